Context: an optimization exercise on an open-source flow, tuned for small area, a short achievable clock period and few clock cycles. The choices shown serve that exercise and are no tape-out recipe. Function was checked by simulation only, so behaviour that the tests miss may differ from the original. Order is by start time. A run may have started before the one above it ended, and the first run may already hold edits. The series may have gaps, and a smaller design here may also do less where the tests do not look.

## flow/design.v

```verilog
`timescale 1ns / 1ps
module van_der_pol_simple(
    input wire clk,
    input wire rst,
    input wire start,
    input wire [31:0] x_init,
    input wire [31:0] u_init,
    input wire [31:0] dt,
    input wire [31:0] mu,
    input wire [31:0] t_max,
    output reg [31:0] x_out,
    output reg [31:0] u_out,
    output reg [31:0] t_out,
    output reg done,
    output reg valid
);
    localparam FRAC_BITS = 16;
    localparam ONE = 32'h00010000;
    localparam IDLE = 2'd0;
    localparam COMPUTE = 2'd1;
    localparam DONE_STATE = 2'd2;
    reg [1:0] state;
    reg [31:0] x, u, t;
    wire signed [63:0] x_sq_full;
    wire signed [31:0] x_squared;
    wire signed [31:0] one_minus_x_sq;
    wire signed [63:0] damping_full;
    wire signed [31:0] damping_term;
    wire signed [63:0] du_dt_full;
    wire signed [31:0] du_dt;
    wire signed [63:0] dx_dt_scaled;
    wire signed [63:0] du_dt_scaled;
    assign x_sq_full = $signed(x) * $signed(x);
    assign x_squared = x_sq_full[47:16];   
    assign one_minus_x_sq = ONE - x_squared;
    assign damping_full = $signed(mu) * $signed(one_minus_x_sq);
    assign damping_term = damping_full[47:16];
    assign du_dt_full = $signed(damping_term) * $signed(u);
    assign du_dt = du_dt_full[47:16] - x;
    assign dx_dt_scaled = $signed(u) * $signed(dt);
    assign du_dt_scaled = $signed(du_dt) * $signed(dt);
    always @(posedge clk or posedge rst) begin
        if (rst) begin
            state <= IDLE;
            x <= 0;
            u <= 0;
            t <= 0;
            x_out <= 0;
            u_out <= 0;
            t_out <= 0;
            done <= 0;
            valid <= 0;
        end
        else begin
            case (state)
                IDLE: begin
                    valid <= 0;
                    done <= 0;
                    if (start) begin
                        x <= x_init;
                        u <= u_init;
                        t <= 0;
                        state <= COMPUTE;
                    end
                end
                COMPUTE: begin
                    if (t < t_max) begin
                        x <= x + dx_dt_scaled[47:16];
                        u <= u + du_dt_scaled[47:16];
                        t <= t + dt;
                        x_out <= x;
                        u_out <= u;
                        t_out <= t;
                        valid <= 1;
                    end
                    else begin
                        state <= DONE_STATE;
                        done <= 1;
                        valid <= 1;
                        x_out <= x;
                        u_out <= u;
                        t_out <= t;
                    end
                end
                DONE_STATE: begin
                    valid <= 1;
                    done <= 1;
                end
                default: state <= IDLE;
            endcase
        end
    end
endmodule
```

## flow/run.sh

```bash
#!/bin/bash
# synth_recipe.tcl (not shown) runs the flow's synth.tcl, then flattens the netlist and writes it again
# the make line also repeats each setting of config.mk as NAME=value (left out here)
make -C /OpenROAD-flow-scripts/flow DESIGN_CONFIG=/design/flow/config.mk WORK_HOME=/design/flow/orfs CLKGATE_MAP_FILE= SYNTH_SCRIPT=/design/flow/synth_recipe.tcl finish
```

## flow/config.mk

```make
export PLATFORM = sky130hd
export DESIGN_NAME = van_der_pol_simple
export DESIGN_NICKNAME = van_der_pol_simple
export VERILOG_FILES = /design/flow/design.v
export SDC_FILE = /design/flow/constraint.sdc
export NUM_CORES = 4
export LEC_CHECK = 0
export CAP_MARGIN = 20
export CORE_MARGIN = 2
export CORE_UTILIZATION = 40
export SLEW_MARGIN = 20
```

## flow/constraint.sdc

```tcl
create_clock -name core_clock -period 40.0 [get_ports {clk}]
set_input_delay 8.0000 -clock core_clock [delete_from_list [all_inputs] [get_ports {clk}]]
set_output_delay 8.0000 -clock core_clock [all_outputs]
set_load 0.01 [all_outputs]
```

==> results of run 1 <==
==> kinds of logic (layout without fill, tap and decap cells) <==
logic type               after synthesis  count (layout)  synth area share (%)
flip-flops                           196             196                 3.209
other                                  0              14                     0
multiplexers                         137             137                0.9806
adder cells (fa/ha/maj)             5109            5109                 62.12
AND/OR/NAND/NOR                     4804            4804                 15.13
XOR/XNOR                             429             430                 2.618
AO/OA/AOI/OAI                        757             757                 3.312
buffers and inverters               5138            4909                 12.62
==> through the flow <==
stage / instances / setup slack (ns) / cell area, sq um / utilization, %
3_5_place_dp: 21327 / 0.6548 / 161600 / 42.36
5_1_grt: 21380 / 0.001780 / 162700 / 42.66
2_1_floorplan: 16570 / 6.039 / 152900 / -
4_1_cts: 21360 / 0.5496 / 162300 / 42.56
3_3_place_gp: 21327 / 0.7896 / 161600 / 42.36
6_report: 21394 / 1.963 / 162700 / 42.67
==> final timing paths <==
path	start	end
worst max-delay path	x[20]	u[31]
worst min-delay path	u_out[6]	u_out[6]
worst max register to register	x[20]	u[31]
worst min register to register	u_out[6]	u_out[6]
max in group asynchronous	rst	u[3]
min in group asynchronous	rst	t[27]
==> per-layer routing <==
layer	vias up	track usage (%)	routed length (microns)	part of all wire, %
li1	46821	-	-	-
met1	57843	34.19	196200	41
met2	4135	41.86	225300	47
met3	769	4.456	38950	8.1
met4	16	9.914	23110	4.8
met5	-	0	107	0.022
==> cells in the final DEF (no fill, tap or decap), drive strengths merged, types with 31 or more instances in the layout <==
master / netlist / layout
a21o: 95 / 95
a21oi: 201 / 201
and2: 1421 / 1421
and3: 62 / 62
buf: 20 / 374
clkdlybuf4s50: 0 / 228
dfrtp: 196 / 196
fa: 4135 / 4135
ha: 974 / 974
inv: 4267 / 4262
mux2: 102 / 102
mux2i: 35 / 35
nand2: 2308 / 2308
nand2b: 104 / 104
nand3: 52 / 52
nor2: 429 / 429
nor2b: 234 / 234
nor3: 86 / 86
o21a: 56 / 56
o21ai: 156 / 156
o21bai: 43 / 43
o31ai: 31 / 31
xnor2: 322 / 322
xor2: 91 / 92
==> worst register-to-register path, delay by kind of cell, from the launching register on <==
family                   cells  cell delay [ns]
AO/OA/AOI/OAI               45             9.86
AND/OR/NAND/NOR             24             5.72
XOR/XNOR                     7             1.67
flip-flops                   1             0.83
buffers and inverters       20             1.68
adder cells (fa/ha/maj)     38            18.13
==> flip-flops by register name, summed over array words and instances, names as in the netlist <==
register,cells
done,1
state,2
t,32
t_out,32
u,32
u_out,32
valid,1
x,32
x_out,32
==> area by class of cell <==
| class | instances | share of cell area, % |
|---|---|---|
| timing repair buffer | 602 | 3.114 |
| multi-input combinational | 11237 | 79.61 |
| clock inverter | 3 | 0.03998 |
| inverter | 4274 | 9.880 |
| antenna | 14 | 0.02153 |
| tap | 5038 | 3.873 |
| clock buffer | 30 | 0.4205 |
| sequential | 196 | 3.038 |
==> timing repair <==
item	CTS	global route
setup buffers	0	18
hold buffers	0	0
endpoints found under the setup margin	0	13
gates resized for setup	0	33
==> run notes, run 1 <==
status=finished clean; ys flop type=dfrtp_1; row count=227; worst slew pin tran=1.163 ns; Area Growth Syn to Fin=6.464%; Reg clk slew, reported paths=approximately 0.080 ns; GP Congestion=just under 1; Post-Syn Nets=21842; CP required=40.44 ns; top cells by count, synth=inv_1 (4258), fa_1 (4135), nand2_1 (2308); largest net degree at the start of global routing=between 70 and 80; Slew Limit Headroom=between 20 and 25%; final hold slack=0.5103 ns; Filler cells=~37000; cell family with most CP delay=adder cells; Routed Antenna Nets=0; Clock Sinks=between 150 and 200; Die Footprint=387100 sq um; CORE AREA=~380000 sq um; I/O Buffers=between 200 and 300; Yosys top cell by area=fa_1; drt total wl=483700 microns; Critical Path Fanout Max=16; Critical Path Most Common Cell=fa_1; RSZ-0062 raised after global routing=false; vias=109584; CTS root buf=clkbuf_16; top cells by area, synth=fa_1 (54%), inv_1 (10%), ha_1 (8.0%), and2_1 (5.8%), nand2_1 (5.7%); fin crit period=roughly 38 ns; CP max-delay cell=dfrtp_1; Final Max Slew Viols=0; Final #Nets=between 20000 and 25000; Via-to-Cell Ratio=5.122; Hold Crit Class=flop to flop; WP buf/inv=20; crit path DAT=between 30 and 40 ns; register area=just under 5000 sq um; Die H=about 620 microns; Post-DP HPWL=roughly 390000 microns; via count of the first global-routing pass=between 100k and 150k; Worst-Skew Late Latency=a little over 0.6 ns; IO Count=between 200 and 300; CP Launch Type=flop; area of the multi-input gates=129600 sq um; Worst Hold Depth=1; chip width=622.2 microns; Initial Utilization=approximately two fifths; share of cells above drive strength 1=4.357%; #FFs+latches synth=~200; first-pass GRT wire length=approximately 750000 microns; async set-reset flop share out of synthesis=between 90% and 100%; H-tree depth=4; library cells used by synthesis=a little under 100; Pre-antenna DRT Iters=5; Mapped Cells=16570; number of synthesized flops with an enable pin=0; count leader, synth=inv_1; Tot GR Track Use=25.69%; slowest stage delay, CP=between 0.8 and 0.9 ns; Clock Path Buffers=3; Ys Warns=1; DRC Markers=0; clock skew=between 0.05 and 0.06 ns; Worst setup EP type=flop; critical path depth=~130; sequential fraction of the synthesis area=between 3 and 4%; Mean Syn Cell Area=just over 9 sq um; Max Clk Rate=about 26 MHz; CTS tree=yes; initial antenna violation count=29; TNS Setup=0 ns; FF-to-FF path depth=134; part of the cycle the worst path needs=roughly 95%; Setup CP Type=flop to flop; DR iter-0 viols=between 7000 and 8000; FF-to-FF setup slack=slightly below 2 ns; number of max-cap violations=0; Congestion Overflow GR=0; post-synth top area share=54.15%; final setup violation count=0; Fin. Hold Viols=0; Synth Cell Area=152900 sq um; TritonCTS buffer count=25; WL/cell=between 20 and 25 microns
Testbench counts, summed over its fixed seeds: cycles 21,157.
Power of run 1 is not shown: default switching activity piles up to over one toggle a cycle in this logic, so the estimate is an artifact.
==> run 2: changes to the inputs <==
==> flow/design.v (replaced) <==
module van_der_pol_simple(
    input wire clk,
    input wire rst,
    input wire start,
    input wire [31:0] x_init,
    input wire [31:0] u_init,
    input wire [31:0] dt,
    input wire [31:0] mu,
    input wire [31:0] t_max,
    output wire [31:0] x_out,
    output wire [31:0] u_out,
    output wire [31:0] t_out,
    output reg done,
    output reg valid
);
    reg [31:0] x, u, t, p;
    reg [31:0] mu_r, dt_r, tm_r;
    reg [4:0] ph;
    reg run;
    assign x_out = x;
    assign u_out = u;
    assign t_out = t;
    wire [31:0] ma = ph[0] ? x : ph[1] ? mu_r : ph[4] ? p : u;
    wire [31:0] mb = ph[0] ? x : (ph[1] | ph[2]) ? p : dt_r;
    wire [31:0] add_hi = ph[0] ? 32'h00010000 : ph[2] ? ~x : ph[3] ? x : ph[4] ? u : 32'd0;
    wire [15:0] add_lo = {16{ph[0] | ph[2]}};
    wire [31:0] r;
    vdp_mul mul (
        .a(ma), .b(mb), .neg(ph[0]), .add({add_hi, add_lo}), .cin(ph[2]), .r(r)
    );
    wire [31:0] t_next = t + dt_r;
    wire last = t_next >= tm_r;
    wire idle = ~run & ~done;
    always @(posedge clk) begin
        if (idle) begin
            x <= x_init;
            u <= u_init;
            t <= 32'd0;
            mu_r <= mu;
            dt_r <= dt;
            tm_r <= t_max;
        end else if (run) begin
            if (ph[0] | ph[1] | ph[2]) p <= r;
            if (ph[3]) x <= r;
            if (ph[4]) begin
                u <= r;
                t <= t_next;
            end
        end
    end
    wire tz = tm_r == 32'd0;
    always @(posedge clk or posedge rst) begin
        if (rst) begin
            ph <= 5'b00001;
            run <= 1'b0;
            done <= 1'b0;
            valid <= 1'b0;
        end else if (idle) begin
            ph <= 5'b00001;
            run <= start;
        end else if (run) begin
            ph <= {ph[3:0], ph[4]};
            valid <= ph[0] & ~tz;
            if ((ph[0] & tz) | (ph[4] & last)) begin
                run <= 1'b0;
                done <= 1'b1;
            end
        end
    end
endmodule
module vdp_mul (
    input  wire [31:0] a,
    input  wire [31:0] b,
    input  wire        neg,
    input  wire [47:0] add,
    input  wire        cin,
    output wire [31:0] r
);
    wire [32:0] bx = {b, 1'b0};
    wire [32:0] ae = {a[31], a};
    wire [33:0] a2 = {a[31], a, 1'b0};
    wire one0 = bx[1] ^ bx[0];
    wire two0 = (bx[2] & ~bx[1] & ~bx[0]) | (~bx[2] & bx[1] & bx[0]);
    wire s0 = bx[2] ^ neg;
    wire [32:0] pp0 = (({33{one0}} & ae) | ({33{two0}} & a2[32:0])) ^ {33{s0}};
    wire one1 = bx[3] ^ bx[2];
    wire two1 = (bx[4] & ~bx[3] & ~bx[2]) | (~bx[4] & bx[3] & bx[2]);
    wire s1 = bx[4] ^ neg;
    wire [32:0] pp1 = (({33{one1}} & ae) | ({33{two1}} & a2[32:0])) ^ {33{s1}};
    wire one2 = bx[5] ^ bx[4];
    wire two2 = (bx[6] & ~bx[5] & ~bx[4]) | (~bx[6] & bx[5] & bx[4]);
    wire s2 = bx[6] ^ neg;
    wire [32:0] pp2 = (({33{one2}} & ae) | ({33{two2}} & a2[32:0])) ^ {33{s2}};
    wire one3 = bx[7] ^ bx[6];
    wire two3 = (bx[8] & ~bx[7] & ~bx[6]) | (~bx[8] & bx[7] & bx[6]);
    wire s3 = bx[8] ^ neg;
    wire [32:0] pp3 = (({33{one3}} & ae) | ({33{two3}} & a2[32:0])) ^ {33{s3}};
    wire one4 = bx[9] ^ bx[8];
    wire two4 = (bx[10] & ~bx[9] & ~bx[8]) | (~bx[10] & bx[9] & bx[8]);
    wire s4 = bx[10] ^ neg;
    wire [32:0] pp4 = (({33{one4}} & ae) | ({33{two4}} & a2[32:0])) ^ {33{s4}};
    wire one5 = bx[11] ^ bx[10];
    wire two5 = (bx[12] & ~bx[11] & ~bx[10]) | (~bx[12] & bx[11] & bx[10]);
    wire s5 = bx[12] ^ neg;
    wire [32:0] pp5 = (({33{one5}} & ae) | ({33{two5}} & a2[32:0])) ^ {33{s5}};
    wire one6 = bx[13] ^ bx[12];
    wire two6 = (bx[14] & ~bx[13] & ~bx[12]) | (~bx[14] & bx[13] & bx[12]);
    wire s6 = bx[14] ^ neg;
    wire [32:0] pp6 = (({33{one6}} & ae) | ({33{two6}} & a2[32:0])) ^ {33{s6}};
    wire one7 = bx[15] ^ bx[14];
    wire two7 = (bx[16] & ~bx[15] & ~bx[14]) | (~bx[16] & bx[15] & bx[14]);
    wire s7 = bx[16] ^ neg;
    wire [32:0] pp7 = (({33{one7}} & ae) | ({33{two7}} & a2[32:0])) ^ {33{s7}};
    wire one8 = bx[17] ^ bx[16];
    wire two8 = (bx[18] & ~bx[17] & ~bx[16]) | (~bx[18] & bx[17] & bx[16]);
    wire s8 = bx[18] ^ neg;
    wire [32:0] pp8 = (({33{one8}} & ae) | ({33{two8}} & a2[32:0])) ^ {33{s8}};
    wire one9 = bx[19] ^ bx[18];
    wire two9 = (bx[20] & ~bx[19] & ~bx[18]) | (~bx[20] & bx[19] & bx[18]);
    wire s9 = bx[20] ^ neg;
    wire [32:0] pp9 = (({33{one9}} & ae) | ({33{two9}} & a2[32:0])) ^ {33{s9}};
    wire one10 = bx[21] ^ bx[20];
    wire two10 = (bx[22] & ~bx[21] & ~bx[20]) | (~bx[22] & bx[21] & bx[20]);
    wire s10 = bx[22] ^ neg;
    wire [32:0] pp10 = (({33{one10}} & ae) | ({33{two10}} & a2[32:0])) ^ {33{s10}};
    wire one11 = bx[23] ^ bx[22];
    wire two11 = (bx[24] & ~bx[23] & ~bx[22]) | (~bx[24] & bx[23] & bx[22]);
    wire s11 = bx[24] ^ neg;
    wire [32:0] pp11 = (({33{one11}} & ae) | ({33{two11}} & a2[32:0])) ^ {33{s11}};
    wire one12 = bx[25] ^ bx[24];
    wire two12 = (bx[26] & ~bx[25] & ~bx[24]) | (~bx[26] & bx[25] & bx[24]);
    wire s12 = bx[26] ^ neg;
    wire [32:0] pp12 = (({33{one12}} & ae) | ({33{two12}} & a2[32:0])) ^ {33{s12}};
    wire one13 = bx[27] ^ bx[26];
    wire two13 = (bx[28] & ~bx[27] & ~bx[26]) | (~bx[28] & bx[27] & bx[26]);
    wire s13 = bx[28] ^ neg;
    wire [32:0] pp13 = (({33{one13}} & ae) | ({33{two13}} & a2[32:0])) ^ {33{s13}};
    wire one14 = bx[29] ^ bx[28];
    wire two14 = (bx[30] & ~bx[29] & ~bx[28]) | (~bx[30] & bx[29] & bx[28]);
    wire s14 = bx[30] ^ neg;
    wire [32:0] pp14 = (({33{one14}} & ae) | ({33{two14}} & a2[32:0])) ^ {33{s14}};
    wire one15 = bx[31] ^ bx[30];
    wire two15 = (bx[32] & ~bx[31] & ~bx[30]) | (~bx[32] & bx[31] & bx[30]);
    wire s15 = bx[32] ^ neg;
    wire [32:0] pp15 = (({33{one15}} & ae) | ({33{two15}} & a2[32:0])) ^ {33{s15}};
    wire fs0;
    wire fc0;
    wire fs1;
    wire fc1;
    wire fs2;
    wire fc2;
    wire fs3;
    wire fc3;
    wire fs4;
    wire fc4;
    wire fs5;
    wire fc5;
    wire fs6;
    wire fc6;
    wire fs7;
    wire fc7;
    wire fs8;
    wire fc8;
    wire fs9;
    wire fc9;
    wire fs10;
    wire fc10;
    wire fs11;
    wire fc11;
    wire fs12;
    wire fc12;
    wire fs13;
    wire fc13;
    wire fs14;
    wire fc14;
    wire fs15;
    wire fc15;
    wire fs16;
    wire fc16;
    wire fs17;
    wire fc17;
    wire fs18;
    wire fc18;
    wire fs19;
    wire fc19;
    wire fs20;
    wire fc20;
    wire fs21;
    wire fc21;
    wire fs22;
    wire fc22;
    wire fs23;
    wire fc23;
    wire fs24;
    wire fc24;
    wire fs25;
    wire fc25;
    wire fs26;
    wire fc26;
    wire fs27;
    wire fc27;
    wire fs28;
    wire fc28;
    wire fs29;
    wire fc29;
    wire fs30;
    wire fc30;
    wire fs31;
    wire fc31;
    wire fs32;
    wire fc32;
    wire fs33;
    wire fc33;
    wire fs34;
    wire fc34;
    wire fs35;
    wire fc35;
    wire fs36;
    wire fc36;
    wire fs37;
    wire fc37;
    wire fs38;
    wire fc38;
    wire fs39;
    wire fc39;
    wire fs40;
    wire fc40;
    wire fs41;
    wire fc41;
    wire fs42;
    wire fc42;
    wire fs43;
    wire fc43;
    wire fs44;
    wire fc44;
    wire fs45;
    wire fc45;
    wire fs46;
    wire fc46;
    wire fs47;
    wire fc47;
    wire fs48;
    wire fc48;
    wire fs49;
    wire fc49;
    wire fs50;
    wire fc50;
    wire fs51;
    wire fc51;
    wire fs52;
    wire fc52;
    wire fs53;
    wire fc53;
    wire fs54;
    wire fc54;
    wire fs55;
    wire fc55;
    wire fs56;
    wire fc56;
    wire fs57;
    wire fc57;
    wire fs58;
    wire fc58;
    wire fs59;
    wire fc59;
    wire fs60;
    wire fc60;
    wire fs61;
    wire fc61;
    wire fs62;
    wire fc62;
    wire fs63;
    wire fc63;
    wire fs64;
    wire fc64;
    wire fs65;
    wire fc65;
    wire fs66;
    wire fc66;
    wire fs67;
    wire fc67;
    wire fs68;
    wire fc68;
    wire fs69;
    wire fc69;
    wire fs70;
    wire fc70;
    wire fs71;
    wire fc71;
    wire fs72;
    wire fc72;
    wire fs73;
    wire fc73;
    wire fs74;
    wire fc74;
    wire fs75;
    wire fc75;
    wire fs76;
    wire fc76;
    wire fs77;
    wire fc77;
    wire fs78;
    wire fc78;
    wire fs79;
    wire fc79;
    wire fs80;
    wire fc80;
    wire fs81;
    wire fc81;
    wire fs82;
    wire fc82;
    wire fs83;
    wire fc83;
    wire fs84;
    wire fc84;
    wire fs85;
    wire fc85;
    wire fs86;
    wire fc86;
    wire fs87;
    wire fc87;
    wire fs88;
    wire fc88;
    wire fs89;
    wire fc89;
    wire fs90;
    wire fc90;
    wire fs91;
    wire fc91;
    wire fs92;
    wire fc92;
    wire fs93;
    wire fc93;
    wire fs94;
    wire fc94;
    wire fs95;
    wire fc95;
    wire fs96;
    wire fc96;
    wire fs97;
    wire fc97;
    wire fs98;
    wire fc98;
    wire fs99;
    wire fc99;
    wire fs100;
    wire fc100;
    wire fs101;
    wire fc101;
    wire fs102;
    wire fc102;
    wire fs103;
    wire fc103;
    wire fs104;
    wire fc104;
    wire fs105;
    wire fc105;
    wire fs106;
    wire fc106;
    wire fs107;
    wire fc107;
    wire fs108;
    wire fc108;
    wire fs109;
    wire fc109;
    wire fs110;
    wire fc110;
    wire fs111;
    wire fc111;
    wire fs112;
    wire fc112;
    wire fs113;
    wire fc113;
    wire fs114;
    wire fc114;
    wire fs115;
    wire fc115;
    wire fs116;
    wire fc116;
    wire fs117;
    wire fc117;
    wire fs118;
    wire fc118;
    wire fs119;
    wire fc119;
    wire fs120;
    wire fc120;
    wire fs121;
    wire fc121;
    wire fs122;
    wire fc122;
    wire fs123;
    wire fc123;
    wire fs124;
    wire fc124;
    wire fs125;
    wire fc125;
    wire fs126;
    wire fc126;
    wire fs127;
    wire fc127;
    wire fs128;
    wire fc128;
    wire fs129;
    wire fc129;
    wire fs130;
    wire fc130;
    wire fs131;
    wire fc131;
    wire fs132;
    wire fc132;
    wire fs133;
    wire fc133;
    wire fs134;
    wire fc134;
    wire fs135;
    wire fc135;
    wire fs136;
    wire fc136;
    wire fs137;
    wire fc137;
    wire fs138;
    wire fc138;
    wire fs139;
    wire fc139;
    wire fs140;
    wire fc140;
    wire fs141;
    wire fc141;
    wire fs142;
    wire fc142;
    wire fs143;
    wire fc143;
    wire fs144;
    wire fc144;
    wire fs145;
    wire fc145;
    wire fs146;
    wire fc146;
    wire fs147;
    wire fc147;
    wire fs148;
    wire fc148;
    wire fs149;
    wire fc149;
    wire fs150;
    wire fc150;
    wire fs151;
    wire fc151;
    wire fs152;
    wire fc152;
    wire fs153;
    wire fc153;
    wire fs154;
    wire fc154;
    wire fs155;
    wire fc155;
    wire fs156;
    wire fc156;
    wire fs157;
    wire fc157;
    wire fs158;
    wire fc158;
    wire fs159;
    wire fc159;
    wire fs160;
    wire fc160;
    wire fs161;
    wire fc161;
    wire fs162;
    wire fc162;
    wire fs163;
    wire fc163;
    wire fs164;
    wire fc164;
    wire fs165;
    wire fc165;
    wire fs166;
    wire fc166;
    wire fs167;
    wire fc167;
    wire fs168;
    wire fc168;
    wire fs169;
    wire fc169;
    wire fs170;
    wire fc170;
    wire fs171;
    wire fc171;
    wire fs172;
    wire fc172;
    wire fs173;
    wire fc173;
    wire fs174;
    wire fc174;
    wire fs175;
    wire fc175;
    wire fs176;
    wire fc176;
    wire fs177;
    wire fc177;
    wire fs178;
    wire fc178;
    wire fs179;
    wire fc179;
    wire fs180;
    wire fc180;
    wire fs181;
    wire fc181;
    wire fs182;
    wire fc182;
    wire fs183;
    wire fc183;
    wire fs184;
    wire fc184;
    wire fs185;
    wire fc185;
    wire fs186;
    wire fc186;
    wire fs187;
    wire fc187;
    wire fs188;
    wire fc188;
    wire fs189;
    wire fc189;
    wire fs190;
    wire fc190;
    wire fs191;
    wire fc191;
    wire fs192;
    wire fc192;
    wire fs193;
    wire fc193;
    wire fs194;
    wire fc194;
    wire fs195;
    wire fc195;
    wire fs196;
    wire fc196;
    wire fs197;
    wire fc197;
    wire fs198;
    wire fc198;
    wire fs199;
    wire fc199;
    wire fs200;
    wire fc200;
    wire fs201;
    wire fc201;
    wire fs202;
    wire fc202;
    wire fs203;
    wire fc203;
    wire fs204;
    wire fc204;
    wire fs205;
    wire fc205;
    wire fs206;
    wire fc206;
    wire fs207;
    wire fc207;
    wire fs208;
    wire fc208;
    wire fs209;
    wire fc209;
    wire fs210;
    wire fc210;
    wire fs211;
    wire fc211;
    wire fs212;
    wire fc212;
    wire fs213;
    wire fc213;
    wire fs214;
    wire fc214;
    wire fs215;
    wire fc215;
    wire fs216;
    wire fc216;
    wire fs217;
    wire fc217;
    wire fs218;
    wire fc218;
    wire fs219;
    wire fc219;
    wire fs220;
    wire fc220;
    wire fs221;
    wire fc221;
    wire fs222;
    wire fc222;
    wire fs223;
    wire fc223;
    wire fs224;
    wire fc224;
    wire fs225;
    wire fc225;
    wire fs226;
    wire fc226;
    wire fs227;
    wire fc227;
    wire fs228;
    wire fc228;
    wire fs229;
    wire fc229;
    wire fs230;
    wire fc230;
    wire fs231;
    wire fc231;
    wire fs232;
    wire fc232;
    wire fs233;
    wire fc233;
    wire fs234;
    wire fc234;
    wire fs235;
    wire fc235;
    wire fs236;
    wire fc236;
    wire fs237;
    wire fc237;
    wire fs238;
    wire fc238;
    wire fs239;
    wire fc239;
    wire fs240;
    wire fc240;
    wire fs241;
    wire fc241;
    wire fs242;
    wire fc242;
    wire fs243;
    wire fc243;
    wire fs244;
    wire fc244;
    wire fs245;
    wire fc245;
    wire fs246;
    wire fc246;
    wire fs247;
    wire fc247;
    wire fs248;
    wire fc248;
    wire fs249;
    wire fc249;
    wire fs250;
    wire fc250;
    wire fs251;
    wire fc251;
    wire fs252;
    wire fc252;
    wire fs253;
    wire fc253;
    wire fs254;
    wire fc254;
    wire fs255;
    wire fc255;
    wire fs256;
    wire fc256;
    wire fs257;
    wire fc257;
    wire fs258;
    wire fc258;
    wire fs259;
    wire fc259;
    wire fs260;
    wire fc260;
    wire fs261;
    wire fc261;
    wire fs262;
    wire fc262;
    wire fs263;
    wire fc263;
    wire fs264;
    wire fc264;
    wire fs265;
    wire fc265;
    wire fs266;
    wire fc266;
    wire fs267;
    wire fc267;
    wire fs268;
    wire fc268;
    wire fs269;
    wire fc269;
    wire fs270;
    wire fc270;
    wire fs271;
    wire fc271;
    wire fs272;
    wire fc272;
    wire fs273;
    wire fc273;
    wire fs274;
    wire fc274;
    wire fs275;
    wire fc275;
    wire fs276;
    wire fc276;
    wire fs277;
    wire fc277;
    wire fs278;
    wire fc278;
    wire fs279;
    wire fc279;
    wire fs280;
    wire fc280;
    wire fs281;
    wire fc281;
    wire fs282;
    wire fc282;
    wire fs283;
    wire fc283;
    wire fs284;
    wire fc284;
    wire fs285;
    wire fc285;
    wire fs286;
    wire fc286;
    wire fs287;
    wire fc287;
    wire fs288;
    wire fc288;
    wire fs289;
    wire fc289;
    wire fs290;
    wire fc290;
    wire fs291;
    wire fc291;
    wire fs292;
    wire fc292;
    wire fs293;
    wire fc293;
    wire fs294;
    wire fc294;
    wire fs295;
    wire fc295;
    wire fs296;
    wire fc296;
    wire fs297;
    wire fc297;
    wire fs298;
    wire fc298;
    wire fs299;
    wire fc299;
    wire fs300;
    wire fc300;
    wire fs301;
    wire fc301;
    wire fs302;
    wire fc302;
    wire fs303;
    wire fc303;
    wire fs304;
    wire fc304;
    wire fs305;
    wire fc305;
    wire fs306;
    wire fc306;
    wire fs307;
    wire fc307;
    wire fs308;
    wire fc308;
    wire fs309;
    wire fc309;
    wire fs310;
    wire fc310;
    wire fs311;
    wire fc311;
    wire fs312;
    wire fc312;
    wire fs313;
    wire fc313;
    wire fs314;
    wire fc314;
    wire fs315;
    wire fc315;
    wire fs316;
    wire fc316;
    wire fs317;
    wire fc317;
    wire fs318;
    wire fc318;
    wire fs319;
    wire fc319;
    wire fs320;
    wire fc320;
    wire fs321;
    wire fc321;
    wire fs322;
    wire fc322;
    wire fs323;
    wire fc323;
    wire fs324;
    wire fc324;
    wire fs325;
    wire fc325;
    wire fs326;
    wire fc326;
    wire fs327;
    wire fc327;
    wire fs328;
    wire fc328;
    wire fs329;
    wire fc329;
    wire fs330;
    wire fc330;
    wire fs331;
    wire fc331;
    wire fs332;
    wire fc332;
    wire fs333;
    wire fc333;
    wire fs334;
    wire fc334;
    wire fs335;
    wire fc335;
    wire fs336;
    wire fc336;
    wire fs337;
    wire fc337;
    wire fs338;
    wire fc338;
    wire fs339;
    wire fc339;
    wire fs340;
    wire fc340;
    wire fs341;
    wire fc341;
    wire fs342;
    wire fc342;
    wire fs343;
    wire fc343;
    wire fs344;
    wire fc344;
    wire fs345;
    wire fc345;
    wire fs346;
    wire fc346;
    wire fs347;
    wire fc347;
    wire fs348;
    wire fc348;
    wire fs349;
    wire fc349;
    wire fs350;
    wire fc350;
    wire fs351;
    wire fc351;
    wire fs352;
    wire fc352;
    wire fs353;
    wire fc353;
    wire fs354;
    wire fc354;
    wire fs355;
    wire fc355;
    wire fs356;
    wire fc356;
    wire fs357;
    wire fc357;
    wire fs358;
    wire fc358;
    wire fs359;
    wire fc359;
    wire fs360;
    wire fc360;
    wire fs361;
    wire fc361;
    wire fs362;
    wire fc362;
    wire fs363;
    wire fc363;
    wire fs364;
    wire fc364;
    wire fs365;
    wire fc365;
    wire fs366;
    wire fc366;
    wire fs367;
    wire fc367;
    wire fs368;
    wire fc368;
    wire fs369;
    wire fc369;
    wire fs370;
    wire fc370;
    wire fs371;
    wire fc371;
    wire fs372;
    wire fc372;
    wire fs373;
    wire fc373;
    wire fs374;
    wire fc374;
    wire fs375;
    wire fc375;
    wire fs376;
    wire fc376;
    wire fs377;
    wire fc377;
    wire fs378;
    wire fc378;
    wire fs379;
    wire fc379;
    wire fs380;
    wire fc380;
    wire fs381;
    wire fc381;
    wire fs382;
    wire fc382;
    wire fs383;
    wire fc383;
    wire fs384;
    wire fc384;
    wire fs385;
    wire fc385;
    wire fs386;
    wire fc386;
    wire fs387;
    wire fc387;
    wire fs388;
    wire fc388;
    wire fs389;
    wire fc389;
    wire fs390;
    wire fc390;
    wire fs391;
    wire fc391;
    wire fs392;
    wire fc392;
    wire fs393;
    wire fc393;
    wire fs394;
    wire fc394;
    wire fs395;
    wire fc395;
    wire fs396;
    wire fc396;
    wire fs397;
    wire fc397;
    wire fs398;
    wire fc398;
    wire fs399;
    wire fc399;
    wire fs400;
    wire fc400;
    wire fs401;
    wire fc401;
    wire fs402;
    wire fc402;
    wire fs403;
    wire fc403;
    wire fs404;
    wire fc404;
    wire fs405;
    wire fc405;
    wire fs406;
    wire fc406;
    wire fs407;
    wire fc407;
    wire fs408;
    wire fc408;
    wire fs409;
    wire fc409;
    wire fs410;
    wire fc410;
    wire fs411;
    wire fc411;
    wire fs412;
    wire fc412;
    wire fs413;
    wire fc413;
    wire fs414;
    wire fc414;
    wire fs415;
    wire fc415;
    wire fs416;
    wire fc416;
    wire fs417;
    wire fc417;
    wire fs418;
    wire fc418;
    wire fs419;
    wire fc419;
    wire fs420;
    wire fc420;
    wire fs421;
    wire fc421;
    wire fs422;
    wire fc422;
    wire fs423;
    wire fc423;
    wire fs424;
    wire fc424;
    wire fs425;
    wire fc425;
    wire fs426;
    wire fc426;
    wire fs427;
    wire fc427;
    wire fs428;
    wire fc428;
    wire fs429;
    wire fc429;
    wire fs430;
    wire fc430;
    wire fs431;
    wire fc431;
    wire fs432;
    wire fc432;
    wire fs433;
    wire fc433;
    wire fs434;
    wire fc434;
    wire fs435;
    wire fc435;
    wire fs436;
    wire fc436;
    wire fs437;
    wire fc437;
    wire fs438;
    wire fc438;
    wire fs439;
    wire fc439;
    wire fs440;
    wire fc440;
    wire fs441;
    wire fc441;
    wire fs442;
    wire fc442;
    wire fs443;
    wire fc443;
    wire fs444;
    wire fc444;
    wire fs445;
    wire fc445;
    wire fs446;
    wire fc446;
    wire fs447;
    wire fc447;
    wire fs448;
    wire fc448;
    wire fs449;
    wire fc449;
    wire fs450;
    wire fc450;
    wire fs451;
    wire fc451;
    wire fs452;
    wire fc452;
    wire fs453;
    wire fc453;
    wire fs454;
    wire fc454;
    wire fs455;
    wire fc455;
    wire fs456;
    wire fc456;
    wire fs457;
    wire fc457;
    wire fs458;
    wire fc458;
    wire fs459;
    wire fc459;
    wire fs460;
    wire fc460;
    wire fs461;
    wire fc461;
    wire fs462;
    wire fc462;
    wire fs463;
    wire fc463;
    wire fs464;
    wire fc464;
    wire fs465;
    wire fc465;
    wire fs466;
    wire fc466;
    wire fs467;
    wire fc467;
    wire fs468;
    wire fc468;
    wire fs469;
    wire fc469;
    wire fs470;
    wire fc470;
    wire fs471;
    wire fc471;
    assign fs0 = add[22] ^ s11;
    assign fc0 = add[22] & s11;
    assign fs1 = add[23] ^ pp0[23];
    assign fc1 = add[23] & pp0[23];
    assign fs2 = add[24] ^ s12 ^ pp0[24];
    assign fc2 = (add[24] & s12) | (add[24] & pp0[24]) | (s12 & pp0[24]);
    assign fs3 = pp1[22] ^ pp2[20];
    assign fc3 = pp1[22] & pp2[20];
    assign fs4 = add[25] ^ pp0[25] ^ pp1[23];
    assign fc4 = (add[25] & pp0[25]) | (add[25] & pp1[23]) | (pp0[25] & pp1[23]);
    assign fs5 = pp2[21] ^ pp3[19];
    assign fc5 = pp2[21] & pp3[19];
    assign fs6 = add[26] ^ s13 ^ pp0[26];
    assign fc6 = (add[26] & s13) | (add[26] & pp0[26]) | (s13 & pp0[26]);
    assign fs7 = pp1[24] ^ pp2[22] ^ pp3[20];
    assign fc7 = (pp1[24] & pp2[22]) | (pp1[24] & pp3[20]) | (pp2[22] & pp3[20]);
    assign fs8 = pp4[18] ^ pp5[16];
    assign fc8 = pp4[18] & pp5[16];
    assign fs9 = add[27] ^ pp0[27] ^ pp1[25];
    assign fc9 = (add[27] & pp0[27]) | (add[27] & pp1[25]) | (pp0[27] & pp1[25]);
    assign fs10 = pp2[23] ^ pp3[21] ^ pp4[19];
    assign fc10 = (pp2[23] & pp3[21]) | (pp2[23] & pp4[19]) | (pp3[21] & pp4[19]);
    assign fs11 = pp5[17] ^ pp6[15];
    assign fc11 = pp5[17] & pp6[15];
    assign fs12 = add[28] ^ s14 ^ pp0[28];
    assign fc12 = (add[28] & s14) | (add[28] & pp0[28]) | (s14 & pp0[28]);
    assign fs13 = pp1[26] ^ pp2[24] ^ pp3[22];
    assign fc13 = (pp1[26] & pp2[24]) | (pp1[26] & pp3[22]) | (pp2[24] & pp3[22]);
    assign fs14 = pp4[20] ^ pp5[18] ^ pp6[16];
    assign fc14 = (pp4[20] & pp5[18]) | (pp4[20] & pp6[16]) | (pp5[18] & pp6[16]);
    assign fs15 = pp7[14] ^ pp8[12];
    assign fc15 = pp7[14] & pp8[12];
    assign fs16 = add[29] ^ pp0[29] ^ pp1[27];
    assign fc16 = (add[29] & pp0[29]) | (add[29] & pp1[27]) | (pp0[29] & pp1[27]);
    assign fs17 = pp2[25] ^ pp3[23] ^ pp4[21];
    assign fc17 = (pp2[25] & pp3[23]) | (pp2[25] & pp4[21]) | (pp3[23] & pp4[21]);
    assign fs18 = pp5[19] ^ pp6[17] ^ pp7[15];
    assign fc18 = (pp5[19] & pp6[17]) | (pp5[19] & pp7[15]) | (pp6[17] & pp7[15]);
    assign fs19 = pp8[13] ^ pp9[11];
    assign fc19 = pp8[13] & pp9[11];
    assign fs20 = add[30] ^ s15 ^ pp0[30];
    assign fc20 = (add[30] & s15) | (add[30] & pp0[30]) | (s15 & pp0[30]);
    assign fs21 = pp1[28] ^ pp2[26] ^ pp3[24];
    assign fc21 = (pp1[28] & pp2[26]) | (pp1[28] & pp3[24]) | (pp2[26] & pp3[24]);
    assign fs22 = pp4[22] ^ pp5[20] ^ pp6[18];
    assign fc22 = (pp4[22] & pp5[20]) | (pp4[22] & pp6[18]) | (pp5[20] & pp6[18]);
    assign fs23 = pp7[16] ^ pp8[14] ^ pp9[12];
    assign fc23 = (pp7[16] & pp8[14]) | (pp7[16] & pp9[12]) | (pp8[14] & pp9[12]);
    assign fs24 = pp10[10] ^ pp11[8];
    assign fc24 = pp10[10] & pp11[8];
    assign fs25 = add[31] ^ pp0[31] ^ pp1[29];
    assign fc25 = (add[31] & pp0[31]) | (add[31] & pp1[29]) | (pp0[31] & pp1[29]);
    assign fs26 = pp2[27] ^ pp3[25] ^ pp4[23];
    assign fc26 = (pp2[27] & pp3[25]) | (pp2[27] & pp4[23]) | (pp3[25] & pp4[23]);
    assign fs27 = pp5[21] ^ pp6[19] ^ pp7[17];
    assign fc27 = (pp5[21] & pp6[19]) | (pp5[21] & pp7[17]) | (pp6[19] & pp7[17]);
    assign fs28 = pp8[15] ^ pp9[13] ^ pp10[11];
    assign fc28 = (pp8[15] & pp9[13]) | (pp8[15] & pp10[11]) | (pp9[13] & pp10[11]);
    assign fs29 = pp11[9] ^ pp12[7];
    assign fc29 = pp11[9] & pp12[7];
    assign fs30 = ~(add[32] ^ ~pp0[32]);
    assign fc30 = add[32] | ~pp0[32];
    assign fs31 = pp1[30] ^ pp2[28] ^ pp3[26];
    assign fc31 = (pp1[30] & pp2[28]) | (pp1[30] & pp3[26]) | (pp2[28] & pp3[26]);
    assign fs32 = pp4[24] ^ pp5[22] ^ pp6[20];
    assign fc32 = (pp4[24] & pp5[22]) | (pp4[24] & pp6[20]) | (pp5[22] & pp6[20]);
    assign fs33 = pp7[18] ^ pp8[16] ^ pp9[14];
    assign fc33 = (pp7[18] & pp8[16]) | (pp7[18] & pp9[14]) | (pp8[16] & pp9[14]);
    assign fs34 = pp10[12] ^ pp11[10] ^ pp12[8];
    assign fc34 = (pp10[12] & pp11[10]) | (pp10[12] & pp12[8]) | (pp11[10] & pp12[8]);
    assign fs35 = ~(add[33] ^ pp1[31]);
    assign fc35 = add[33] | pp1[31];
    assign fs36 = pp2[29] ^ pp3[27] ^ pp4[25];
    assign fc36 = (pp2[29] & pp3[27]) | (pp2[29] & pp4[25]) | (pp3[27] & pp4[25]);
    assign fs37 = pp5[23] ^ pp6[21] ^ pp7[19];
    assign fc37 = (pp5[23] & pp6[21]) | (pp5[23] & pp7[19]) | (pp6[21] & pp7[19]);
    assign fs38 = pp8[17] ^ pp9[15] ^ pp10[13];
    assign fc38 = (pp8[17] & pp9[15]) | (pp8[17] & pp10[13]) | (pp9[15] & pp10[13]);
    assign fs39 = pp11[11] ^ pp12[9];
    assign fc39 = pp11[11] & pp12[9];
    assign fs40 = add[34] ^ ~pp1[32] ^ pp2[30];
    assign fc40 = (add[34] & ~pp1[32]) | (add[34] & pp2[30]) | (~pp1[32] & pp2[30]);
    assign fs41 = pp3[28] ^ pp4[26] ^ pp5[24];
    assign fc41 = (pp3[28] & pp4[26]) | (pp3[28] & pp5[24]) | (pp4[26] & pp5[24]);
    assign fs42 = pp6[22] ^ pp7[20] ^ pp8[18];
    assign fc42 = (pp6[22] & pp7[20]) | (pp6[22] & pp8[18]) | (pp7[20] & pp8[18]);
    assign fs43 = pp9[16] ^ pp10[14] ^ pp11[12];
    assign fc43 = (pp9[16] & pp10[14]) | (pp9[16] & pp11[12]) | (pp10[14] & pp11[12]);
    assign fs44 = ~(add[35] ^ pp2[31]);
    assign fc44 = add[35] | pp2[31];
    assign fs45 = pp3[29] ^ pp4[27] ^ pp5[25];
    assign fc45 = (pp3[29] & pp4[27]) | (pp3[29] & pp5[25]) | (pp4[27] & pp5[25]);
    assign fs46 = pp6[23] ^ pp7[21] ^ pp8[19];
    assign fc46 = (pp6[23] & pp7[21]) | (pp6[23] & pp8[19]) | (pp7[21] & pp8[19]);
    assign fs47 = pp9[17] ^ pp10[15];
    assign fc47 = pp9[17] & pp10[15];
    assign fs48 = add[36] ^ ~pp2[32] ^ pp3[30];
    assign fc48 = (add[36] & ~pp2[32]) | (add[36] & pp3[30]) | (~pp2[32] & pp3[30]);
    assign fs49 = pp4[28] ^ pp5[26] ^ pp6[24];
    assign fc49 = (pp4[28] & pp5[26]) | (pp4[28] & pp6[24]) | (pp5[26] & pp6[24]);
    assign fs50 = pp7[22] ^ pp8[20] ^ pp9[18];
    assign fc50 = (pp7[22] & pp8[20]) | (pp7[22] & pp9[18]) | (pp8[20] & pp9[18]);
    assign fs51 = ~(add[37] ^ pp3[31]);
    assign fc51 = add[37] | pp3[31];
    assign fs52 = pp4[29] ^ pp5[27] ^ pp6[25];
    assign fc52 = (pp4[29] & pp5[27]) | (pp4[29] & pp6[25]) | (pp5[27] & pp6[25]);
    assign fs53 = pp7[23] ^ pp8[21];
    assign fc53 = pp7[23] & pp8[21];
    assign fs54 = add[38] ^ ~pp3[32] ^ pp4[30];
    assign fc54 = (add[38] & ~pp3[32]) | (add[38] & pp4[30]) | (~pp3[32] & pp4[30]);
    assign fs55 = pp5[28] ^ pp6[26] ^ pp7[24];
    assign fc55 = (pp5[28] & pp6[26]) | (pp5[28] & pp7[24]) | (pp6[26] & pp7[24]);
    assign fs56 = ~(add[39] ^ pp4[31]);
    assign fc56 = add[39] | pp4[31];
    assign fs57 = pp5[29] ^ pp6[27];
    assign fc57 = pp5[29] & pp6[27];
    assign fs58 = add[40] ^ ~pp4[32] ^ pp5[30];
    assign fc58 = (add[40] & ~pp4[32]) | (add[40] & pp5[30]) | (~pp4[32] & pp5[30]);
    assign fs59 = add[14] ^ s7;
    assign fc59 = add[14] & s7;
    assign fs60 = add[15] ^ pp0[15];
    assign fc60 = add[15] & pp0[15];
    assign fs61 = add[16] ^ s8 ^ pp0[16];
    assign fc61 = (add[16] & s8) | (add[16] & pp0[16]) | (s8 & pp0[16]);
    assign fs62 = pp1[14] ^ pp2[12];
    assign fc62 = pp1[14] & pp2[12];
    assign fs63 = add[17] ^ pp0[17] ^ pp1[15];
    assign fc63 = (add[17] & pp0[17]) | (add[17] & pp1[15]) | (pp0[17] & pp1[15]);
    assign fs64 = pp2[13] ^ pp3[11];
    assign fc64 = pp2[13] & pp3[11];
    assign fs65 = add[18] ^ s9 ^ pp0[18];
    assign fc65 = (add[18] & s9) | (add[18] & pp0[18]) | (s9 & pp0[18]);
    assign fs66 = pp1[16] ^ pp2[14] ^ pp3[12];
    assign fc66 = (pp1[16] & pp2[14]) | (pp1[16] & pp3[12]) | (pp2[14] & pp3[12]);
    assign fs67 = pp4[10] ^ pp5[8];
    assign fc67 = pp4[10] & pp5[8];
    assign fs68 = add[19] ^ pp0[19] ^ pp1[17];
    assign fc68 = (add[19] & pp0[19]) | (add[19] & pp1[17]) | (pp0[19] & pp1[17]);
    assign fs69 = pp2[15] ^ pp3[13] ^ pp4[11];
    assign fc69 = (pp2[15] & pp3[13]) | (pp2[15] & pp4[11]) | (pp3[13] & pp4[11]);
    assign fs70 = pp5[9] ^ pp6[7];
    assign fc70 = pp5[9] & pp6[7];
    assign fs71 = add[20] ^ s10 ^ pp0[20];
    assign fc71 = (add[20] & s10) | (add[20] & pp0[20]) | (s10 & pp0[20]);
    assign fs72 = pp1[18] ^ pp2[16] ^ pp3[14];
    assign fc72 = (pp1[18] & pp2[16]) | (pp1[18] & pp3[14]) | (pp2[16] & pp3[14]);
    assign fs73 = pp4[12] ^ pp5[10] ^ pp6[8];
    assign fc73 = (pp4[12] & pp5[10]) | (pp4[12] & pp6[8]) | (pp5[10] & pp6[8]);
    assign fs74 = pp7[6] ^ pp8[4];
    assign fc74 = pp7[6] & pp8[4];
    assign fs75 = add[21] ^ pp0[21] ^ pp1[19];
    assign fc75 = (add[21] & pp0[21]) | (add[21] & pp1[19]) | (pp0[21] & pp1[19]);
    assign fs76 = pp2[17] ^ pp3[15] ^ pp4[13];
    assign fc76 = (pp2[17] & pp3[15]) | (pp2[17] & pp4[13]) | (pp3[15] & pp4[13]);
    assign fs77 = pp5[11] ^ pp6[9] ^ pp7[7];
    assign fc77 = (pp5[11] & pp6[9]) | (pp5[11] & pp7[7]) | (pp6[9] & pp7[7]);
    assign fs78 = pp8[5] ^ pp9[3];
    assign fc78 = pp8[5] & pp9[3];
    assign fs79 = fs0 ^ pp0[22] ^ pp1[20];
    assign fc79 = (fs0 & pp0[22]) | (fs0 & pp1[20]) | (pp0[22] & pp1[20]);
    assign fs80 = pp2[18] ^ pp3[16] ^ pp4[14];
    assign fc80 = (pp2[18] & pp3[16]) | (pp2[18] & pp4[14]) | (pp3[16] & pp4[14]);
    assign fs81 = pp5[12] ^ pp6[10] ^ pp7[8];
    assign fc81 = (pp5[12] & pp6[10]) | (pp5[12] & pp7[8]) | (pp6[10] & pp7[8]);
    assign fs82 = pp8[6] ^ pp9[4] ^ pp10[2];
    assign fc82 = (pp8[6] & pp9[4]) | (pp8[6] & pp10[2]) | (pp9[4] & pp10[2]);
    assign fs83 = fc0 ^ pp1[21] ^ pp2[19];
    assign fc83 = (fc0 & pp1[21]) | (fc0 & pp2[19]) | (pp1[21] & pp2[19]);
    assign fs84 = pp3[17] ^ pp4[15] ^ pp5[13];
    assign fc84 = (pp3[17] & pp4[15]) | (pp3[17] & pp5[13]) | (pp4[15] & pp5[13]);
    assign fs85 = pp6[11] ^ pp7[9] ^ pp8[7];
    assign fc85 = (pp6[11] & pp7[9]) | (pp6[11] & pp8[7]) | (pp7[9] & pp8[7]);
    assign fs86 = pp9[5] ^ pp10[3] ^ pp11[1];
    assign fc86 = (pp9[5] & pp10[3]) | (pp9[5] & pp11[1]) | (pp10[3] & pp11[1]);
    assign fs87 = pp3[18] ^ pp4[16] ^ pp5[14];
    assign fc87 = (pp3[18] & pp4[16]) | (pp3[18] & pp5[14]) | (pp4[16] & pp5[14]);
    assign fs88 = pp6[12] ^ pp7[10] ^ pp8[8];
    assign fc88 = (pp6[12] & pp7[10]) | (pp6[12] & pp8[8]) | (pp7[10] & pp8[8]);
    assign fs89 = pp9[6] ^ pp10[4] ^ pp11[2];
    assign fc89 = (pp9[6] & pp10[4]) | (pp9[6] & pp11[2]) | (pp10[4] & pp11[2]);
    assign fs90 = pp12[0] ^ fc1 ^ fs3;
    assign fc90 = (pp12[0] & fc1) | (pp12[0] & fs3) | (fc1 & fs3);
    assign fs91 = pp4[17] ^ pp5[15] ^ pp6[13];
    assign fc91 = (pp4[17] & pp5[15]) | (pp4[17] & pp6[13]) | (pp5[15] & pp6[13]);
    assign fs92 = pp7[11] ^ pp8[9] ^ pp9[7];
    assign fc92 = (pp7[11] & pp8[9]) | (pp7[11] & pp9[7]) | (pp8[9] & pp9[7]);
    assign fs93 = pp10[5] ^ pp11[3] ^ pp12[1];
    assign fc93 = (pp10[5] & pp11[3]) | (pp10[5] & pp12[1]) | (pp11[3] & pp12[1]);
    assign fs94 = fc3 ^ fs5 ^ fc2;
    assign fc94 = (fc3 & fs5) | (fc3 & fc2) | (fs5 & fc2);
    assign fs95 = pp6[14] ^ pp7[12] ^ pp8[10];
    assign fc95 = (pp6[14] & pp7[12]) | (pp6[14] & pp8[10]) | (pp7[12] & pp8[10]);
    assign fs96 = pp9[8] ^ pp10[6] ^ pp11[4];
    assign fc96 = (pp9[8] & pp10[6]) | (pp9[8] & pp11[4]) | (pp10[6] & pp11[4]);
    assign fs97 = pp12[2] ^ pp13[0] ^ fc5;
    assign fc97 = (pp12[2] & pp13[0]) | (pp12[2] & fc5) | (pp13[0] & fc5);
    assign fs98 = fs8 ^ fc4 ^ fs6;
    assign fc98 = (fs8 & fc4) | (fs8 & fs6) | (fc4 & fs6);
    assign fs99 = pp7[13] ^ pp8[11] ^ pp9[9];
    assign fc99 = (pp7[13] & pp8[11]) | (pp7[13] & pp9[9]) | (pp8[11] & pp9[9]);
    assign fs100 = pp10[7] ^ pp11[5] ^ pp12[3];
    assign fc100 = (pp10[7] & pp11[5]) | (pp10[7] & pp12[3]) | (pp11[5] & pp12[3]);
    assign fs101 = pp13[1] ^ fc8 ^ fs11;
    assign fc101 = (pp13[1] & fc8) | (pp13[1] & fs11) | (fc8 & fs11);
    assign fs102 = fc6 ^ fc7 ^ fs9;
    assign fc102 = (fc6 & fc7) | (fc6 & fs9) | (fc7 & fs9);
    assign fs103 = pp9[10] ^ pp10[8] ^ pp11[6];
    assign fc103 = (pp9[10] & pp10[8]) | (pp9[10] & pp11[6]) | (pp10[8] & pp11[6]);
    assign fs104 = pp12[4] ^ pp13[2] ^ pp14[0];
    assign fc104 = (pp12[4] & pp13[2]) | (pp12[4] & pp14[0]) | (pp13[2] & pp14[0]);
    assign fs105 = fc11 ^ fs15 ^ fc9;
    assign fc105 = (fc11 & fs15) | (fc11 & fc9) | (fs15 & fc9);
    assign fs106 = fc10 ^ fs12 ^ fs13;
    assign fc106 = (fc10 & fs12) | (fc10 & fs13) | (fs12 & fs13);
    assign fs107 = pp10[9] ^ pp11[7] ^ pp12[5];
    assign fc107 = (pp10[9] & pp11[7]) | (pp10[9] & pp12[5]) | (pp11[7] & pp12[5]);
    assign fs108 = pp13[3] ^ pp14[1] ^ fc15;
    assign fc108 = (pp13[3] & pp14[1]) | (pp13[3] & fc15) | (pp14[1] & fc15);
    assign fs109 = fs19 ^ fc12 ^ fc13;
    assign fc109 = (fs19 & fc12) | (fs19 & fc13) | (fc12 & fc13);
    assign fs110 = fc14 ^ fs16 ^ fs17;
    assign fc110 = (fc14 & fs16) | (fc14 & fs17) | (fs16 & fs17);
    assign fs111 = pp12[6] ^ pp13[4] ^ pp14[2];
    assign fc111 = (pp12[6] & pp13[4]) | (pp12[6] & pp14[2]) | (pp13[4] & pp14[2]);
    assign fs112 = pp15[0] ^ fc19 ^ fs24;
    assign fc112 = (pp15[0] & fc19) | (pp15[0] & fs24) | (fc19 & fs24);
    assign fs113 = fc16 ^ fc17 ^ fc18;
    assign fc113 = (fc16 & fc17) | (fc16 & fc18) | (fc17 & fc18);
    assign fs114 = fs20 ^ fs21 ^ fs22;
    assign fc114 = (fs20 & fs21) | (fs20 & fs22) | (fs21 & fs22);
    assign fs115 = pp13[5] ^ pp14[3] ^ pp15[1];
    assign fc115 = (pp13[5] & pp14[3]) | (pp13[5] & pp15[1]) | (pp14[3] & pp15[1]);
    assign fs116 = fc24 ^ fs29 ^ fc20;
    assign fc116 = (fc24 & fs29) | (fc24 & fc20) | (fs29 & fc20);
    assign fs117 = fc21 ^ fc22 ^ fc23;
    assign fc117 = (fc21 & fc22) | (fc21 & fc23) | (fc22 & fc23);
    assign fs118 = fs25 ^ fs26 ^ fs27;
    assign fc118 = (fs25 & fs26) | (fs25 & fs27) | (fs26 & fs27);
    assign fs119 = pp13[6] ^ pp14[4] ^ pp15[2];
    assign fc119 = (pp13[6] & pp14[4]) | (pp13[6] & pp15[2]) | (pp14[4] & pp15[2]);
    assign fs120 = fc29 ^ fc25 ^ fc26;
    assign fc120 = (fc29 & fc25) | (fc29 & fc26) | (fc25 & fc26);
    assign fs121 = fc27 ^ fc28 ^ fs30;
    assign fc121 = (fc27 & fc28) | (fc27 & fs30) | (fc28 & fs30);
    assign fs122 = fs31 ^ fs32 ^ fs33;
    assign fc122 = (fs31 & fs32) | (fs31 & fs33) | (fs32 & fs33);
    assign fs123 = pp13[7] ^ pp14[5] ^ pp15[3];
    assign fc123 = (pp13[7] & pp14[5]) | (pp13[7] & pp15[3]) | (pp14[5] & pp15[3]);
    assign fs124 = fs39 ^ fc30 ^ fc31;
    assign fc124 = (fs39 & fc30) | (fs39 & fc31) | (fc30 & fc31);
    assign fs125 = fc32 ^ fc33 ^ fc34;
    assign fc125 = (fc32 & fc33) | (fc32 & fc34) | (fc33 & fc34);
    assign fs126 = fs35 ^ fs36 ^ fs37;
    assign fc126 = (fs35 & fs36) | (fs35 & fs37) | (fs36 & fs37);
    assign fs127 = pp12[10] ^ pp13[8] ^ pp14[6];
    assign fc127 = (pp12[10] & pp13[8]) | (pp12[10] & pp14[6]) | (pp13[8] & pp14[6]);
    assign fs128 = pp15[4] ^ fc39 ^ fc35;
    assign fc128 = (pp15[4] & fc39) | (pp15[4] & fc35) | (fc39 & fc35);
    assign fs129 = fc36 ^ fc37 ^ fc38;
    assign fc129 = (fc36 & fc37) | (fc36 & fc38) | (fc37 & fc38);
    assign fs130 = fs40 ^ fs41 ^ fs42;
    assign fc130 = (fs40 & fs41) | (fs40 & fs42) | (fs41 & fs42);
    assign fs131 = pp11[13] ^ pp12[11] ^ pp13[9];
    assign fc131 = (pp11[13] & pp12[11]) | (pp11[13] & pp13[9]) | (pp12[11] & pp13[9]);
    assign fs132 = pp14[7] ^ pp15[5] ^ fs47;
    assign fc132 = (pp14[7] & pp15[5]) | (pp14[7] & fs47) | (pp15[5] & fs47);
    assign fs133 = fc40 ^ fc41 ^ fc42;
    assign fc133 = (fc40 & fc41) | (fc40 & fc42) | (fc41 & fc42);
    assign fs134 = fc43 ^ fs44 ^ fs45;
    assign fc134 = (fc43 & fs44) | (fc43 & fs45) | (fs44 & fs45);
    assign fs135 = pp10[16] ^ pp11[14] ^ pp12[12];
    assign fc135 = (pp10[16] & pp11[14]) | (pp10[16] & pp12[12]) | (pp11[14] & pp12[12]);
    assign fs136 = pp13[10] ^ pp14[8] ^ pp15[6];
    assign fc136 = (pp13[10] & pp14[8]) | (pp13[10] & pp15[6]) | (pp14[8] & pp15[6]);
    assign fs137 = fc47 ^ fc44 ^ fc45;
    assign fc137 = (fc47 & fc44) | (fc47 & fc45) | (fc44 & fc45);
    assign fs138 = fc46 ^ fs48 ^ fs49;
    assign fc138 = (fc46 & fs48) | (fc46 & fs49) | (fs48 & fs49);
    assign fs139 = pp9[19] ^ pp10[17] ^ pp11[15];
    assign fc139 = (pp9[19] & pp10[17]) | (pp9[19] & pp11[15]) | (pp10[17] & pp11[15]);
    assign fs140 = pp12[13] ^ pp13[11] ^ pp14[9];
    assign fc140 = (pp12[13] & pp13[11]) | (pp12[13] & pp14[9]) | (pp13[11] & pp14[9]);
    assign fs141 = pp15[7] ^ fs53 ^ fc48;
    assign fc141 = (pp15[7] & fs53) | (pp15[7] & fc48) | (fs53 & fc48);
    assign fs142 = fc49 ^ fc50 ^ fs51;
    assign fc142 = (fc49 & fc50) | (fc49 & fs51) | (fc50 & fs51);
    assign fs143 = pp8[22] ^ pp9[20] ^ pp10[18];
    assign fc143 = (pp8[22] & pp9[20]) | (pp8[22] & pp10[18]) | (pp9[20] & pp10[18]);
    assign fs144 = pp11[16] ^ pp12[14] ^ pp13[12];
    assign fc144 = (pp11[16] & pp12[14]) | (pp11[16] & pp13[12]) | (pp12[14] & pp13[12]);
    assign fs145 = pp14[10] ^ pp15[8] ^ fc53;
    assign fc145 = (pp14[10] & pp15[8]) | (pp14[10] & fc53) | (pp15[8] & fc53);
    assign fs146 = fc51 ^ fc52 ^ fs54;
    assign fc146 = (fc51 & fc52) | (fc51 & fs54) | (fc52 & fs54);
    assign fs147 = pp7[25] ^ pp8[23] ^ pp9[21];
    assign fc147 = (pp7[25] & pp8[23]) | (pp7[25] & pp9[21]) | (pp8[23] & pp9[21]);
    assign fs148 = pp10[19] ^ pp11[17] ^ pp12[15];
    assign fc148 = (pp10[19] & pp11[17]) | (pp10[19] & pp12[15]) | (pp11[17] & pp12[15]);
    assign fs149 = pp13[13] ^ pp14[11] ^ pp15[9];
    assign fc149 = (pp13[13] & pp14[11]) | (pp13[13] & pp15[9]) | (pp14[11] & pp15[9]);
    assign fs150 = fs57 ^ fc54 ^ fc55;
    assign fc150 = (fs57 & fc54) | (fs57 & fc55) | (fc54 & fc55);
    assign fs151 = pp6[28] ^ pp7[26] ^ pp8[24];
    assign fc151 = (pp6[28] & pp7[26]) | (pp6[28] & pp8[24]) | (pp7[26] & pp8[24]);
    assign fs152 = pp9[22] ^ pp10[20] ^ pp11[18];
    assign fc152 = (pp9[22] & pp10[20]) | (pp9[22] & pp11[18]) | (pp10[20] & pp11[18]);
    assign fs153 = pp12[16] ^ pp13[14] ^ pp14[12];
    assign fc153 = (pp12[16] & pp13[14]) | (pp12[16] & pp14[12]) | (pp13[14] & pp14[12]);
    assign fs154 = pp15[10] ^ fc57 ^ fc56;
    assign fc154 = (pp15[10] & fc57) | (pp15[10] & fc56) | (fc57 & fc56);
    assign fs155 = ~add[41] ^ pp5[31] ^ pp6[29];
    assign fc155 = (~add[41] & pp5[31]) | (~add[41] & pp6[29]) | (pp5[31] & pp6[29]);
    assign fs156 = pp7[27] ^ pp8[25] ^ pp9[23];
    assign fc156 = (pp7[27] & pp8[25]) | (pp7[27] & pp9[23]) | (pp8[25] & pp9[23]);
    assign fs157 = pp10[21] ^ pp11[19] ^ pp12[17];
    assign fc157 = (pp10[21] & pp11[19]) | (pp10[21] & pp12[17]) | (pp11[19] & pp12[17]);
    assign fs158 = pp13[15] ^ pp14[13] ^ pp15[11];
    assign fc158 = (pp13[15] & pp14[13]) | (pp13[15] & pp15[11]) | (pp14[13] & pp15[11]);
    assign fs159 = add[41] ^ add[42] ^ ~pp5[32];
    assign fc159 = (add[41] & add[42]) | (add[41] & ~pp5[32]) | (add[42] & ~pp5[32]);
    assign fs160 = pp6[30] ^ pp7[28] ^ pp8[26];
    assign fc160 = (pp6[30] & pp7[28]) | (pp6[30] & pp8[26]) | (pp7[28] & pp8[26]);
    assign fs161 = pp9[24] ^ pp10[22] ^ pp11[20];
    assign fc161 = (pp9[24] & pp10[22]) | (pp9[24] & pp11[20]) | (pp10[22] & pp11[20]);
    assign fs162 = pp12[18] ^ pp13[16] ^ pp14[14];
    assign fc162 = (pp12[18] & pp13[16]) | (pp12[18] & pp14[14]) | (pp13[16] & pp14[14]);
    assign fs163 = ~(add[43] ^ pp6[31]);
    assign fc163 = add[43] | pp6[31];
    assign fs164 = pp7[29] ^ pp8[27] ^ pp9[25];
    assign fc164 = (pp7[29] & pp8[27]) | (pp7[29] & pp9[25]) | (pp8[27] & pp9[25]);
    assign fs165 = pp10[23] ^ pp11[21] ^ pp12[19];
    assign fc165 = (pp10[23] & pp11[21]) | (pp10[23] & pp12[19]) | (pp11[21] & pp12[19]);
    assign fs166 = pp13[17] ^ pp14[15];
    assign fc166 = pp13[17] & pp14[15];
    assign fs167 = add[44] ^ ~pp6[32] ^ pp7[30];
    assign fc167 = (add[44] & ~pp6[32]) | (add[44] & pp7[30]) | (~pp6[32] & pp7[30]);
    assign fs168 = pp8[28] ^ pp9[26] ^ pp10[24];
    assign fc168 = (pp8[28] & pp9[26]) | (pp8[28] & pp10[24]) | (pp9[26] & pp10[24]);
    assign fs169 = pp11[22] ^ pp12[20] ^ pp13[18];
    assign fc169 = (pp11[22] & pp12[20]) | (pp11[22] & pp13[18]) | (pp12[20] & pp13[18]);
    assign fs170 = ~(add[45] ^ pp7[31]);
    assign fc170 = add[45] | pp7[31];
    assign fs171 = pp8[29] ^ pp9[27] ^ pp10[25];
    assign fc171 = (pp8[29] & pp9[27]) | (pp8[29] & pp10[25]) | (pp9[27] & pp10[25]);
    assign fs172 = pp11[23] ^ pp12[21];
    assign fc172 = pp11[23] & pp12[21];
    assign fs173 = add[46] ^ ~pp7[32] ^ pp8[30];
    assign fc173 = (add[46] & ~pp7[32]) | (add[46] & pp8[30]) | (~pp7[32] & pp8[30]);
    assign fs174 = pp9[28] ^ pp10[26] ^ pp11[24];
    assign fc174 = (pp9[28] & pp10[26]) | (pp9[28] & pp11[24]) | (pp10[26] & pp11[24]);
    assign fs175 = ~(add[47] ^ pp8[31]);
    assign fc175 = add[47] | pp8[31];
    assign fs176 = pp9[29] ^ pp10[27];
    assign fc176 = pp9[29] & pp10[27];
    assign fs177 = add[8] ^ s4;
    assign fc177 = add[8] & s4;
    assign fs178 = add[9] ^ pp0[9];
    assign fc178 = add[9] & pp0[9];
    assign fs179 = add[10] ^ s5 ^ pp0[10];
    assign fc179 = (add[10] & s5) | (add[10] & pp0[10]) | (s5 & pp0[10]);
    assign fs180 = pp1[8] ^ pp2[6];
    assign fc180 = pp1[8] & pp2[6];
    assign fs181 = add[11] ^ pp0[11] ^ pp1[9];
    assign fc181 = (add[11] & pp0[11]) | (add[11] & pp1[9]) | (pp0[11] & pp1[9]);
    assign fs182 = pp2[7] ^ pp3[5];
    assign fc182 = pp2[7] & pp3[5];
    assign fs183 = add[12] ^ s6 ^ pp0[12];
    assign fc183 = (add[12] & s6) | (add[12] & pp0[12]) | (s6 & pp0[12]);
    assign fs184 = pp1[10] ^ pp2[8] ^ pp3[6];
    assign fc184 = (pp1[10] & pp2[8]) | (pp1[10] & pp3[6]) | (pp2[8] & pp3[6]);
    assign fs185 = pp4[4] ^ pp5[2];
    assign fc185 = pp4[4] & pp5[2];
    assign fs186 = add[13] ^ pp0[13] ^ pp1[11];
    assign fc186 = (add[13] & pp0[13]) | (add[13] & pp1[11]) | (pp0[13] & pp1[11]);
    assign fs187 = pp2[9] ^ pp3[7] ^ pp4[5];
    assign fc187 = (pp2[9] & pp3[7]) | (pp2[9] & pp4[5]) | (pp3[7] & pp4[5]);
    assign fs188 = pp5[3] ^ pp6[1];
    assign fc188 = pp5[3] & pp6[1];
    assign fs189 = fs59 ^ pp0[14] ^ pp1[12];
    assign fc189 = (fs59 & pp0[14]) | (fs59 & pp1[12]) | (pp0[14] & pp1[12]);
    assign fs190 = pp2[10] ^ pp3[8] ^ pp4[6];
    assign fc190 = (pp2[10] & pp3[8]) | (pp2[10] & pp4[6]) | (pp3[8] & pp4[6]);
    assign fs191 = pp5[4] ^ pp6[2] ^ pp7[0];
    assign fc191 = (pp5[4] & pp6[2]) | (pp5[4] & pp7[0]) | (pp6[2] & pp7[0]);
    assign fs192 = fc59 ^ pp1[13] ^ pp2[11];
    assign fc192 = (fc59 & pp1[13]) | (fc59 & pp2[11]) | (pp1[13] & pp2[11]);
    assign fs193 = pp3[9] ^ pp4[7] ^ pp5[5];
    assign fc193 = (pp3[9] & pp4[7]) | (pp3[9] & pp5[5]) | (pp4[7] & pp5[5]);
    assign fs194 = pp6[3] ^ pp7[1] ^ fs60;
    assign fc194 = (pp6[3] & pp7[1]) | (pp6[3] & fs60) | (pp7[1] & fs60);
    assign fs195 = pp3[10] ^ pp4[8] ^ pp5[6];
    assign fc195 = (pp3[10] & pp4[8]) | (pp3[10] & pp5[6]) | (pp4[8] & pp5[6]);
    assign fs196 = pp6[4] ^ pp7[2] ^ pp8[0];
    assign fc196 = (pp6[4] & pp7[2]) | (pp6[4] & pp8[0]) | (pp7[2] & pp8[0]);
    assign fs197 = fc60 ^ fs62 ^ fs61;
    assign fc197 = (fc60 & fs62) | (fc60 & fs61) | (fs62 & fs61);
    assign fs198 = pp4[9] ^ pp5[7] ^ pp6[5];
    assign fc198 = (pp4[9] & pp5[7]) | (pp4[9] & pp6[5]) | (pp5[7] & pp6[5]);
    assign fs199 = pp7[3] ^ pp8[1] ^ fc62;
    assign fc199 = (pp7[3] & pp8[1]) | (pp7[3] & fc62) | (pp8[1] & fc62);
    assign fs200 = fs64 ^ fc61 ^ fs63;
    assign fc200 = (fs64 & fc61) | (fs64 & fs63) | (fc61 & fs63);
    assign fs201 = pp6[6] ^ pp7[4] ^ pp8[2];
    assign fc201 = (pp6[6] & pp7[4]) | (pp6[6] & pp8[2]) | (pp7[4] & pp8[2]);
    assign fs202 = pp9[0] ^ fc64 ^ fs67;
    assign fc202 = (pp9[0] & fc64) | (pp9[0] & fs67) | (fc64 & fs67);
    assign fs203 = fc63 ^ fs65 ^ fs66;
    assign fc203 = (fc63 & fs65) | (fc63 & fs66) | (fs65 & fs66);
    assign fs204 = pp7[5] ^ pp8[3] ^ pp9[1];
    assign fc204 = (pp7[5] & pp8[3]) | (pp7[5] & pp9[1]) | (pp8[3] & pp9[1]);
    assign fs205 = fc67 ^ fs70 ^ fc65;
    assign fc205 = (fc67 & fs70) | (fc67 & fc65) | (fs70 & fc65);
    assign fs206 = fc66 ^ fs68 ^ fs69;
    assign fc206 = (fc66 & fs68) | (fc66 & fs69) | (fs68 & fs69);
    assign fs207 = pp9[2] ^ pp10[0] ^ fc70;
    assign fc207 = (pp9[2] & pp10[0]) | (pp9[2] & fc70) | (pp10[0] & fc70);
    assign fs208 = fs74 ^ fc68 ^ fc69;
    assign fc208 = (fs74 & fc68) | (fs74 & fc69) | (fc68 & fc69);
    assign fs209 = fs71 ^ fs72 ^ fs73;
    assign fc209 = (fs71 & fs72) | (fs71 & fs73) | (fs72 & fs73);
    assign fs210 = pp10[1] ^ fc74 ^ fs78;
    assign fc210 = (pp10[1] & fc74) | (pp10[1] & fs78) | (fc74 & fs78);
    assign fs211 = fc71 ^ fc72 ^ fc73;
    assign fc211 = (fc71 & fc72) | (fc71 & fc73) | (fc72 & fc73);
    assign fs212 = fs75 ^ fs76 ^ fs77;
    assign fc212 = (fs75 & fs76) | (fs75 & fs77) | (fs76 & fs77);
    assign fs213 = pp11[0] ^ fc78 ^ fc75;
    assign fc213 = (pp11[0] & fc78) | (pp11[0] & fc75) | (fc78 & fc75);
    assign fs214 = fc76 ^ fc77 ^ fs79;
    assign fc214 = (fc76 & fc77) | (fc76 & fs79) | (fc77 & fs79);
    assign fs215 = fs80 ^ fs81 ^ fs82;
    assign fc215 = (fs80 & fs81) | (fs80 & fs82) | (fs81 & fs82);
    assign fs216 = fs1 ^ fc79 ^ fc80;
    assign fc216 = (fs1 & fc79) | (fs1 & fc80) | (fc79 & fc80);
    assign fs217 = fc81 ^ fc82 ^ fs83;
    assign fc217 = (fc81 & fc82) | (fc81 & fs83) | (fc82 & fs83);
    assign fs218 = fs84 ^ fs85 ^ fs86;
    assign fc218 = (fs84 & fs85) | (fs84 & fs86) | (fs85 & fs86);
    assign fs219 = fc83 ^ fc84 ^ fc85;
    assign fc219 = (fc83 & fc84) | (fc83 & fc85) | (fc84 & fc85);
    assign fs220 = fc86 ^ fs87 ^ fs88;
    assign fc220 = (fc86 & fs87) | (fc86 & fs88) | (fs87 & fs88);
    assign fs221 = fs89 ^ fs2 ^ fs90;
    assign fc221 = (fs89 & fs2) | (fs89 & fs90) | (fs2 & fs90);
    assign fs222 = fc87 ^ fc88 ^ fc89;
    assign fc222 = (fc87 & fc88) | (fc87 & fc89) | (fc88 & fc89);
    assign fs223 = fs91 ^ fs92 ^ fs93;
    assign fc223 = (fs91 & fs92) | (fs91 & fs93) | (fs92 & fs93);
    assign fs224 = fs4 ^ fc90 ^ fs94;
    assign fc224 = (fs4 & fc90) | (fs4 & fs94) | (fc90 & fs94);
    assign fs225 = fc91 ^ fc92 ^ fc93;
    assign fc225 = (fc91 & fc92) | (fc91 & fc93) | (fc92 & fc93);
    assign fs226 = fs95 ^ fs96 ^ fs7;
    assign fc226 = (fs95 & fs96) | (fs95 & fs7) | (fs96 & fs7);
    assign fs227 = fs97 ^ fc94 ^ fs98;
    assign fc227 = (fs97 & fc94) | (fs97 & fs98) | (fc94 & fs98);
    assign fs228 = fc95 ^ fc96 ^ fs99;
    assign fc228 = (fc95 & fc96) | (fc95 & fs99) | (fc96 & fs99);
    assign fs229 = fs100 ^ fs10 ^ fc97;
    assign fc229 = (fs100 & fs10) | (fs100 & fc97) | (fs10 & fc97);
    assign fs230 = fs101 ^ fc98 ^ fs102;
    assign fc230 = (fs101 & fc98) | (fs101 & fs102) | (fc98 & fs102);
    assign fs231 = fc99 ^ fc100 ^ fs103;
    assign fc231 = (fc99 & fc100) | (fc99 & fs103) | (fc100 & fs103);
    assign fs232 = fs104 ^ fs14 ^ fc101;
    assign fc232 = (fs104 & fs14) | (fs104 & fc101) | (fs14 & fc101);
    assign fs233 = fc102 ^ fs105 ^ fs106;
    assign fc233 = (fc102 & fs105) | (fc102 & fs106) | (fs105 & fs106);
    assign fs234 = fc103 ^ fc104 ^ fs107;
    assign fc234 = (fc103 & fc104) | (fc103 & fs107) | (fc104 & fs107);
    assign fs235 = fs18 ^ fs108 ^ fc105;
    assign fc235 = (fs18 & fs108) | (fs18 & fc105) | (fs108 & fc105);
    assign fs236 = fc106 ^ fs109 ^ fs110;
    assign fc236 = (fc106 & fs109) | (fc106 & fs110) | (fs109 & fs110);
    assign fs237 = fc107 ^ fs111 ^ fs23;
    assign fc237 = (fc107 & fs111) | (fc107 & fs23) | (fs111 & fs23);
    assign fs238 = fc108 ^ fc109 ^ fs112;
    assign fc238 = (fc108 & fc109) | (fc108 & fs112) | (fc109 & fs112);
    assign fs239 = fc110 ^ fs113 ^ fs114;
    assign fc239 = (fc110 & fs113) | (fc110 & fs114) | (fs113 & fs114);
    assign fs240 = fc111 ^ fs115 ^ fs28;
    assign fc240 = (fc111 & fs115) | (fc111 & fs28) | (fs115 & fs28);
    assign fs241 = fc112 ^ fc113 ^ fc114;
    assign fc241 = (fc112 & fc113) | (fc112 & fc114) | (fc113 & fc114);
    assign fs242 = fs116 ^ fs117 ^ fs118;
    assign fc242 = (fs116 & fs117) | (fs116 & fs118) | (fs117 & fs118);
    assign fs243 = fc115 ^ fs119 ^ fs34;
    assign fc243 = (fc115 & fs119) | (fc115 & fs34) | (fs119 & fs34);
    assign fs244 = fc116 ^ fc117 ^ fc118;
    assign fc244 = (fc116 & fc117) | (fc116 & fc118) | (fc117 & fc118);
    assign fs245 = fs120 ^ fs121 ^ fs122;
    assign fc245 = (fs120 & fs121) | (fs120 & fs122) | (fs121 & fs122);
    assign fs246 = fc119 ^ fs123 ^ fs38;
    assign fc246 = (fc119 & fs123) | (fc119 & fs38) | (fs123 & fs38);
    assign fs247 = fc120 ^ fc121 ^ fc122;
    assign fc247 = (fc120 & fc121) | (fc120 & fc122) | (fc121 & fc122);
    assign fs248 = fs124 ^ fs125 ^ fs126;
    assign fc248 = (fs124 & fs125) | (fs124 & fs126) | (fs125 & fs126);
    assign fs249 = fc123 ^ fs127 ^ fs43;
    assign fc249 = (fc123 & fs127) | (fc123 & fs43) | (fs127 & fs43);
    assign fs250 = fc124 ^ fc125 ^ fc126;
    assign fc250 = (fc124 & fc125) | (fc124 & fc126) | (fc125 & fc126);
    assign fs251 = fs128 ^ fs129 ^ fs130;
    assign fc251 = (fs128 & fs129) | (fs128 & fs130) | (fs129 & fs130);
    assign fs252 = fc127 ^ fs131 ^ fs46;
    assign fc252 = (fc127 & fs131) | (fc127 & fs46) | (fs131 & fs46);
    assign fs253 = fc128 ^ fc129 ^ fs132;
    assign fc253 = (fc128 & fc129) | (fc128 & fs132) | (fc129 & fs132);
    assign fs254 = fc130 ^ fs133 ^ fs134;
    assign fc254 = (fc130 & fs133) | (fc130 & fs134) | (fs133 & fs134);
    assign fs255 = fc131 ^ fs135 ^ fs136;
    assign fc255 = (fc131 & fs135) | (fc131 & fs136) | (fs135 & fs136);
    assign fs256 = fs50 ^ fc132 ^ fc133;
    assign fc256 = (fs50 & fc132) | (fs50 & fc133) | (fc132 & fc133);
    assign fs257 = fc134 ^ fs137 ^ fs138;
    assign fc257 = (fc134 & fs137) | (fc134 & fs138) | (fs137 & fs138);
    assign fs258 = fc135 ^ fc136 ^ fs139;
    assign fc258 = (fc135 & fc136) | (fc135 & fs139) | (fc136 & fs139);
    assign fs259 = fs140 ^ fs52 ^ fc137;
    assign fc259 = (fs140 & fs52) | (fs140 & fc137) | (fs52 & fc137);
    assign fs260 = fc138 ^ fs141 ^ fs142;
    assign fc260 = (fc138 & fs141) | (fc138 & fs142) | (fs141 & fs142);
    assign fs261 = fc139 ^ fc140 ^ fs143;
    assign fc261 = (fc139 & fc140) | (fc139 & fs143) | (fc140 & fs143);
    assign fs262 = fs144 ^ fs55 ^ fs145;
    assign fc262 = (fs144 & fs55) | (fs144 & fs145) | (fs55 & fs145);
    assign fs263 = fc141 ^ fc142 ^ fs146;
    assign fc263 = (fc141 & fc142) | (fc141 & fs146) | (fc142 & fs146);
    assign fs264 = fc143 ^ fc144 ^ fs147;
    assign fc264 = (fc143 & fc144) | (fc143 & fs147) | (fc144 & fs147);
    assign fs265 = fs148 ^ fs149 ^ fs56;
    assign fc265 = (fs148 & fs149) | (fs148 & fs56) | (fs149 & fs56);
    assign fs266 = fc145 ^ fc146 ^ fs150;
    assign fc266 = (fc145 & fc146) | (fc145 & fs150) | (fc146 & fs150);
    assign fs267 = fc147 ^ fc148 ^ fc149;
    assign fc267 = (fc147 & fc148) | (fc147 & fc149) | (fc148 & fc149);
    assign fs268 = fs151 ^ fs152 ^ fs153;
    assign fc268 = (fs151 & fs152) | (fs151 & fs153) | (fs152 & fs153);
    assign fs269 = fs58 ^ fc150 ^ fs154;
    assign fc269 = (fs58 & fc150) | (fs58 & fs154) | (fc150 & fs154);
    assign fs270 = fc151 ^ fc152 ^ fc153;
    assign fc270 = (fc151 & fc152) | (fc151 & fc153) | (fc152 & fc153);
    assign fs271 = fc58 ^ fs155 ^ fs156;
    assign fc271 = (fc58 & fs155) | (fc58 & fs156) | (fs155 & fs156);
    assign fs272 = fs157 ^ fs158 ^ fc154;
    assign fc272 = (fs157 & fs158) | (fs157 & fc154) | (fs158 & fc154);
    assign fs273 = pp15[12] ^ fc155 ^ fc156;
    assign fc273 = (pp15[12] & fc155) | (pp15[12] & fc156) | (fc155 & fc156);
    assign fs274 = fc157 ^ fc158 ^ fs159;
    assign fc274 = (fc157 & fc158) | (fc157 & fs159) | (fc158 & fs159);
    assign fs275 = fs160 ^ fs161 ^ fs162;
    assign fc275 = (fs160 & fs161) | (fs160 & fs162) | (fs161 & fs162);
    assign fs276 = pp15[13] ^ fs166 ^ fc159;
    assign fc276 = (pp15[13] & fs166) | (pp15[13] & fc159) | (fs166 & fc159);
    assign fs277 = fc160 ^ fc161 ^ fc162;
    assign fc277 = (fc160 & fc161) | (fc160 & fc162) | (fc161 & fc162);
    assign fs278 = fs163 ^ fs164 ^ fs165;
    assign fc278 = (fs163 & fs164) | (fs163 & fs165) | (fs164 & fs165);
    assign fs279 = pp14[16] ^ pp15[14] ^ fc166;
    assign fc279 = (pp14[16] & pp15[14]) | (pp14[16] & fc166) | (pp15[14] & fc166);
    assign fs280 = fc163 ^ fc164 ^ fc165;
    assign fc280 = (fc163 & fc164) | (fc163 & fc165) | (fc164 & fc165);
    assign fs281 = fs167 ^ fs168 ^ fs169;
    assign fc281 = (fs167 & fs168) | (fs167 & fs169) | (fs168 & fs169);
    assign fs282 = pp13[19] ^ pp14[17] ^ pp15[15];
    assign fc282 = (pp13[19] & pp14[17]) | (pp13[19] & pp15[15]) | (pp14[17] & pp15[15]);
    assign fs283 = fs172 ^ fc167 ^ fc168;
    assign fc283 = (fs172 & fc167) | (fs172 & fc168) | (fc167 & fc168);
    assign fs284 = fc169 ^ fs170 ^ fs171;
    assign fc284 = (fc169 & fs170) | (fc169 & fs171) | (fs170 & fs171);
    assign fs285 = pp12[22] ^ pp13[20] ^ pp14[18];
    assign fc285 = (pp12[22] & pp13[20]) | (pp12[22] & pp14[18]) | (pp13[20] & pp14[18]);
    assign fs286 = pp15[16] ^ fc172 ^ fc170;
    assign fc286 = (pp15[16] & fc172) | (pp15[16] & fc170) | (fc172 & fc170);
    assign fs287 = fc171 ^ fs173 ^ fs174;
    assign fc287 = (fc171 & fs173) | (fc171 & fs174) | (fs173 & fs174);
    assign fs288 = pp11[25] ^ pp12[23] ^ pp13[21];
    assign fc288 = (pp11[25] & pp12[23]) | (pp11[25] & pp13[21]) | (pp12[23] & pp13[21]);
    assign fs289 = pp14[19] ^ pp15[17] ^ fs176;
    assign fc289 = (pp14[19] & pp15[17]) | (pp14[19] & fs176) | (pp15[17] & fs176);
    assign fs290 = fc173 ^ fc174 ^ fs175;
    assign fc290 = (fc173 & fc174) | (fc173 & fs175) | (fc174 & fs175);
    assign fs291 = add[4] ^ s2;
    assign fc291 = add[4] & s2;
    assign fs292 = add[5] ^ pp0[5];
    assign fc292 = add[5] & pp0[5];
    assign fs293 = add[6] ^ s3 ^ pp0[6];
    assign fc293 = (add[6] & s3) | (add[6] & pp0[6]) | (s3 & pp0[6]);
    assign fs294 = pp1[4] ^ pp2[2];
    assign fc294 = pp1[4] & pp2[2];
    assign fs295 = add[7] ^ pp0[7] ^ pp1[5];
    assign fc295 = (add[7] & pp0[7]) | (add[7] & pp1[5]) | (pp0[7] & pp1[5]);
    assign fs296 = pp2[3] ^ pp3[1];
    assign fc296 = pp2[3] & pp3[1];
    assign fs297 = fs177 ^ pp0[8] ^ pp1[6];
    assign fc297 = (fs177 & pp0[8]) | (fs177 & pp1[6]) | (pp0[8] & pp1[6]);
    assign fs298 = pp2[4] ^ pp3[2] ^ pp4[0];
    assign fc298 = (pp2[4] & pp3[2]) | (pp2[4] & pp4[0]) | (pp3[2] & pp4[0]);
    assign fs299 = fc177 ^ pp1[7] ^ pp2[5];
    assign fc299 = (fc177 & pp1[7]) | (fc177 & pp2[5]) | (pp1[7] & pp2[5]);
    assign fs300 = pp3[3] ^ pp4[1] ^ fs178;
    assign fc300 = (pp3[3] & pp4[1]) | (pp3[3] & fs178) | (pp4[1] & fs178);
    assign fs301 = pp3[4] ^ pp4[2] ^ pp5[0];
    assign fc301 = (pp3[4] & pp4[2]) | (pp3[4] & pp5[0]) | (pp4[2] & pp5[0]);
    assign fs302 = fc178 ^ fs180 ^ fs179;
    assign fc302 = (fc178 & fs180) | (fc178 & fs179) | (fs180 & fs179);
    assign fs303 = pp4[3] ^ pp5[1] ^ fc180;
    assign fc303 = (pp4[3] & pp5[1]) | (pp4[3] & fc180) | (pp5[1] & fc180);
    assign fs304 = fs182 ^ fc179 ^ fs181;
    assign fc304 = (fs182 & fc179) | (fs182 & fs181) | (fc179 & fs181);
    assign fs305 = pp6[0] ^ fc182 ^ fs185;
    assign fc305 = (pp6[0] & fc182) | (pp6[0] & fs185) | (fc182 & fs185);
    assign fs306 = fc181 ^ fs183 ^ fs184;
    assign fc306 = (fc181 & fs183) | (fc181 & fs184) | (fs183 & fs184);
    assign fs307 = fc185 ^ fs188 ^ fc183;
    assign fc307 = (fc185 & fs188) | (fc185 & fc183) | (fs188 & fc183);
    assign fs308 = fc184 ^ fs186 ^ fs187;
    assign fc308 = (fc184 & fs186) | (fc184 & fs187) | (fs186 & fs187);
    assign fs309 = fc188 ^ fc186 ^ fc187;
    assign fc309 = (fc188 & fc186) | (fc188 & fc187) | (fc186 & fc187);
    assign fs310 = fs189 ^ fs190 ^ fs191;
    assign fc310 = (fs189 & fs190) | (fs189 & fs191) | (fs190 & fs191);
    assign fs311 = fc189 ^ fc190 ^ fc191;
    assign fc311 = (fc189 & fc190) | (fc189 & fc191) | (fc190 & fc191);
    assign fs312 = fs192 ^ fs193 ^ fs194;
    assign fc312 = (fs192 & fs193) | (fs192 & fs194) | (fs193 & fs194);
    assign fs313 = fc192 ^ fc193 ^ fs195;
    assign fc313 = (fc192 & fc193) | (fc192 & fs195) | (fc193 & fs195);
    assign fs314 = fs196 ^ fc194 ^ fs197;
    assign fc314 = (fs196 & fc194) | (fs196 & fs197) | (fc194 & fs197);
    assign fs315 = fc195 ^ fc196 ^ fs198;
    assign fc315 = (fc195 & fc196) | (fc195 & fs198) | (fc196 & fs198);
    assign fs316 = fs199 ^ fc197 ^ fs200;
    assign fc316 = (fs199 & fc197) | (fs199 & fs200) | (fc197 & fs200);
    assign fs317 = fc198 ^ fs201 ^ fc199;
    assign fc317 = (fc198 & fs201) | (fc198 & fc199) | (fs201 & fc199);
    assign fs318 = fs202 ^ fc200 ^ fs203;
    assign fc318 = (fs202 & fc200) | (fs202 & fs203) | (fc200 & fs203);
    assign fs319 = fc201 ^ fs204 ^ fc202;
    assign fc319 = (fc201 & fs204) | (fc201 & fc202) | (fs204 & fc202);
    assign fs320 = fc203 ^ fs205 ^ fs206;
    assign fc320 = (fc203 & fs205) | (fc203 & fs206) | (fs205 & fs206);
    assign fs321 = fc204 ^ fs207 ^ fc205;
    assign fc321 = (fc204 & fs207) | (fc204 & fc205) | (fs207 & fc205);
    assign fs322 = fc206 ^ fs208 ^ fs209;
    assign fc322 = (fc206 & fs208) | (fc206 & fs209) | (fs208 & fs209);
    assign fs323 = fc207 ^ fc208 ^ fs210;
    assign fc323 = (fc207 & fc208) | (fc207 & fs210) | (fc208 & fs210);
    assign fs324 = fc209 ^ fs211 ^ fs212;
    assign fc324 = (fc209 & fs211) | (fc209 & fs212) | (fs211 & fs212);
    assign fs325 = fc210 ^ fc211 ^ fc212;
    assign fc325 = (fc210 & fc211) | (fc210 & fc212) | (fc211 & fc212);
    assign fs326 = fs213 ^ fs214 ^ fs215;
    assign fc326 = (fs213 & fs214) | (fs213 & fs215) | (fs214 & fs215);
    assign fs327 = fc213 ^ fc214 ^ fc215;
    assign fc327 = (fc213 & fc214) | (fc213 & fc215) | (fc214 & fc215);
    assign fs328 = fs216 ^ fs217 ^ fs218;
    assign fc328 = (fs216 & fs217) | (fs216 & fs218) | (fs217 & fs218);
    assign fs329 = fc216 ^ fc217 ^ fc218;
    assign fc329 = (fc216 & fc217) | (fc216 & fc218) | (fc217 & fc218);
    assign fs330 = fs219 ^ fs220 ^ fs221;
    assign fc330 = (fs219 & fs220) | (fs219 & fs221) | (fs220 & fs221);
    assign fs331 = fc219 ^ fc220 ^ fs222;
    assign fc331 = (fc219 & fc220) | (fc219 & fs222) | (fc220 & fs222);
    assign fs332 = fs223 ^ fc221 ^ fs224;
    assign fc332 = (fs223 & fc221) | (fs223 & fs224) | (fc221 & fs224);
    assign fs333 = fc222 ^ fc223 ^ fs225;
    assign fc333 = (fc222 & fc223) | (fc222 & fs225) | (fc223 & fs225);
    assign fs334 = fs226 ^ fc224 ^ fs227;
    assign fc334 = (fs226 & fc224) | (fs226 & fs227) | (fc224 & fs227);
    assign fs335 = fc225 ^ fc226 ^ fs228;
    assign fc335 = (fc225 & fc226) | (fc225 & fs228) | (fc226 & fs228);
    assign fs336 = fs229 ^ fc227 ^ fs230;
    assign fc336 = (fs229 & fc227) | (fs229 & fs230) | (fc227 & fs230);
    assign fs337 = fc228 ^ fs231 ^ fc229;
    assign fc337 = (fc228 & fs231) | (fc228 & fc229) | (fs231 & fc229);
    assign fs338 = fs232 ^ fc230 ^ fs233;
    assign fc338 = (fs232 & fc230) | (fs232 & fs233) | (fc230 & fs233);
    assign fs339 = fc231 ^ fs234 ^ fc232;
    assign fc339 = (fc231 & fs234) | (fc231 & fc232) | (fs234 & fc232);
    assign fs340 = fs235 ^ fc233 ^ fs236;
    assign fc340 = (fs235 & fc233) | (fs235 & fs236) | (fc233 & fs236);
    assign fs341 = fc234 ^ fs237 ^ fc235;
    assign fc341 = (fc234 & fs237) | (fc234 & fc235) | (fs237 & fc235);
    assign fs342 = fs238 ^ fc236 ^ fs239;
    assign fc342 = (fs238 & fc236) | (fs238 & fs239) | (fc236 & fs239);
    assign fs343 = fc237 ^ fs240 ^ fc238;
    assign fc343 = (fc237 & fs240) | (fc237 & fc238) | (fs240 & fc238);
    assign fs344 = fc239 ^ fs241 ^ fs242;
    assign fc344 = (fc239 & fs241) | (fc239 & fs242) | (fs241 & fs242);
    assign fs345 = fc240 ^ fs243 ^ fc241;
    assign fc345 = (fc240 & fs243) | (fc240 & fc241) | (fs243 & fc241);
    assign fs346 = fc242 ^ fs244 ^ fs245;
    assign fc346 = (fc242 & fs244) | (fc242 & fs245) | (fs244 & fs245);
    assign fs347 = fc243 ^ fs246 ^ fc244;
    assign fc347 = (fc243 & fs246) | (fc243 & fc244) | (fs246 & fc244);
    assign fs348 = fc245 ^ fs247 ^ fs248;
    assign fc348 = (fc245 & fs247) | (fc245 & fs248) | (fs247 & fs248);
    assign fs349 = fc246 ^ fs249 ^ fc247;
    assign fc349 = (fc246 & fs249) | (fc246 & fc247) | (fs249 & fc247);
    assign fs350 = fc248 ^ fs250 ^ fs251;
    assign fc350 = (fc248 & fs250) | (fc248 & fs251) | (fs250 & fs251);
    assign fs351 = fc249 ^ fs252 ^ fc250;
    assign fc351 = (fc249 & fs252) | (fc249 & fc250) | (fs252 & fc250);
    assign fs352 = fs253 ^ fc251 ^ fs254;
    assign fc352 = (fs253 & fc251) | (fs253 & fs254) | (fc251 & fs254);
    assign fs353 = fc252 ^ fs255 ^ fc253;
    assign fc353 = (fc252 & fs255) | (fc252 & fc253) | (fs255 & fc253);
    assign fs354 = fs256 ^ fc254 ^ fs257;
    assign fc354 = (fs256 & fc254) | (fs256 & fs257) | (fc254 & fs257);
    assign fs355 = fc255 ^ fs258 ^ fc256;
    assign fc355 = (fc255 & fs258) | (fc255 & fc256) | (fs258 & fc256);
    assign fs356 = fs259 ^ fc257 ^ fs260;
    assign fc356 = (fs259 & fc257) | (fs259 & fs260) | (fc257 & fs260);
    assign fs357 = fc258 ^ fs261 ^ fc259;
    assign fc357 = (fc258 & fs261) | (fc258 & fc259) | (fs261 & fc259);
    assign fs358 = fs262 ^ fc260 ^ fs263;
    assign fc358 = (fs262 & fc260) | (fs262 & fs263) | (fc260 & fs263);
    assign fs359 = fc261 ^ fs264 ^ fs265;
    assign fc359 = (fc261 & fs264) | (fc261 & fs265) | (fs264 & fs265);
    assign fs360 = fc262 ^ fc263 ^ fs266;
    assign fc360 = (fc262 & fc263) | (fc262 & fs266) | (fc263 & fs266);
    assign fs361 = fc264 ^ fc265 ^ fs267;
    assign fc361 = (fc264 & fc265) | (fc264 & fs267) | (fc265 & fs267);
    assign fs362 = fs268 ^ fc266 ^ fs269;
    assign fc362 = (fs268 & fc266) | (fs268 & fs269) | (fc266 & fs269);
    assign fs363 = fc267 ^ fc268 ^ fs270;
    assign fc363 = (fc267 & fc268) | (fc267 & fs270) | (fc268 & fs270);
    assign fs364 = fs271 ^ fc269 ^ fs272;
    assign fc364 = (fs271 & fc269) | (fs271 & fs272) | (fc269 & fs272);
    assign fs365 = fc270 ^ fc271 ^ fs273;
    assign fc365 = (fc270 & fc271) | (fc270 & fs273) | (fc271 & fs273);
    assign fs366 = fs274 ^ fs275 ^ fc272;
    assign fc366 = (fs274 & fs275) | (fs274 & fc272) | (fs275 & fc272);
    assign fs367 = fc273 ^ fc274 ^ fc275;
    assign fc367 = (fc273 & fc274) | (fc273 & fc275) | (fc274 & fc275);
    assign fs368 = fs276 ^ fs277 ^ fs278;
    assign fc368 = (fs276 & fs277) | (fs276 & fs278) | (fs277 & fs278);
    assign fs369 = fs279 ^ fc276 ^ fc277;
    assign fc369 = (fs279 & fc276) | (fs279 & fc277) | (fc276 & fc277);
    assign fs370 = fc278 ^ fs280 ^ fs281;
    assign fc370 = (fc278 & fs280) | (fc278 & fs281) | (fs280 & fs281);
    assign fs371 = fs282 ^ fc279 ^ fc280;
    assign fc371 = (fs282 & fc279) | (fs282 & fc280) | (fc279 & fc280);
    assign fs372 = fc281 ^ fs283 ^ fs284;
    assign fc372 = (fc281 & fs283) | (fc281 & fs284) | (fs283 & fs284);
    assign fs373 = fc282 ^ fs285 ^ fc283;
    assign fc373 = (fc282 & fs285) | (fc282 & fc283) | (fs285 & fc283);
    assign fs374 = fc284 ^ fs286 ^ fs287;
    assign fc374 = (fc284 & fs286) | (fc284 & fs287) | (fs286 & fs287);
    assign fs375 = fc285 ^ fs288 ^ fc286;
    assign fc375 = (fc285 & fs288) | (fc285 & fc286) | (fs288 & fc286);
    assign fs376 = fs289 ^ fc287 ^ fs290;
    assign fc376 = (fs289 & fc287) | (fs289 & fs290) | (fc287 & fs290);
    assign fs377 = add[0] ^ cin;
    assign fc377 = add[0] & cin;
    assign fs378 = add[2] ^ s1;
    assign fc378 = add[2] & s1;
    assign fs379 = add[3] ^ pp0[3];
    assign fc379 = add[3] & pp0[3];
    assign fs380 = fs291 ^ pp0[4] ^ pp1[2];
    assign fc380 = (fs291 & pp0[4]) | (fs291 & pp1[2]) | (pp0[4] & pp1[2]);
    assign fs381 = fc291 ^ pp1[3] ^ pp2[1];
    assign fc381 = (fc291 & pp1[3]) | (fc291 & pp2[1]) | (pp1[3] & pp2[1]);
    assign fs382 = pp3[0] ^ fc292 ^ fs294;
    assign fc382 = (pp3[0] & fc292) | (pp3[0] & fs294) | (fc292 & fs294);
    assign fs383 = fc294 ^ fs296 ^ fc293;
    assign fc383 = (fc294 & fs296) | (fc294 & fc293) | (fs296 & fc293);
    assign fs384 = fc296 ^ fc295 ^ fs297;
    assign fc384 = (fc296 & fc295) | (fc296 & fs297) | (fc295 & fs297);
    assign fs385 = fc297 ^ fc298 ^ fs299;
    assign fc385 = (fc297 & fc298) | (fc297 & fs299) | (fc298 & fs299);
    assign fs386 = fc299 ^ fs301 ^ fc300;
    assign fc386 = (fc299 & fs301) | (fc299 & fc300) | (fs301 & fc300);
    assign fs387 = fc301 ^ fs303 ^ fc302;
    assign fc387 = (fc301 & fs303) | (fc301 & fc302) | (fs303 & fc302);
    assign fs388 = fc303 ^ fs305 ^ fc304;
    assign fc388 = (fc303 & fs305) | (fc303 & fc304) | (fs305 & fc304);
    assign fs389 = fc305 ^ fc306 ^ fs307;
    assign fc389 = (fc305 & fc306) | (fc305 & fs307) | (fc306 & fs307);
    assign fs390 = fc307 ^ fc308 ^ fs309;
    assign fc390 = (fc307 & fc308) | (fc307 & fs309) | (fc308 & fs309);
    assign fs391 = fc309 ^ fc310 ^ fs311;
    assign fc391 = (fc309 & fc310) | (fc309 & fs311) | (fc310 & fs311);
    assign fs392 = fc311 ^ fs313 ^ fc312;
    assign fc392 = (fc311 & fs313) | (fc311 & fc312) | (fs313 & fc312);
    assign fs393 = fc313 ^ fs315 ^ fc314;
    assign fc393 = (fc313 & fs315) | (fc313 & fc314) | (fs315 & fc314);
    assign fs394 = fc315 ^ fs317 ^ fc316;
    assign fc394 = (fc315 & fs317) | (fc315 & fc316) | (fs317 & fc316);
    assign fs395 = fc317 ^ fs319 ^ fc318;
    assign fc395 = (fc317 & fs319) | (fc317 & fc318) | (fs319 & fc318);
    assign fs396 = fc319 ^ fs321 ^ fc320;
    assign fc396 = (fc319 & fs321) | (fc319 & fc320) | (fs321 & fc320);
    assign fs397 = fc321 ^ fs323 ^ fc322;
    assign fc397 = (fc321 & fs323) | (fc321 & fc322) | (fs323 & fc322);
    assign fs398 = fc323 ^ fc324 ^ fs325;
    assign fc398 = (fc323 & fc324) | (fc323 & fs325) | (fc324 & fs325);
    assign fs399 = fc325 ^ fc326 ^ fs327;
    assign fc399 = (fc325 & fc326) | (fc325 & fs327) | (fc326 & fs327);
    assign fs400 = fc327 ^ fc328 ^ fs329;
    assign fc400 = (fc327 & fc328) | (fc327 & fs329) | (fc328 & fs329);
    assign fs401 = fc329 ^ fs331 ^ fc330;
    assign fc401 = (fc329 & fs331) | (fc329 & fc330) | (fs331 & fc330);
    assign fs402 = fc331 ^ fs333 ^ fc332;
    assign fc402 = (fc331 & fs333) | (fc331 & fc332) | (fs333 & fc332);
    assign fs403 = fc333 ^ fs335 ^ fc334;
    assign fc403 = (fc333 & fs335) | (fc333 & fc334) | (fs335 & fc334);
    assign fs404 = fc335 ^ fs337 ^ fc336;
    assign fc404 = (fc335 & fs337) | (fc335 & fc336) | (fs337 & fc336);
    assign fs405 = fc337 ^ fs339 ^ fc338;
    assign fc405 = (fc337 & fs339) | (fc337 & fc338) | (fs339 & fc338);
    assign fs406 = fc339 ^ fs341 ^ fc340;
    assign fc406 = (fc339 & fs341) | (fc339 & fc340) | (fs341 & fc340);
    assign fs407 = fc341 ^ fs343 ^ fc342;
    assign fc407 = (fc341 & fs343) | (fc341 & fc342) | (fs343 & fc342);
    assign fs408 = fc343 ^ fs345 ^ fc344;
    assign fc408 = (fc343 & fs345) | (fc343 & fc344) | (fs345 & fc344);
    assign fs409 = fc345 ^ fs347 ^ fc346;
    assign fc409 = (fc345 & fs347) | (fc345 & fc346) | (fs347 & fc346);
    assign fs410 = fc347 ^ fs349 ^ fc348;
    assign fc410 = (fc347 & fs349) | (fc347 & fc348) | (fs349 & fc348);
    assign fs411 = fc349 ^ fs351 ^ fc350;
    assign fc411 = (fc349 & fs351) | (fc349 & fc350) | (fs351 & fc350);
    assign fs412 = fc351 ^ fs353 ^ fc352;
    assign fc412 = (fc351 & fs353) | (fc351 & fc352) | (fs353 & fc352);
    assign fs413 = fc353 ^ fs355 ^ fc354;
    assign fc413 = (fc353 & fs355) | (fc353 & fc354) | (fs355 & fc354);
    assign fs414 = fc355 ^ fs357 ^ fc356;
    assign fc414 = (fc355 & fs357) | (fc355 & fc356) | (fs357 & fc356);
    assign fs415 = fs359 ^ fc357 ^ fc358;
    assign fc415 = (fs359 & fc357) | (fs359 & fc358) | (fc357 & fc358);
    assign fs416 = fc359 ^ fs361 ^ fc360;
    assign fc416 = (fc359 & fs361) | (fc359 & fc360) | (fs361 & fc360);
    assign fs417 = fc361 ^ fs363 ^ fc362;
    assign fc417 = (fc361 & fs363) | (fc361 & fc362) | (fs363 & fc362);
    assign fs418 = fc363 ^ fs365 ^ fc364;
    assign fc418 = (fc363 & fs365) | (fc363 & fc364) | (fs365 & fc364);
    assign fs419 = fc365 ^ fs367 ^ fs368;
    assign fc419 = (fc365 & fs367) | (fc365 & fs368) | (fs367 & fs368);
    assign fs420 = fc367 ^ fs369 ^ fc368;
    assign fc420 = (fc367 & fs369) | (fc367 & fc368) | (fs369 & fc368);
    assign fs421 = fc369 ^ fs371 ^ fc370;
    assign fc421 = (fc369 & fs371) | (fc369 & fc370) | (fs371 & fc370);
    assign fs422 = fc371 ^ fs373 ^ fc372;
    assign fc422 = (fc371 & fs373) | (fc371 & fc372) | (fs373 & fc372);
    assign fs423 = fc373 ^ fs375 ^ fc374;
    assign fc423 = (fc373 & fs375) | (fc373 & fc374) | (fs375 & fc374);
    assign fs424 = s0 ^ fs377;
    assign fc424 = s0 & fs377;
    assign fs425 = add[1] ^ fc377 ^ pp0[1];
    assign fc425 = (add[1] & fc377) | (add[1] & pp0[1]) | (fc377 & pp0[1]);
    assign fs426 = fs378 ^ pp0[2] ^ pp1[0];
    assign fc426 = (fs378 & pp0[2]) | (fs378 & pp1[0]) | (pp0[2] & pp1[0]);
    assign fs427 = fc378 ^ pp1[1] ^ fs379;
    assign fc427 = (fc378 & pp1[1]) | (fc378 & fs379) | (pp1[1] & fs379);
    assign fs428 = pp2[0] ^ fc379 ^ fs380;
    assign fc428 = (pp2[0] & fc379) | (pp2[0] & fs380) | (fc379 & fs380);
    assign fs429 = fs292 ^ fc380 ^ fs381;
    assign fc429 = (fs292 & fc380) | (fs292 & fs381) | (fc380 & fs381);
    assign fs430 = fc381 ^ fs293 ^ fs382;
    assign fc430 = (fc381 & fs293) | (fc381 & fs382) | (fs293 & fs382);
    assign fs431 = fs295 ^ fc382 ^ fs383;
    assign fc431 = (fs295 & fc382) | (fs295 & fs383) | (fc382 & fs383);
    assign fs432 = fs298 ^ fc383 ^ fs384;
    assign fc432 = (fs298 & fc383) | (fs298 & fs384) | (fc383 & fs384);
    assign fs433 = fs300 ^ fc384 ^ fs385;
    assign fc433 = (fs300 & fc384) | (fs300 & fs385) | (fc384 & fs385);
    assign fs434 = fc385 ^ fs302 ^ fs386;
    assign fc434 = (fc385 & fs302) | (fc385 & fs386) | (fs302 & fs386);
    assign fs435 = fs304 ^ fc386 ^ fs387;
    assign fc435 = (fs304 & fc386) | (fs304 & fs387) | (fc386 & fs387);
    assign fs436 = fs306 ^ fc387 ^ fs388;
    assign fc436 = (fs306 & fc387) | (fs306 & fs388) | (fc387 & fs388);
    assign fs437 = fs308 ^ fc388 ^ fs389;
    assign fc437 = (fs308 & fc388) | (fs308 & fs389) | (fc388 & fs389);
    assign fs438 = fs310 ^ fc389 ^ fs390;
    assign fc438 = (fs310 & fc389) | (fs310 & fs390) | (fc389 & fs390);
    assign fs439 = fc390 ^ fs312 ^ fs391;
    assign fc439 = (fc390 & fs312) | (fc390 & fs391) | (fs312 & fs391);
    assign fs440 = fc391 ^ fs314 ^ fs392;
    assign fc440 = (fc391 & fs314) | (fc391 & fs392) | (fs314 & fs392);
    assign fs441 = fs316 ^ fc392 ^ fs393;
    assign fc441 = (fs316 & fc392) | (fs316 & fs393) | (fc392 & fs393);
    assign fs442 = fs318 ^ fc393 ^ fs394;
    assign fc442 = (fs318 & fc393) | (fs318 & fs394) | (fc393 & fs394);
    assign fs443 = fs320 ^ fc394 ^ fs395;
    assign fc443 = (fs320 & fc394) | (fs320 & fs395) | (fc394 & fs395);
    assign fs444 = fs322 ^ fc395 ^ fs396;
    assign fc444 = (fs322 & fc395) | (fs322 & fs396) | (fc395 & fs396);
    assign fs445 = fs324 ^ fc396 ^ fs397;
    assign fc445 = (fs324 & fc396) | (fs324 & fs397) | (fc396 & fs397);
    assign fs446 = fs326 ^ fc397 ^ fs398;
    assign fc446 = (fs326 & fc397) | (fs326 & fs398) | (fc397 & fs398);
    assign fs447 = fs328 ^ fc398 ^ fs399;
    assign fc447 = (fs328 & fc398) | (fs328 & fs399) | (fc398 & fs399);
    assign fs448 = fc399 ^ fs330 ^ fs400;
    assign fc448 = (fc399 & fs330) | (fc399 & fs400) | (fs330 & fs400);
    assign fs449 = fc400 ^ fs332 ^ fs401;
    assign fc449 = (fc400 & fs332) | (fc400 & fs401) | (fs332 & fs401);
    assign fs450 = fs334 ^ fc401 ^ fs402;
    assign fc450 = (fs334 & fc401) | (fs334 & fs402) | (fc401 & fs402);
    assign fs451 = fs336 ^ fc402 ^ fs403;
    assign fc451 = (fs336 & fc402) | (fs336 & fs403) | (fc402 & fs403);
    assign fs452 = fs338 ^ fc403 ^ fs404;
    assign fc452 = (fs338 & fc403) | (fs338 & fs404) | (fc403 & fs404);
    assign fs453 = fs340 ^ fc404 ^ fs405;
    assign fc453 = (fs340 & fc404) | (fs340 & fs405) | (fc404 & fs405);
    assign fs454 = fs342 ^ fc405 ^ fs406;
    assign fc454 = (fs342 & fc405) | (fs342 & fs406) | (fc405 & fs406);
    assign fs455 = fs344 ^ fc406 ^ fs407;
    assign fc455 = (fs344 & fc406) | (fs344 & fs407) | (fc406 & fs407);
    assign fs456 = fs346 ^ fc407 ^ fs408;
    assign fc456 = (fs346 & fc407) | (fs346 & fs408) | (fc407 & fs408);
    assign fs457 = fs348 ^ fc408 ^ fs409;
    assign fc457 = (fs348 & fc408) | (fs348 & fs409) | (fc408 & fs409);
    assign fs458 = fs350 ^ fc409 ^ fs410;
    assign fc458 = (fs350 & fc409) | (fs350 & fs410) | (fc409 & fs410);
    assign fs459 = fs352 ^ fc410 ^ fs411;
    assign fc459 = (fs352 & fc410) | (fs352 & fs411) | (fc410 & fs411);
    assign fs460 = fs354 ^ fc411 ^ fs412;
    assign fc460 = (fs354 & fc411) | (fs354 & fs412) | (fc411 & fs412);
    assign fs461 = fs356 ^ fc412 ^ fs413;
    assign fc461 = (fs356 & fc412) | (fs356 & fs413) | (fc412 & fs413);
    assign fs462 = fs358 ^ fc413 ^ fs414;
    assign fc462 = (fs358 & fc413) | (fs358 & fs414) | (fc413 & fs414);
    assign fs463 = fs360 ^ fc414 ^ fs415;
    assign fc463 = (fs360 & fc414) | (fs360 & fs415) | (fc414 & fs415);
    assign fs464 = fs362 ^ fc415 ^ fs416;
    assign fc464 = (fs362 & fc415) | (fs362 & fs416) | (fc415 & fs416);
    assign fs465 = fs364 ^ fc416 ^ fs417;
    assign fc465 = (fs364 & fc416) | (fs364 & fs417) | (fc416 & fs417);
    assign fs466 = fs366 ^ fc417 ^ fs418;
    assign fc466 = (fs366 & fc417) | (fs366 & fs418) | (fc417 & fs418);
    assign fs467 = fc366 ^ fs419 ^ fc418;
    assign fc467 = (fc366 & fs419) | (fc366 & fc418) | (fs419 & fc418);
    assign fs468 = fs370 ^ fc419 ^ fs420;
    assign fc468 = (fs370 & fc419) | (fs370 & fs420) | (fc419 & fs420);
    assign fs469 = fs372 ^ fc420 ^ fs421;
    assign fc469 = (fs372 & fc420) | (fs372 & fs421) | (fc420 & fs421);
    assign fs470 = fs374 ^ fc421 ^ fs422;
    assign fc470 = (fs374 & fc421) | (fs374 & fs422) | (fc421 & fs422);
    assign fs471 = fs376 ^ fc422 ^ fs423;
    assign fc471 = (fs376 & fc422) | (fs376 & fs423) | (fc422 & fs423);
    wire [47:0] rx = {fc470, fc469, fc468, fc467, fc466, fc465, fc464, fc463, fc462, fc461, fc460, fc459, fc458, fc457, fc456, fc455, fc454, fc453, fc452, fc451, fc450, fc449, fc448, fc447, fc446, fc445, fc444, fc443, fc442, fc441, fc440, fc439, fc438, fc437, fc436, fc435, fc434, fc433, fc432, fc431, fc430, fc429, fc428, fc427, fc426, fc425, fc424, fs424};
    wire [47:0] ry = {fs471, fs470, fs469, fs468, fs467, fs466, fs465, fs464, fs463, fs462, fs461, fs460, fs459, fs458, fs457, fs456, fs455, fs454, fs453, fs452, fs451, fs450, fs449, fs448, fs447, fs446, fs445, fs444, fs443, fs442, fs441, fs440, fs439, fs438, fs437, fs436, fs435, fs434, fs433, fs432, fs431, fs430, fs429, fs428, fs427, fs426, fs425, pp0[0]};
    wire [47:0] sum = rx + ry;
    assign r = sum[47:16];
endmodule
==> run 2 against run 1 <==
Sequential cell count rose by 36. Critical path depth decreased by 108. Critical endpoint is now u[28]. Sequential share of layout area rose by 14 points. Clock skew fell by 0.029 ns. Critical path type unchanged. Via count shrank 72%. Final cell count is 77% lower. First-iteration DRC count fell by 54%. Die area fell by 77%. Still clean. Synthesized cell count down 78%. Largest cell class unchanged. Register-to-register slack gained 28 ns. Global-route usage rose by 6.3 points.
==> run notes, run 2 <==
most frequent cells in the layout=inv_1 (469), o22ai_1 (436), xnor2_1 (432) (was inv_1 (4251), fa_1 (4135), nand2_1 (2308)); Clock Sinks=232 (was 196); Post-Synth Adder-Cell Area=30.20% (was 62.12%); CORE AREA=84750 sq um (was 381400 sq um); Area Growth Syn to Fin=14.28% (was 6.464%); fin crit period=10.34 ns (was 38.04 ns); #FFs+latches synth=232 (was 196); largest net degree at the start of global routing=92 (was 72); clock skew=0.02602 ns (was 0.05500 ns); async set-reset flop share out of synthesis=3.448% (was 100.0%); Slew Limit Headroom=18.73% (was 21.91%); I/O Buffers=260 (unchanged); number of max-cap violations=0 (unchanged); dpl ws=29.86 ns (was 0.6548 ns); ys flop type=edfxtp_1 (was dfrtp_1); Reg2Reg Capture Point=u[28] (was u[31]); Die Footprint=87470 sq um (was 387100 sq um); largest family of logic cells by synthesized area=adder cells (unchanged); Hold Path Sink=t[0] (was u_out[6]); status=finished clean (unchanged); slowest stage delay, CP=0.98 ns (was 0.83 ns); Synth Area in Compound Gates=18.60% (was 3.312%); DRC Markers=0 (unchanged); Worst setup EP type=flop (unchanged); crit path DAT=10.62 ns (was 38.48 ns); IO Count=261 (unchanged); first-pass GRT wire length=205600 microns (was 748500 microns); Finished Layout Cells=4916 (was 21394); cell family with most CP delay=adder cells (unchanged); drt total wl=140400 microns (was 483700 microns); top cells by count, synth=inv_1 (470), xnor2_1 (442), o22ai_1 (436) (was inv_1 (4258), fa_1 (4135), nand2_1 (2308)); Die H=295.8 microns (was 622.2 microns); Worst-Skew Late Latency=0.56 ns (was 0.61 ns); Final Max Slew Viols=0 (unchanged); top cells by area, synth=fa_1 (25%), edfxtp_1 (17%), xnor2_1 (11%), o22ai_1 (8.0%), ha_1 (5.6%) (was fa_1 (54%), inv_1 (10%), ha_1 (8.0%), and2_1 (5.8%), nand2_1 (5.7%)); Reg clk slew, reported paths=0.06 ns (was 0.08 ns); sequential fraction of the synthesis area=19.41% (was 3.209%); vias=30343 (was 109584); Ys Warns=1 (unchanged); Synth Cell Area=34050 sq um (was 152900 sq um); TritonCTS buffer count=25 (unchanged); worst r2r src=ph[0] (was x[20]); final setup violation count=0 (unchanged); TNS Setup=0 ns (unchanged); number of synthesized flops with an enable pin=192 (was 0); worst setup path startpoint=ph[0] (was x[20]); row count=107 (was 227); CP max-delay cell=dfstp_4 (was dfrtp_1); Routed Antenna Nets=0 (unchanged); Congestion Overflow GR=0 (unchanged); final hold slack=0.4937 ns (was 0.5103 ns); final setup margin=29.66 ns (was 1.963 ns); FF-to-FF setup slack=29.66 ns (was 1.96 ns); Clock Path Buffers=3 (unchanged); Post-Syn Nets=4390 (was 21842); FF-to-FF path depth=26 (was 134); count leader, synth=inv_1 (unchanged); initial antenna violation count=5 (was 29); XOR/XNOR share of the synthesized area=14.21% (was 2.618%); part of the cycle the worst path needs=25.84% (was 95.09%); via count of the first global-routing pass=30197 (was 119689); Max Clk Rate=96.74 MHz (was 26.29 MHz); DR iter-0 viols=3515 (was 7590); hold-fix buffer count after cts=0 (unchanged); Placed Cells=4868 (was 21327); GP Congestion=0.9905 (was 0.9711); WP buf/inv=3 (was 20); Via-to-Cell Ratio=6.172 (was 5.122); Hold Crit Class=flop to flop (unchanged); Fin. Hold Viols=0 (unchanged); H-tree depth=1 (was 4); share of cells above drive strength 1=6.897% (was 4.357%); CTS root buf=clkbuf_16 (unchanged); simple-gate share of the synthesized area=7.272% (was 15.13%); Mapped Cells=3656 (was 16570); CP required=40.29 ns (was 40.44 ns); Initial Utilization=40.18% (was 40.08%); Tot GR Track Use=32.00% (was 25.69%); Worst Hold Depth=2 (was 1); RSZ-0062 raised after global routing=false (unchanged); Setup Fix Bufs, Post-CTS=0 (unchanged); library cells used by synthesis=95 (was 99); Yosys top cell by area=fa_1 (unchanged); post-synth top area share=24.58% (was 54.15%); post-CTS sizing=0 (unchanged); CTS tree=yes (unchanged); chip width=295.8 microns (was 622.2 microns); CP Launch Type=flop (unchanged); worst slew pin tran=1.212 ns (was 1.163 ns); Mean Syn Cell Area=9.314 sq um (was 9.225 sq um); most common cell after layout, fill and taps aside=inv_1 (unchanged); Post-DP HPWL=97710 microns (was 388000 microns); Pre-antenna DRT Iters=8 (was 5); Hold Crit Start=t[0] (was u_out[6]); WL/cell=28.57 microns (was 22.61 microns); mux cell area share after synthesis=1.628% (was 0.9806%); Critical Path Most Common Cell=fa_1 (unchanged); Critical Path Fanout Max=62 (was 16); Setup CP Type=flop to flop (unchanged); Final #Nets=4485 (was 21608)
## run 2: final cells by class
| class | instances | area, sq um |
|---|---|---|
| clock inverters | 13 | 182.7 |
| multi-input cells | 2652 | 24830 |
| flip-flops and latches | 232 | 6618 |
| fillers | 8164 | 45830 |
| inverters | 479 | 1803 |
| repair buffers | 361 | 3361 |
| well taps | 1144 | 1431 |
| diodes | 2 | 5.005 |
| clock buffers | 33 | 685.7 |
## run 2: stage by stage
stage	instance area [sq um]	util, %
5_1_grt	38910	45.92
3_5_place_dp	38040	44.89
6_report	38910	45.92
3_3_place_gp	38040	44.89
2_1_floorplan	34050	-
4_1_cts	38910	45.91
## run 2: cell families (layout without fill, tap and decap cells)
kind of cell,after synthesis,after routing
xor gates and xnor gates,549,549
other,0,2
and+or+nand+nor,520,520
AOI/OAI and AO/OA,960,960
adders and majority gates,571,571
muxes,52,52
DFF,232,232
buffers and inverters,772,886
## run 2: how the worst max path moves through the flow
stage                        to  slack, ns  cells after the start
after floorplan           u[24]      31.51                      1
after global placement    u[28]      29.94                     26
after detailed placement  x[28]      29.86                     26
after CTS                 x[28]      29.85                     26
after global routing      x[28]      29.31                     26
final                     u[28]      29.66                     26
## run 2: layer usage
metal  routed length (microns)  global-route usage (%)  vias to the layer above  part of all wire, %
li1                          -                       -                    12717                    -
met1                     55070                   43.00                    15146                   39
met2                     62210                   49.51                     1991                   44
met3                     15020                   6.475                      487                   11
met4                      8121                   14.98                        2                  5.8
met5                        13                       0                        -               0.0093
## run 2: tightest hold or removal path: stages (launching register included)
cell     delay, ns
dfxtp_1       0.33
nand2_1       0.05
o21ai_0       0.06
Testbench counts for the RTL of run 2, summed over its fixed seeds: cycles 104,057.
Power of run 2 is left out for the same reason.
--- run 3: outline of the changes from run 2 ---
flow/design.v: 2038 -> 2888 lines; modules unchanged: 0
  van_der_pol_simple: edited, 70 -> 74 lines
  vdp_mul: edited, 1968 -> 2814 lines, shown in part
==> module van_der_pol_simple as of run 3 <==
module van_der_pol_simple(
    input wire clk,
    input wire rst,
    input wire start,
    input wire [31:0] x_init,
    input wire [31:0] u_init,
    input wire [31:0] dt,
    input wire [31:0] mu,
    input wire [31:0] t_max,
    output wire [31:0] x_out,
    output wire [31:0] u_out,
    output wire [31:0] t_out,
    output reg done,
    output reg valid
);
    reg [31:0] x, u, t;
    reg [31:0] a, b;
    reg [31:0] tm_r;
    reg [4:0] ph;
    reg run;
    reg ge;
    assign x_out = x;
    assign u_out = u;
    assign t_out = t;
    wire [31:0] add_hi = ph[0] ? 32'h00010000 : ph[2] ? ~x : ph[3] ? u : ph[4] ? x : 32'd0;
    wire [15:0] add_lo = {16{ph[0]}};
    wire [31:0] r;
    vdp_mul mul (
        .a(a), .b(b), .neg(ph[0]), .add({add_hi, add_lo}), .cin(ph[2]), .r(r)
    );
    wire idle = ~run & ~done;
    wire [31:0] t_next = t + b;
    always @(posedge clk) begin
        tm_r <= t_max;
        if (idle) begin
            a <= x_init;
            b <= x_init;
        end else begin
            a <= ph[0] ? mu : (ph[1] | ph[3]) ? u : r;
            b <= (ph[2] | ph[3]) ? dt : r;
        end
        if (idle) begin
            x <= x_init;
            u <= u_init;
            t <= 32'd0;
        end else if (run) begin
            if (ph[3]) u <= r;
            if (ph[4]) begin
                x <= r;
                t <= t_next;
            end
        end
    end
    always @(posedge clk) ge <= t_next >= tm_r;
    wire tz = tm_r == 32'd0;
    always @(posedge clk or posedge rst) begin
        if (rst) begin
            ph <= 5'b00001;
            run <= 1'b0;
            done <= 1'b0;
            valid <= 1'b0;
        end else if (idle) begin
            ph <= 5'b00001;
            run <= start;
        end else if (run) begin
            ph <= {ph[3:0], ph[4]};
            valid <= ph[0] & ~tz;
            if ((ph[0] & tz) | (ph[4] & ge)) begin
                run <= 1'b0;
                done <= 1'b1;
            end
        end
    end
endmodule
==> module vdp_mul, changes in run 3, first 111 of 3682 lines <==
@@ -79,350 +79,495 @@
     wire fc1;
     wire fs2;
     wire fc2;
+    wire fs2x;
     wire fs3;
     wire fc3;
     wire fs4;
     wire fc4;
+    wire fs4x;
     wire fs5;
     wire fc5;
     wire fs6;
     wire fc6;
+    wire fs6x;
     wire fs7;
     wire fc7;
+    wire fs7x;
     wire fs8;
     wire fc8;
     wire fs9;
     wire fc9;
+    wire fs9x;
     wire fs10;
     wire fc10;
+    wire fs10x;
     wire fs11;
     wire fc11;
     wire fs12;
     wire fc12;
+    wire fs12x;
     wire fs13;
     wire fc13;
+    wire fs13x;
     wire fs14;
     wire fc14;
+    wire fs14x;
     wire fs15;
     wire fc15;
     wire fs16;
     wire fc16;
+    wire fs16x;
     wire fs17;
     wire fc17;
+    wire fs17x;
     wire fs18;
     wire fc18;
+    wire fs18x;
     wire fs19;
     wire fc19;
     wire fs20;
     wire fc20;
+    wire fs20x;
     wire fs21;
     wire fc21;
+    wire fs21x;
     wire fs22;
     wire fc22;
+    wire fs22x;
     wire fs23;
     wire fc23;
+    wire fs23x;
     wire fs24;
     wire fc24;
     wire fs25;
     wire fc25;
+    wire fs25x;
     wire fs26;
     wire fc26;
+    wire fs26x;
     wire fs27;
     wire fc27;
+    wire fs27x;
     wire fs28;
     wire fc28;
+    wire fs28x;
     wire fs29;
     wire fc29;
     wire fs30;
     wire fc30;
     wire fs31;
     wire fc31;
+    wire fs31x;
     wire fs32;
     wire fc32;
+    wire fs32x;
     wire fs33;
     wire fc33;
+    wire fs33x;
     wire fs34;
     wire fc34;
+    wire fs34x;
     wire fs35;
     wire fc35;
     wire fs36;
     wire fc36;
+    wire fs36x;
     wire fs37;
     wire fc37;
+    wire fs37x;
     wire fs38;
     wire fc38;
+    wire fs38x;
     wire fs39;
     wire fc39;
     wire fs40;
     wire fc40;
+    wire fs40x;
     wire fs41;
     wire fc41;
+    wire fs41x;
==> run 3 against run 2 <==
Area after synthesis decreased by 1.6%. Design area decreased by 2.4%. Critical path depth decreased by 25.
==> run notes, run 3 <==
Synth Cell Area=33500 sq um (was 34050 sq um); Post-Syn Nets=4512 (was 4390); Reg2Reg Capture Point=x[21] (was u[28]); Final #Nets=4532 (was 4485); Clock Path Buffers=3 (unchanged); fin crit period=9.656 ns (was 10.34 ns); Hold Crit Class=flop to flop (unchanged); count leader, synth=fa_1 (was inv_1); CTS tree=yes (unchanged); first-pass GRT wire length=199700 microns (was 205600 microns); FF-to-FF setup slack=30.78 ns (was 29.66 ns); Critical Path Fanout Max=9 (was 62); row count=106 (was 107); Filler cells=8104 (was 8164); post-CTS sizing=0 (unchanged); GP Congestion=0.9504 (was 0.9905); diode count=0 (was 2); via count of the first global-routing pass=30590 (was 30197); hold-fix buffer count after cts=0 (unchanged); Fin. Hold Viols=0 (unchanged); sequential fraction of the synthesis area=14.05% (was 19.41%); Placed Cells=4855 (was 4868); largest net degree at the start of global routing=67 (was 92); vias=30293 (was 30343); Clock Sinks=201 (was 232); async set-reset flop share out of synthesis=3.980% (was 3.448%); Via-to-Cell Ratio=6.191 (was 6.172); DRC Markers=0 (unchanged); Die H=293.4 microns (was 295.8 microns); top cells by area, synth=fa_1 (25%), xor2_1 (9.1%), a22oi_1 (8.1%), dfxtp_1 (7.7%), xnor2_1 (6.3%) (was fa_1 (25%), edfxtp_1 (17%), xnor2_1 (11%), o22ai_1 (8.0%), ha_1 (5.6%)); CTS root buf=clkbuf_16 (unchanged); library cells used by synthesis=78 (was 95); number of synthesized flops with an enable pin=64 (was 192); H-tree depth=1 (unchanged); Hold Path Sink=t[0] (unchanged); Yosys top cell by area=fa_1 (unchanged); Setup CP Type=flop to output port (was flop to flop); initial antenna violation count=2 (was 5); slowest stage delay, CP=0.61 ns (was 0.98 ns); number of max-cap violations=0 (unchanged); Hold Crit Start=t[0] (unchanged); Slew Limit Headroom=23.05% (was 18.73%); WL/cell=27.10 microns (was 28.57 microns); FF-to-FF path depth=21 (was 26); Max Clk Rate=103.6 MHz (was 96.74 MHz); Worst setup EP type=output port (was flop); Final Max Slew Viols=0 (unchanged); CP max-delay cell=clkdlybuf4s50_1 (was dfstp_4); IO Count=261 (unchanged); I/O Buffers=260 (unchanged); Die Footprint=86090 sq um (was 87470 sq um); Area Growth Syn to Fin=13.31% (was 14.28%); most frequent cells in the layout=fa_1 (416), a22oi_1 (362), xor2_1 (326) (was inv_1 (469), o22ai_1 (436), xnor2_1 (432)); TNS Setup=0 ns (unchanged); WP buf/inv=1 (was 3); Ys Warns=1 (unchanged); Initial Utilization=40.22% (was 40.18%); Setup Fix Bufs, Post-CTS=0 (unchanged); final core area utilization=45.58% (was 45.92%); Mean Syn Cell Area=8.868 sq um (was 9.314 sq um); Tot GR Track Use=30.60% (was 32.00%); chip width=293.4 microns (was 295.8 microns); Pre-antenna DRT Iters=6 (was 8); post-synth top area share=24.86% (was 24.58%); CP required=32.00 ns (was 40.29 ns); Finished Layout Cells=4893 (was 4916); TritonCTS buffer count=21 (was 25); crit-path cells=clkdlybuf4s50_1; CORE AREA=83290 sq um (was 84750 sq um); register area=4725 sq um (was 6618 sq um); drt total wl=132600 microns (was 140400 microns); part of the cycle the worst path needs=24.14% (was 25.84%); DR iter-0 viols=3407 (was 3515); Congestion Overflow GR=0 (unchanged); area of the multi-input gates=26900 sq um (was 24830 sq um); share of cells above drive strength 1=5.403% (was 6.897%); #FFs+latches synth=201 (was 232); worst r2r src=ph[0] (unchanged); RSZ-0062 raised after global routing=false (unchanged); Reg clk slew, reported paths=0.07 ns (was 0.06 ns); worst slew pin tran=1.147 ns (was 1.212 ns); status=finished clean (unchanged); crit path DAT=1.66 ns (was 10.62 ns); most common cell after layout, fill and taps aside=fa_1 (was inv_1); clock skew=0.03559 ns (was 0.02602 ns); final setup violation count=0 (unchanged); top cells by count, synth=fa_1 (416), a22oi_1 (362), xor2_1 (350) (was inv_1 (470), xnor2_1 (442), o22ai_1 (436)); Worst-Skew Late Latency=0.54 ns (was 0.56 ns); Mapped Cells=3778 (was 3656); CP Launch Type=flop (unchanged); ys flop type=dfxtp_1 (was edfxtp_1); Post-DP HPWL=92640 microns (was 97710 microns); cell family with most CP delay=buffers and inverters (was adder cells); Worst Hold Depth=2 (unchanged); Routed Antenna Nets=0 (unchanged)
run 3: cell count changes in the layout (fill, tap and decap cells not counted), moves of 26 or more:
cell	change
xor2_1	+224
nand2_1	+83
o22ai_1	-369
nor2_1	-26
dfxtp_1	+86
o21ai_1	+74
nor2b_1	+38
inv_1	-218
a22oi_1	+362
maj3_1	+48
edfxtp_1	-128
xnor2_1	-190
a21oi_1	+113
run 3: layer usage:
layer,GRT usage (%),wire [microns]
met4,11.26,5246
met3,7.118,14110
met2,47.86,59790
met5,0,26
met1,41.23,53410
run 3: cell type report:
| class | instances | share of cell area (%) |
|---|---|---|
| Tap cell | 1080 | 3.560 |
| Clock buffer | 25 | 1.589 |
| Multi-Input combinational cell | 2965 | 70.87 |
| Timing Repair Buffer | 356 | 8.754 |
| Clock inverter | 13 | 0.2736 |
| Inverter | 253 | 2.508 |
| Sequential cell | 201 | 12.45 |
run 3: worst max path at each step:
| stage | from | endpoint | slack [ns] | cells past startpoint |
|---|---|---|---|---|
| after floorplan | u_init[29] | u[29] | 31.51 | 1 |
| after global placement | ph[0] | u[21] | 30.73 | 20 |
| after detailed placement | ph[0] | x[21] | 30.83 | 21 |
| after CTS | done | done | 30.35 | 1 |
| after global routing | done | done | 30.30 | 1 |
| final | done | done | 30.34 | 1 |
run 3: kinds of logic after synthesis:
kind of cell / count (synthesis) / synth area share, %
buffers and inverters: 612 / 6.887
adders and majority gates: 619 / 32.08
xor gates and xnor gates: 593 / 15.54
muxes: 28 / 0.8440
AOI/OAI and AO/OA: 1117 / 22.02
DFF: 201 / 14.05
and+or+nand+nor: 608 / 8.582
run 3: metrics by stage:
stage                     hold WS, ns  setup WS (ns)  cell area [sq um]
after global placement         0.4836          30.73              37240
final                          0.5045          30.34              37960
after CTS                      0.5055          30.35              37950
after global routing           0.5284          30.30              37960
after floorplan                0.4408          31.51              33500
after detailed placement       0.4815          30.83              37240
Testbench counts for the RTL of run 3, summed over its fixed seeds: cycles 104,057.
Power of run 3 is left out for the same reason.
==> run 4: changes to the inputs <==
==> flow/flow/run.sh (new file) <==
#!/bin/bash
set -euo pipefail
export BUFFER_PORTS_ARGS="-buffer_cell sky130_fd_sc_hd__buf_4"
export SETUP_SLACK_MARGIN=31
bash standard.sh > standard.log 2>&1
==> flow/standard.sh (new file) <==
#!/bin/bash
# synth_recipe.tcl (not shown) runs the flow's synth.tcl, then flattens the netlist and writes it again
# the make line also repeats each setting of config.mk as NAME=value (left out here)
make -C /OpenROAD-flow-scripts/flow DESIGN_CONFIG=/design/flow/config.mk WORK_HOME=/design/flow/orfs CLKGATE_MAP_FILE= SYNTH_SCRIPT=/design/flow/synth_recipe.tcl "${@:-finish}"
removed: flow/run.sh
==> run 4 against run 3 <==
Largest cell class unchanged. Area after synthesis did not move. Sequential cell count did not move. Final cell count increased by 2.5%. Core utilization increased by 0.86 points. Clock-buffer cell count is 4 higher. Routed wire length up 0.11%. Global-route usage is 0.10 points lower. Still clean. Register-to-register slack better by 0.63 ns.
==> run notes, run 4 <==
share of cells above drive strength 1=15.68% (was 5.403%); Post-DP HPWL=92860 microns (was 92640 microns); CTS root buf=clkbuf_16 (unchanged); part of the cycle the worst path needs=22.96% (was 24.14%); CORE AREA=83290 sq um (unchanged); Final Max Slew Viols=0 (unchanged); count leader, synth=fa_1 (unchanged); worst slew pin tran=1.024 ns (was 1.147 ns); Mean Syn Cell Area=8.868 sq um (unchanged); CP max-delay cell=edfxtp_1 (was clkdlybuf4s50_1); CP Launch Type=flop (unchanged); Clock Path Buffers=3 (unchanged); post-synth top area share=24.86% (unchanged); initial antenna violation count=2 (unchanged); Ys Warns=1 (unchanged); I/O Buffers=260 (unchanged); Die Footprint=86090 sq um (unchanged); Clock Sinks=201 (unchanged); diode count=0 (unchanged); Worst setup EP type=output port (unchanged); number of max-cap violations=0 (unchanged); H-tree depth=1 (unchanged); Area Growth Syn to Fin=15.45% (was 13.31%); Die H=293.4 microns (unchanged); first-pass GRT wire length=199100 microns (was 199700 microns); RSZ-0062 raised after global routing=true (was false); top cells by area, synth=fa_1 (25%), xor2_1 (9.1%), a22oi_1 (8.1%), dfxtp_1 (7.7%), xnor2_1 (6.3%) (unchanged); largest net degree at the start of global routing=67 (unchanged); dpl ws=31.15 ns (was 30.83 ns); DRC Markers=0 (unchanged); vias=30658 (was 30293); DR iter-0 viols=3480 (was 3407); Worst-Skew Late Latency=0.53 ns (was 0.54 ns); async set-reset flop share out of synthesis=3.980% (unchanged); #FFs+latches synth=201 (unchanged); Reg clk slew, reported paths=0.07 ns (about the same); Yosys top cell by area=fa_1 (unchanged); hold-fix buffer count after cts=0 (unchanged); library cells used by synthesis=78 (unchanged); row count=106 (unchanged); Tot GR Track Use=30.50% (was 30.60%); Routed Antenna Nets=0 (unchanged); fin crit period=9.185 ns (was 9.656 ns); status=finished clean (unchanged); Synth Cell Area=33500 sq um (unchanged); Placement Cell Area=36650 sq um (was 37240 sq um); fin area=38680 sq um (was 37960 sq um); WL/cell=26.47 microns (was 27.10 microns); Critical Path Fanout Max=3 (was 9); final setup violation count=0 (unchanged); clock skew=0.03479 ns (was 0.03559 ns); via count of the first global-routing pass=30963 (was 30590); TritonCTS buffer count=20 (was 21); TNS Setup=0 ns (unchanged); Congestion Overflow GR=0 (unchanged); crit-path cells=buf_6 (was clkdlybuf4s50_1); chip width=293.4 microns (unchanged); CTS tree=yes (unchanged); sequential fraction of the synthesis area=14.05% (unchanged); WP buf/inv=1 (unchanged); most common cell after layout, fill and taps aside=fa_1 (unchanged); drt total wl=132700 microns (was 132600 microns); Final #Nets=4654 (was 4532); final setup margin=30.81 ns (was 30.34 ns); cell family with most CP delay=flip-flops (was buffers and inverters); Setup CP Type=flop to output port (unchanged); Slew Limit Headroom=31.35% (was 23.05%); number of synthesized flops with an enable pin=64 (unchanged); Mapped Cells=3778 (unchanged); Initial Utilization=40.22% (unchanged); GP Congestion=0.9557 (was 0.9504); CP required=32.00 ns (about the same); Pre-antenna DRT Iters=6 (unchanged); ys flop type=dfxtp_1 (unchanged); Max Clk Rate=108.9 MHz (was 103.6 MHz); top cells by count, synth=fa_1 (416), a22oi_1 (362), xor2_1 (350) (unchanged); Hold Crit Class=flop to flop (unchanged); slowest stage delay, CP=0.49 ns (was 0.61 ns); Fin. Hold Viols=0 (unchanged); crit path DAT=1.19 ns (was 1.66 ns); IO Count=261 (unchanged); most frequent cells in the layout=fa_1 (416), buf_4 (381), a22oi_1 (362) (was fa_1 (416), a22oi_1 (362), xor2_1 (326)); final core area utilization=46.44% (was 45.58%); Post-Syn Nets=4512 (unchanged); Via-to-Cell Ratio=6.114 (was 6.191)
-- run 4: changes by cell type in the layout (fill, tap and decap cells not counted), sizes merged --
cell / change
clkbuf: +4
clkinv: -5
clkdlybuf4s50: -260
buf: +383
inv: -1
-- run 4: kinds of logic after synthesis --
group           after synthesis  share of synthesized area, %
buf+inv                     612                         6.887
mux                          28                        0.8440
simple gates                608                         8.582
xor+xnor                    593                         15.54
flops                       201                         14.05
fa+ha+maj                   619                         32.08
compound gates             1117                         22.02
-- run 4: path summary, 6_finish.rpt --
kind / startpoint / end / slack (ns) / depth (start not counted)
hold / removal: ge / done / 0.48 / 2
setup / recovery: u[10] / u_out[10] / 30.81 / 1
setup reg to reg: ph[0] / x[29] / 31.41 / 19
max in group asynchronous: rst / ph[2] / 32.20 / 2
hold reg to reg: ge / done / 0.48 / 2
min in group asynchronous: rst / valid / 7.48 / 2
-- run 4: per-layer routing --
layer	track usage (%)	vias up	routed length, microns
met5	0	-	28
met4	12.01	4	6192
met1	40.61	15113	51920
met2	48.07	1861	59590
met3	6.906	356	15010
li1	-	13324	-
-- run 4: stage by stage --
stage | hold slack (ns) | instances
6_report | 0.4844 | 5014
5_1_grt | 0.5320 | 5014
4_1_cts | 0.4847 | 4986
3_5_place_dp | 0.4690 | 4859
3_3_place_gp | 0.4690 | 4857
2_1_floorplan | 0.4408 | 3778
-- run 4: timing repair --
item,CTS,global route
resized for setup,128,14
setup endpoints to repair,98,119
buffers inserted,91,28
cloned,0,0
pin swaps,0,0
-- run 4: area by class of cell --
| type | instances | area (sq um) |
|---|---|---|
| inverters | 253 | 952.2 |
| multi-input cells | 2965 | 26900 |
| clock buffers | 29 | 618.1 |
| flip-flops and latches | 201 | 4793 |
| clock inverters | 7 | 70.07 |
| well taps | 1080 | 1351 |
| repair buffers | 479 | 3996 |
| fillers | 8037 | 44610 |
Power of run 4 is left out for the same reason.
==> run 5: changes to the inputs <==
--- a/flow/design.v
+++ b/flow/design.v
@@ -13,59 +13,66 @@
     output reg done,
     output reg valid
 );
-    reg [31:0] x, u, t;
-    reg [31:0] a, b;
+    reg [31:0] xc, xn, u, t;
+    reg [31:0] a1, b1, a2, b2;
     reg [31:0] tm_r;
-    reg [4:0] ph;
+    reg [4:0] c;
     reg run;
-    reg ge;
-    assign x_out = x;
+    assign x_out = xc;
     assign u_out = u;
     assign t_out = t;
-    wire [31:0] add_hi = ph[0] ? 32'h00010000 : ph[2] ? ~x : ph[3] ? u : ph[4] ? x : 32'd0;
-    wire [15:0] add_lo = {16{ph[0]}};
-    wire [31:0] r;
-    vdp_mul mul (
-        .a(a), .b(b), .neg(ph[0]), .add({add_hi, add_lo}), .cin(ph[2]), .r(r)
+    wire [31:0] add1 = c[0] ? 32'h00010000 : c[2] ? ~xc : c[3] ? u : c[4] ? xc : 32'd0;
+    wire [31:0] add2 = c[2] ? 32'h00010000 : c[4] ? ~xc : c[0] ? u : c[1] ? xc : 32'd0;
+    wire [31:0] r1, r2;
+    vdp_mul mul1 (
+        .a(a1), .b(b1), .neg(c[0]), .add({add1, {16{c[0]}}}), .cin(c[2]), .r(r1)
+    );
+    vdp_mul mul2 (
+        .a(a2), .b(b2), .neg(c[2]), .add({add2, {16{c[2]}}}), .cin(c[4]), .r(r2)
     );
     wire idle = ~run & ~done;
-    wire [31:0] t_next = t + b;
+    wire [31:0] t_next = t + (c[3] ? b1 : b2);
+    wire last = t_next >= tm_r;
     always @(posedge clk) begin
         tm_r <= t_max;
         if (idle) begin
-            a <= x_init;
-            b <= x_init;
+            a1 <= x_init;
+            b1 <= x_init;
+            a2 <= 32'd0;
+            b2 <= 32'd0;
         end else begin
-            a <= ph[0] ? mu : (ph[1] | ph[3]) ? u : r;
-            b <= (ph[2] | ph[3]) ? dt : r;
+            a1 <= c[0] ? mu : c[1] ? u : r1;
+            b1 <= (c[2] | c[3]) ? dt : r1;
+            a2 <= c[2] ? mu : c[3] ? r1 : r2;
+            b2 <= (c[4] | c[0]) ? dt : r2;
         end
         if (idle) begin
-            x <= x_init;
+            xc <= x_init;
+            xn <= x_init;
             u <= u_init;
             t <= 32'd0;
         end else if (run) begin
-            if (ph[3]) u <= r;
-            if (ph[4]) begin
-                x <= r;
-                t <= t_next;
-            end
+            if (c[1]) xn <= r2;
+            if (c[4]) xn <= r1;
+            if (c[0] | c[2]) xc <= xn;
+            if (c[0]) u <= r2;
+            if (c[3]) u <= r1;
+            if (c[0] | c[3]) t <= t_next;
         end
     end
-    always @(posedge clk) ge <= t_next >= tm_r;
-    wire tz = tm_r == 32'd0;
     always @(posedge clk or posedge rst) begin
         if (rst) begin
-            ph <= 5'b00001;
+            c <= 5'b00001;
             run <= 1'b0;
             done <= 1'b0;
             valid <= 1'b0;
         end else if (idle) begin
-            ph <= 5'b00001;
+            c <= 5'b00001;
             run <= start;
         end else if (run) begin
-            ph <= {ph[3:0], ph[4]};
-            valid <= ph[0] & ~tz;
-            if ((ph[0] & tz) | (ph[4] & ge)) begin
+            c <= {c[3:0], c[4]};
+            valid <= (c[0] | c[3]) & ~last;
+            if ((c[0] | c[3]) & last) begin
                 run <= 1'b0;
                 done <= 1'b1;
             end
==> run 5 against run 4 <==
Register-to-register slack worse by 0.19 ns. Routed wire length is 120% higher. Global-route usage is 5.7 points higher. Clock-buffer cell count is 20 higher. Core utilization is 1.7 points lower. Area after synthesis is 85% higher. Fmax is 1.9% lower. Via count is 92% higher. First-iteration DRC count is 130% higher. Worst hold slack better by 0.011 ns. Die area is 84% higher.
==> run notes, run 5 <==
part of the cycle the worst path needs=23.41% (was 22.96%); CTS tree=yes (unchanged); Tot GR Track Use=36.20% (was 30.50%); most frequent cells in the layout=fa_1 (831), a22oi_1 (727), xnor2_1 (583) (was fa_1 (416), buf_4 (381), a22oi_1 (362)); Setup CP Type=flop to output port (unchanged); cell family with most CP delay=flip-flops (unchanged); GP Congestion=1.034 (was 0.9557); final core area utilization=44.79% (was 46.44%); fin crit period=9.365 ns (was 9.185 ns); first-pass GRT wire length=417900 microns (was 199100 microns); Die H=397.7 microns (was 293.4 microns); Final #Nets=8338 (was 4654); library cells used by synthesis=82 (was 78); Ys Warns=1 (unchanged); Routed Antenna Nets=0 (unchanged); Die Footprint=158200 sq um (was 86090 sq um); Initial Utilization=40.26% (was 40.22%); WL/cell=32.02 microns (was 26.47 microns); async set-reset flop share out of synthesis=2.703% (was 3.980%); FF-to-FF path depth=21 (was 19); #FFs+latches synth=296 (was 201); I/O Buffers=260 (unchanged); met2 wire length=124700 microns (was 59590 microns); Pre-antenna DRT Iters=6 (unchanged); Hold Crit Class=flop to flop (unchanged); Max Clk Rate=106.8 MHz (was 108.9 MHz); worst slew pin tran=1.068 ns (was 1.024 ns); hold-fix buffer count after cts=0 (unchanged); chip width=397.7 microns (was 293.4 microns); largest net degree at the start of global routing=90 (was 67); Via-to-Cell Ratio=6.424 (was 6.114); Clock Sinks=296 (was 201); WL met1=110400 microns (was 51920 microns); Slew Limit Headroom=28.53% (was 31.35%); Placement Cell Area=66090 sq um (was 36650 sq um); final hold slack=0.4952 ns (was 0.4844 ns); Fin. Hold Viols=0 (unchanged); worst r2r src=c[2] (was ph[0]); clock skew=0.03052 ns (was 0.03479 ns); RSZ-0062 raised after global routing=true (unchanged); crit-path cells=buf_6 (unchanged); top cells by count, synth=fa_1 (831), a22oi_1 (727), clkbuf_1 (641) (was fa_1 (416), a22oi_1 (362), xor2_1 (350)); CP max-delay cell=edfxtp_1 (unchanged); Worst setup EP type=output port (unchanged); Hold Crit Start=xn[19] (was ge); via count of the first global-routing pass=57767 (was 30963); Post-Syn Nets=8429 (was 4512); Congestion Overflow GR=0 (unchanged); fin area=68990 sq um (was 38680 sq um); most common cell after layout, fill and taps aside=fa_1 (unchanged); post-synth top area share=26.83% (was 24.86%); DRC Markers=0 (unchanged); slowest stage delay, CP=0.58 ns (was 0.49 ns); Mapped Cells=7188 (was 3778); CP Launch Type=flop (unchanged); Worst Hold Depth=2 (unchanged); number of max-cap violations=0 (unchanged); CORE AREA=154000 sq um (was 83290 sq um); ys flop type=dfxtp_1 (unchanged); WP buf/inv=1 (unchanged); Top Metal Used=met5 (unchanged); Post-DP HPWL=204200 microns (was 92860 microns); Final Max Slew Viols=0 (unchanged); row count=144 (was 106); FF-to-FF setup slack=31.22 ns (was 31.41 ns); status=finished clean (unchanged); DR iter-0 viols=8162 (was 3480); Mean Syn Cell Area=8.628 sq um (was 8.868 sq um); sequential fraction of the synthesis area=11.17% (was 14.05%); TNS Setup=0 ns (unchanged); Worst-Skew Late Latency=0.57 ns (was 0.53 ns); final setup violation count=0 (unchanged); count leader, synth=fa_1 (unchanged); CTS root buf=clkbuf_16 (unchanged); number of synthesized flops with an enable pin=96 (was 64); vias=58969 (was 30658); Reg clk slew, reported paths=0.06 ns (was 0.07 ns); Critical Path Fanout Max=2 (was 3); Synth Cell Area=62010 sq um (was 33500 sq um); drt total wl=293900 microns (was 132700 microns); Yosys top cell by area=fa_1 (unchanged); Hold Path Sink=xc[19] (was done); crit path DAT=1.37 ns (was 1.19 ns); Clock Path Buffers=3 (unchanged); TritonCTS buffer count=35 (was 20); Area Growth Syn to Fin=11.25% (was 15.45%); CP required=32.00 ns (about the same); IO Count=261 (unchanged); share of cells above drive strength 1=12.35% (was 15.68%); top cells by area, synth=fa_1 (27%), a22oi_1 (8.8%), xnor2_1 (8.3%), xor2_1 (7.4%), dfxtp_1 (6.2%) (was fa_1 (25%), xor2_1 (9.1%), a22oi_1 (8.1%), dfxtp_1 (7.7%), xnor2_1 (6.3%)); initial antenna violation count=22 (was 2); Reg2Reg Capture Point=a2[22] (was x[29]); met3 routed WL=41070 microns (was 15010 microns); H-tree depth=2 (was 1)
-- run 5: layout make-up --
cell class	instances	area, sq um
Fill cell	15086	85050
Multi-Input combinational cell	5664	51230
Sequential cell	296	7038
Timing Repair Buffer	611	5151
Tap cell	2044	2557
Inverter	489	1839
Clock buffer	49	998.5
Clock inverter	14	145.1
Antenna cell	13	32.53
-- run 5: timing repair --
item,4_1_cts,5_1_grt
pin swaps,1,2
cloned,0,1
resized for setup,166,14
buffers inserted,116,18
setup endpoints to repair,129,194
-- run 5: logic make-up (layout without fill, tap and decap cells) --
| family | after synthesis | after routing | share of synthesized area (%) |
|---|---|---|---|
| buffers and inverters | 1228 | 1163 | 7.467 |
| AO/OA/AOI/OAI | 2086 | 2086 | 22.00 |
| adder cells (fa/ha/maj) | 1168 | 1168 | 33.26 |
| XOR/XNOR | 1114 | 1114 | 15.79 |
| flip-flops | 296 | 296 | 11.17 |
| other | 0 | 13 | 0 |
| AND/OR/NAND/NOR | 1217 | 1217 | 8.960 |
| multiplexers | 79 | 79 | 1.352 |
-- run 5: worst max-delay path by stage --
stage | from | to | cells past startpoint
finish | u[31] | u_out[31] | 1
global route | xc[14] | x_out[14] | 1
CTS | xc[14] | x_out[14] | 1
detailed placement | c[0] | u[28] | 19
global placement | c[0] | u[28] | 19
floorplan | u_init[29] | u[29] | 1
-- run 5: metrics by stage --
stage          setup WS, ns  cells
4_1_cts               30.66   9148
5_1_grt               30.64   9171
3_5_place_dp          30.56   8969
3_3_place_gp          30.58   8969
6_report              30.63   9180
2_1_floorplan         31.46   7188
-- run 5: layer usage --
metal / vias to the layer above / GRT usage [%]
li1: 24397 / -
met3: 891 / 12.40
met4: 16 / 18.05
met5: - / 0
met1: 29316 / 47.11
met2: 4349 / 53.24
Testbench counts for the RTL of run 5, summed over its fixed seeds: cycles 52,364.
Power of run 5 is left out for the same reason.
==> run 6: changes to the inputs <==
--- a/flow/design.v
+++ b/flow/design.v
@@ -13,7 +13,7 @@
     output reg done,
     output reg valid
 );
-    reg [31:0] xc, xn, u, t;
+    reg [31:0] xc, u, t;
     reg [31:0] a1, b1, a2, b2;
     reg [31:0] tm_r;
     reg [4:0] c;
@@ -48,13 +48,11 @@
         end
         if (idle) begin
             xc <= x_init;
-            xn <= x_init;
             u <= u_init;
             t <= 32'd0;
         end else if (run) begin
-            if (c[1]) xn <= r2;
-            if (c[4]) xn <= r1;
-            if (c[0] | c[2]) xc <= xn;
+            if (c[0]) xc <= b1;
+            if (c[2]) xc <= b2;
             if (c[0]) u <= r2;
             if (c[3]) u <= r1;
             if (c[0] | c[3]) t <= t_next;
==> run 6 against run 5 <==
Critical path type unchanged. Highest routed layer unchanged. Design area fell by 1.8%. Worst setup slack got worse by 0.068 ns. Worst hold slack improved by 0.084 ns. Still clean on timing, DRC and antenna.
==> run notes, run 6 <==
status=finished clean (unchanged); Mean Syn Cell Area=8.580 sq um (was 8.628 sq um); #FFs+latches synth=264 (was 296); area of the multi-input gates=51170 sq um (was 51230 sq um); Yosys top cell by area=fa_1 (unchanged); CORE AREA=151900 sq um (was 154000 sq um); top cells by count, synth=fa_1 (831), a22oi_1 (701), clkbuf_1 (628) (was fa_1 (831), a22oi_1 (727), clkbuf_1 (641)); initial antenna violation count=10 (was 22); Ys Warns=1 (unchanged); first-pass GRT wire length=407600 microns (was 417900 microns); Critical Path Fanout Max=2 (unchanged); fin crit period=9.433 ns (was 9.365 ns); Area Growth Syn to Fin=10.73% (was 11.25%); ys flop type=dfxtp_1 (unchanged); Final #Nets=8252 (was 8338); drt total wl=282400 microns (was 293900 microns); Via-to-Cell Ratio=6.414 (was 6.424); crit path DAT=1.43 ns (was 1.37 ns); number of max-cap violations=0 (unchanged); largest net degree at the start of global routing=178 (was 90); Worst-Skew Late Latency=0.64 ns (was 0.57 ns); Synth Cell Area=61170 sq um (was 62010 sq um); post-synth top area share=27.20% (was 26.83%); Die H=395.1 microns (was 397.7 microns); share of cells above drive strength 1=12.06% (was 12.35%); Post-Syn Nets=8371 (was 8429); DR iter-0 viols=8017 (was 8162); cell family with most CP delay=flip-flops (unchanged); TNS Setup=0 ns (unchanged); Clock Path Buffers=3 (unchanged); Tot GR Track Use=35.30% (was 36.20%); vias=58153 (was 58969); Worst setup EP type=output port (unchanged); slowest stage delay, CP=0.58 ns (about the same); RSZ-0062 raised after global routing=true (unchanged); Slew Limit Headroom=20.32% (was 28.53%); Setup CP Type=flop to output port (unchanged); most common cell after layout, fill and taps aside=fa_1 (unchanged); sequential fraction of the synthesis area=9.754% (was 11.17%); Pre-antenna DRT Iters=7 (was 6); Mapped Cells=7130 (was 7188); Reg clk slew, reported paths=0.07 ns (was 0.06 ns); Post-DP HPWL=198500 microns (was 204200 microns); register area=6070 sq um (was 7038 sq um); CTS tree=yes (unchanged); Fin. Hold Viols=0 (unchanged); Die Footprint=156100 sq um (was 158200 sq um); Hold Crit Class=flop to flop (unchanged); Max Clk Rate=106.0 MHz (was 106.8 MHz); Congestion Overflow GR=0 (unchanged); async set-reset flop share out of synthesis=3.030% (was 2.703%); WL/cell=31.15 microns (was 32.02 microns); Filler cells=14756 (was 15086); hold-fix buffer count after cts=0 (unchanged); WP buf/inv=1 (unchanged); final hold slack=0.5789 ns (was 0.4952 ns); most frequent cells in the layout=fa_1 (831), a22oi_1 (701), xnor2_1 (596) (was fa_1 (831), a22oi_1 (727), xnor2_1 (583)); top cells by area, synth=fa_1 (27%), a22oi_1 (8.6%), xnor2_1 (8.5%), xor2_1 (7.8%), dfxtp_1 (6.3%) (was fa_1 (27%), a22oi_1 (8.8%), xnor2_1 (8.3%), xor2_1 (7.4%), dfxtp_1 (6.2%)); I/O Buffers=260 (unchanged); Clock Sinks=264 (was 296); IO Count=261 (unchanged); CP max-delay cell=edfxtp_1 (unchanged); GP Congestion=0.9611 (was 1.034); row count=143 (was 144); CP Launch Type=flop (unchanged); TritonCTS buffer count=29 (was 35); chip width=395.1 microns (was 397.7 microns); CTS root buf=clkbuf_16 (unchanged); via count of the first global-routing pass=56958 (was 57767); clock skew=0.03272 ns (was 0.03052 ns); Initial Utilization=40.27% (was 40.26%); worst slew pin tran=1.188 ns (was 1.068 ns); final setup violation count=0 (unchanged); part of the cycle the worst path needs=23.58% (was 23.41%); H-tree depth=1 (was 2); number of synthesized flops with an enable pin=64 (was 96); Routed Antenna Nets=0 (unchanged); library cells used by synthesis=82 (unchanged); DRC Markers=0 (unchanged); count leader, synth=fa_1 (unchanged); CP required=32.00 ns (about the same); Final Max Slew Viols=0 (unchanged); crit-path cells=buf_6 (unchanged)
[run 6: cell types whose count changed after synthesis, sizes merged, moves of 25 or more]
| cell | delta |
|---|---|
| a21oi | +74 |
| a22oi | -26 |
| buf | +25 |
| edfxtp | -32 |
| nand2 | -97 |
| nand3 | -41 |
| nor2 | +26 |
[run 6: area by class of cell]
class / instances / area share [%]
Tap cell: 2030 / 3.750
Clock buffer: 34 / 1.114
Inverter: 493 / 2.745
Multi-Input combinational cell: 5622 / 75.54
Clock inverter: 20 / 0.3177
Antenna cell: 3 / 0.01108
Sequential cell: 264 / 8.960
Timing Repair Buffer: 601 / 7.564
[run 6: cell families after synthesis]
logic type	Yosys count	synth area share [%]
buffers and inverters	1244	7.709
multiplexers	98	1.671
AND/OR/NAND/NOR	1106	8.325
flip-flops	264	9.754
AO/OA/AOI/OAI	2089	22.11
XOR/XNOR	1142	16.40
adder cells (fa/ha/maj)	1187	34.03
[run 6: metrics by stage]
| step | worst slack, ns | area (sq um) | instances | util [%] |
|---|---|---|---|---|
| 2_1_floorplan | 31.51 | 61170 | 7130 | - |
| 3_3_place_gp | 30.28 | 65010 | 8869 | 42.80 |
| 3_5_place_dp | 30.28 | 65010 | 8869 | 42.80 |
| 4_1_cts | 30.61 | 67440 | 9041 | 44.40 |
| 5_1_grt | 30.57 | 67730 | 9064 | 44.59 |
| 6_report | 30.57 | 67740 | 9067 | 44.59 |
[run 6: timing repair]
action / 4_1_cts / 5_1_grt
resized for setup: 158 / 29
pin swaps: 0 / 1
buffers inserted: 117 / 22
setup endpoints to repair: 151 / 145
gates cloned: 1 / 0
[run 6: path summary, 6_finish.rpt]
path	start	endpoint	slack, ns	cells past startpoint
min	t[30]	t[30]	0.58	2
min in group asynchronous	rst	run	7.43	2
max	xc[22]	x_out[22]	30.57	1
max reg2reg	c[0]	u[29]	31.18	22
min reg2reg	t[30]	t[30]	0.58	2
max in group asynchronous	rst	c[3]	32.12	2
[run 6: tightest hold or removal path, cell delays in order, from the launching register on]
cell     delay [ns]
dfxtp_2        0.34
buf_4          0.11
a22o_1         0.11
[run 6: layer usage]
| metal | track usage (%) | vias up | part of all wire, % |
|---|---|---|---|
| met5 | 0 | - | 0.028 |
| met4 | 19.45 | 14 | 6.8 |
| met3 | 11.78 | 903 | 14 |
| met2 | 50.23 | 4234 | 41 |
| met1 | 46.86 | 28907 | 38 |
| li1 | - | 24095 | - |
Testbench counts for the RTL of run 6, summed over its fixed seeds: cycles 52,364.
Power of run 6 is left out for the same reason.
==> run 7: changes to the inputs <==
--- a/flow/config.mk
+++ b/flow/config.mk
@@ -5,7 +5,7 @@
 export SDC_FILE = /design/flow/constraint.sdc
 export NUM_CORES = 4
 export LEC_CHECK = 0
-export CAP_MARGIN = 20
+export CAP_MARGIN = 0
 export CORE_MARGIN = 2
 export CORE_UTILIZATION = 40
-export SLEW_MARGIN = 20
+export SLEW_MARGIN = 0
==> run 7 against run 6 <==
Sequential share of layout area barely moved. Routed wire length barely moved. First-iteration DRC count is 2.2% higher. Synthesized cell count unchanged. Worst hold slack is essentially flat. Clock skew decreased by 0.0016 ns. Global-route usage unchanged. Still clean. Area after synthesis unchanged.
==> run notes, run 7 <==
IO Count=261 (unchanged); Congestion Overflow GR=0 (unchanged); Synth Cell Area=61170 sq um (unchanged); vias=58393 (was 58153); Setup CP Type=flop to output port (unchanged); part of the cycle the worst path needs=23.60% (was 23.58%); Mean Syn Cell Area=8.580 sq um (unchanged); CP required=32.00 ns (about the same); row count=143 (unchanged); drt total wl=282200 microns (was 282400 microns); most frequent cells in the layout=fa_1 (831), a22oi_1 (701), xnor2_1 (596) (unchanged); Clock Path Buffers=3 (unchanged); crit path DAT=1.44 ns (was 1.43 ns); DRC Markers=0 (unchanged); Mapped Cells=7130 (unchanged); Clock Sinks=264 (unchanged); initial antenna violation count=11 (was 10); final hold slack=0.5790 ns (was 0.5789 ns); Fin. Hold Viols=0 (unchanged); FF-to-FF path depth=22 (unchanged); Die Footprint=156100 sq um (unchanged); TritonCTS buffer count=29 (unchanged); first-pass GRT wire length=407600 microns (unchanged); Initial Utilization=40.27% (unchanged); final setup violation count=0 (unchanged); most common cell after layout, fill and taps aside=fa_1 (unchanged); status=finished clean (unchanged); Area Growth Syn to Fin=10.69% (was 10.73%); WP buf/inv=1 (unchanged); final core area utilization=44.58% (was 44.59%); ys flop type=dfxtp_1 (unchanged); I/O Buffers=260 (unchanged); H-tree depth=1 (unchanged); count leader, synth=fa_1 (unchanged); CTS tree=yes (unchanged); clock skew=0.03107 ns (was 0.03272 ns); CP max-delay cell=edfxtp_1 (unchanged); Tot GR Track Use=35.30% (unchanged); Pre-antenna DRT Iters=10 (was 7); RSZ-0062 raised after global routing=true (unchanged); CP Launch Type=flop (unchanged); Slew Limit Headroom=15.65% (was 20.32%); Reg clk slew, reported paths=0.07 ns (about the same); hold-fix buffer count after cts=0 (unchanged); #FFs+latches synth=264 (unchanged); WL/cell=31.13 microns (was 31.15 microns); Worst Hold Depth=2 (unchanged); Die H=395.1 microns (unchanged); Finished Layout Cells=9065 (was 9067); Worst-Skew Late Latency=0.64 ns (about the same); Via-to-Cell Ratio=6.442 (was 6.414); library cells used by synthesis=82 (unchanged); share of cells above drive strength 1=12.01% (was 12.06%); via count of the first global-routing pass=56958 (unchanged); GP Congestion=0.9611 (unchanged); worst slew pin tran=1.265 ns (was 1.188 ns); Placed Cells=8869 (unchanged); largest net degree at the start of global routing=178 (unchanged); sequential fraction of the synthesis area=9.754% (unchanged); Post-Syn Nets=8371 (unchanged); DR iter-0 viols=8191 (was 8017); Final #Nets=8251 (was 8252); fin crit period=9.438 ns (was 9.433 ns); Post-DP HPWL=198500 microns (unchanged); Worst setup EP type=output port (unchanged); post-synth top area share=27.20% (unchanged); Hold Crit Start=t[30] (unchanged); CTS root buf=clkbuf_16 (unchanged); chip width=395.1 microns (unchanged); worst setup path startpoint=xc[22] (unchanged); top cells by area, synth=fa_1 (27%), a22oi_1 (8.6%), xnor2_1 (8.5%), xor2_1 (7.8%), dfxtp_1 (6.3%) (unchanged); number of max-cap violations=0 (unchanged); top cells by count, synth=fa_1 (831), a22oi_1 (701), clkbuf_1 (628) (unchanged); CORE AREA=151900 sq um (unchanged); async set-reset flop share out of synthesis=3.030% (unchanged); critical path depth=1 (unchanged); slowest stage delay, CP=0.59 ns (was 0.58 ns); Ys Warns=1 (unchanged); crit-path cells=buf_6 (unchanged); Routed Antenna Nets=0 (unchanged); Hold Crit Class=flop to flop (unchanged); Yosys top cell by area=fa_1 (unchanged); cell family with most CP delay=flip-flops (unchanged); number of synthesized flops with an enable pin=64 (unchanged); Critical Path Fanout Max=2 (unchanged); TNS Setup=0 ns (unchanged); Final Max Slew Viols=0 (unchanged); Max Clk Rate=106.0 MHz (about the same); worst r2r src=c[0] (unchanged)
-- run 7: timing repair --
item,4_1_cts,5_1_grt
gates cloned,1,0
pin swaps,0,1
resized for setup,158,29
endpoints found under the setup margin,151,146
setup buffers,117,22
hold endpoints to repair,0,0
-- run 7: per-stage QoR --
step / cell area [sq um] / worst slack (ns)
after global routing: 67710 / 30.57
after global placement: 65010 / 30.28
after detailed placement: 65010 / 30.28
final: 67710 / 30.56
after floorplan: 61170 / 31.51
after CTS: 67440 / 30.61
-- run 7: cell families (layout without fill, tap and decap cells) --
logic type | Yosys count | count (layout) | synth area share [%]
other | 0 | 2 | 0
muxes | 98 | 98 | 1.671
adders and majority gates | 1187 | 1187 | 34.03
AOI/OAI and AO/OA | 2089 | 2089 | 22.11
xor gates and xnor gates | 1142 | 1142 | 16.40
and+or+nand+nor | 1106 | 1106 | 8.325
DFF | 264 | 264 | 9.754
buffers and inverters | 1244 | 1147 | 7.709
-- run 7: layout make-up --
class,instances,area [sq um]
Antenna cell,2,5.005
Multi-Input combinational cell,5622,51170
Fill cell,14760,84190
Tap cell,2030,2540
Clock inverter,20,215.2
Inverter,493,1859
Sequential cell,264,6068
Timing Repair Buffer,600,5104
Clock buffer,34,754.5
-- run 7: worst paths after layout --
path                            slack [ns]        end
min in group asynchronous             7.43       c[2]
worst max-delay path                 30.56  x_out[22]
worst max register to register       31.17      u[29]
worst min-delay path                  0.58      t[30]
max in group asynchronous            32.10       c[3]
worst min register to register        0.58      t[30]
-- run 7: layer usage --
| metal | part of all wire (%) | vias to the layer above | wire [microns] | global-route usage (%) |
|---|---|---|---|---|
| li1 | - | 24087 | - | - |
| met1 | 38 | 28885 | 107000 | 46.86 |
| met2 | 41 | 4421 | 116000 | 50.23 |
| met3 | 14 | 984 | 39550 | 11.78 |
| met4 | 6.9 | 16 | 19610 | 19.45 |
| met5 | 0.033 | - | 92 | 0 |
Power of run 7 is left out for the same reason.
==> run 8: changes to the inputs <==
==> flow/flow/run.sh (replaced) <==
#!/bin/bash
set -euo pipefail
export BUFFER_PORTS_ARGS="-buffer_cell sky130_fd_sc_hd__buf_1"
export SETUP_SLACK_MARGIN=30.6
bash standard.sh > standard.log 2>&1
--- a/flow/config.mk
+++ b/flow/config.mk
@@ -5,7 +5,7 @@
 export SDC_FILE = /design/flow/constraint.sdc
 export NUM_CORES = 4
 export LEC_CHECK = 0
-export CAP_MARGIN = 0
+export CAP_MARGIN = 20
 export CORE_MARGIN = 2
-export CORE_UTILIZATION = 40
-export SLEW_MARGIN = 0
+export CORE_UTILIZATION = 65
+export SLEW_MARGIN = 20
==> run 8 against run 7 <==
Clock skew decreased by 0.0066 ns. Non-clock buffer count is 121 lower. Sequential cell count unchanged. Design area is 4.9% lower. Global-route usage grew 17 points. Critical path depth unchanged. First-iteration DRC count is 29% higher. Routed wire length down 8.3%. Worst hold slack lost 0.091 ns.
==> run notes, run 8 <==
RSZ-0062 raised after global routing=false (was true); WP buf/inv=1 (unchanged); Ys Warns=1 (unchanged); Post-DP HPWL=182100 microns (was 198500 microns); Routed Antenna Nets=0 (unchanged); top cells by area, synth=fa_1 (27%), a22oi_1 (8.6%), xnor2_1 (8.5%), xor2_1 (7.8%), dfxtp_1 (6.3%) (unchanged); library cells used by synthesis=82 (unchanged); number of synthesized flops with an enable pin=64 (unchanged); post-synth top area share=27.20% (unchanged); Synth Cell Area=61170 sq um (unchanged); simple-gate share of the synthesized area=8.325% (unchanged); Final #Nets=8130 (was 8251); Post-Synth Adder-Cell Area=34.03% (unchanged); Die Footprint=96580 sq um (was 156100 sq um); I/O Buffers=260 (unchanged); TritonCTS buffer count=29 (unchanged); via count of the first global-routing pass=57133 (was 56958); crit path DAT=1.43 ns (was 1.44 ns); largest family of logic cells by synthesized area=adder cells (unchanged); Initial Utilization=65.54% (was 40.27%); Area Growth Syn to Fin=5.238% (was 10.69%); Synth Area in Compound Gates=22.11% (unchanged); part of the cycle the worst path needs=23.59% (was 23.60%); vias=59016 (was 58393); slowest stage delay, CP=0.64 ns (was 0.59 ns); hold-fix buffer count after cts=0 (unchanged); drt total wl=258800 microns (was 282200 microns); Mapped Cells=7130 (unchanged); async set-reset flop share out of synthesis=3.030% (unchanged); most frequent cells in the layout=fa_1 (831), a22oi_1 (701), xnor2_1 (596) (unchanged); CTS tree=yes (unchanged); Die H=310.8 microns (was 395.1 microns); mux cell area share after synthesis=1.671% (unchanged); DR iter-0 viols=10583 (was 8191); count leader, synth=fa_1 (unchanged); Slew Limit Headroom=15.91% (was 15.65%); Mean Syn Cell Area=8.580 sq um (unchanged); WL/cell=31.68 microns (was 31.13 microns); IO Count=261 (unchanged); chip width=310.8 microns (was 395.1 microns); DRC Markers=0 (unchanged); #FFs+latches synth=264 (unchanged); Fin. Hold Viols=0 (unchanged); Yosys top cell by area=fa_1 (unchanged); ys flop type=dfxtp_1 (unchanged); worst slew pin tran=1.254 ns (was 1.265 ns); sequential fraction of the synthesis area=9.754% (unchanged); share of cells above drive strength 1=6.293% (was 12.01%); H-tree depth=1 (unchanged); Critical Path Fanout Max=6 (was 2); final setup violation count=0 (unchanged); Tot GR Track Use=52.30% (was 35.30%); Pre-antenna DRT Iters=9 (was 10); Max Clk Rate=106.0 MHz (about the same); Congestion Overflow GR=0 (unchanged); Post-Syn Nets=8371 (unchanged); Filler cells=7745 (was 14760); Reg clk slew, reported paths=0.07 ns (about the same); fin crit period=9.434 ns (was 9.438 ns); status=finished clean (unchanged); first-pass GRT wire length=378400 microns (was 407600 microns); Clock Path Buffers=3 (unchanged); CP max-delay cell=edfxtp_1 (unchanged); CP required=32.00 ns (about the same); Hold Crit Start=t[7] (was t[30]); Worst-Skew Late Latency=0.60 ns (was 0.64 ns); Hold Crit Class=flop to flop (unchanged); clock skew=0.02452 ns (was 0.03107 ns); worst setup path startpoint=xc[11] (was xc[22]); most common cell after layout, fill and taps aside=fa_1 (unchanged); register area=5997 sq um (was 6068 sq um); GP Congestion=1.096 (was 0.9611); area of the multi-input gates=51170 sq um (about the same); TNS Setup=0 ns (unchanged); Worst setup EP type=output port (unchanged); Final Max Slew Viols=0 (unchanged); crit-path cells=buf_1 (was buf_6); Via-to-Cell Ratio=7.223 (was 6.442); final hold slack=0.4875 ns (was 0.5790 ns); XOR/XNOR share of the synthesized area=16.40% (unchanged); CTS root buf=clkbuf_16 (unchanged); largest net degree at the start of global routing=98 (was 178); Setup CP Type=flop to output port (unchanged); CORE AREA=93330 sq um (was 151900 sq um); worst r2r src=c[2] (was c[0]); Clock Sinks=264 (unchanged); CP Launch Type=flop (unchanged); top cells by count, synth=fa_1 (831), a22oi_1 (701), clkbuf_1 (628) (unchanged); row count=112 (was 143); initial antenna violation count=16 (was 11); number of max-cap violations=0 (unchanged); cell family with most CP delay=flip-flops (unchanged)
-- run 8: final cells by class --
class / instances / share of cell area [%]
Tap cell: 1254 / 2.437
Clock inverter: 13 / 0.2488
Inverter: 493 / 2.896
Multi-Input combinational cell: 5622 / 79.49
Sequential cell: 264 / 9.315
Clock buffer: 41 / 1.423
Antenna cell: 5 / 0.01944
Timing Repair Buffer: 479 / 4.175
-- run 8: per-layer routing --
metal  track usage (%)  vias up  part of all wire [%]
li1                  -    23843                     -
met1             66.39    28097                    34
met2             73.15     5630                    40
met3             23.81     1426                    18
met4             30.40       20                   7.9
met5                 0        -                 0.064
-- run 8: cell families after synthesis --
group | count (synthesis)
compound gates | 2089
buf+inv | 1244
fa+ha+maj | 1187
xor+xnor | 1142
simple gates | 1106
flops | 264
mux | 98
-- run 8: worst reg2reg max path: cells and delay by family (launching register included) --
family | cells | cell delay, ns
compound gates | 4 | 1.00
xor+xnor | 3 | 0.69
simple gates | 3 | 0.88
mux | 1 | 0.24
buf+inv | 4 | 1.78
fa+ha+maj | 7 | 3.63
flops | 1 | 0.65
-- run 8: timing repair --
item                       CTS  global route
buffers inserted             5            17
setup endpoints to repair   43            71
hold endpoints to repair     0             0
pin swaps                    0             2
resized for setup            6            18
-- run 8: worst paths after layout --
| path | endpoint | slack, ns | depth (start not counted) |
|---|---|---|---|
| worst max-delay path | x_out[11] | 30.57 | 1 |
| worst min-delay path | t[7] | 0.49 | 2 |
| worst max register to register | u[29] | 30.86 | 22 |
| worst min register to register | t[7] | 0.49 | 2 |
| max in group asynchronous | c[3] | 32.01 | 2 |
| min in group asynchronous | run | 7.47 | 2 |
-- run 8: stage by stage --
| step | instances | worst slack (ns) | instance area, sq um | utilization, % |
|---|---|---|---|---|
| 3_5_place_dp | 8090 | 30.09 | 63020 | 67.53 |
| 4_1_cts | 8149 | 30.49 | 64180 | 68.76 |
| 2_1_floorplan | 7130 | 31.51 | 61170 | - |
| 3_3_place_gp | 8090 | 30.23 | 63020 | 67.52 |
| 6_report | 8171 | 30.57 | 64380 | 68.98 |
| 5_1_grt | 8167 | 30.61 | 64370 | 68.97 |
Power of run 8 is left out for the same reason.
==> run 9: changes to the inputs <==
--- a/flow/config.mk
+++ b/flow/config.mk
@@ -7,5 +7,5 @@
 export LEC_CHECK = 0
 export CAP_MARGIN = 20
 export CORE_MARGIN = 2
-export CORE_UTILIZATION = 65
+export CORE_UTILIZATION = 40
 export SLEW_MARGIN = 20
==> run 9 against run 8 <==
Still clean. First-iteration DRC count fell by 18%. Clock-buffer cell count fell by 6. Global-route usage fell by 18 points. Via count fell by 1.8%. Synthesized cell count did not move. Sequential cell count did not move. Worst setup slack improved by 0.0019 ns. Final cell count rose by 9.6%. Worst hold slack improved by 0.0018 ns. Clock skew rose by 0.022 ns. Routed wire length rose by 7.5%. Register-to-register slack got worse by 0.08 ns. Critical path type unchanged. Highest routed layer unchanged.
==> run notes, run 9 <==
CTS root buf=clkbuf_16 (unchanged); TritonCTS buffer count=27 (was 29); most common cell after layout, fill and taps aside=fa_1 (unchanged); Critical Path Fanout Max=4 (was 6); Final Max Slew Viols=0 (unchanged); register area=6002 sq um (was 5997 sq um); sequential fraction of the synthesis area=9.754% (unchanged); slowest stage delay, CP=0.55 ns (was 0.64 ns); drt total wl=278400 microns (was 258800 microns); DRC Markers=0 (unchanged); status=finished clean (unchanged); Reg clk slew, reported paths=0.07 ns (about the same); GP Congestion=0.9899 (was 1.096); Clock Sinks=264 (unchanged); Congestion Overflow GR=0 (unchanged); number of synthesized flops with an enable pin=64 (unchanged); Synth Cell Area=61170 sq um (unchanged); IO Count=261 (unchanged); I/O Buffers=260 (unchanged); worst r2r src=c[0] (was c[2]); Filler cells=15033 (was 7745); Post-Synth Adder-Cell Area=34.03% (unchanged); worst slew pin tran=1.131 ns (was 1.254 ns); count leader, synth=fa_1 (unchanged); Via-to-Cell Ratio=6.476 (was 7.223); crit-path cells=buf_2 (was buf_1); Setup CP Type=flop to output port (unchanged); Reg2Reg Capture Point=u[27] (was u[29]); Final #Nets=8138 (was 8130); Post-Syn Nets=8371 (unchanged); worst setup path startpoint=u[30] (was xc[11]); largest net degree at the start of global routing=96 (was 98); CORE AREA=151900 sq um (was 93330 sq um); initial antenna violation count=28 (was 16); Clock Path Buffers=3 (unchanged); part of the cycle the worst path needs=23.58% (was 23.59%); final setup violation count=0 (unchanged); area of the multi-input gates=51190 sq um (was 51170 sq um); async set-reset flop share out of synthesis=3.030% (unchanged); Initial Utilization=40.27% (was 65.54%); WL/cell=31.09 microns (was 31.68 microns); Tot GR Track Use=34.67% (was 52.30%); #FFs+latches synth=264 (unchanged); Worst-Skew Late Latency=0.62 ns (was 0.60 ns); critical path depth=1 (unchanged); Post-DP HPWL=193800 microns (was 182100 microns); FF-to-FF path depth=22 (unchanged); library cells used by synthesis=82 (unchanged); first-pass GRT wire length=401400 microns (was 378400 microns); CP max-delay cell=edfxtp_1 (unchanged); share of cells above drive strength 1=6.563% (was 6.293%); Synth Area in Compound Gates=22.11% (unchanged); post-synth top area share=27.20% (unchanged); chip width=395.1 microns (was 310.8 microns); RSZ-0062 raised after global routing=true (was false); Pre-antenna DRT Iters=9 (unchanged); fin area=65390 sq um (was 64380 sq um); number of max-cap violations=0 (unchanged); Worst Hold Depth=2 (unchanged); final setup margin=30.57 ns (about the same); Area Growth Syn to Fin=6.893% (was 5.238%); Die Footprint=156100 sq um (was 96580 sq um); vias=57982 (was 59016); Mapped Cells=7130 (unchanged); XOR/XNOR share of the synthesized area=16.40% (unchanged); FF-to-FF setup slack=30.78 ns (was 30.86 ns); Yosys top cell by area=fa_1 (unchanged); Placement Cell Area=64050 sq um (was 63020 sq um); final hold slack=0.4894 ns (was 0.4875 ns); top cells by count, synth=fa_1 (831), a22oi_1 (701), clkbuf_1 (628) (unchanged); TNS Setup=0 ns (unchanged); Ys Warns=1 (unchanged); Routed Antenna Nets=0 (unchanged); Worst Setup EP=u_out[30] (was x_out[11]); mux cell area share after synthesis=1.671% (unchanged); ys flop type=dfxtp_1 (unchanged); dpl ws=30.28 ns (was 30.09 ns); H-tree depth=1 (unchanged); Fin. Hold Viols=0 (unchanged); fin crit period=9.432 ns (was 9.434 ns); Hold Crit Class=flop to flop (unchanged); largest family of logic cells by synthesized area=adder cells (unchanged); crit path DAT=1.43 ns (about the same); Worst setup EP type=output port (unchanged); clock skew=0.04653 ns (was 0.02452 ns); Max Clk Rate=106.0 MHz (about the same); CTS tree=yes (unchanged); most frequent cells in the layout=fa_1 (831), a22oi_1 (701), xnor2_1 (596) (unchanged); top cells by area, synth=fa_1 (27%), a22oi_1 (8.6%), xnor2_1 (8.5%), xor2_1 (7.8%), dfxtp_1 (6.3%) (unchanged); hold-fix buffer count after cts=0 (unchanged); CP required=32.00 ns (about the same); Slew Limit Headroom=24.12% (was 15.91%); via count of the first global-routing pass=57076 (was 57133); cell family with most CP delay=flip-flops (unchanged); WP buf/inv=1 (unchanged); Mean Syn Cell Area=8.580 sq um (unchanged); simple-gate share of the synthesized area=8.325% (unchanged); DR iter-0 viols=8634 (was 10583); CP Launch Type=flop (unchanged); row count=143 (was 112); Die H=395.1 microns (was 310.8 microns)
==> run 9: changes by cell type in the layout (fill, tap and decap cells not counted), moves of 3 or more <==
cell / delta
dfxtp_1: -4
buf_12: +4
clkbuf_16: -6
dfxtp_2: +4
inv_2: +3
buf_1: -15
xor2_2: -4
clkbuf_1: +4
buf_4: +7
clkbuf_2: +6
clkbuf_8: -4
buf_2: +8
==> run 9: kinds of logic after synthesis <==
logic type / count (synthesis)
DFF: 264
and+or+nand+nor: 1106
AOI/OAI and AO/OA: 2089
xor gates and xnor gates: 1142
buffers and inverters: 1244
adders and majority gates: 1187
muxes: 98
==> run 9: what timing repair did <==
item	4_1_cts	5_1_grt
gates resized for setup	12	14
setup buffers	20	10
pin swaps	0	1
setup endpoints to repair	40	61
==> run 9: worst min path at each step <==
stage | start | end | slack, ns
global placement | t[29] | t[29] | 0.48
finish | t[29] | t[29] | 0.49
CTS | t[29] | t[29] | 0.49
global route | t[29] | t[29] | 0.51
floorplan | t[25] | t[25] | 0.49
detailed placement | t[29] | t[29] | 0.48
==> run 9: metrics by stage <==
| stage | std cells | utilization, % |
|---|---|---|
| 6_report | 8953 | 43.05 |
| 5_1_grt | 8951 | 43.04 |
| 4_1_cts | 8937 | 42.93 |
| 3_5_place_dp | 8867 | 42.17 |
| 3_3_place_gp | 8867 | 42.16 |
| 2_1_floorplan | 7130 | - |
==> run 9: metal layers <==
| metal | up-vias | global-route usage [%] | part of all wire, % |
|---|---|---|---|
| li1 | 23852 | - | - |
| met1 | 28602 | 45.79 | 38 |
| met2 | 4410 | 48.96 | 41 |
| met3 | 1076 | 11.78 | 14 |
| met4 | 42 | 20.11 | 7.3 |
| met5 | - | 0.1847 | 0.10 |
==> run 9: final cells by class <==
cell class | instances | area share (%)
antenna | 5 | 0.01913
clock buffer | 35 | 1.110
clock inverter | 15 | 0.3387
inverter | 493 | 2.838
multi-input combinational | 5622 | 78.29
sequential | 264 | 9.179
tap | 2030 | 3.884
timing repair buffer | 489 | 4.342
Power of run 9 is left out for the same reason.
==> run 10: changes to the inputs <==
--- a/flow/config.mk
+++ b/flow/config.mk
@@ -5,6 +5,7 @@
 export SDC_FILE = /design/flow/constraint.sdc
 export NUM_CORES = 4
 export LEC_CHECK = 0
+export ABC_AREA = 1
 export CAP_MARGIN = 20
 export CORE_MARGIN = 2
 export CORE_UTILIZATION = 40
==> run 10 against run 9 <==
Fmax up 0.22%. Area after synthesis is 5.3% lower. Clock skew is 0.030 ns lower. Design area decreased by 5.0%. Register-to-register slack lost 0.06 ns. Non-clock buffer count down 32. Worst setup slack gained 0.020 ns. Worst hold slack improved by 0.0050 ns. Critical path depth unchanged. Final cell count rose by 2.4%.
==> run notes, run 10 <==
fin crit period=9.412 ns (was 9.432 ns); Hold Path Sink=t[30] (was t[29]); Via-to-Cell Ratio=6.295 (was 6.476); post-synth top area share=28.72% (was 27.20%); WL/cell=32.66 microns (was 31.09 microns); Final Max Slew Viols=0 (unchanged); Area Growth Syn to Fin=7.252% (was 6.893%); Routed Antenna Nets=0 (unchanged); Clock Path Buffers=3 (unchanged); via count of the first global-routing pass=57476 (was 57076); Final #Nets=8473 (was 8138); most common cell after layout, fill and taps aside=nand2_1 (was fa_1); status=finished clean (unchanged); Critical Path Fanout Max=4 (unchanged); first-pass GRT wire length=423800 microns (was 401400 microns); Hold Crit Start=t[30] (was t[29]); Post-Syn Nets=8495 (was 8371); Max Clk Rate=106.2 MHz (was 106.0 MHz); #FFs+latches synth=264 (unchanged); Mean Syn Cell Area=7.984 sq um (was 8.580 sq um); WP buf/inv=1 (unchanged); Die H=384.5 microns (was 395.1 microns); Die Footprint=147800 sq um (was 156100 sq um); RSZ-0062 raised after global routing=true (unchanged); Tot GR Track Use=39.87% (was 34.67%); async set-reset flop share out of synthesis=3.030% (unchanged); Post-DP HPWL=224600 microns (was 193800 microns); DRC Markers=0 (unchanged); part of the cycle the worst path needs=23.53% (was 23.58%); Ys Warns=1 (unchanged); Yosys top cell by area=fa_1 (unchanged); critical path depth=1 (unchanged); library cells used by synthesis=64 (was 82); GP Congestion=1.086 (was 0.9899); CP Launch Type=flop (unchanged); Worst-Skew Late Latency=0.58 ns (was 0.62 ns); Hold Crit Class=flop to flop (unchanged); TNS Setup=0 ns (unchanged); Synth Cell Area=57920 sq um (was 61170 sq um); number of max-cap violations=0 (unchanged); CTS tree=yes (unchanged); largest net degree at the start of global routing=100 (was 96); CTS root buf=clkbuf_16 (unchanged); final core area utilization=43.24% (was 43.05%); sequential fraction of the synthesis area=10.30% (was 9.754%); initial antenna violation count=26 (was 28); Clock Sinks=264 (unchanged); ys flop type=dfxtp_1 (unchanged); Reg2Reg Capture Point=u[31] (was u[27]); TritonCTS buffer count=35 (was 27); Fin. Hold Viols=0 (unchanged); FF-to-FF setup slack=30.72 ns (was 30.78 ns); Congestion Overflow GR=0 (unchanged); count leader, synth=nand2_1 (was fa_1); Worst Hold Depth=2 (unchanged); worst r2r src=c[2] (was c[0]); Filler cells=14817 (was 15033); CP required=32.00 ns (about the same); slowest stage delay, CP=0.63 ns (was 0.55 ns); clock skew=0.01653 ns (was 0.04653 ns); Setup CP Type=flop to output port (unchanged); Pre-antenna DRT Iters=20 (was 9); drt total wl=299600 microns (was 278400 microns); number of synthesized flops with an enable pin=64 (unchanged); CORE AREA=143700 sq um (was 151900 sq um); crit path DAT=1.41 ns (was 1.43 ns); Worst setup EP type=output port (unchanged); Initial Utilization=40.32% (was 40.27%); I/O Buffers=260 (unchanged); CP max-delay cell=edfxtp_1 (unchanged); Mapped Cells=7254 (was 7130); worst setup path startpoint=u[10] (was u[30]); most frequent cells in the layout=nand2_1 (986), xor2_1 (949), inv_1 (926) (was fa_1 (831), a22oi_1 (701), xnor2_1 (596)); crit-path cells=buf_1 (was buf_2); row count=139 (was 143); Placement Cell Area=60740 sq um (was 64050 sq um); worst slew pin tran=1.352 ns (was 1.131 ns); fin area=62120 sq um (was 65390 sq um); FF-to-FF path depth=26 (was 22); cell family with most CP delay=flip-flops (unchanged); share of cells above drive strength 1=5.318% (was 6.563%); Slew Limit Headroom=8.925% (was 24.12%); chip width=384.5 microns (was 395.1 microns); top cells by area, synth=fa_1 (29%), xor2_1 (14%), o22ai_1 (9.4%), dfxtp_1 (6.6%), nand2_1 (6.4%) (was fa_1 (27%), a22oi_1 (8.6%), xnor2_1 (8.5%), xor2_1 (7.8%), dfxtp_1 (6.3%)); top cells by count, synth=nand2_1 (986), xor2_1 (951), inv_1 (935) (was fa_1 (831), a22oi_1 (701), clkbuf_1 (628)); DR iter-0 viols=8540 (was 8634); IO Count=261 (unchanged); final hold slack=0.4944 ns (was 0.4894 ns); vias=57738 (was 57982); H-tree depth=2 (was 1); final setup violation count=0 (unchanged); Reg clk slew, reported paths=0.06 ns (was 0.07 ns)
==> run 10: tightest hold or removal path, cell delays in order, from the launching register on <==
cell and delay (ns):
dfxtp_1 0.33, nand2_1 0.07, nand2_1 0.05
==> run 10: timing repair <==
action                                  in CTS  in global routing
endpoints found under the setup margin       8                 22
pin swaps                                    1                  0
resized for setup                            4                  9
hold buffers                                 0                  0
setup buffers                                5                  4
endpoints found under the hold margin        0                  0
==> run 10: how the worst max path moves through the flow <==
stage                           end  slack (ns)
final                     u_out[10]       30.59
after floorplan              a1[15]       31.50
after global routing          u[31]       30.52
after detailed placement      u[31]       30.55
after CTS                 u_out[31]       30.60
after global placement        u[31]       30.53
==> run 10: metal layers <==
layer	routed length, microns	track usage, %	vias to the layer above	share of wire, %
met1	111900	50.33	28226	37
li1	-	-	23934	-
met4	19640	20.64	20	6.6
met3	44540	17.26	1065	15
met5	272	0	-	0.091
met2	123200	57.47	4493	41
==> run 10: stage by stage <==
step / setup WS, ns / cells
after floorplan: 31.50 / 7254
after global placement: 30.53 / 9087
after detailed placement: 30.55 / 9087
after CTS: 30.60 / 9156
after global routing: 30.52 / 9169
final: 30.59 / 9172
==> run 10: cell type report <==
| cell class | count | area, sq um | area share [%] |
|---|---|---|---|
| Antenna cell | 10 | 25.02 | 0.04029 |
| Clock buffer | 46 | 1001 | 1.611 |
| Clock inverter | 18 | 221.5 | 0.3565 |
| Inverter | 981 | 3722 | 5.993 |
| Multi-Input combinational cell | 5493 | 46280 | 74.50 |
| Sequential cell | 264 | 5979 | 9.626 |
| Tap cell | 1903 | 2381 | 3.833 |
| Timing Repair Buffer | 457 | 2509 | 4.039 |
==> run 10: cells by family (layout without fill, tap and decap cells) <==
family	after synthesis	count (layout)	share of synthesized area [%]
other	0	10	0
adder cells (fa/ha/maj)	1078	1078	34.06
multiplexers	1	1	0.01728
AND/OR/NAND/NOR	1645	1645	11.57
XOR/XNOR	996	996	15.50
buffers and inverters	1497	1502	10.12
flip-flops	264	264	10.30
AO/OA/AOI/OAI	1773	1773	18.44
Power of run 10 is not shown: the default activity estimate is doubtful for this run.

-- what the ideal ports hide --
The results above use ideal ports. As a check the final layouts listed here were re-extracted and re-timed, cells and wires unchanged. Step 1 sets driving cells, clkbuf_16 on the clock port and buf_2 on the other inputs (assumed; they add their load-dependent delay and slew). Step 2 adds t to the input delays and takes it off the output delays; t is the mean of the earliest and latest rising clock arrival at the registers after step 1. Input paths then give back, and output paths get back, about the clock's delay inside the block. Slacks: ideal / step 1 / step 2; pairs: ideal / step 1.
run	shift t [ns]	setup slack, ns	worst setup path at the end	latest minus earliest clock arrival (ns)	cell pins on the clock port's net
run 1	0.647	1.963 / 1.963 / 1.963	register to register	0.055 / 0.055	1
run 2	0.599	29.663 / 29.663 / 29.663	register to register	0.026 / 0.027	1
run 3	0.573	30.344 / 30.288 / 30.776	register to register	0.036 / 0.036	1
run 4	0.571	30.815 / 30.761 / 31.126	input to register	0.035 / 0.035	1
run 5	0.611	30.635 / 30.577 / 31.011	input to register	0.030 / 0.031	1
run 6	0.691	30.567 / 30.500 / 30.814	input to register	0.033 / 0.033	1
run 7	0.689	30.562 / 30.495 / 30.815	input to register	0.031 / 0.031	1
run 8	0.653	30.566 / 30.502 / 30.855	input to register	0.025 / 0.025	1
run 9	0.663	30.568 / 30.505 / 30.780	register to register	0.047 / 0.047	1
run 10	0.630	30.588 / 30.529 / 30.721	register to register	0.017 / 0.016	1
After both steps setup and hold are still met in every run listed.
